What follows belongs to an exercise in optimizing a design on an open flow for small area; a production flow would make more cautious choices. Only simulation tests tie the RTL to the original design; equivalence was not proved. Order is by start time. A run may have started before the one above it ended, and the first run may already hold edits. The series may have gaps, and a smaller design here may also do less where the tests do not look.

`flow/config.mk`:
```
export PLATFORM = sky130hd
export DESIGN_NAME = TwoDigitAdder
export DESIGN_NICKNAME = TwoDigitAdder
export VERILOG_FILES = /design/flow/design.v
export SDC_FILE = /design/flow/constraint.sdc
export NUM_CORES = 4
export LEC_CHECK = 0
export CAP_MARGIN = 20
export CORE_MARGIN = 2
export CORE_UTILIZATION = 40
export SLEW_MARGIN = 20
```
`flow/constraint.sdc`:
```
create_clock -name core_clock -period 40.0 [get_ports {clk}]
set_input_delay 8.0000 -clock core_clock [delete_from_list [all_inputs] [get_ports {clk}]]
set_output_delay 8.0000 -clock core_clock [all_outputs]
set_load 0.01 [all_outputs]
```
`flow/design.v`:
```
module ButtonDebounce(
    input wire clk,         
    input wire reset,       
    input wire button_in,   
    output reg button_out   
);
parameter DEBOUNCE_LIMIT = 20'h3FFFF;
reg [19:0] counter;
reg button_ff1, button_ff2;     
reg button_state;               
reg button_state_prev;          
always @(posedge clk) begin
    if (reset) begin
        button_ff1 <= 0;
        button_ff2 <= 0;
    end else begin
        button_ff1 <= button_in;
        button_ff2 <= button_ff1;
    end
end
always @(posedge clk) begin
    if (reset) begin
        counter <= 0;
        button_state <= 0;
    end else begin
        if (button_ff2 != button_state && counter < DEBOUNCE_LIMIT) begin
            counter <= counter + 1;
        end else if (counter == DEBOUNCE_LIMIT) begin
            button_state <= button_ff2;
            counter <= 0;
        end else begin
            counter <= 0;
        end
    end
end
always @(posedge clk) begin
    if (reset) begin
        button_state_prev <= 0;
        button_out <= 0;
    end else begin
        button_state_prev <= button_state;
        if (button_state && !button_state_prev) begin
            button_out <= 1;
        end else begin
            button_out <= 0;
        end
    end
end
endmodule
module uart_tx
#(parameter CLKS_PER_BIT = 10416)   
(
    input wire i_Clock,
    input wire i_Reset,
    input wire i_Tx_DV,
    input wire [7:0] i_Tx_Byte,
    output reg o_Tx_Active,
    output reg o_Tx_Serial,
    output reg o_Tx_Done
);
    localparam IDLE         = 3'b000;
    localparam TX_START_BIT = 3'b001;
    localparam TX_DATA_BITS = 3'b010;
    localparam TX_STOP_BIT  = 3'b011;
    localparam CLEANUP      = 3'b100;
    reg [2:0] r_SM_Main;
    reg [15:0] r_Clock_Count;
    reg [2:0] r_Bit_Index;
    reg [7:0] r_Tx_Data;
    always @(posedge i_Clock) begin
        if (i_Reset) begin
            r_SM_Main <= IDLE;
            r_Clock_Count <= 0;
            r_Bit_Index <= 0;
            o_Tx_Active <= 1'b0;
            o_Tx_Serial <= 1'b1;
            o_Tx_Done <= 1'b0;
        end else
        case (r_SM_Main)
            IDLE: begin
                o_Tx_Done <= 0;
                o_Tx_Serial <= 1'b1;
                r_Clock_Count <= 0;
                r_Bit_Index <= 0;
                if (i_Tx_DV) begin
                    r_Tx_Data <= i_Tx_Byte;
                    o_Tx_Active <= 1'b1;
                    r_SM_Main <= TX_START_BIT;
                end else begin
                    o_Tx_Active <= 1'b0;
                end
            end
            TX_START_BIT: begin
                o_Tx_Serial <= 1'b0;
                if (r_Clock_Count < CLKS_PER_BIT - 1) begin
                    r_Clock_Count <= r_Clock_Count + 1;
                end else begin
                    r_Clock_Count <= 0;
                    r_SM_Main <= TX_DATA_BITS;
                end
            end
            TX_DATA_BITS: begin
                o_Tx_Serial <= r_Tx_Data[r_Bit_Index];
                if (r_Clock_Count < CLKS_PER_BIT - 1) begin
                    r_Clock_Count <= r_Clock_Count + 1;
                end else begin
                    r_Clock_Count <= 0;
                    if (r_Bit_Index < 7) begin
                        r_Bit_Index <= r_Bit_Index + 1;
                    end else begin
                        r_Bit_Index <= 0;
                        r_SM_Main <= TX_STOP_BIT;
                    end
                end
            end
            TX_STOP_BIT: begin
                o_Tx_Serial <= 1'b1;
                if (r_Clock_Count < CLKS_PER_BIT - 1) begin
                    r_Clock_Count <= r_Clock_Count + 1;
                end else begin
                    r_Clock_Count <= 0;
                    r_SM_Main <= CLEANUP;
                    o_Tx_Done <= 1'b1;
                end
            end
            CLEANUP: begin
                o_Tx_Done <= 1'b0;
                r_SM_Main <= IDLE;
                o_Tx_Active <= 1'b0;
            end
            default: r_SM_Main <= IDLE;
        endcase
    end
endmodule
module TwoDigitAdder(
    input wire clk,
    input wire rst,
    input wire rx,
    input wire [3:0] switches,    
    input wire btn_right,    
    input wire btn_left,     
    input wire btn_up,       
    input wire btn_down,     
    input wire btn_calc,     
    output wire tx,
    output reg [3:0] an,
    output reg [6:0] seg,
    output reg [3:0] led
);
localparam CLK_FREQ = 100_000_000;
localparam BAUD_RATE = 9600;
localparam CLKS_PER_BIT = CLK_FREQ / BAUD_RATE;
wire btn_right_debounced;
wire btn_left_debounced;
wire btn_up_debounced;
wire btn_down_debounced;
wire btn_calc_debounced;
ButtonDebounce #(.DEBOUNCE_LIMIT(20'h3FFFF)) debounce_calc (
    .clk(clk),
    .reset(rst),
    .button_in(btn_calc),
    .button_out(btn_calc_debounced)
);
ButtonDebounce #(.DEBOUNCE_LIMIT(20'h3FFFF)) debounce_right (
    .clk(clk),
    .reset(rst),
    .button_in(btn_right),
    .button_out(btn_right_debounced)
);
ButtonDebounce #(.DEBOUNCE_LIMIT(20'h3FFFF)) debounce_left (
    .clk(clk),
    .reset(rst),
    .button_in(btn_left),
    .button_out(btn_left_debounced)
);
ButtonDebounce #(.DEBOUNCE_LIMIT(20'h3FFFF)) debounce_up (
    .clk(clk),
    .reset(rst),
    .button_in(btn_up),
    .button_out(btn_up_debounced)
);
ButtonDebounce #(.DEBOUNCE_LIMIT(20'h3FFFF)) debounce_down (
    .clk(clk),
    .reset(rst),
    .button_in(btn_down),
    .button_out(btn_down_debounced)
);
wire tx_active;
wire tx_done;
reg tx_dv;
reg [7:0] tx_byte;
uart_tx #(.CLKS_PER_BIT(CLKS_PER_BIT)) uart_transmitter (
    .i_Clock(clk),
    .i_Reset(rst),
    .i_Tx_DV(tx_dv),
    .i_Tx_Byte(tx_byte),
    .o_Tx_Active(tx_active),
    .o_Tx_Serial(tx),
    .o_Tx_Done(tx_done)
);
localparam WAIT_NUM1 = 4'd0,
           STORE_NUM1 = 4'd1,
           WAIT_NUM2 = 4'd2,
           STORE_NUM2 = 4'd3,
           WAIT_COMMAND = 4'd4,
           ADDITION = 4'd5,
           SUBTRACTION = 4'd6,
           MULTIPLICATION = 4'd7,
           DIVISION = 4'd8,
           DISPLAY_RESULT = 4'd9,
           WAIT_RESTART = 4'd10,
           SENDING_RESULT = 4'd11;  
reg [3:0] control_state;
reg [7:0] num1, num2;
reg [15:0] result;
reg result_negative;
reg division_by_zero;
reg [1:0] operation_type;
localparam OP_ADD = 2'd0,
           OP_SUB = 2'd1,
           OP_MUL = 2'd2,
           OP_DIV = 2'd3;
reg [16:0] refresh_counter;
reg [1:0] display_selector;
reg [3:0] current_digit;
reg dp;
localparam SHOW_NUM1 = 2'd0,
           SHOW_NUM2 = 2'd1,
           SHOW_RESULT = 2'd2,
           SHOW_BOTH = 2'd3;
reg [1:0] display_mode;
reg [2:0] tx_state;
reg [15:0] result_buffer;
reg display_uart_done;
reg tx_done_previous;  
always @(posedge clk) begin
    if (rst) begin
        tx_state <= 0;
        tx_dv <= 0;
        tx_byte <= 0;
        result_buffer <= 0;
        tx_done_previous <= 0;
    end else begin
        if (tx_done && !tx_done_previous) begin
            tx_dv <= 0;  
        end
        tx_done_previous <= tx_done;
        if (control_state == DISPLAY_RESULT && !display_uart_done) begin
            case (tx_state)
                0: begin
                    result_buffer <= result;
                    tx_byte <= ((result / 1000) % 10) + 8'd48;
                    if (!tx_dv && !tx_done) begin
                        tx_dv <= 1;
                    end
                    if (tx_done && !tx_done_previous) begin
                        tx_state <= 1;
                    end
                end
                1: begin
                    tx_byte <= ((result / 100) % 10) + 8'd48;
                    if (!tx_dv && !tx_done) begin
                        tx_dv <= 1;
                    end
                    if (tx_done && !tx_done_previous) begin
                        tx_state <= 2;
                    end
                end
                2: begin
                    tx_byte <= ((result / 10) % 10) + 8'd48;
                    if (!tx_dv && !tx_done) begin
                        tx_dv <= 1;
                    end
                    if (tx_done && !tx_done_previous) begin
                        tx_state <= 3;
                    end
                end
                3: begin
                    tx_byte <= (result % 10) + 8'd48;
                    if (!tx_dv && !tx_done) begin
                        tx_dv <= 1;
                    end
                    if (tx_done && !tx_done_previous) begin
                        tx_state <= 4;
                    end
                end
                4: begin
                    tx_byte <= 8'd10;  
                    if (!tx_dv && !tx_done) begin
                        tx_dv <= 1;
                    end
                    if (tx_done && !tx_done_previous) begin
                        tx_state <= 5;
                    end
                end
                5: begin
                    tx_dv <= 0;
                end
            endcase
        end else if (control_state != DISPLAY_RESULT) begin
            tx_dv <= 0;
            tx_state <= 0;
        end
    end
end
localparam IDLE = 2'd0,
           START_BIT = 2'd1,
           DATA_BITS = 2'd2,
           STOP_BIT = 2'd3;
reg [1:0] uart_state;
reg rx_data_valid;
reg [7:0] rx_byte;
reg [$clog2(CLKS_PER_BIT)-1:0] clk_count;
reg [2:0] bit_index;
always @(posedge clk) begin
    if (rst) begin
        uart_state <= IDLE;
        rx_data_valid <= 0;
        rx_byte <= 0;
        clk_count <= 0;
        bit_index <= 0;
    end else begin
        rx_data_valid <= 0;
        case (uart_state)
            IDLE: begin
                clk_count <= 0;
                bit_index <= 0;
                if (rx == 1'b0)
                    uart_state <= START_BIT;
            end
            START_BIT: begin
                if (clk_count == (CLKS_PER_BIT/2)) begin
                    if (rx == 1'b0) begin
                        clk_count <= 0;
                        uart_state <= DATA_BITS;
                    end else
                        uart_state <= IDLE;
                end else
                    clk_count <= clk_count + 1;
            end
            DATA_BITS: begin
                if (clk_count == (CLKS_PER_BIT-1)) begin
                    clk_count <= 0;
                    rx_byte[bit_index] <= rx;
                    if (bit_index == 7) begin
                        bit_index <= 0;
                        uart_state <= STOP_BIT;
                    end else
                        bit_index <= bit_index + 1;
                end else
                    clk_count <= clk_count + 1;
            end
            STOP_BIT: begin
                if (clk_count == (CLKS_PER_BIT-1)) begin
                    clk_count <= 0;
                    rx_data_valid <= 1;
                    uart_state <= IDLE;
                end else
                    clk_count <= clk_count + 1;
            end
        endcase
    end
end
always @(posedge clk) begin
    if (rst) begin
        control_state <= WAIT_NUM1;
        num1 <= 0; num2 <= 0; result <= 0;
        result_negative <= 0; division_by_zero <= 0;
        operation_type <= OP_ADD;
        display_mode <= SHOW_BOTH;  
        display_uart_done <= 0;
        led <= 4'b0000;
    end else begin
        if (control_state == DISPLAY_RESULT && !display_uart_done && tx_state == 3'd4 && tx_done && !tx_done_previous)
            display_uart_done <= 1;
        if (btn_right_debounced && num1 < 99) begin
            num1 <= num1 + 1;  
        end
        if (btn_left_debounced && num1 > 0) begin
            num1 <= num1 - 1;  
        end
        if (btn_up_debounced && num2 < 99) begin
            num2 <= num2 + 1;  
        end
        if (btn_down_debounced && num2 > 0) begin
            num2 <= num2 - 1;  
        end
                if (btn_calc_debounced) begin
            case (switches)
                4'b0001: begin   
                    operation_type <= OP_ADD;
                    led <= 4'b0001;
                    control_state <= ADDITION;
                end
                4'b0010: begin   
                    operation_type <= OP_SUB;
                    led <= 4'b0010;
                    control_state <= SUBTRACTION;
                end
                4'b0100: begin   
                    operation_type <= OP_MUL;
                    led <= 4'b0100;
                    control_state <= MULTIPLICATION;
                end
                4'b1000: begin   
                    operation_type <= OP_DIV;
                    led <= 4'b1000;
                    control_state <= DIVISION;
                end
                default: begin   
                    operation_type <= OP_ADD;
                    led <= 4'b0001;
                    control_state <= ADDITION;
                end
            endcase
        end
        if (rx_data_valid) begin
            case (control_state)
                WAIT_NUM1: begin
                    if (rx_byte >= 8'd48 && rx_byte <= 8'd57) begin
                        num1 <= rx_byte - 8'd48;
                        control_state <= STORE_NUM1;
                    end
                end
                STORE_NUM1: begin
                    if (rx_byte >= 8'd48 && rx_byte <= 8'd57) begin
                        num1 <= (num1 * 10) + (rx_byte - 8'd48);
                        control_state <= WAIT_NUM2;
                    end
                end
                WAIT_NUM2: begin
                    if (rx_byte >= 8'd48 && rx_byte <= 8'd57) begin
                        num2 <= rx_byte - 8'd48;
                        control_state <= STORE_NUM2;
                    end
                end
                STORE_NUM2: begin
                    if (rx_byte >= 8'd48 && rx_byte <= 8'd57) begin
                        num2 <= (num2 * 10) + (rx_byte - 8'd48);
                        control_state <= WAIT_COMMAND;
                    end
                end
                WAIT_COMMAND: begin
                    if (switches[0]) begin           
                        operation_type <= OP_ADD;
                        led <= 4'b0001;
                        control_state <= ADDITION;
                    end
                    else if (switches[1]) begin      
                        operation_type <= OP_SUB;
                        led <= 4'b0010;
                        control_state <= SUBTRACTION;
                    end
                    else if (switches[2]) begin      
                        operation_type <= OP_MUL;
                        led <= 4'b0100;
                        control_state <= MULTIPLICATION;
                    end
                    else if (switches[3]) begin      
                        operation_type <= OP_DIV;
                        led <= 4'b1000;
                        control_state <= DIVISION;
                    end
                    if (rx_byte == 8'd43) begin   
                        operation_type <= OP_ADD;
                        control_state <= ADDITION;
                    end else if (rx_byte == 8'd45) begin   
                        operation_type <= OP_SUB;
                        control_state <= SUBTRACTION;
                    end else if (rx_byte == 8'd42) begin   
                        operation_type <= OP_MUL;
                        control_state <= MULTIPLICATION;
                    end else if (rx_byte == 8'd47) begin   
                        operation_type <= OP_DIV;
                        control_state <= DIVISION;
                    end
                end
                DISPLAY_RESULT: begin
                    if (rx_byte == 8'd114 || rx_byte == 8'd82) begin   
                        control_state <= WAIT_NUM1;
                        display_uart_done <= 0;
                        num1 <= 0; num2 <= 0;
                    end
                    else if (rx_byte == 8'd110 || rx_byte == 8'd78) begin   
                        control_state <= WAIT_RESTART;
                        display_uart_done <= 0;
                    end
                end
                WAIT_RESTART: begin
                    if (rx_byte >= 8'd48 && rx_byte <= 8'd57) begin
                        num1 <= rx_byte - 8'd48;
                        num2 <= 0;
                        result <= 0;
                        result_negative <= 0;
                        division_by_zero <= 0;
                        led <= 4'b0000;
                        control_state <= STORE_NUM1;
                    end
                end
            endcase
        end
        case (control_state)
            ADDITION: begin
                result <= num1 + num2;
                result_negative <= 0;
                division_by_zero <= 0;
                display_uart_done <= 0;
                control_state <= DISPLAY_RESULT;
            end
            SUBTRACTION: begin
                if (num1 >= num2) begin
                    result <= num1 - num2;
                    result_negative <= 0;
                end else begin
                    result <= num2 - num1;
                    result_negative <= 1;
                end
                division_by_zero <= 0;
                display_uart_done <= 0;
                control_state <= DISPLAY_RESULT;
            end
            MULTIPLICATION: begin
                result <= num1 * num2;
                result_negative <= 0;
                division_by_zero <= 0;
                display_uart_done <= 0;
                control_state <= DISPLAY_RESULT;
            end
            DIVISION: begin
                if (num2 == 0) begin
                    result <= 0;
                    division_by_zero <= 1;
                end else begin
                    result <= num1 / num2;
                    division_by_zero <= 0;
                end
                result_negative <= 0;
                display_uart_done <= 0;
                control_state <= DISPLAY_RESULT;
            end
            DISPLAY_RESULT: begin
                display_mode <= SHOW_RESULT;
                case (operation_type)
                    OP_ADD: led <= 4'b0001;
                    OP_SUB: led <= 4'b0010;
                    OP_MUL: led <= 4'b0100;
                    OP_DIV: led <= 4'b1000;
                    default: led <= 4'b0000;
                endcase
            end
        endcase
    end
end
always @(posedge clk) begin
    if (rst) begin
        refresh_counter <= 0;
        display_selector <= 0;
        an <= 4'b1111;   
        seg <= 7'b1111111;  
        dp <= 1;  
    end else begin
        if (refresh_counter == 17'd100000) begin
            refresh_counter <= 0;
            if (display_selector == 2'd3) begin
                display_selector <= 0;
            end else begin
                display_selector <= display_selector + 1;
            end
        end else begin
            refresh_counter <= refresh_counter + 1;
        end
        dp <= 1;
        case (display_mode)
            SHOW_NUM1: begin
                case (display_selector)
                    2'd2: begin 
                        an <= 4'b1011; 
                        current_digit <= num1 % 10;         
                    end
                    2'd3: begin 
                        an <= 4'b0111; 
                        current_digit <= (num1 / 10) % 10;  
                    end
                    default: begin 
                        an <= 4'b1111; 
                        current_digit <= 0;                 
                    end
                endcase
            end
            SHOW_NUM2: begin
                case (display_selector)
                    2'd2: begin 
                        an <= 4'b1011; 
                        current_digit <= num2 % 10;         
                    end
                    2'd3: begin 
                        an <= 4'b0111; 
                        current_digit <= (num2 / 10) % 10;  
                    end
                    default: begin 
                        an <= 4'b1111; 
                        current_digit <= 0;                 
                    end
                endcase
            end
            SHOW_BOTH: begin
                case (display_selector)
                    2'd0: begin 
                        an <= 4'b1110; 
                        current_digit <= num2 % 10;         
                    end
                    2'd1: begin 
                        an <= 4'b1101; 
                        current_digit <= (num2 / 10) % 10;  
                    end
                    2'd2: begin 
                        an <= 4'b1011; 
                        current_digit <= num1 % 10;         
                    end
                    2'd3: begin 
                        an <= 4'b0111; 
                        current_digit <= (num1 / 10) % 10;  
                    end
                endcase
            end
            SHOW_RESULT: begin
                if (division_by_zero) begin
                    case (display_selector)
                        2'd0: begin   
                            an <= 4'b1110; 
                            current_digit <= 11;   
                        end
                        2'd1: begin   
                            an <= 4'b1101; 
                            current_digit <= 12;   
                        end
                        2'd2: begin   
                            an <= 4'b1011; 
                            current_digit <= 11;   
                        end
                        2'd3: begin   
                            an <= 4'b0111;
                            current_digit <= 14;   
                        end
                    endcase
                end
                else if (operation_type == OP_MUL) begin
                    case (display_selector)
                        2'd0: begin   
                            an <= 4'b1110; 
                            current_digit <= result % 10;
                        end
                        2'd1: begin   
                            an <= 4'b1101; 
                            current_digit <= (result / 10) % 10;
                        end
                        2'd2: begin   
                            an <= 4'b1011; 
                            current_digit <= (result / 100) % 10;
                        end
                        2'd3: begin   
                            an <= 4'b0111;
                                current_digit <= (result / 1000) % 10;
                        end
                    endcase
                end
                else if (operation_type == OP_DIV) begin
                    case (display_selector)
                        2'd0: begin   
                            an <= 4'b1110; 
                            current_digit <= result % 10;
                        end
                        2'd1: begin   
                            an <= 4'b1101; 
                            current_digit <= (result / 10) % 10;
                        end
                        2'd2: begin   
                            an <= 4'b1011;
                            current_digit <= (result / 100) % 10;
                        end
                        2'd3: begin   
                            an <= 4'b0111;
                            current_digit <= (result / 1000) % 10;
                        end
                    endcase
                end
                else begin
                    case (display_selector)
                        2'd0: begin 
                            an <= 4'b1110; 
                            current_digit <= result % 10;          
                        end
                        2'd1: begin 
                            an <= 4'b1101; 
                            current_digit <= (result / 10) % 10;   
                        end
                        2'd2: begin 
                            an <= 4'b1011; 
                            current_digit <= (result / 100) % 10;  
                        end
                        2'd3: begin
                            an <= 4'b0111;
                            if (result_negative) begin
                                current_digit <= 10;   
                                dp <= 0;               
                            end else begin
                                    an <= 4'b0111;
                                    current_digit <= (result / 100) % 10;
                            end
                        end
                    endcase
                end
            end
            default: begin
                an <= 4'b1111;
                current_digit <= 0;
            end
        endcase
        case (current_digit)
            4'd0: seg <= 7'b1000000;   
            4'd1: seg <= 7'b1111001;   
            4'd2: seg <= 7'b0100100;   
            4'd3: seg <= 7'b0110000;   
            4'd4: seg <= 7'b0011001;   
            4'd5: seg <= 7'b0010010;   
            4'd6: seg <= 7'b0000010;   
            4'd7: seg <= 7'b1111000;   
            4'd8: seg <= 7'b0000000;   
            4'd9: seg <= 7'b0010000;   
            4'd10: seg <= 7'b0111111;  
            4'd11: seg <= 7'b0101111;  
            4'd12: seg <= 7'b0100011;  
            4'd13: seg <= 7'b1000111;  
            4'd14: seg <= 7'b0000110;  
            default: seg <= 7'b1111111;  
        endcase
    end
end
endmodule
```
`flow/run.sh`:
```
#!/bin/bash
# synth_recipe.tcl (not shown) runs the flow's synth.tcl, then flattens the netlist and writes it again
# the make line also repeats each setting of config.mk as NAME=value (left out here)
make -C /OpenROAD-flow-scripts/flow DESIGN_CONFIG=/design/flow/config.mk WORK_HOME=/design/flow/orfs CLKGATE_MAP_FILE= SYNTH_SCRIPT=/design/flow/synth_recipe.tcl finish
```
==> results of run 1 <==
==> critical path, delay by kind of cell, from the launching register on <==
family | cells | cell delay, ps
buffers and inverters | 4 | 640
adder cells (fa/ha/maj) | 16 | 4820
AND/OR/NAND/NOR | 37 | 8150
multiplexers | 5 | 1690
AO/OA/AOI/OAI | 91 | 17550
flip-flops | 1 | 790
==> kinds of logic (layout without fill, tap and decap cells) <==
logic type               Yosys count  after routing  synth area share
buffers and inverters            432            353            0.0528
adder cells (fa/ha/maj)          319            319             0.129
XOR/XNOR                         304            304            0.0815
AO/OA/AOI/OAI                   1274           1274             0.263
flip-flops                       278            278             0.172
AND/OR/NAND/NOR                 1839           1839             0.267
multiplexers                     102            102            0.0347
other                              1             19          0.000114
==> stage by stage <==
step                      hold slack (ps)  worst slack [ps]
after global placement                371              7370
after global routing                  389              3030
after detailed placement              378              6460
final                                 384              6150
after CTS                             387              6340
after floorplan                       367              8420
==> registers in the layout, summed over array words and instances (netlist names), 4 cells and up, named ones only <==
| register | flops |
|---|---|
| seg | 7 |
| clk_count | 14 |
| uart_transmitter.r_Clock_Count | 16 |
| num1 | 8 |
| rx_byte | 8 |
| an | 4 |
| num2 | 8 |
| debounce_calc.counter | 20 |
| current_digit | 4 |
| debounce_left.counter | 20 |
| debounce_down.counter | 20 |
| tx_byte | 8 |
| debounce_right.counter | 20 |
| refresh_counter | 17 |
| led | 4 |
| debounce_up.counter | 20 |
| result | 16 |
| control_state | 4 |
| uart_transmitter.r_Tx_Data | 8 |
==> worst max path at each step <==
stage	from	slack [ps]	end
2_1_floorplan	num2[1]$_SDFF_PP0_	8420	result[0]$_SDFFE_PP0P_
3_3_place_gp	num2[1]$_SDFF_PP0_	7370	result[0]$_SDFFE_PP0P_
3_5_place_dp	num2[1]$_SDFF_PP0_	6460	result[0]$_SDFFE_PP0P_
4_1_cts	num2[1]$_SDFF_PP0_	6340	result[0]$_SDFFE_PP0P_
5_1_grt	num2[1]$_SDFF_PP0_	3030	result[0]$_SDFFE_PP0P_
6_report	num2[1]$_SDFF_PP0_	6150	result[0]$_SDFFE_PP0P_
==> metal layers <==
layer | wire, um | part of all wire | track usage | up-vias
met5 | 0 | 0 | 0 | -
met2 | 44200 | 0.46 | 0.370 | 866
li1 | - | - | - | 16400
met4 | 2420 | 0.025 | 0.0571 | 0
met3 | 5190 | 0.054 | 0.0193 | 147
met1 | 43800 | 0.46 | 0.293 | 15500
==> Yosys cell counts, types with 28 or more instances <==
| cell | instances |
|---|---|
| a211oi_1 | 38 |
| a21o_1 | 49 |
| a21oi_1 | 285 |
| a22oi_1 | 34 |
| a31oi_1 | 66 |
| and2_1 | 44 |
| and3_1 | 67 |
| clkbuf_1 | 167 |
| dfxtp_1 | 266 |
| fa_1 | 43 |
| ha_1 | 256 |
| inv_1 | 191 |
| mux2_2 | 44 |
| mux2i_1 | 50 |
| nand2_1 | 435 |
| nand2b_1 | 52 |
| nand3_1 | 168 |
| nand4_1 | 52 |
| nor2_1 | 579 |
| nor2b_1 | 50 |
| nor3_1 | 179 |
| nor4_1 | 43 |
| o211ai_1 | 38 |
| o21a_1 | 93 |
| o21ai_0 | 238 |
| o22ai_1 | 28 |
| o31ai_1 | 61 |
| or2_2 | 33 |
| or3_1 | 33 |
| xnor2_1 | 192 |
| xor2_1 | 108 |
==> final cells by class <==
type | count | share of cell area
Sequential cell | 278 | 0.161
Antenna cell | 1 | 0.0000710
Multi-Input combinational cell | 3856 | 0.729
Tap cell | 1070 | 0.0380
Clock buffer | 39 | 0.0243
Clock inverter | 19 | 0.00522
Inverter | 207 | 0.0220
Timing Repair Buffer | 88 | 0.0205
==> impl_results.md, run 1 <==
- Status: timing/DRC/antenna clean
- Reg2Reg Setup Slack: between 6000 and 7000 ps
- Final period util: 0.846
- WL final: 95600 um
- Period minus WS final: 33850 ps
- Largest net degree at the start of global routing: 73
- Setup bufs post-CTS: 0
- Element type at the critical path end: flip-flop
- Final ANT Viol Nets: 0
- Area of the multi-input gates: approximately 0.026 mm^2
- Hold Path Class: reg2reg
- # IOs: 28
- Fmax: 29.5 MHz
- Fillers: 8524
- Area of placed instances: 0.0342 mm^2
- Cell taking the most area after synthesis: dfxtp_1
- Initial Util: 0.403
- Final hold vios: 0
- Syn Inst Count: ~4500
- Area contributors post-synth: dfxtp_1 16%, ha_1 9.7%, nor2_1 6.6%
- Die height: 291 um
- Fraction of layout cells with a size suffix above 1: 0.0613
- Worst r2r src: num2[1]$_SDFF_PP0_
- CP peak stage delay: 790 ps
- Most used cell, CP: o21a_1
- Pre-antenna DRT Iters: 6
- Final Cell Area: between 0.03 and 0.04 mm^2
- Core box area: around 0.082 mm^2
- Max Slew Vio Count: 0
- Register Area: 0.00569 mm^2
- Top cell type's share of synthesized area: 0.161
- H-tree levels: 1
- Type of the worst setup path: reg2reg
- Yosys reg bits: 278
- Max Cap Violations: 0
- Initial antenna violation count: 0
- Ys async rst share: 0
- Startpoint types: flip-flop
- Final nets: 4773
- Gr usage total: 0.217
- CP max FO: 18
- Max Root-Sink Buffers: 3
- Syn_area_per_cell: 7.26 um^2
- Seq/Total Area, Yosys: 0.172
- Routability cong.: 0.912
- CTS tree: yes
- Hold Crit Start: debounce_left.button_state_prev$_SDFF_PP0_
- DPL Wire Length: 70900 um
- Number of global-route vias before repair: 30900
- R2R cell count: 153
- I/O Buffers: 27
- Worst-path clk slew: 70 ps
- Crit-path slowest cell: dfxtp_1
- Number of clock sinks: 278
- Cts repair resizes: 0
- Inst Count DP: around 5500
- Commonest non-fill, non-tap cell in the layout: nor2_1
- Final std cells w/o fill: 5558
- Residual DRC: 0
- Predominant post-synthesis flop cell: dfxtp_1
- Area of the mapped netlist: 0.0330 mm^2
- CTS Root Cell: clkbuf_16
- Die W: 291 um
- Setup TNS: 0 ps
- Number of flops mapped to enable cells by yosys: 12
- # setup viols final: 0
- Vias: 33000
- Number of DRC markers in iteration 0: 2553
- Area growth syn-to-layout: 6.70%
- Hold Path Sink: debounce_left.button_out$_SDFF_PP0_
- Synth Warn #: 3
- Worst Tran Pin Value: 1080 ps
- Clk Latency, worst-skew pair: just over 600 ps
- Setup Skew: 21.6 ps
- Wire per inst: ~17 um
- RSZ-0062 raised after global routing: false
- Reg2Reg Capture Point: result[0]$_SDFFE_PP0P_
- Worst Path Arrival: 34300 ps
- Most frequent cells in the layout: 579 x nor2_1, 435 x nand2_1, 284 x a21oi_1, 266 x dfxtp_1, 256 x ha_1
- Hold buffer count at cts: 0
- Row count: 105
- Post-layout util: 0.430
- Inserted Clock Buffers: 31
- Max_slew headroom: 0.277
- Synth unique cells: roughly 130
- Die ar.: 0.0849 mm^2
- Drt via density: 5.93
- Grt total ovfl: 0
- First-pass GRT wire length: 158000 um
- CP required: 40450 ps
- Worst hold path depth: 1
Power of run 1 is not shown: default switching activity piles up to over one toggle a cycle in this logic, so the estimate is an artifact.
==> run 2: changes to the inputs <==
==> flow/design.v (replaced) <==
module ButtonDebounce(
    input wire clk,
    input wire reset,
    input wire button_in,
    output reg button_out
);
reg button_ff1, button_ff2;
reg button_state;
reg button_state_prev;
reg [17:0] counter;
wire at_limit = (counter == 18'd0);
wire fb = counter[17] ^ counter[10] ^ (counter[16:0] == 17'd0);
wire run = ~reset & ~at_limit & (button_ff2 ^ button_state);
always @(posedge clk) begin
    if (reset) begin
        button_ff1 <= 1'b0;
        button_ff2 <= 1'b0;
        button_state <= 1'b0;
        button_state_prev <= 1'b0;
        button_out <= 1'b0;
    end else begin
        button_ff1 <= button_in;
        button_ff2 <= button_ff1;
        if (at_limit)
            button_state <= button_ff2;
        button_state_prev <= button_state;
        button_out <= button_state & ~button_state_prev;
    end
end
always @(posedge clk) begin
    counter[0] <= ~run | fb;
    counter[17:1] <= counter[16:0] & {17{run}};
end
endmodule
module uart_tx (
    input wire i_Clock,
    input wire i_Reset,
    input wire i_Tx_DV,
    input wire [3:0] i_Tx_Code,
    output reg o_Tx_Serial,
    output wire o_Tx_Done,
    output wire o_Tx_Done_Prev
);
    localparam IDLE    = 4'd0;
    localparam IDLE_D  = 4'd1;
    localparam START   = 4'd2;
    localparam STOP    = 4'd3;
    localparam CLEANUP = 4'd4;
    reg [3:0] r_SM;
    reg [13:0] r_Clock_Count;
    reg [3:0] r_Tx_Code;
    wire bit_end = (r_Clock_Count == 14'h0729);    
    wire idle = (r_SM[3:1] == 3'b000);
    wire is_nl = r_Tx_Code[3] & r_Tx_Code[1];
    reg data_bit;
    always @* begin
        case (r_SM[2:0])
            3'd0: data_bit = r_Tx_Code[0];
            3'd1: data_bit = r_Tx_Code[1];
            3'd2: data_bit = r_Tx_Code[2];
            3'd3: data_bit = r_Tx_Code[3];
            3'd4: data_bit = ~is_nl;
            3'd5: data_bit = ~is_nl;
            default: data_bit = 1'b0;
        endcase
    end
    assign o_Tx_Done = (r_SM == CLEANUP);
    assign o_Tx_Done_Prev = (r_SM == IDLE_D);
    always @(posedge i_Clock) begin
        if (i_Reset | idle | bit_end)
            r_Clock_Count <= 14'd0;
        else
            r_Clock_Count <= {r_Clock_Count[12:0], ~(r_Clock_Count[13] ^ r_Clock_Count[12])};
    end
    always @(posedge i_Clock) begin
        if (idle & i_Tx_DV)
            r_Tx_Code <= i_Tx_Code;
    end
    always @(posedge i_Clock) begin
        if (i_Reset) begin
            r_SM <= IDLE;
            o_Tx_Serial <= 1'b1;
        end else if (r_SM[3]) begin
            o_Tx_Serial <= data_bit;
            if (bit_end)
                r_SM <= (r_SM == 4'd15) ? STOP : r_SM + 4'd1;
        end else begin
            case (r_SM)
                IDLE, IDLE_D: begin
                    o_Tx_Serial <= 1'b1;
                    r_SM <= i_Tx_DV ? START : IDLE;
                end
                START: begin
                    o_Tx_Serial <= 1'b0;
                    if (bit_end) r_SM <= 4'd8;
                end
                STOP: begin
                    o_Tx_Serial <= 1'b1;
                    if (bit_end) r_SM <= CLEANUP;
                end
                CLEANUP: r_SM <= IDLE_D;
                default: r_SM <= IDLE;
            endcase
        end
    end
endmodule
module fa_cell(input wire a, input wire b, input wire c, output wire s, output wire co);
    assign s = a ^ b ^ c;
    assign co = (a & b) | (a & c) | (b & c);
endmodule
module add3(input wire [3:0] d, output wire [3:0] o);
    assign o[3] = d[3] | (d[2] & d[0]) | (d[2] & d[1]);
    assign o[2] = (d[3] & d[0]) | (d[2] & ~d[1] & ~d[0]);
    assign o[1] = (~d[3] & d[1] & (~d[2] | d[0])) | (d[3] & ~d[0]);
    assign o[0] = (d[3] & ~d[0]) | (~d[3] & ~d[2] & d[0]) | (d[2] & d[1] & ~d[0]);
endmodule
module mul8(input wire [7:0] a, input wire [7:0] b, output wire [15:0] p);
    wire [8:0] r [0:7];
    assign r[0] = {1'b0, a & {8{b[0]}}};
    assign p[0] = r[0][0];
    genvar i, j;
    generate
        for (i = 1; i < 8; i = i + 1) begin : row
            wire [8:0] c;
            assign c[0] = 1'b0;
            for (j = 0; j < 8; j = j + 1) begin : col
                fa_cell u(.a(r[i-1][j+1]), .b(a[j] & b[i]), .c(c[j]), .s(r[i][j]), .co(c[j+1]));
            end
            assign r[i][8] = c[8];
            assign p[i] = r[i][0];
        end
    endgenerate
    assign p[15:8] = r[7][8:1];
endmodule
module div8(input wire [7:0] a, input wire [7:0] b, output wire [7:0] q);
    wire [7:0] nb = ~b;
    wire [8:0] hz;
    assign hz[8] = 1'b1;
    genvar i, j;
    generate
        for (i = 7; i >= 0; i = i - 1) begin : hzg
            assign hz[i] = hz[i+1] & ~b[i];
        end
    endgenerate
    wire [7:0] rem [0:8];
    assign rem[8] = 8'd0;
    generate
        for (i = 7; i >= 0; i = i - 1) begin : st
            localparam W = 8 - i;
            wire [W-1:0] t;
            if (W > 1) begin : tw
                assign t = {rem[i+1][W-2:0], a[i]};
            end else begin : t1
                assign t = a[i];
            end
            wire [W:0] c;
            wire [W-1:0] d;
            assign c[0] = 1'b1;
            for (j = 0; j < W; j = j + 1) begin : sb
                fa_cell u(.a(t[j]), .b(nb[j]), .c(c[j]), .s(d[j]), .co(c[j+1]));
            end
            assign q[i] = hz[W] & c[W];
            if (i > 0) begin : rm
                assign rem[i][W-1:0] = q[i] ? d : t;
                if (W < 8) begin : pad
                    assign rem[i][7:W] = {(8-W){1'b0}};
                end
            end else begin : rm0
                assign rem[i] = 8'd0;
            end
        end
    endgenerate
endmodule
module bin2bcd16(input wire [15:0] x, output wire [15:0] bcd);
    wire [15:0] s [0:16];
    assign s[0] = 16'd0;
    genvar i, k;
    generate
        for (i = 0; i < 16; i = i + 1) begin : sh
            wire [15:0] adj;
            for (k = 0; k < 4; k = k + 1) begin : dg
                add3 u(.d(s[i][4*k+3:4*k]), .o(adj[4*k+3:4*k]));
            end
            assign s[i+1] = {adj[14:0], x[15-i]};
        end
    endgenerate
    assign bcd = s[16];
endmodule
module bin2bcd8(input wire [7:0] x, output wire [7:0] bcd);
    wire [7:0] s [0:8];
    assign s[0] = 8'd0;
    genvar i, k;
    generate
        for (i = 0; i < 8; i = i + 1) begin : sh
            wire [7:0] adj;
            for (k = 0; k < 2; k = k + 1) begin : dg
                add3 u(.d(s[i][4*k+3:4*k]), .o(adj[4*k+3:4*k]));
            end
            assign s[i+1] = {adj[6:0], x[7-i]};
        end
    endgenerate
    assign bcd = s[8];
endmodule
module TwoDigitAdder(
    input wire clk,
    input wire rst,
    input wire rx,
    input wire [3:0] switches,
    input wire btn_right,
    input wire btn_left,
    input wire btn_up,
    input wire btn_down,
    input wire btn_calc,
    output wire tx,
    output reg [3:0] an,
    output wire [6:0] seg,
    output reg [3:0] led
);
wire btn_right_debounced, btn_left_debounced;
wire btn_up_debounced, btn_down_debounced, btn_calc_debounced;
ButtonDebounce debounce_calc  (.clk(clk), .reset(rst), .button_in(btn_calc),  .button_out(btn_calc_debounced));
ButtonDebounce debounce_right (.clk(clk), .reset(rst), .button_in(btn_right), .button_out(btn_right_debounced));
ButtonDebounce debounce_left  (.clk(clk), .reset(rst), .button_in(btn_left),  .button_out(btn_left_debounced));
ButtonDebounce debounce_up    (.clk(clk), .reset(rst), .button_in(btn_up),    .button_out(btn_up_debounced));
ButtonDebounce debounce_down  (.clk(clk), .reset(rst), .button_in(btn_down),  .button_out(btn_down_debounced));
localparam WAIT_NUM1 = 4'd0,
           STORE_NUM1 = 4'd1,
           WAIT_NUM2 = 4'd2,
           STORE_NUM2 = 4'd3,
           WAIT_COMMAND = 4'd4,
           ADDITION = 4'd5,
           SUBTRACTION = 4'd6,
           MULTIPLICATION = 4'd7,
           DIVISION = 4'd8,
           DISPLAY_RESULT = 4'd9,
           WAIT_RESTART = 4'd10;
localparam OP_ADD = 2'd0,
           OP_SUB = 2'd1,
           OP_MUL = 2'd2,
           OP_DIV = 2'd3;
reg [3:0] control_state;
reg [7:0] num1, num2;
reg [15:0] result;           
reg result_negative;
reg division_by_zero;
reg [1:0] operation_type;
reg show_result;             
reg display_uart_done;
reg [2:0] tx_state;
reg tx_dv;
wire tx_done, tx_done_previous;
wire tx_done_edge = tx_done;     
reg [3:0] tx_code;
always @* begin
    case (tx_state)
        3'd0: tx_code = result[15:12];
        3'd1: tx_code = result[11:8];
        3'd2: tx_code = result[7:4];
        3'd3: tx_code = result[3:0];
        default: tx_code = 4'd10;
    endcase
end
uart_tx uart_transmitter (
    .i_Clock(clk),
    .i_Reset(rst),
    .i_Tx_DV(tx_dv),
    .i_Tx_Code(tx_code),
    .o_Tx_Serial(tx),
    .o_Tx_Done(tx_done),
    .o_Tx_Done_Prev(tx_done_previous)
);
wire in_display = (control_state == DISPLAY_RESULT);
always @(posedge clk) begin
    if (rst) begin
        tx_state <= 3'd0;
        tx_dv <= 1'b0;
    end else begin
        if (tx_done_edge)
            tx_dv <= 1'b0;
        if (in_display && !display_uart_done) begin
            if (tx_state == 3'd5) begin
                tx_dv <= 1'b0;
            end else begin
                if (!tx_dv && !tx_done)
                    tx_dv <= 1'b1;
                if (tx_done_edge)
                    tx_state <= tx_state + 3'd1;
            end
        end else if (!in_display) begin
            tx_dv <= 1'b0;
            tx_state <= 3'd0;
        end
    end
end
reg [3:0] rx_state;
reg [13:0] clk_count;
reg [7:0] rx_byte;
wire rx_data_valid = (rx_state == 4'd1);
wire rx_idle = (rx_state[3:1] == 3'b000);
wire half_bit = (clk_count == 14'h3a31);    
wire full_bit = (clk_count == 14'h0729);    
wire rx_sample = rx_state[3] ? full_bit :
                 (rx_state == 4'd2) ? half_bit :
                 (rx_state == 4'd3) ? full_bit : 1'b0;
always @(posedge clk) begin
    if (rst | rx_idle | rx_sample)
        clk_count <= 14'd0;
    else
        clk_count <= {clk_count[12:0], ~(clk_count[13] ^ clk_count[12])};
end
always @(posedge clk) begin
    if (rx_state[3] & full_bit)
        rx_byte <= {rx, rx_byte[7:1]};
end
always @(posedge clk) begin
    if (rst) begin
        rx_state <= 4'd0;
    end else if (rx_idle) begin
        rx_state <= rx ? 4'd0 : 4'd2;
    end else if (rx_sample) begin
        if (rx_state == 4'd2)
            rx_state <= rx ? 4'd0 : 4'd8;
        else if (rx_state == 4'd3)
            rx_state <= 4'd1;
        else if (rx_state == 4'd15)
            rx_state <= 4'd3;
        else
            rx_state <= rx_state + 4'd1;
    end
end
wire [15:0] product;
wire [7:0] quotient;
mul8 u_mul(.a(num1), .b(num2), .p(product));
div8 u_div(.a(num1), .b(num2), .q(quotient));
wire [8:0] sum = {1'b0, num1} + {1'b0, num2};
wire [8:0] diff = {1'b0, num1} - {1'b0, num2};    
wire num1_lt = diff[8];
wire [7:0] absdiff = num1_lt ? (~diff[7:0] + 8'd1) : diff[7:0];
wire num2_zero = (num2 == 8'd0);
reg [15:0] calc_bin;
always @* begin
    case (control_state)
        ADDITION:       calc_bin = {7'd0, sum};
        SUBTRACTION:    calc_bin = {8'd0, absdiff};
        MULTIPLICATION: calc_bin = product;
        default:        calc_bin = num2_zero ? 16'd0 : {8'd0, quotient};
    endcase
end
wire [15:0] calc_bcd;
bin2bcd16 u_conv(.x(calc_bin), .bcd(calc_bcd));
wire rx_is_digit = (rx_byte >= 8'd48) && (rx_byte <= 8'd57);
wire [7:0] rx_digit = {4'd0, rx_byte[3:0]};
always @(posedge clk) begin
    if (rst) begin
        control_state <= WAIT_NUM1;
        num1 <= 8'd0; num2 <= 8'd0; result <= 16'd0;
        result_negative <= 1'b0; division_by_zero <= 1'b0;
        operation_type <= OP_ADD;
        show_result <= 1'b0;
        display_uart_done <= 1'b0;
        led <= 4'b0000;
    end else begin
        if (in_display && !display_uart_done && tx_state == 3'd4 && tx_done_edge)
            display_uart_done <= 1'b1;
        if (btn_right_debounced && num1 < 8'd99) num1 <= num1 + 8'd1;
        if (btn_left_debounced && num1 != 8'd0) num1 <= num1 - 8'd1;
        if (btn_up_debounced && num2 < 8'd99) num2 <= num2 + 8'd1;
        if (btn_down_debounced && num2 != 8'd0) num2 <= num2 - 8'd1;
        if (btn_calc_debounced) begin
            case (switches)
                4'b0010: begin operation_type <= OP_SUB; led <= 4'b0010; control_state <= SUBTRACTION; end
                4'b0100: begin operation_type <= OP_MUL; led <= 4'b0100; control_state <= MULTIPLICATION; end
                4'b1000: begin operation_type <= OP_DIV; led <= 4'b1000; control_state <= DIVISION; end
                default: begin operation_type <= OP_ADD; led <= 4'b0001; control_state <= ADDITION; end
            endcase
        end
        if (rx_data_valid) begin
            case (control_state)
                WAIT_NUM1: if (rx_is_digit) begin
                    num1 <= rx_digit;
                    control_state <= STORE_NUM1;
                end
                STORE_NUM1: if (rx_is_digit) begin
                    num1 <= (num1 * 8'd10) + rx_digit;
                    control_state <= WAIT_NUM2;
                end
                WAIT_NUM2: if (rx_is_digit) begin
                    num2 <= rx_digit;
                    control_state <= STORE_NUM2;
                end
                STORE_NUM2: if (rx_is_digit) begin
                    num2 <= (num2 * 8'd10) + rx_digit;
                    control_state <= WAIT_COMMAND;
                end
                WAIT_COMMAND: begin
                    if (switches[0]) begin
                        operation_type <= OP_ADD; led <= 4'b0001; control_state <= ADDITION;
                    end else if (switches[1]) begin
                        operation_type <= OP_SUB; led <= 4'b0010; control_state <= SUBTRACTION;
                    end else if (switches[2]) begin
                        operation_type <= OP_MUL; led <= 4'b0100; control_state <= MULTIPLICATION;
                    end else if (switches[3]) begin
                        operation_type <= OP_DIV; led <= 4'b1000; control_state <= DIVISION;
                    end
                    if (rx_byte == 8'd43) begin
                        operation_type <= OP_ADD; control_state <= ADDITION;
                    end else if (rx_byte == 8'd45) begin
                        operation_type <= OP_SUB; control_state <= SUBTRACTION;
                    end else if (rx_byte == 8'd42) begin
                        operation_type <= OP_MUL; control_state <= MULTIPLICATION;
                    end else if (rx_byte == 8'd47) begin
                        operation_type <= OP_DIV; control_state <= DIVISION;
                    end
                end
                DISPLAY_RESULT: begin
                    if (rx_byte == 8'd114 || rx_byte == 8'd82) begin
                        control_state <= WAIT_NUM1;
                        display_uart_done <= 1'b0;
                        num1 <= 8'd0; num2 <= 8'd0;
                    end else if (rx_byte == 8'd110 || rx_byte == 8'd78) begin
                        control_state <= WAIT_RESTART;
                        display_uart_done <= 1'b0;
                    end
                end
                WAIT_RESTART: if (rx_is_digit) begin
                    num1 <= rx_digit;
                    num2 <= 8'd0;
                    result <= 16'd0;
                    result_negative <= 1'b0;
                    division_by_zero <= 1'b0;
                    led <= 4'b0000;
                    control_state <= STORE_NUM1;
                end
                default: ;
            endcase
        end
        case (control_state)
            ADDITION, SUBTRACTION, MULTIPLICATION, DIVISION: begin
                result <= calc_bcd;
                result_negative <= (control_state == SUBTRACTION) & num1_lt;
                division_by_zero <= (control_state == DIVISION) & num2_zero;
                display_uart_done <= 1'b0;
                control_state <= DISPLAY_RESULT;
            end
            DISPLAY_RESULT: begin
                show_result <= 1'b1;
                case (operation_type)
                    OP_ADD: led <= 4'b0001;
                    OP_SUB: led <= 4'b0010;
                    OP_MUL: led <= 4'b0100;
                    default: led <= 4'b1000;
                endcase
            end
            default: ;
        endcase
    end
end
reg [16:0] refresh_counter;
reg [1:0] display_selector;
reg [3:0] current_digit;
reg [3:0] shown_digit;       
wire refresh_end = (refresh_counter == 17'h0a8d7);    
always @(posedge clk) begin
    if (rst | refresh_end)
        refresh_counter <= 17'd0;
    else
        refresh_counter <= {refresh_counter[15:0], ~(refresh_counter[16] ^ refresh_counter[13])};
end
always @(posedge clk) begin
    if (rst)
        display_selector <= 2'd0;
    else if (refresh_end)
        display_selector <= display_selector + 2'd1;
end
always @(posedge clk) begin
    if (rst)
        an <= 4'b1111;
    else
        an <= ~(4'b0001 << display_selector);
end
wire [7:0] num_shown = display_selector[1] ? num1 : num2;
wire [7:0] num_bcd;
bin2bcd8 u_numconv(.x(num_shown), .bcd(num_bcd));
always @(posedge clk) begin
    if (!show_result) begin
        current_digit <= display_selector[0] ? num_bcd[7:4] : num_bcd[3:0];
    end else if (division_by_zero) begin
        case (display_selector)
            2'd0: current_digit <= 4'd11;
            2'd1: current_digit <= 4'd12;
            2'd2: current_digit <= 4'd11;
            default: current_digit <= 4'd14;
        endcase
    end else begin
        case (display_selector)
            2'd0: current_digit <= result[3:0];
            2'd1: current_digit <= result[7:4];
            2'd2: current_digit <= result[11:8];
            default: current_digit <= operation_type[1] ? result[15:12] :
                                      result_negative ? 4'd10 : result[11:8];
        endcase
    end
end
always @(posedge clk) begin
    if (rst)
        shown_digit <= 4'd15;
    else
        shown_digit <= current_digit;
end
reg [6:0] seg_r;
always @* begin
    case (shown_digit)
        4'd0: seg_r = 7'b1000000;
        4'd1: seg_r = 7'b1111001;
        4'd2: seg_r = 7'b0100100;
        4'd3: seg_r = 7'b0110000;
        4'd4: seg_r = 7'b0011001;
        4'd5: seg_r = 7'b0010010;
        4'd6: seg_r = 7'b0000010;
        4'd7: seg_r = 7'b1111000;
        4'd8: seg_r = 7'b0000000;
        4'd9: seg_r = 7'b0010000;
        4'd10: seg_r = 7'b0111111;
        4'd11: seg_r = 7'b0101111;
        4'd12: seg_r = 7'b0100011;
        4'd13: seg_r = 7'b1000111;
        4'd14: seg_r = 7'b0000110;
        default: seg_r = 7'b1111111;
    endcase
end
assign seg = seg_r;
endmodule
--- a/flow/config.mk
+++ b/flow/config.mk
@@ -5,6 +5,7 @@
 export SDC_FILE = /design/flow/constraint.sdc
 export NUM_CORES = 4
 export LEC_CHECK = 0
+export ABC_AREA = 1
 export CAP_MARGIN = 20
 export CORE_MARGIN = 2
 export CORE_UTILIZATION = 40
==> run 2 against run 1 <==
Final cell count decreased by 41%. Wire length decreased by 54%. Sequential share of layout area increased by 9.5 points.
==> impl_results.md, run 2 <==
- Synth unique cells: 65
- Post-Synth Simple-Gate Area: 0.320
- Cts repair resizes: 0
- Status: timing/DRC/antenna clean
- WL final: 43800 um
- Multiplexer share of the synthesized area: 0.00369
- # setup viols final: 0
- Inserted Clock Buffers: 26
- Final hold vios: 0
- Element type at the critical path end: flip-flop
- Predominant post-synthesis flop cell: dfxtp_1
- Max_slew headroom: 0.402
- Final period util: 0.395
- Setup bufs post-CTS: 0
- Routability cong.: roughly 0.9
- Worst Path Arrival: around 16000 ps
- I/O Buffers: 27
- Worst Tran Pin Value: 897 ps
- Pre-antenna DRT Iters: 7
- Yosys reg bits: between 200 and 250
- Initial Util: 0.406
- Area of the mapped netlist: between 0.015 and 0.02 mm^2
- XOR/XNOR share of the synthesized area: 0.0156
- Largest family of logic cells by synthesized area: simple AND/OR/NAND/NOR gates
- Drt via density: 5.02
- CP peak stage delay: 710 ps
- CP max FO: 13
- Area contributors post-synth: dfxtp_1 26%, nand2_1 11%, inv_1 9.2%
- Most used cell, CP: fa_1
- Largest net degree at the start of global routing: 74
- Most frequent cells in the layout: 548 x nand2_1, 443 x inv_1, 336 x nor2_1, 236 x dfxtp_1, 171 x nand3_1
- Final ANT Viol Nets: 0
- RSZ-0062 raised after global routing: false
- Ys async rst share: 0
- Number of DRC markers in iteration 0: 1117
- Post-Synth Adder-Cell Area: 0.149
- Number of clock sinks: 248
- Gr usage total: 0.188
- Number of flops mapped to enable cells by yosys: 12
- Vias: 16400
- Max Slew Vio Count: 0
- Max Cap Violations: 0
- CTS tree: yes
- Kind of cell adding the most delay to the critical path: adder cells
- Hold buffer count at cts: 0
- Setup TNS: 0 ps
- Number of antenna diodes: 0
- Top cell type's share of synthesized area: 0.263
- Seq/Total Area, Yosys: 0.283
- Commonest non-fill, non-tap cell in the layout: nand2_1
- Row count: 77
- Number of global-route vias before repair: approximately 16000
- Max Root-Sink Buffers: 3
- Synth Area in Compound Gates: 0.118
- Core box area: 0.0443 mm^2
- Syn_area_per_cell: 6.85 um^2
- Fraction of layout cells with a size suffix above 1: 0.0882
- H-tree levels: 1
- Synth Warn #: 7
- Hold Path Class: reg2reg
- Initial antenna violation count: 0
- Final nets: roughly 2800
- Type of the worst setup path: reg2reg
- Grt total ovfl: 0
- Die ar.: 0.0467 mm^2
- # IOs: 28
- Worst-path clk slew: 60 ps
- Syn Inst Count: 2624
- Wire per inst: 13.4 um
- Area growth syn-to-layout: 10.3%
- Cell taking the most area after synthesis: dfxtp_1
- Setup Skew: 15.7 ps
- Clk Latency, worst-skew pair: 550 ps
- First-pass GRT wire length: about 74000 um
- Die W: around 220 um
- Die height: around 220 um
- CP required: between 40000 and 50000 ps
- DPL Wire Length: 33800 um
- Commonest cells in the netlist: 548 x nand2_1, 443 x inv_1, 336 x nor2_1
- Crit-path slowest cell: dfxtp_1
- Crit path buf inv count: 7
- Period minus WS final: 15810 ps
- Fmax: 63.2 MHz
- CTS Root Cell: clkbuf_16
- Startpoint types: flip-flop
- Residual DRC: 0
- Top-count cell post-synth: nand2_1
==> run 2: worst paths after layout <==
path	startpoint	endpoint	slack, ps	depth (start not counted)
hold / removal	debounce_up.button_state_prev$_SDFF_PP0_	debounce_up.button_out$_SDFF_PP0_	380	1
setup reg to reg	num1[7]$_SDFF_PP0_	result[0]$_SDFFE_PP0P_	24190	59
hold reg to reg	debounce_up.button_state_prev$_SDFF_PP0_	debounce_up.button_out$_SDFF_PP0_	380	1
setup / recovery	num1[7]$_SDFF_PP0_	result[0]$_SDFFE_PP0P_	24190	59
==> run 2: routing by layer <==
layer  share of wire  GRT usage  vias to the layer above
met5               0          0                        -
met1            0.48      0.253                     7674
li1                -          -                     8402
met4           0.014     0.0324                        0
met3           0.035     0.0185                       45
met2            0.47      0.329                      282
==> run 2: kinds of logic after synthesis <==
logic type | after synthesis
compound gates | 357
fa+ha+maj | 172
xor+xnor | 32
buf+inv | 523
mux | 6
flops | 248
simple gates | 1286
==> run 2: per-stage QoR <==
step           hold WS (ps)  instance area, um^2  worst slack (ps)   util  std cells
6_report                383                19800             24190  0.447       3268
5_1_grt                 387                19800             23210  0.447       3268
4_1_cts                 382                19800             24420  0.447       3268
3_5_place_dp            380                19000             24510  0.428       3220
3_3_place_gp            380                19000             24900  0.428       3217
2_1_floorplan           373                18000             26140      -       2624
==> run 2: area by class of cell <==
class / instances / area [um^2]
Tap cell: 592 / 741
Clock buffer: 39 / 719
Fill cell: 4548 / 24500
Multi-Input combinational cell: 1853 / 10900
Sequential cell: 248 / 5080
Timing Repair Buffer: 51 / 445
Clock inverter: 9 / 129
Inverter: 476 / 1790
==> run 2: worst reg2reg max path: cells and delay by family (launching register included) <==
family          cells  cell delay [ps]
simple gates       13             2190
fa+ha+maj          27            10000
buf+inv             7             1010
compound gates     12             1820
flops               1              710
Power of run 2 is not shown: the default activity estimate is doubtful for this run.
==> run 3: changes to the inputs <==
--- a/flow/design.v
+++ b/flow/design.v
@@ -7,7 +7,9 @@
 reg button_ff1, button_ff2;
 reg button_state;
 reg button_state_prev;
-reg [17:0] counter;
+reg [17:0] cnt_q;
+localparam [17:0] INV = 18'h2AAAA;
+wire [17:0] counter = cnt_q ^ INV;
 wire at_limit = (counter == 18'd0);
 wire fb = counter[17] ^ counter[10] ^ (counter[16:0] == 17'd0);
 wire run = ~reset & ~at_limit & (button_ff2 ^ button_state);
@@ -16,20 +18,19 @@
         button_ff1 <= 1'b0;
         button_ff2 <= 1'b0;
         button_state <= 1'b0;
-        button_state_prev <= 1'b0;
         button_out <= 1'b0;
     end else begin
         button_ff1 <= button_in;
         button_ff2 <= button_ff1;
         if (at_limit)
             button_state <= button_ff2;
-        button_state_prev <= button_state;
         button_out <= button_state & ~button_state_prev;
     end
 end
+always @(posedge clk)
+    button_state_prev <= button_state;
 always @(posedge clk) begin
-    counter[0] <= ~run | fb;
-    counter[17:1] <= counter[16:0] & {17{run}};
+    cnt_q <= {counter[16:0] & {17{run}}, ~run | fb} ^ INV;
 end
 endmodule
 module uart_tx (
@@ -46,11 +47,14 @@
     localparam START   = 4'd2;
     localparam STOP    = 4'd3;
     localparam CLEANUP = 4'd4;
+    localparam [13:0] INV = 14'h2AAA;
     reg [3:0] r_SM;
-    reg [13:0] r_Clock_Count;
+    reg [13:0] cnt_q;
     reg [3:0] r_Tx_Code;
+    wire [13:0] r_Clock_Count = cnt_q ^ INV;
     wire bit_end = (r_Clock_Count == 14'h0729);    
     wire idle = (r_SM[3:1] == 3'b000);
+    wire cnt_run = ~(idle | bit_end);    
     wire is_nl = r_Tx_Code[3] & r_Tx_Code[1];
     reg data_bit;
     always @* begin
@@ -67,10 +71,7 @@
     assign o_Tx_Done = (r_SM == CLEANUP);
     assign o_Tx_Done_Prev = (r_SM == IDLE_D);
     always @(posedge i_Clock) begin
-        if (i_Reset | idle | bit_end)
-            r_Clock_Count <= 14'd0;
-        else
-            r_Clock_Count <= {r_Clock_Count[12:0], ~(r_Clock_Count[13] ^ r_Clock_Count[12])};
+        cnt_q <= ({r_Clock_Count[12:0], ~(r_Clock_Count[13] ^ r_Clock_Count[12])} & {14{cnt_run}}) ^ INV;
     end
     always @(posedge i_Clock) begin
         if (idle & i_Tx_DV)
@@ -109,22 +110,28 @@
     assign co = (a & b) | (a & c) | (b & c);
 endmodule
 module add3(input wire [3:0] d, output wire [3:0] o);
-    assign o[3] = d[3] | (d[2] & d[0]) | (d[2] & d[1]);
-    assign o[2] = (d[3] & d[0]) | (d[2] & ~d[1] & ~d[0]);
-    assign o[1] = (~d[3] & d[1] & (~d[2] | d[0])) | (d[3] & ~d[0]);
-    assign o[0] = (d[3] & ~d[0]) | (~d[3] & ~d[2] & d[0]) | (d[2] & d[1] & ~d[0]);
+    assign o[3] = d[3] | (d[2] & (d[1] | d[0]));
+    assign o[2] = d[0] ? d[3] : (d[2] & ~d[1]);
+    assign o[1] = d[0] ? d[1] : (d[3] | (~d[2] & d[1]));
+    assign o[0] = d[0] ? ~(d[3] | d[2]) : o[3];
 endmodule
-module mul8(input wire [7:0] a, input wire [7:0] b, output wire [15:0] p);
+module mac8(input wire [7:0] x, input wire [7:0] y, input wire [7:0] z,
+            input wire cin, output wire [15:0] p);
     wire [8:0] r [0:7];
-    assign r[0] = {1'b0, a & {8{b[0]}}};
-    assign p[0] = r[0][0];
     genvar i, j;
     generate
+        wire [8:0] c0;
+        assign c0[0] = cin;
+        for (j = 0; j < 8; j = j + 1) begin : row0
+            fa_cell u(.a(x[j] & y[0]), .b(z[j]), .c(c0[j]), .s(r[0][j]), .co(c0[j+1]));
+        end
+        assign r[0][8] = c0[8];
+        assign p[0] = r[0][0];
         for (i = 1; i < 8; i = i + 1) begin : row
             wire [8:0] c;
             assign c[0] = 1'b0;
             for (j = 0; j < 8; j = j + 1) begin : col
-                fa_cell u(.a(r[i-1][j+1]), .b(a[j] & b[i]), .c(c[j]), .s(r[i][j]), .co(c[j+1]));
+                fa_cell u(.a(r[i-1][j+1]), .b(x[j] & y[i]), .c(c[j]), .s(r[i][j]), .co(c[j+1]));
             end
             assign r[i][8] = c[8];
             assign p[i] = r[i][0];
@@ -201,6 +208,50 @@
     endgenerate
     assign bcd = s[8];
 endmodule
+module calc_unit(
+    input wire st_add, input wire st_sub, input wire st_mul, input wire st_div,
+    input wire st_s1, input wire st_s2,
+    input wire [7:0] num1, input wire [7:0] num2, input wire [3:0] digit,
+    output wire [15:0] bcd, output wire [7:0] mac_lo,
+    output wire num1_lt, output wire num2_zero
+);
+    wire st_store = st_s1 | st_s2;
+    wire [7:0] quotient;
+    div8 u_div(.a(num1), .b(num2), .q(quotient));
+    assign num2_zero = (num2 == 8'd0);
+    assign num1_lt = ~num2_zero & (quotient == 8'd0);
+    wire x_q  = st_div & ~num2_zero;
+    wire x_n2 = st_s2 | (st_sub & num1_lt);
+    wire x_n1 = ~st_div & ~x_n2;
+    wire [7:0] mac_x = ({8{x_n1}} & num1) | ({8{x_n2}} & num2) | ({8{x_q}} & quotient);
+    wire [7:0] mac_y = st_mul ? num2 : {4'b0000, st_store, 1'b0, st_store, ~st_store};
+    wire z_n2  = st_add;
+    wire z_nn1 = st_sub & num1_lt;
+    wire z_nn2 = st_sub & ~num1_lt;
+    wire [7:0] mac_z = ({8{z_n2}} & num2) | ({8{z_nn1}} & ~num1) | ({8{z_nn2}} & ~num2) |
+                       ({8{st_store}} & {4'b0000, digit});
+    wire [15:0] mac_p;
+    mac8 u_mac(.x(mac_x), .y(mac_y), .z(mac_z), .cin(st_sub), .p(mac_p));
+    assign mac_lo = mac_p[7:0];
+    wire [15:0] calc_bin = {mac_p[15:9], mac_p[8] & ~st_sub, mac_p[7:0]};
+    bin2bcd16 u_conv(.x(calc_bin), .bcd(bcd));
+endmodule
+module lt99(input wire [7:0] x, output wire lt);
+    wire l1 = ~x[1] | ~x[0];
+    wire l4 = ~x[4] & ~x[3] & ~x[2] & l1;
+    assign lt = ~x[7] & (~x[6] | ~x[5] | l4);
+endmodule
+module incdec8(input wire [7:0] x, input wire dec, output wire [7:0] y);
+    wire [8:0] t;
+    assign t[0] = 1'b1;
+    genvar i;
+    generate
+        for (i = 0; i < 8; i = i + 1) begin : b
+            assign y[i] = x[i] ^ t[i];
+            assign t[i+1] = t[i] & (x[i] ^ dec);
+        end
+    endgenerate
+endmodule
 module TwoDigitAdder(
     input wire clk,
     input wire rst,
@@ -223,17 +274,17 @@
 ButtonDebounce debounce_left  (.clk(clk), .reset(rst), .button_in(btn_left),  .button_out(btn_left_debounced));
 ButtonDebounce debounce_up    (.clk(clk), .reset(rst), .button_in(btn_up),    .button_out(btn_up_debounced));
 ButtonDebounce debounce_down  (.clk(clk), .reset(rst), .button_in(btn_down),  .button_out(btn_down_debounced));
-localparam WAIT_NUM1 = 4'd0,
-           STORE_NUM1 = 4'd1,
-           WAIT_NUM2 = 4'd2,
-           STORE_NUM2 = 4'd3,
-           WAIT_COMMAND = 4'd4,
-           ADDITION = 4'd5,
-           SUBTRACTION = 4'd6,
-           MULTIPLICATION = 4'd7,
-           DIVISION = 4'd8,
-           DISPLAY_RESULT = 4'd9,
-           WAIT_RESTART = 4'd10;
+localparam WAIT_NUM1      = 4'd0,
+           STORE_NUM1     = 4'd1,
+           WAIT_NUM2      = 4'd2,
+           STORE_NUM2     = 4'd3,
+           WAIT_COMMAND   = 4'd4,
+           DISPLAY_RESULT = 4'd5,
+           WAIT_RESTART   = 4'd6,
+           ADDITION       = 4'd12,
+           SUBTRACTION    = 4'd13,
+           MULTIPLICATION = 4'd14,
+           DIVISION       = 4'd15;
 localparam OP_ADD = 2'd0,
            OP_SUB = 2'd1,
            OP_MUL = 2'd2,
@@ -246,6 +297,15 @@
 reg [1:0] operation_type;
 reg show_result;             
 reg display_uart_done;
+wire in_op   = control_state[3] & control_state[2];
+wire st_add  = (control_state == ADDITION);
+wire st_sub  = (control_state == SUBTRACTION);
+wire st_mul  = (control_state == MULTIPLICATION);
+wire st_div  = (control_state == DIVISION);
+wire st_s1   = (control_state == STORE_NUM1);
+wire st_s2   = (control_state == STORE_NUM2);
+wire st_store = st_s1 | st_s2;
+wire in_display = (control_state == DISPLAY_RESULT);
 reg [2:0] tx_state;
 reg tx_dv;
 wire tx_done, tx_done_previous;
@@ -269,7 +329,6 @@
     .o_Tx_Done(tx_done),
     .o_Tx_Done_Prev(tx_done_previous)
 );
-wire in_display = (control_state == DISPLAY_RESULT);
 always @(posedge clk) begin
     if (rst) begin
         tx_state <= 3'd0;
@@ -292,9 +351,11 @@
         end
     end
 end
+localparam [13:0] RX_INV = 14'h2AAA;
 reg [3:0] rx_state;
-reg [13:0] clk_count;
+reg [13:0] rx_cnt_q;
 reg [7:0] rx_byte;
+wire [13:0] clk_count = rx_cnt_q ^ RX_INV;
 wire rx_data_valid = (rx_state == 4'd1);
 wire rx_idle = (rx_state[3:1] == 3'b000);
 wire half_bit = (clk_count == 14'h3a31);    
@@ -302,11 +363,9 @@
 wire rx_sample = rx_state[3] ? full_bit :
                  (rx_state == 4'd2) ? half_bit :
                  (rx_state == 4'd3) ? full_bit : 1'b0;
+wire rx_cnt_run = ~(rx_idle | rx_sample);    
 always @(posedge clk) begin
-    if (rst | rx_idle | rx_sample)
-        clk_count <= 14'd0;
-    else
-        clk_count <= {clk_count[12:0], ~(clk_count[13] ^ clk_count[12])};
+    rx_cnt_q <= ({clk_count[12:0], ~(clk_count[13] ^ clk_count[12])} & {14{rx_cnt_run}}) ^ RX_INV;
 end
 always @(posedge clk) begin
     if (rx_state[3] & full_bit)
@@ -328,28 +387,20 @@
             rx_state <= rx_state + 4'd1;
     end
 end
-wire [15:0] product;
-wire [7:0] quotient;
-mul8 u_mul(.a(num1), .b(num2), .p(product));
-div8 u_div(.a(num1), .b(num2), .q(quotient));
-wire [8:0] sum = {1'b0, num1} + {1'b0, num2};
-wire [8:0] diff = {1'b0, num1} - {1'b0, num2};    
-wire num1_lt = diff[8];
-wire [7:0] absdiff = num1_lt ? (~diff[7:0] + 8'd1) : diff[7:0];
-wire num2_zero = (num2 == 8'd0);
-reg [15:0] calc_bin;
-always @* begin
-    case (control_state)
-        ADDITION:       calc_bin = {7'd0, sum};
-        SUBTRACTION:    calc_bin = {8'd0, absdiff};
-        MULTIPLICATION: calc_bin = product;
-        default:        calc_bin = num2_zero ? 16'd0 : {8'd0, quotient};
-    endcase
-end
+wire rx_is_digit = (rx_byte[7:4] == 4'h3) & ~(rx_byte[3] & (rx_byte[2] | rx_byte[1]));
+wire [3:0] rx_digit = rx_byte[3:0];
 wire [15:0] calc_bcd;
-bin2bcd16 u_conv(.x(calc_bin), .bcd(calc_bcd));
-wire rx_is_digit = (rx_byte >= 8'd48) && (rx_byte <= 8'd57);
-wire [7:0] rx_digit = {4'd0, rx_byte[3:0]};
+wire [7:0] mac_lo;
+wire num1_lt, num2_zero;
+calc_unit u_calc(.st_add(st_add), .st_sub(st_sub), .st_mul(st_mul), .st_div(st_div),
+                 .st_s1(st_s1), .st_s2(st_s2), .num1(num1), .num2(num2), .digit(rx_digit),
+                 .bcd(calc_bcd), .mac_lo(mac_lo), .num1_lt(num1_lt), .num2_zero(num2_zero));
+wire num1_lt99, num2_lt99;
+lt99 u_lt1(.x(num1), .lt(num1_lt99));
+lt99 u_lt2(.x(num2), .lt(num2_lt99));
+wire [7:0] num1_step, num2_step;
+incdec8 u_step1(.x(num1), .dec(btn_left_debounced), .y(num1_step));
+incdec8 u_step2(.x(num2), .dec(btn_down_debounced), .y(num2_step));
 always @(posedge clk) begin
     if (rst) begin
         control_state <= WAIT_NUM1;
@@ -362,10 +413,10 @@
     end else begin
         if (in_display && !display_uart_done && tx_state == 3'd4 && tx_done_edge)
             display_uart_done <= 1'b1;
-        if (btn_right_debounced && num1 < 8'd99) num1 <= num1 + 8'd1;
-        if (btn_left_debounced && num1 != 8'd0) num1 <= num1 - 8'd1;
-        if (btn_up_debounced && num2 < 8'd99) num2 <= num2 + 8'd1;
-        if (btn_down_debounced && num2 != 8'd0) num2 <= num2 - 8'd1;
+        if ((btn_right_debounced && num1_lt99) || (btn_left_debounced && num1 != 8'd0))
+            num1 <= num1_step;
+        if ((btn_up_debounced && num2_lt99) || (btn_down_debounced && num2 != 8'd0))
+            num2 <= num2_step;
         if (btn_calc_debounced) begin
             case (switches)
                 4'b0010: begin operation_type <= OP_SUB; led <= 4'b0010; control_state <= SUBTRACTION; end
@@ -377,19 +428,19 @@
         if (rx_data_valid) begin
             case (control_state)
                 WAIT_NUM1: if (rx_is_digit) begin
-                    num1 <= rx_digit;
+                    num1 <= {4'd0, rx_digit};
                     control_state <= STORE_NUM1;
                 end
                 STORE_NUM1: if (rx_is_digit) begin
-                    num1 <= (num1 * 8'd10) + rx_digit;
+                    num1 <= mac_lo;
                     control_state <= WAIT_NUM2;
                 end
                 WAIT_NUM2: if (rx_is_digit) begin
-                    num2 <= rx_digit;
+                    num2 <= {4'd0, rx_digit};
                     control_state <= STORE_NUM2;
                 end
                 STORE_NUM2: if (rx_is_digit) begin
-                    num2 <= (num2 * 8'd10) + rx_digit;
+                    num2 <= mac_lo;
                     control_state <= WAIT_COMMAND;
                 end
                 WAIT_COMMAND: begin
@@ -423,7 +474,7 @@
                     end
                 end
                 WAIT_RESTART: if (rx_is_digit) begin
-                    num1 <= rx_digit;
+                    num1 <= {4'd0, rx_digit};
                     num2 <= 8'd0;
                     result <= 16'd0;
                     result_negative <= 1'b0;
@@ -434,37 +485,29 @@
                 default: ;
             endcase
         end
-        case (control_state)
-            ADDITION, SUBTRACTION, MULTIPLICATION, DIVISION: begin
-                result <= calc_bcd;
-                result_negative <= (control_state == SUBTRACTION) & num1_lt;
-                division_by_zero <= (control_state == DIVISION) & num2_zero;
-                display_uart_done <= 1'b0;
-                control_state <= DISPLAY_RESULT;
-            end
-            DISPLAY_RESULT: begin
-                show_result <= 1'b1;
-                case (operation_type)
-                    OP_ADD: led <= 4'b0001;
-                    OP_SUB: led <= 4'b0010;
-                    OP_MUL: led <= 4'b0100;
-                    default: led <= 4'b1000;
-                endcase
-            end
-            default: ;
-        endcase
+        if (in_op) begin
+            result <= calc_bcd;
+            result_negative <= st_sub & num1_lt;
+            division_by_zero <= st_div & num2_zero;
+            display_uart_done <= 1'b0;
+            control_state <= DISPLAY_RESULT;
+        end
+        if (in_display) begin
+            show_result <= 1'b1;
+            led <= 4'b0001 << operation_type;
+        end
     end
 end
-reg [16:0] refresh_counter;
+localparam [16:0] RF_INV = 17'h0AAAA;
+reg [16:0] rf_cnt_q;
 reg [1:0] display_selector;
 reg [3:0] current_digit;
 reg [3:0] shown_digit;       
+wire [16:0] refresh_counter = rf_cnt_q ^ RF_INV;
 wire refresh_end = (refresh_counter == 17'h0a8d7);    
+wire rf_run = ~(rst | refresh_end);
 always @(posedge clk) begin
-    if (rst | refresh_end)
-        refresh_counter <= 17'd0;
-    else
-        refresh_counter <= {refresh_counter[15:0], ~(refresh_counter[16] ^ refresh_counter[13])};
+    rf_cnt_q <= ({refresh_counter[15:0], ~(refresh_counter[16] ^ refresh_counter[13])} & {17{rf_run}}) ^ RF_INV;
 end
 always @(posedge clk) begin
     if (rst)
==> run 3 against run 2 <==
Design area shrank 13%. Largest cell class unchanged. Wire length fell by 15%. Critical path depth rose by 68. Utilization grew 0.18 points. Still clean.
==> impl_results.md, run 3 <==
- I/O Buffers: 27
- Fillers: 4007
- H-tree levels: 1
- Drt via density: 5.17
- Grt total ovfl: 0
- Area of placed instances: 0.0164 mm^2
- Crit-path slowest cell: a21oi_1
- Final ANT Viol Nets: 0
- Die ar.: 0.0405 mm^2
- Worst-path clk slew: around 70 ps
- CP peak stage delay: 630 ps
- Wire per inst: 13.7 um
- Final std cells w/o fill: 2713
- Number of DRC markers in iteration 0: roughly 1000
- Cts repair resizes: 0
- # IOs: 28
- DPL Wire Length: 28300 um
- CTS Root Cell: clkbuf_16
- Commonest cells in the netlist: 492 x nand2_1, 280 x nor2_1, 247 x inv_1
- Vias: approximately 14000
- Commonest non-fill, non-tap cell in the layout: nand2_1
- Clk Latency, worst-skew pair: 540 ps
- Top cell type's share of synthesized area: 0.304
- Setup Skew: 16.9 ps
- Fraction of layout cells with a size suffix above 1: 0.0907
- First-pass GRT wire length: 63700 um
- Inserted Clock Buffers: 26
- WL final: 37100 um
- Most used cell, CP: fa_1
- Max Cap Violations: 0
- Syn Inst Count: 2147
- Hold Path Class: reg2reg
- Max Root-Sink Buffers: 3
- Synth unique cells: 76
- Cell taking the most area after synthesis: dfxtp_1
- CP required: 40380 ps
- Syn_area_per_cell: 7.25 um^2
- Seq/Total Area, Yosys: 0.327
- # setup viols final: 0
- Yosys reg bits: 248
- CP max FO: 13
- Final hold vios: 0
- Status: timing/DRC/antenna clean
- Inst Count DP: 2665
- Area contributors post-synth: dfxtp_1 30%, nand2_1 12%, fa_1 9.8%
- Startpoint types: flip-flop
- Period minus WS final: 30640 ps
- Initial antenna violation count: 0
- Initial Util: 0.404
- Row count: 72
- Top-count cell post-synth: nand2_1
- Worst Path Arrival: 31020 ps
- Residual DRC: 0
- Core box area: 0.0386 mm^2
- Max Slew Vio Count: 0
- Type of the worst setup path: reg2reg
- Setup TNS: 0 ps
- Most frequent cells in the layout: 492 x nand2_1, 280 x nor2_1, 247 x inv_1, 236 x dfxtp_1, 127 x nand3_1
- RSZ-0062 raised after global routing: false
- Number of global-route vias before repair: 13700
- Pre-antenna DRT Iters: 6
- Setup bufs post-CTS: 0
- Number of clock sinks: approximately 250
- Final nets: 2306
- Area growth syn-to-layout: 11.3%
- Routability cong.: 0.962
- Ys async rst share: 0
- Largest net degree at the start of global routing: 68
- Synth Warn #: 7
- Element type at the critical path end: flip-flop
- Final Cell Area: around 0.017 mm^2
- Number of flops mapped to enable cells by yosys: 12
- Die height: between 200 and 250 um
- Number of antenna diodes: 0
- Worst Tran Pin Value: 1040 ps
- CTS tree: yes
- Final period util: 0.766
- Fmax: 32.6 MHz
- Die W: slightly above 200 um
- Hold buffer count at cts: 0
- Predominant post-synthesis flop cell: dfxtp_1
- Gr usage total: 0.183
- Max_slew headroom: 0.302
- Area of the mapped netlist: 0.0156 mm^2
run 3: area by class of cell:
type                    count  area, um^2  share of cell area
multi-input cells        1571        9230               0.533
clock buffers              35         756              0.0436
inverters                 295        1110              0.0642
clock inverters            13         185              0.0107
well taps                 518         648              0.0374
flip-flops and latches    248        5080               0.294
repair buffers             33         310              0.0179
run 3: cells by family after synthesis:
logic type | after synthesis | share of synthesized area
buffers and inverters | 328 | 0.0807
flip-flops | 248 | 0.327
XOR/XNOR | 15 | 0.00844
adder cells (fa/ha/maj) | 121 | 0.134
AND/OR/NAND/NOR | 1077 | 0.307
AO/OA/AOI/OAI | 358 | 0.143
run 3: worst paths after layout:
kind / cells after the start / slack [ps] / startpoint / endpoint
min: 0 / 380 / debounce_down.button_state$_SDFFE_PP0P_ / debounce_down.button_state_prev$_DFF_P_
max reg2reg: 127 / 9360 / num2[5]$_SDFF_PP0_ / result[13]$_SDFFE_PP0P_
min reg2reg: 0 / 380 / debounce_down.button_state$_SDFFE_PP0P_ / debounce_down.button_state_prev$_DFF_P_
max: 127 / 9360 / num2[5]$_SDFF_PP0_ / result[13]$_SDFFE_PP0P_
run 3: worst max-delay path, delay by kind of cell, from the launching register on:
family                   cells  cell delay (ps)
adder cells (fa/ha/maj)     45            18790
AO/OA/AOI/OAI               20             3520
flip-flops                   1              480
AND/OR/NAND/NOR             47             6160
buffers and inverters       15             1510
run 3: stage by stage:
stage / setup WS [ps] / hold WS [ps] / util
after floorplan: 12110 / 361 / -
after global placement: 10350 / 368 / 0.425
after detailed placement: 9440 / 372 / 0.425
after CTS: 9390 / 380 / 0.449
after global routing: 7210 / 391 / 0.449
final: 9360 / 378 / 0.449
run 3: metal layers:
layer | track usage | share of wire | vias to the layer above
met5 | 0 | 0 | -
met4 | 0.0439 | 0.020 | 0
met3 | 0.0256 | 0.049 | 55
met2 | 0.316 | 0.46 | 304
met1 | 0.244 | 0.47 | 6576
li1 | - | - | 7101
Power of run 3 is not shown: the default activity estimate is doubtful for this run.
==> run 4: changes to the inputs <==
==> flow/flow/run.sh (new file) <==
#!/bin/bash
# Own layout flow: the standard synthesis, then the combinational logic of its netlist is
# mapped again with a stronger ABC script (every flip-flop instance, name and cell type is kept),
# then the standard layout from the floorplan on. The new netlist is used only if ABC's cec
# proves it equivalent to the standard one (flip-flops cut into inputs and outputs); otherwise the
# standard netlist is laid out unchanged.
# Logs: log_synth.txt, log_reopt.txt, log_cec.txt, log_layout.txt in the work folder.
set -uo pipefail
W=$(pwd)
F=$W/flow
YOSYS=$(command -v yosys || true)
[[ -x "$YOSYS" ]] || YOSYS=$FLOW_HOME/../tools/install/yosys/bin/yosys
ABC=$(dirname "$YOSYS")/yosys-abc
R=$W/orfs/results/$FLOW_PLATFORM/TwoDigitAdder/base
LIB=$FLOW_HOME/platforms/$FLOW_PLATFORM/lib/sky130_fd_sc_hd__tt_025C_1v80.lib
TOP=$FLOW_TOP

bash standard.sh synth > "$W/log_synth.txt" 2>&1 || exit 1
cp "$R/1_2_yosys.v" "$W/synth_std.v"

# don't-use cells of the platform
DU=""
for c in $(grep -o "lpflow_[a-z0-9_]*\|probe[a-z_0-9]*" "$FLOW_HOME/platforms/$FLOW_PLATFORM/config.mk" | sort -u); do
  DU="$DU -dont_use sky130_fd_sc_hd__$c"
done
SEQ="sky130_fd_sc_hd__dfxtp_1 sky130_fd_sc_hd__dfxtp_2 sky130_fd_sc_hd__dfxtp_4 sky130_fd_sc_hd__edfxtp_1 sky130_fd_sc_hd__dfrtp_1 sky130_fd_sc_hd__dfrtp_2 sky130_fd_sc_hd__dfrtp_4 sky130_fd_sc_hd__dfstp_1 sky130_fd_sc_hd__dfxbp_1"

cat > "$W/reopt.ys" <<EOS
read_liberty -overwrite -ignore_miss_func $LIB
blackbox $SEQ
read_verilog -sv $W/synth_std.v
hierarchy -top $TOP
flatten
opt_clean -purge
abc -liberty $LIB $DU -script $F/abc_area.script -D $(awk "BEGIN{print $FLOW_PERIOD_NS*1000}")
opt_clean -purge
hilomap -singleton -hicell sky130_fd_sc_hd__conb_1 HI -locell sky130_fd_sc_hd__conb_1 LO
splitnets
opt_clean -purge
insbuf -buf sky130_fd_sc_hd__buf_4 A X
rename -hide w:_*
read_liberty -overwrite -setattr liberty_cell -lib $LIB
check -assert -mapped
stat -liberty $LIB
write_verilog -noattr -nohex -nodec $W/synth_reopt.v
EOS

use_reopt=0
if "$YOSYS" -l "$W/log_reopt.txt" "$W/reopt.ys" > /dev/null 2>&1; then
  # equivalence: flip-flops cut into ports in both netlists, then ABC cec
  ok=1
  for n in std reopt; do
    python3 "$F/cutff.py" "$W/synth_$n.v" "$W/cut_$n.v" >> "$W/log_cec.txt" 2>&1 || ok=0
    "$YOSYS" -q -p "read_liberty -overwrite -ignore_miss_func $LIB; read_verilog -sv $W/cut_$n.v; hierarchy -top $TOP; flatten; techmap; opt_clean -purge; setundef -zero; write_blif $W/cut_$n.blif" >> "$W/log_cec.txt" 2>&1 || ok=0
  done
  if [[ $ok == 1 ]]; then
    timeout 1200 "$ABC" -c "cec $W/cut_std.blif $W/cut_reopt.blif" >> "$W/log_cec.txt" 2>&1 || true
    if grep -q "Networks are equivalent" "$W/log_cec.txt"; then use_reopt=1; fi
  fi
fi
if [[ $use_reopt == 1 ]]; then
  echo "using the re-mapped netlist" | tee -a "$W/log_cec.txt"
  cp "$W/synth_reopt.v" "$R/1_2_yosys.v"
  touch "$R/1_2_yosys.v"
else
  echo "using the standard netlist" | tee -a "$W/log_cec.txt"
fi

bash standard.sh finish > "$W/log_layout.txt" 2>&1 || exit 1
==> flow/flow/abc_area.script (new file) <==
&get -n
&deepsyn -T 60
&put
dch -f
amap
strash
dch -f
amap
topo
==> flow/flow/cutff.py (new file) <==
#!/usr/bin/env python3
# cutff.py in.v out.v : turn every flip-flop instance into a port pair (Q -> input, next state -> output)
import re, sys
src = open(sys.argv[1]).read()
inst_re = re.compile(r'^\s*(sky130_fd_sc_hd__(e?dfxtp|dfrtp|dfxbp)_\d)\s+(\\\S+\s|\S+)\s*\((.*?)\);', re.S | re.M)
ports = []; decl = []; assigns = []
def pins(body):
    return dict(re.findall(r'\.(\w+)\(\s*(.*?)\s*\)\s*(?:,|$)', body.strip(), re.S))
n = 0
def repl(m):
    global n
    cell, kind, name, body = m.group(1), m.group(2), m.group(3).strip(), m.group(4)
    p = pins(body)
    tag = re.sub(r'[^A-Za-z0-9_]', '_', name)
    q, d = p['Q'], p['D']
    ports.append(f'ffq_{tag}'); ports.append(f'ffd_{tag}')
    decl.append(f'  input ffq_{tag};\n  output ffd_{tag};')
    assigns.append(f'  assign {q} = ffq_{tag} ;')
    if kind == 'edfxtp':
        assigns.append(f'  assign ffd_{tag} = {p["DE"]} ? {d} : {q} ;')
    else:
        assigns.append(f'  assign ffd_{tag} = {d} ;')
    n += 1
    return ''
out = inst_re.sub(repl, src)
# add ports to module header and declarations after header
m = re.search(r'module\s+TwoDigitAdder\s*\((.*?)\);', out, re.S)
hdr = m.group(0)
newhdr = hdr[:-2] + ', ' + ', '.join(ports) + ');\n' + '\n'.join(decl)
out = out.replace(hdr, newhdr, 1)
out = out.replace('endmodule', '\n'.join(assigns) + '\nendmodule', 1)
open(sys.argv[2], 'w').write(out)
print("cut", n, "flops", file=sys.stderr)
==> flow/standard.sh (new file) <==
#!/bin/bash
# synth_recipe.tcl (not shown) runs the flow's synth.tcl, then flattens the netlist and writes it again
# the make line also repeats each setting of config.mk as NAME=value (left out here)
make -C /OpenROAD-flow-scripts/flow DESIGN_CONFIG=/design/flow/config.mk WORK_HOME=/design/flow/orfs CLKGATE_MAP_FILE= SYNTH_SCRIPT=/design/flow/synth_recipe.tcl "${@:-finish}"
removed: flow/run.sh
==> run 4 against run 3 <==
Still clean on timing, DRC and antenna. Sequential share of layout area is 4.0 points higher. Worst hold slack worse by 31 ps. Global-route usage is 2.2 points higher. Design area is 12% lower. First-iteration DRC count is 0.40% higher.
==> impl_results.md, run 4 <==
- Status: timing/DRC/antenna clean
- Final Cell Area: 0.0153 mm^2
- Setup TNS: 0 ps
- Core box area: 0.0333 mm^2
- Setup bufs post-CTS: 0
- Number of global-route vias before repair: 12800
- # IOs: 28
- Worst hold slack: 347 ps
- Max Root-Sink Buffers: 3
- Cts repair resizes: 0
- Synth Warn #: 7
- Area growth syn-to-layout: 13.9%
- Initial Util: 0.403
- H-tree levels: 1
- Global routing's busiest layer: met2
- Fraction of layout cells with a size suffix above 1: 0.0303
- Most used cell, CP: o21ai_0
- Max Cap Violations: 0
- Hold buffer count at cts: 0
- Type of the worst setup path: reg2reg
- RSZ-0062 raised after global routing: false
- Drt via density: 5.57
- Number of antenna diodes: 0
- Vias: 13700
- Final nets: 2007
- Clk Latency, worst-skew pair: 570 ps
- Element type at the critical path end: flip-flop
- Inserted Clock Buffers: 28
- Number of clock sinks: about 250
- Number of DRC markers in iteration 0: ~1000
- Commonest non-fill, non-tap cell in the layout: nor2_1
- CP max FO: 9
- Max_slew headroom: 0.266
- Worst Tran Pin Value: 1090 ps
- Final hold vios: 0
- Wire per inst: 14.8 um
- I/O Buffers: 27
- Die height: roughly 190 um
- Row count: 67
- Met2 Usage GRT: 0.336
- Routability cong.: 0.928
- Initial antenna violation count: 0
- Final period util: 0.863
- Global Route met3 Usage: 0.0310
- Grt total ovfl: 0
- Final ANT Viol Nets: 0
- Syn_area_per_cell: 6.95 um^2
- Residual DRC: 0
- Crit-path slowest cell: o21ai_0
- Die W: 187 um
- Max Slew Vio Count: 0
- Largest net degree at the start of global routing: between 50 and 60
- GRT met1 Usage: 0.281
- Area of the mapped netlist: 0.0134 mm^2
- Setup Skew: 61.5 ps
- First-pass GRT wire length: 61400 um
- WL final: 36400 um
- Worst Path Arrival: 34900 ps
- Startpoint types: flip-flop
- Die ar.: approximately 0.035 mm^2
- CP required: 40400 ps
- CTS Root Cell: clkbuf_16
- Hold Path Class: reg2reg
- Period minus WS final: around 35000 ps
- Worst-path clk slew: 70 ps
- Gr usage total: 0.205
- Pre-antenna DRT Iters: 7
- Area of placed instances: 0.0143 mm^2
- Most frequent cells in the layout: 470 x nor2_1, 236 x dfxtp_1, 190 x clkinv_1, 179 x o21ai_0, 155 x nand2_1
- DPL Wire Length: between 20000 and 30000 um
- CTS tree: yes
- # setup viols final: 0
- Syn Inst Count: slightly below 2000
- Fmax: around 29 MHz
- CP peak stage delay: 870 ps
-- run 4: cell type report --
class	instances	area [um^2]
clock buffer	39	815
sequential	248	5080
clock inverter	12	148
fill	3427	18000
tap	448	561
timing repair buffer	39	355
inverter	191	717
multi-input combinational	1487	7580
-- run 4: critical path, delay by kind of cell, from the launching register on --
family          cells  cell delay (ps)
buf+inv            16             2940
flops               1              520
compound gates     97            19300
simple gates       76            11530
-- run 4: layer usage --
metal	wire length, um	vias up
li1	-	7035
met4	1010	0
met5	0	-
met3	2150	70
met2	15800	365
met1	17400	6246
-- run 4: worst paths after layout --
path / startpoint / to / slack [ps] / depth (start not counted)
setup / recovery: num2[5]$_SDFF_PP0_ / result[10]$_SDFFE_PP0P_ / 5490 / 189
hold / removal: debounce_calc.button_state$_SDFFE_PP0P_ / debounce_calc.button_state_prev$_DFF_P_ / 350 / 0
setup reg to reg: num2[5]$_SDFF_PP0_ / result[10]$_SDFFE_PP0P_ / 5490 / 189
hold reg to reg: debounce_calc.button_state$_SDFFE_PP0P_ / debounce_calc.button_state_prev$_DFF_P_ / 350 / 0
-- run 4: metrics by stage --
| step | util | instances | setup slack, ps |
|---|---|---|---|
| after floorplan | - | 1930 | 11520 |
| after global placement | 0.429 | 2413 | 7790 |
| after detailed placement | 0.429 | 2413 | 6330 |
| after CTS | 0.458 | 2464 | 6110 |
| after global routing | 0.459 | 2464 | 612 |
| final | 0.459 | 2464 | 5490 |
Power of run 4 is not shown: the default activity estimate is doubtful for this run.
==> run 5: changes to the inputs <==
--- a/flow/config.mk
+++ b/flow/config.mk
@@ -9,4 +9,5 @@
 export CAP_MARGIN = 20
 export CORE_MARGIN = 2
 export CORE_UTILIZATION = 40
+export CTS_BUF_LIST = sky130_fd_sc_hd__clkbuf_4
 export SLEW_MARGIN = 20
==> run 5 against run 4 <==
Die area unchanged. Sequential share of layout area rose by 0.20 points. Final cell count rose by 2.6%. Count of clock-buffer cells in the layout grew 57. First-iteration DRC count rose by 0.40%. Flip-flop and latch count unchanged. Critical path depth is 1 higher. Register-to-register slack worse by 40 ps. Non-clock buffer count is the same. Highest routed layer unchanged.
==> impl_results.md, run 5 <==
- Period minus WS final: 34550 ps
- Grt total ovfl: 0
- Max Slew Vio Count: 0
- R2R cell count: 190
- Initial Util: 0.403
- Pre-antenna DRT Iters: 9
- Element type at the critical path end: flip-flop
- RSZ-0062 raised after global routing: false
- Inst Count DP: roughly 2400
- Number of clock sinks: about 250
- Most frequent cells in the layout: 470 x nor2_1, 236 x dfxtp_1, 201 x clkinv_1, 179 x o21ai_0, 155 x nand2_1
- Max Cap Violations: 0
- Reg2Reg Setup Slack: 5450 ps
- Vias: 14000
- Core box area: around 0.033 mm^2
- Routability cong.: 0.928
- Commonest non-fill, non-tap cell in the layout: nor2_1
- Final std cells w/o fill: approximately 2500
- Syn_area_per_cell: ~6.9 um^2
- Residual DRC: 0
- Hold Path Class: reg2reg
- Cts repair resizes: 0
- Row count: 67
- CP required: 40580 ps
- Hold Crit Start: debounce_calc.cnt_q[6]$_DFF_P_
- CP max FO: 9
- Final ANT Viol Nets: 0
- Final hold vios: 0
- CTS Root Cell: clkbuf_4
- Crit-path slowest cell: o21ai_0
- Setup crit end: result[10]$_SDFFE_PP0P_
- Type of the worst setup path: reg2reg
- Final nets: 2046
- Fmax: 28.9 MHz
- Fillers: 3448
- Number of global-route vias before repair: 13100
- Worst Path Arrival: around 35000 ps
- CTS tree: yes
- Most used cell, CP: nor2_1
- Setup TNS: 0 ps
- Largest net degree at the start of global routing: 55
- Worst-path clk slew: 70 ps
- DPL Wire Length: 27100 um
- Final period util: 0.864
- WL final: roughly 37000 um
- Reg2Reg Capture Point: result[10]$_SDFFE_PP0P_
- Initial antenna violation count: 1
- Hold buffer count at cts: 0
- Die height: about 190 um
- H-tree levels: 3
- Die ar.: between 0.03 and 0.04 mm^2
- Worst Tran Pin Value: roughly 1100 ps
- Setup Skew: 61.7 ps
- Number of DRC markers in iteration 0: 1006
- Area of the mapped netlist: 0.0134 mm^2
- Area growth syn-to-layout: 13.2%
- I/O Buffers: 27
- Drt via density: 5.54
- Gr usage total: 0.210
- # IOs: 28
- Syn Inst Count: 1930
- Worst r2r src: num2[5]$_SDFF_PP0_
- Max_slew headroom: 0.284
- Synth Warn #: 7
- Max Root-Sink Buffers: 3
- Setup bufs post-CTS: 0
- Wire per inst: 14.6 um
- # setup viols final: 0
- Inserted Clock Buffers: 67
- Clk Latency, worst-skew pair: between 700 and 800 ps
- Fraction of layout cells with a size suffix above 1: 0.0577
- Critical Path Source: num2[5]$_SDFF_PP0_
- First-pass GRT wire length: 61800 um
- CP peak stage delay: 850 ps
- Startpoint types: flip-flop
- Status: timing/DRC/antenna clean
- Die W: 187 um
==> run 5: cell type report <==
cell class	instances	area, um^2	share of cell area
tap	448	561	0.0369
timing repair buffer	39	355	0.0234
clock buffer	96	721	0.0475
antenna	1	2.50	0.000165
inverter	191	717	0.0472
multi-input combinational	1487	7580	0.500
clock inverter	19	149	0.00981
sequential	248	5080	0.335
==> run 5: metrics by stage <==
stage          hold WS (ps)  setup WS, ps  cell area [um^2]   util
6_report                356          5450             15200  0.456
4_1_cts                 357          6150             15200  0.456
2_1_floorplan           338         11520             13400      -
3_3_place_gp            345          7790             14300  0.429
5_1_grt                 370           669             15200  0.456
3_5_place_dp            346          6330             14300  0.429
==> run 5: worst max-delay path: cells and delay by family, from the launching register on <==
family                 cells  cell delay [ps]
buffers and inverters     15             2880
DFF                        1              530
AOI/OAI and AO/OA         94            18530
and+or+nand+nor           81            12420
==> run 5: worst min path at each step <==
stage | slack (ps) | cells past startpoint | end
global route | 370 | 1 | debounce_calc.cnt_q[7]$_DFF_P_
CTS | 360 | 1 | debounce_calc.cnt_q[12]$_DFF_P_
detailed placement | 350 | 0 | debounce_up.button_state_prev$_DFF_P_
floorplan | 340 | 0 | debounce_up.button_state_prev$_DFF_P_
global placement | 340 | 0 | debounce_up.button_state_prev$_DFF_P_
finish | 360 | 1 | debounce_calc.cnt_q[7]$_DFF_P_
==> run 5: per-layer routing <==
metal  vias to the layer above  GRT usage  routed length, um
met4                         0     0.0907               1220
met3                        91     0.0490               2460
met2                       439      0.329              15900
li1                       7160          -                  -
met1                      6313      0.278              17200
met5                         -          0                  0
Power of run 5 is not shown: the default activity estimate is doubtful for this run.
==> run 6: changes to the inputs <==
--- a/flow/design.v
+++ b/flow/design.v
@@ -296,7 +296,6 @@
 reg division_by_zero;
 reg [1:0] operation_type;
 reg show_result;             
-reg display_uart_done;
 wire in_op   = control_state[3] & control_state[2];
 wire st_add  = (control_state == ADDITION);
 wire st_sub  = (control_state == SUBTRACTION);
@@ -336,15 +335,11 @@
     end else begin
         if (tx_done_edge)
             tx_dv <= 1'b0;
-        if (in_display && !display_uart_done) begin
-            if (tx_state == 3'd5) begin
-                tx_dv <= 1'b0;
-            end else begin
-                if (!tx_dv && !tx_done)
-                    tx_dv <= 1'b1;
-                if (tx_done_edge)
-                    tx_state <= tx_state + 3'd1;
-            end
+        if (in_display && tx_state != 3'd5) begin
+            if (!tx_dv && !tx_done)
+                tx_dv <= 1'b1;
+            if (tx_done_edge)
+                tx_state <= tx_state + 3'd1;
         end else if (!in_display) begin
             tx_dv <= 1'b0;
             tx_state <= 3'd0;
@@ -398,9 +393,13 @@
 wire num1_lt99, num2_lt99;
 lt99 u_lt1(.x(num1), .lt(num1_lt99));
 lt99 u_lt2(.x(num2), .lt(num2_lt99));
+wire num1_nz = (num1 != 8'd0);
+wire num2_nz = (num2 != 8'd0);
+wire num1_dec = btn_left_debounced & num1_nz;
+wire num2_dec = btn_down_debounced & num2_nz;
 wire [7:0] num1_step, num2_step;
-incdec8 u_step1(.x(num1), .dec(btn_left_debounced), .y(num1_step));
-incdec8 u_step2(.x(num2), .dec(btn_down_debounced), .y(num2_step));
+incdec8 u_step1(.x(num1), .dec(num1_dec), .y(num1_step));
+incdec8 u_step2(.x(num2), .dec(num2_dec), .y(num2_step));
 always @(posedge clk) begin
     if (rst) begin
         control_state <= WAIT_NUM1;
@@ -408,14 +407,11 @@
         result_negative <= 1'b0; division_by_zero <= 1'b0;
         operation_type <= OP_ADD;
         show_result <= 1'b0;
-        display_uart_done <= 1'b0;
         led <= 4'b0000;
     end else begin
-        if (in_display && !display_uart_done && tx_state == 3'd4 && tx_done_edge)
-            display_uart_done <= 1'b1;
-        if ((btn_right_debounced && num1_lt99) || (btn_left_debounced && num1 != 8'd0))
+        if ((btn_right_debounced && num1_lt99) || num1_dec)
             num1 <= num1_step;
-        if ((btn_up_debounced && num2_lt99) || (btn_down_debounced && num2 != 8'd0))
+        if ((btn_up_debounced && num2_lt99) || num2_dec)
             num2 <= num2_step;
         if (btn_calc_debounced) begin
             case (switches)
@@ -466,11 +462,9 @@
                 DISPLAY_RESULT: begin
                     if (rx_byte == 8'd114 || rx_byte == 8'd82) begin
                         control_state <= WAIT_NUM1;
-                        display_uart_done <= 1'b0;
                         num1 <= 8'd0; num2 <= 8'd0;
                     end else if (rx_byte == 8'd110 || rx_byte == 8'd78) begin
                         control_state <= WAIT_RESTART;
-                        display_uart_done <= 1'b0;
                     end
                 end
                 WAIT_RESTART: if (rx_is_digit) begin
@@ -489,7 +483,6 @@
             result <= calc_bcd;
             result_negative <= st_sub & num1_lt;
             division_by_zero <= st_div & num2_zero;
-            display_uart_done <= 1'b0;
             control_state <= DISPLAY_RESULT;
         end
         if (in_display) begin
--- a/flow/config.mk
+++ b/flow/config.mk
@@ -9,5 +9,4 @@
 export CAP_MARGIN = 20
 export CORE_MARGIN = 2
 export CORE_UTILIZATION = 40
-export CTS_BUF_LIST = sky130_fd_sc_hd__clkbuf_4
 export SLEW_MARGIN = 20
==> run 6 against run 5 <==
Global-route usage shrank 0.31 points. Area after synthesis shrank 0.28%. Utilization is 0.75 points higher. Sequential share of layout area shrank 0.091 points. Non-clock buffer count unchanged. Synthesized cell count decreased by 0.36%. Clock skew is 45 ps lower. Wire length grew 0.73%.
==> impl_results.md, run 6 <==
- Status: timing/DRC/antenna clean
- Grt total ovfl: 0
- Hold Path Class: reg2reg
- Max Root-Sink Buffers: 3
- Final hold vios: 0
- CP peak stage delay: 750 ps
- Final nets: between 1500 and 2000
- Period minus WS final: 35370 ps
- Worst Path Arrival: 35800 ps
- Initial antenna violation count: 0
- Setup bufs post-CTS: 0
- Routability cong.: 0.945
- Residual DRC: 0
- Commonest non-fill, non-tap cell in the layout: nor2_1
- Crit path buf inv count: 24
- Number of DRC markers in iteration 0: 1048
- Number of antenna diodes: 0
- Vias: 13700
- # IOs: 28
- Area of the multi-input gates: around 0.0075 mm^2
- Max_slew headroom: 0.358
- Initial Util: 0.409
- Clk Latency, worst-skew pair: 540 ps
- Crit path depth: 197
- Most used cell, CP: nor2_1
- Most frequent cells in the layout: 431 x nor2_1, 235 x dfxtp_1, 215 x clkinv_1, 196 x nand2_1, 184 x o21ai_0
- Hold buffer count at cts: 0
- Register Area: 0.00506 mm^2
- Max Slew Vio Count: 0
- Wire per inst: between 15 and 20 um
- Number of clock sinks: around 250
- Crit-path slowest cell: dfxtp_1
- Number of global-route vias before repair: 12500
- Die ar.: 0.0349 mm^2
- Type of the worst setup path: reg2reg
- Startpoint types: flip-flop
- Drt via density: 5.58
- Syn_area_per_cell: 6.95 um^2
- Row count: 66
- Gr usage total: 0.207
- Core box area: 0.0327 mm^2
- # setup viols final: 0
- CTS Root Cell: clkbuf_16
- CTS tree: yes
- Die height: 187 um
- Largest net degree at the start of global routing: 48
- Fillers: 3365
- Worst r2r src: num2[2]$_SDFF_PP0_
- Worst Tran Pin Value: 955 ps
- Critical Path Source: num2[2]$_SDFF_PP0_
- Kind of cell adding the most delay to the critical path: compound AO/OA/AOI/OAI gates
- Die W: 187 um
- Syn Inst Count: approximately 1900
- DPL Wire Length: roughly 28000 um
- Worst-path clk slew: 60 ps
- Max Cap Violations: 0
- Setup Skew: between 15 and 20 ps
- R2R cell count: 197
- Synth Warn #: 7
- Fmax: 28.3 MHz
- Setup TNS: 0 ps
- Worst hold path depth: 0
- Reg2Reg Setup Slack: 4630 ps
- Final ANT Viol Nets: 0
- Reg2Reg Capture Point: result[2]$_SDFFE_PP0P_
- First-pass GRT wire length: 61400 um
- RSZ-0062 raised after global routing: false
- Final period util: 0.884
- I/O Buffers: 27
- Inserted Clock Buffers: 26
- Pre-antenna DRT Iters: 6
- CP required: 40440 ps
- Element type at the critical path end: flip-flop
- Area growth syn-to-layout: 13.4%
- Area of the mapped netlist: 0.0134 mm^2
- WL final: around 37000 um
- H-tree levels: 1
- CP max FO: 13
- Fraction of layout cells with a size suffix above 1: 0.0309
- Setup crit end: result[2]$_SDFFE_PP0P_
run 6: worst min path at each step:
| stage | end | slack, ps | from |
|---|---|---|---|
| after global placement | debounce_calc.button_state_prev$_DFF_P_ | 340 | debounce_calc.button_state$_SDFFE_PP0P_ |
| after CTS | debounce_calc.button_state_prev$_DFF_P_ | 370 | debounce_calc.button_state$_SDFFE_PP0P_ |
| after detailed placement | debounce_calc.button_state_prev$_DFF_P_ | 350 | debounce_calc.button_state$_SDFFE_PP0P_ |
| after global routing | debounce_calc.button_state_prev$_DFF_P_ | 380 | debounce_calc.button_state$_SDFFE_PP0P_ |
| final | debounce_calc.button_state_prev$_DFF_P_ | 370 | debounce_calc.button_state$_SDFFE_PP0P_ |
| after floorplan | debounce_calc.button_state_prev$_DFF_P_ | 340 | debounce_calc.button_state$_SDFFE_PP0P_ |
run 6: layout make-up:
| class | instances | share of cell area |
|---|---|---|
| Clock buffer | 33 | 0.0494 |
| Clock inverter | 15 | 0.0102 |
| Inverter | 216 | 0.0537 |
| Multi-Input combinational cell | 1456 | 0.493 |
| Sequential cell | 247 | 0.334 |
| Tap cell | 442 | 0.0365 |
| Timing Repair Buffer | 39 | 0.0233 |
run 6: what timing repair did:
| item | CTS | global route |
|---|---|---|
| endpoints found under the setup margin | 0 | 1 |
| gates resized for setup | 0 | 1 |
| endpoints found under the hold margin | 0 | 0 |
run 6: per-layer routing:
| metal | vias up | part of all wire | GRT usage |
|---|---|---|---|
| met5 | - | 0 | 0 |
| met4 | 0 | 0.025 | 0.0571 |
| met3 | 75 | 0.054 | 0.0256 |
| met2 | 343 | 0.44 | 0.338 |
| met1 | 6238 | 0.48 | 0.288 |
| li1 | 7012 | - | - |
run 6: worst register-to-register path, delay by kind of cell, from the launching register on:
| family | cells | cell delay [ps] |
|---|---|---|
| AND/OR/NAND/NOR | 81 | 11100 |
| flip-flops | 1 | 750 |
| AO/OA/AOI/OAI | 92 | 19320 |
| buffers and inverters | 24 | 4190 |
run 6: metrics by stage:
step	setup slack [ps]	hold WS (ps)	instance area, um^2	utilization	cells
after detailed placement	5110	351	14200	0.435	2399
after global placement	6840	343	14200	0.435	2399
after floorplan	11130	338	13400	-	1923
final	4630	366	15200	0.463	2448
after CTS	4980	365	15100	0.463	2447
after global routing	116	378	15200	0.463	2448
Power of run 6 is not shown: the default activity estimate is doubtful for this run.
==> run 7: changes to the inputs <==
--- a/flow/flow/run.sh
+++ b/flow/flow/run.sh
@@ -4,6 +4,7 @@
 # then the standard layout from the floorplan on. The new netlist is used only if ABC's cec
 # proves it equivalent to the standard one (flip-flops cut into inputs and outputs); otherwise the
 # standard netlist is laid out unchanged.
+# The clock tree is built with small buffers and without dummy loads (CTS_ARGS below).
 # Logs: log_synth.txt, log_reopt.txt, log_cec.txt, log_layout.txt in the work folder.
 set -uo pipefail
 W=$(pwd)
@@ -66,4 +67,6 @@
   echo "using the standard netlist" | tee -a "$W/log_cec.txt"
 fi
 
+# clock tree: small clock buffers in larger clusters, no dummy loads
+export CTS_ARGS="-sink_clustering_enable -repair_clock_nets -dont_use_dummy_load -buf_list sky130_fd_sc_hd__clkbuf_8 -sink_clustering_size 15 -sink_clustering_max_diameter 50"
 bash standard.sh finish > "$W/log_layout.txt" 2>&1 || exit 1
==> run 7 against run 6 <==
Register-to-register slack worse by 60 ps. Via count down 0.17%. Clock skew grew 92 ps. Still clean. Wire length shrank 0.61%.
==> impl_results.md, run 7 <==
- DP Worst Slack: just over 5000 ps
- Period minus WS final: 35420 ps
- Final setup margin: 4580 ps
- Area of the multi-input gates: ~0.0075 mm^2
- Row count: 66
- Vias: around 14000
- Element type at the critical path end: flip-flop
- Register Area: 0.00506 mm^2
- Most used cell, CP: nor2_1
- Inserted Clock Buffers: 25
- Die height: 187 um
- CTS tree: yes
- Most frequent cells in the layout: 431 x nor2_1, 235 x dfxtp_1, 215 x clkinv_1, 196 x nand2_1, 184 x o21ai_0
- WL final: 36900 um
- Setup TNS: 0 ps
- Grt total ovfl: 0
- Routability cong.: 0.945
- Initial antenna violation count: 0
- Synth Warn #: 7
- Max Cap Violations: 0
- Max_slew headroom: 0.397
- Status: timing/DRC/antenna clean
- CP required: just over 40000 ps
- # setup viols final: 0
- Number of DRC markers in iteration 0: approximately 1100
- Syn_area_per_cell: 6.95 um^2
- Fmax: 28.2 MHz
- Area of the mapped netlist: about 0.013 mm^2
- I/O Buffers: 27
- Hold Path Class: reg2reg
- RSZ-0062 raised after global routing: false
- CP peak stage delay: 730 ps
- Worst hold slack: about 350 ps
- GRT met1 Usage: 0.284
- Initial Util: 0.409
- Met2 Usage GRT: 0.339
- DPL Wire Length: 27800 um
- Drt via density: 5.63
- Commonest non-fill, non-tap cell in the layout: nor2_1
- Largest net degree at the start of global routing: 48
- Crit-path slowest cell: dfxtp_1
- Final ANT Viol Nets: 0
- Global routing's busiest layer: met2
- Number of clock sinks: 247
- Area growth syn-to-layout: 9.21%
- Die W: 187 um
- Wire per inst: around 15 um
- Fraction of layout cells with a size suffix above 1: 0.0202
- Worst Tran Pin Value: between 800 and 900 ps
- Startpoint types: flip-flop
- Gr usage total: 0.207
- Syn Inst Count: 1923
- Number of global-route vias before repair: ~13000
- Max Root-Sink Buffers: 3
- First-pass GRT wire length: 61300 um
- Final hold vios: 0
- Number of antenna diodes: 0
- Fillers: roughly 3400
- Final period util: 0.886
- Residual DRC: 0
- Type of the worst setup path: reg2reg
- Final nets: 1997
- H-tree levels: 1
- Worst-path clk slew: 90 ps
- Max Slew Vio Count: 0
- # IOs: 28
- Setup Skew: 108 ps
- Core box area: 0.0327 mm^2
- Global Route met3 Usage: 0.0299
- Pre-antenna DRT Iters: 8
- Clk Latency, worst-skew pair: 600 ps
- Die ar.: between 0.03 and 0.04 mm^2
- CTS Root Cell: clkbuf_8
- Worst Path Arrival: 35840 ps
- CP max FO: 13
run 7: per-stage QoR:
step | instances | cell area, um^2 | utilization
final | 2425 | 14600 | 0.446
after global routing | 2425 | 14600 | 0.446
after CTS | 2424 | 14600 | 0.446
after detailed placement | 2399 | 14200 | 0.435
after global placement | 2399 | 14200 | 0.435
after floorplan | 1923 | 13400 | -
run 7: final timing paths:
| path | slack (ps) | endpoint | cells after the start | from |
|---|---|---|---|---|
| worst max-delay path | 4580 | result[2]$_SDFFE_PP0P_ | 198 | num2[2]$_SDFF_PP0_ |
| worst min-delay path | 350 | debounce_down.cnt_q[3]$_DFF_P_ | 1 | debounce_down.cnt_q[2]$_DFF_P_ |
| worst max register to register | 4580 | result[2]$_SDFFE_PP0P_ | 198 | num2[2]$_SDFF_PP0_ |
| worst min register to register | 350 | debounce_down.cnt_q[3]$_DFF_P_ | 1 | debounce_down.cnt_q[2]$_DFF_P_ |
run 7: worst max-delay path: cells and delay by family, from the launching register on:
kind | cells | cell delay (ps)
and+or+nand+nor | 82 | 11100
buffers and inverters | 24 | 4150
AOI/OAI and AO/OA | 92 | 19310
DFF | 1 | 730
run 7: repair_timing:
action,CTS,global route
hold buffers,0,0
endpoints found under the hold margin,0,0
setup endpoints to repair,0,2
setup buffers,0,0
resized for setup,0,1
run 7: per-layer routing:
layer  part of all wire  wire length (um)  vias up
met1               0.47             17400     6235
met4              0.027               982        0
met2               0.44             16300      353
met5                  0                 0        -
li1                   -                 -     6980
met3              0.058              2140       77
run 7: layout make-up:
type	count	area share
clock buffers	25	0.0236
inverters	216	0.0558
multi-input cells	1456	0.512
flip-flops and latches	247	0.347
well taps	442	0.0379
repair buffers	39	0.0242
Power of run 7 is not shown: the default activity estimate is doubtful for this run.
==> run 8: changes to the inputs <==
--- a/flow/flow/run.sh
+++ b/flow/flow/run.sh
@@ -68,5 +68,5 @@
 fi
 
 # clock tree: small clock buffers in larger clusters, no dummy loads
-export CTS_ARGS="-sink_clustering_enable -repair_clock_nets -dont_use_dummy_load -buf_list sky130_fd_sc_hd__clkbuf_8 -sink_clustering_size 15 -sink_clustering_max_diameter 50"
+export CTS_ARGS="-sink_clustering_enable -repair_clock_nets -dont_use_dummy_load -buf_list sky130_fd_sc_hd__clkbuf_4 -sink_clustering_size 9 -sink_clustering_max_diameter 40"
 bash standard.sh finish > "$W/log_layout.txt" 2>&1 || exit 1
==> run 8 against run 7 <==
Still clean. Synthesized cell count unchanged. Critical path depth unchanged. Area after synthesis unchanged. Die area unchanged. Flip-flop and latch count unchanged. Non-clock buffer count unchanged. Setup slack better by 37 ps. Maximum frequency up 0.10%. Via count up 0.15%. Highest routed layer unchanged.
==> impl_results.md, run 8 <==
- Wire per inst: 15.2 um
- Post-layout util: 0.444
- Syn Inst Count: 1923
- Fraction of layout cells with a size suffix above 1: 0.0261
- CP required: between 40000 and 50000 ps
- DPL Wire Length: 27800 um
- Fillers: 3426
- Inserted Clock Buffers: 37
- I/O Buffers: 27
- Hold buffer count at cts: 0
- Max Slew Vio Count: 0
- Worst hold path depth: 0
- Final ANT Viol Nets: 0
- Routability cong.: between 0.9 and 1
- Final hold vios: 0
- CTS tree: yes
- Final setup margin: between 4000 and 5000 ps
- Pre-antenna DRT Iters: 6
- Setup TNS: 0 ps
- Type of the worst setup path: reg2reg
- CP max FO: 14
- Syn_area_per_cell: 6.95 um^2
- Number of global-route vias before repair: 12600
- WL final: between 30000 and 40000 um
- Residual DRC: 0
- Final period util: 0.885
- Crit path depth: 198
- Reg2Reg Setup Slack: 4610 ps
- Vias: 13700
- Max_slew headroom: 0.360
- Worst Tran Pin Value: between 900 and 1000 ps
- Die ar.: approximately 0.035 mm^2
- Area of the multi-input gates: 0.00747 mm^2
- Area of the mapped netlist: 0.0134 mm^2
- Status: timing/DRC/antenna clean
- Worst Path Arrival: 35910 ps
- Setup Skew: between 70 and 80 ps
- # setup viols final: 0
- Final nets: 2009
- Grt total ovfl: 0
- Max Cap Violations: 0
- Crit-path slowest cell: dfxtp_1
- Most frequent cells in the layout: 431 x nor2_1, 235 x dfxtp_1, 215 x clkinv_1, 196 x nand2_1, 184 x o21ai_0
- H-tree levels: 2
- Commonest non-fill, non-tap cell in the layout: nor2_1
- Number of clock sinks: ~250
- First-pass GRT wire length: 61300 um
- Core box area: 0.0327 mm^2
- Clk Latency, worst-skew pair: between 600 and 700 ps
- Die height: around 190 um
- Die W: 187 um
- Initial Util: 0.409
- Area growth syn-to-layout: 8.73%
- CTS Root Cell: clkbuf_4
- Startpoint types: flip-flop
- Most used cell, CP: nor2_1
- Element type at the critical path end: flip-flop
- Kind of cell adding the most delay to the critical path: compound AO/OA/AOI/OAI gates
- Period minus WS final: 35390 ps
- Setup bufs post-CTS: 0
- Cts repair resizes: 0
- Initial antenna violation count: 1
- Worst-path clk slew: 90 ps
- CP peak stage delay: 770 ps
- Register Area: 0.00506 mm^2
- Drt via density: 5.61
- R2R cell count: approximately 200
- Crit path buf inv count: 24
- Hold Path Class: reg2reg
- Largest net degree at the start of global routing: 48
- Number of DRC markers in iteration 0: ~1100
- Fmax: 28.3 MHz
- Max Root-Sink Buffers: 3
- # IOs: 28
- DP Worst Slack: about 5100 ps
- Gr usage total: 0.209
- Row count: 66
- RSZ-0062 raised after global routing: false
- Synth Warn #: 7
run 8: worst paths after layout:
path	start	end
setup / recovery	num2[4]$_SDFF_PP0_	result[2]$_SDFFE_PP0P_
hold / removal	debounce_calc.button_state$_SDFFE_PP0P_	debounce_calc.button_state_prev$_DFF_P_
hold reg to reg	debounce_calc.button_state$_SDFFE_PP0P_	debounce_calc.button_state_prev$_DFF_P_
setup reg to reg	num2[4]$_SDFF_PP0_	result[2]$_SDFFE_PP0P_
run 8: metal layers:
metal  up-vias  global-route usage  part of all wire
met5         -                   0                 0
met4         0              0.0653             0.025
met3        84              0.0372             0.067
met2       400               0.337              0.44
met1      6169               0.283              0.47
li1       7012                   -                 -
run 8: worst register-to-register path: cells and delay by family, from the launching register on:
kind	cells	cell delay (ps)
buffers and inverters	24	4170
AND/OR/NAND/NOR	82	11110
flip-flops	1	770
AO/OA/AOI/OAI	92	19310
run 8: cell type report:
| type | count | share of cell area |
|---|---|---|
| clock buffer | 37 | 0.0191 |
| multi-input combinational | 1456 | 0.514 |
| timing repair buffer | 39 | 0.0243 |
| antenna | 1 | 0.000172 |
| tap | 442 | 0.0381 |
| inverter | 216 | 0.0560 |
| sequential | 247 | 0.348 |
run 8: metrics by stage:
stage | instances | hold slack, ps | area (um^2)
finish | 2438 | 336 | 14500
global route | 2438 | 352 | 14500
CTS | 2436 | 344 | 14500
detailed placement | 2399 | 351 | 14200
global placement | 2399 | 343 | 14200
floorplan | 1923 | 338 | 13400
Power of run 8 is not shown: the default activity estimate is doubtful for this run.
==> run 9: changes to the inputs <==
--- a/flow/flow/run.sh
+++ b/flow/flow/run.sh
@@ -4,7 +4,8 @@
 # then the standard layout from the floorplan on. The new netlist is used only if ABC's cec
 # proves it equivalent to the standard one (flip-flops cut into inputs and outputs); otherwise the
 # standard netlist is laid out unchanged.
-# The clock tree is built with small buffers and without dummy loads (CTS_ARGS below).
+# The clock tree is built with small buffers and without dummy loads (CTS_ARGS below), and the
+# port buffers are the platform's smallest buffer (BUFFER_PORTS_ARGS below).
 # Logs: log_synth.txt, log_reopt.txt, log_cec.txt, log_layout.txt in the work folder.
 set -uo pipefail
 W=$(pwd)
@@ -69,4 +70,6 @@
 
 # clock tree: small clock buffers in larger clusters, no dummy loads
 export CTS_ARGS="-sink_clustering_enable -repair_clock_nets -dont_use_dummy_load -buf_list sky130_fd_sc_hd__clkbuf_4 -sink_clustering_size 9 -sink_clustering_max_diameter 40"
+# every input and output port still gets its own buffer, the smallest one
+export BUFFER_PORTS_ARGS="-inputs -outputs -buffer_cell sky130_fd_sc_hd__buf_1"
 bash standard.sh finish > "$W/log_layout.txt" 2>&1 || exit 1
==> run 9 against run 8 <==
Wire length fell by 0.52%. Flip-flop and latch count did not move. Worst hold slack improved by 26 ps. Count of clock-buffer cells in the layout fell by 1. Global-route usage fell by 0.28 points. Utilization fell by 0.55 points. Critical endpoint unchanged. Largest cell class unchanged.
==> impl_results.md, run 9 <==
- Hold Path Sink: debounce_calc.button_state_prev$_DFF_P_
- Fmax: 28.7 MHz
- Residual DRC: 0
- Die height: 187 um
- Wire per inst: 15.1 um
- Kind of cell adding the most delay to the critical path: compound AO/OA/AOI/OAI gates
- Largest net degree at the start of global routing: 48
- Initial antenna violation count: 1
- # setup viols final: 0
- Max Slew Vio Count: 0
- Syn_area_per_cell: slightly below 7 um^2
- Hold Crit Start: debounce_calc.button_state$_SDFFE_PP0P_
- Final period util: 0.871
- Drt via density: 5.63
- H-tree levels: 2
- I/O Buffers: 27
- CTS Root Cell: clkbuf_4
- Vias: 13700
- Commonest non-fill, non-tap cell in the layout: nor2_1
- CP max FO: 14
- Pre-antenna DRT Iters: 7
- Status: timing/DRC/antenna clean
- Startpoint types: flip-flop
- WL final: 36800 um
- Cts repair resizes: 0
- Most frequent cells in the layout: 431 x nor2_1, 235 x dfxtp_1, 216 x clkinv_1, 196 x nand2_1, 185 x o21ai_0
- Setup Skew: 114 ps
- Setup bufs post-CTS: 0
- Final nets: 2008
- Reg2Reg Capture Point: result[2]$_SDFFE_PP0P_
- CTS tree: yes
- Max_slew headroom: 0.277
- Max Root-Sink Buffers: 3
- Worst Tran Pin Value: 1080 ps
- Clk Latency, worst-skew pair: around 650 ps
- Max Cap Violations: 0
- Crit path buf inv count: 24
- Number of DRC markers in iteration 0: 1189
- CP peak stage delay: 670 ps
- Core box area: 0.0327 mm^2
- Most used cell, CP: nor2_1
- Setup TNS: 0 ps
- Hold buffer count at cts: 0
- Area growth syn-to-layout: 7.39%
- Crit-path slowest cell: dfxtp_1
- Inserted Clock Buffers: 36
- Final hold vios: 0
- Die W: 187 um
- First-pass GRT wire length: 60900 um
- Final ANT Viol Nets: 0
- Die ar.: 0.0349 mm^2
- DPL Wire Length: 27500 um
- Worst r2r src: num2[4]$_SDFF_PP0_
- Initial Util: 0.409
- Routability cong.: 0.964
- Gr usage total: 0.206
- RSZ-0062 raised after global routing: false
- Worst Path Arrival: 35310 ps
- Worst hold path depth: 0
- Synth Warn #: 7
- Number of global-route vias before repair: ~13000
- Reg2Reg Setup Slack: 5140 ps
- Element type at the critical path end: flip-flop
- Syn Inst Count: just under 2000
- # IOs: 28
- R2R cell count: 200
- Row count: 66
- CP required: 40460 ps
- Grt total ovfl: 0
- Type of the worst setup path: reg2reg
- Fraction of layout cells with a size suffix above 1: 0.0246
- Area of the mapped netlist: 0.0134 mm^2
- Hold Path Class: reg2reg
- Worst-path clk slew: around 90 ps
- Number of clock sinks: 247
- Period minus WS final: 34860 ps
## run 9: layout make-up
type | count | area (um^2)
clock buffers | 36 | 270
well taps | 442 | 553
flip-flops and latches | 247 | 5060
fillers | 3456 | 18300
multi-input cells | 1456 | 7460
diodes | 1 | 2.50
repair buffers | 39 | 190
inverters | 216 | 811
## run 9: worst max path at each step
stage	from	end	slack [ps]	depth (start not counted)
finish	num2[4]$_SDFF_PP0_	result[2]$_SDFFE_PP0P_	5140	200
global route	num2[4]$_SDFF_PP0_	result[2]$_SDFFE_PP0P_	50	201
CTS	num2[4]$_SDFF_PP0_	result[2]$_SDFFE_PP0P_	5610	200
detailed placement	num2[4]$_SDFF_PP0_	result[2]$_SDFFE_PP0P_	5820	198
global placement	num2[4]$_SDFF_PP0_	result[2]$_SDFFE_PP0P_	7460	200
floorplan	num2[6]$_SDFF_PP0_	result[2]$_SDFFE_PP0P_	11130	200
## run 9: routing by layer
metal  share of wire  vias up  global-route usage
met5               0        -                   0
met4           0.024        0              0.0678
met3           0.063       86              0.0305
met2            0.44      412               0.336
met1            0.47     6211               0.279
li1                -     7012                   -
## run 9: stage by stage
| step | cells | hold slack [ps] | worst slack (ps) | instance area [um^2] | utilization |
|---|---|---|---|---|---|
| detailed placement | 2399 | 351 | 5820 | 14100 | 0.430 |
| finish | 2437 | 362 | 5140 | 14400 | 0.439 |
| floorplan | 1923 | 338 | 11130 | 13400 | - |
| CTS | 2435 | 365 | 5610 | 14300 | 0.439 |
| global route | 2437 | 370 | 49.1 | 14400 | 0.439 |
| global placement | 2399 | 346 | 7460 | 14100 | 0.430 |
Power of run 9 is not shown: the default activity estimate is doubtful for this run.
==> run 10: changes to the inputs <==
--- a/flow/config.mk
+++ b/flow/config.mk
@@ -8,5 +8,5 @@
 export ABC_AREA = 1
 export CAP_MARGIN = 20
 export CORE_MARGIN = 2
-export CORE_UTILIZATION = 40
+export CORE_UTILIZATION = 60
 export SLEW_MARGIN = 20
==> run 10 against run 9 <==
Wire length down 4.3%. Die area shrank 33%. Critical endpoint unchanged. Worst hold slack is essentially flat. Area after synthesis is the same. Still clean on timing, DRC and antenna. Largest cell class unchanged. Via count is 0.17% higher. Maximum frequency is 0.29% lower.
==> impl_results.md, run 10 <==
- Element type at the critical path end: flip-flop
- Grt total ovfl: 0
- Number of DRC markers in iteration 0: 1312
- Die height: ~150 um
- Period minus WS final: 34960 ps
- Largest net degree at the start of global routing: between 40 and 50
- Crit path buf inv count: 24
- Fillers: 2054
- I/O Buffers: 27
- Most used cell, CP: nor2_1
- CP peak stage delay: 700 ps
- Setup Skew: 112 ps
- Final nets: 2007
- Max_slew headroom: 0.307
- Gr usage total: 0.295
- Most frequent cells in the layout: 430 x nor2_1, 235 x dfxtp_1, 215 x clkinv_1, 196 x nand2_1, 184 x o21ai_0
- Max Slew Vio Count: 0
- Number of clock sinks: 247
- Core box area: ~0.022 mm^2
- Synth Warn #: 7
- Die ar.: 0.0235 mm^2
- Clk Latency, worst-skew pair: about 640 ps
- First-pass GRT wire length: 58900 um
- Setup TNS: 0 ps
- Drt via density: ~6.0
- Row count: 54
- Pre-antenna DRT Iters: 9
- # IOs: 28
- Final hold vios: 0
- Hold Path Class: reg2reg
- Number of global-route vias before repair: about 13000
- Commonest non-fill, non-tap cell in the layout: nor2_1
- Syn_area_per_cell: 6.95 um^2
- Area growth syn-to-layout: 5.90%
- Wire per inst: 15.5 um
- Routability cong.: 1.03
- Syn Inst Count: 1923
- Residual DRC: 0
- Crit-path slowest cell: dfxtp_1
- Initial Util: 0.612
- Max Cap Violations: 0
- Fraction of layout cells with a size suffix above 1: 0.0261
- Final period util: 0.874
- Cts repair resizes: 0
- Worst Tran Pin Value: 1010 ps
- Initial antenna violation count: 1
- Area of the mapped netlist: 0.0134 mm^2
- DPL Wire Length: 26300 um
- CTS Root Cell: clkbuf_4
- Worst-path clk slew: 90 ps
- Worst Path Arrival: 35440 ps
- Startpoint types: flip-flop
- Inserted Clock Buffers: 36
- Setup bufs post-CTS: 0
- Type of the worst setup path: reg2reg
- H-tree levels: 2
- # setup viols final: 0
- Die W: roughly 150 um
- Kind of cell adding the most delay to the critical path: compound AO/OA/AOI/OAI gates
- Hold buffer count at cts: 0
- Status: timing/DRC/antenna clean
- Vias: ~14000
- CP max FO: 14
- CTS tree: yes
- WL final: approximately 35000 um
- CP required: between 40000 and 50000 ps
- RSZ-0062 raised after global routing: false
- Max Root-Sink Buffers: 3
- Final ANT Viol Nets: 0
- Fmax: 28.6 MHz
-- run 10: cell type report --
class	count	area (um^2)	area share
multi-input cells	1456	7470	0.528
flip-flops and latches	247	5060	0.358
inverters	216	811	0.0573
well taps	280	350	0.0248
clock buffers	36	270	0.0191
repair buffers	38	183	0.0129
diodes	1	2.50	0.000177
-- run 10: path summary, 6_finish.rpt --
path | endpoint | start | slack (ps) | cells after the start
setup / recovery | result[2]$_SDFFE_PP0P_ | num2[4]$_SDFF_PP0_ | 5040 | 200
hold / removal | debounce_calc.button_out$_SDFF_PP0_ | debounce_calc.button_state_prev$_DFF_P_ | 360 | 1
setup reg to reg | result[2]$_SDFFE_PP0P_ | num2[4]$_SDFF_PP0_ | 5040 | 200
hold reg to reg | debounce_calc.button_out$_SDFF_PP0_ | debounce_calc.button_state_prev$_DFF_P_ | 360 | 1
-- run 10: metal layers --
| metal | GRT usage | wire [um] | vias up |
|---|---|---|---|
| li1 | - | - | 6991 |
| met3 | 0.0394 | 2370 | 100 |
| met5 | 0 | 0 | - |
| met4 | 0.110 | 1050 | 0 |
| met2 | 0.506 | 16300 | 469 |
| met1 | 0.381 | 15500 | 6185 |
-- run 10: stage by stage --
| stage | std cells | cell area, um^2 | hold WS, ps | worst slack (ps) | utilization |
|---|---|---|---|---|---|
| floorplan | 1923 | 13400 | 338 | 11130 | - |
| global placement | 2236 | 13900 | 344 | 6850 | 0.635 |
| detailed placement | 2236 | 13900 | 350 | 5290 | 0.635 |
| CTS | 2272 | 14100 | 363 | 5060 | 0.648 |
| global route | 2274 | 14200 | 371 | 134 | 0.649 |
| finish | 2274 | 14200 | 362 | 5040 | 0.649 |
Power of run 10 is not shown: the default activity estimate is doubtful for this run.
==> run 11: changes to the inputs <==
==> flow/flow/run.sh (replaced) <==
#!/bin/bash
# Own layout flow: the standard synthesis, then the combinational logic of its netlist is
# mapped again with a stronger ABC script, in two passes (every flip-flop instance, name and cell
# type is kept), then the standard layout from the floorplan on. A re-mapped netlist is used
# only if ABC's cec proves it equivalent to the standard one (flip-flops cut into inputs and
# outputs); of those, the smallest is laid out, else the standard netlist is laid out unchanged.
# The clock tree is built with small buffers and without dummy loads (CTS_ARGS below), and the
# port buffers are the platform's smallest buffer (BUFFER_PORTS_ARGS below).
# Logs: log_synth.txt, log_reopt1.txt, log_reopt2.txt, log_cec.txt, log_layout.txt in the work folder.
set -uo pipefail
W=$(pwd)
F=$W/flow
YOSYS=$(command -v yosys || true)
[[ -x "$YOSYS" ]] || YOSYS=$FLOW_HOME/../tools/install/yosys/bin/yosys
ABC=$(dirname "$YOSYS")/yosys-abc
R=$W/orfs/results/$FLOW_PLATFORM/TwoDigitAdder/base
LIB=$FLOW_HOME/platforms/$FLOW_PLATFORM/lib/sky130_fd_sc_hd__tt_025C_1v80.lib
TOP=$FLOW_TOP

bash standard.sh synth > "$W/log_synth.txt" 2>&1 || exit 1
cp "$R/1_2_yosys.v" "$W/synth_std.v"

# don't-use cells of the platform
DU=""
for c in $(grep -o "lpflow_[a-z0-9_]*\|probe[a-z_0-9]*" "$FLOW_HOME/platforms/$FLOW_PLATFORM/config.mk" | sort -u); do
  DU="$DU -dont_use sky130_fd_sc_hd__$c"
done
SEQ="sky130_fd_sc_hd__dfxtp_1 sky130_fd_sc_hd__dfxtp_2 sky130_fd_sc_hd__dfxtp_4 sky130_fd_sc_hd__edfxtp_1 sky130_fd_sc_hd__dfrtp_1 sky130_fd_sc_hd__dfrtp_2 sky130_fd_sc_hd__dfrtp_4 sky130_fd_sc_hd__dfstp_1 sky130_fd_sc_hd__dfxbp_1"
PERIOD_PS=$(awk "BEGIN{print $FLOW_PERIOD_NS*1000}")

# combinational equivalence of $1 with the standard netlist: flip-flops cut into ports, ABC cec
to_blif() {
  python3 "$F/cutff.py" "$1" "$2.v" >> "$W/log_cec.txt" 2>&1 &&
  "$YOSYS" -q -p "read_liberty -overwrite -ignore_miss_func $LIB; read_verilog -sv $2.v; hierarchy -top $TOP; flatten; techmap; opt_clean -purge; setundef -zero; write_blif $2.blif" >> "$W/log_cec.txt" 2>&1
}
equivalent() {
  to_blif "$1" "$W/cut_$2" || return 1
  echo "== cec $2" >> "$W/log_cec.txt"
  timeout 1200 "$ABC" -c "cec $W/cut_std.blif $W/cut_$2.blif" > "$W/cec_$2.txt" 2>&1
  cat "$W/cec_$2.txt" >> "$W/log_cec.txt"
  grep -q "Networks are equivalent" "$W/cec_$2.txt"
}

best=""
best_area=1e18
if to_blif "$W/synth_std.v" "$W/cut_std"; then
  prev=$W/synth_std.v
  for p in 1 2; do
    cat > "$W/reopt$p.ys" <<EOS
read_liberty -overwrite -ignore_miss_func $LIB
blackbox $SEQ
read_verilog -sv $prev
hierarchy -top $TOP
flatten
opt_clean -purge
abc -liberty $LIB $DU -script $F/abc_area.script -D $PERIOD_PS
opt_clean -purge
hilomap -singleton -hicell sky130_fd_sc_hd__conb_1 HI -locell sky130_fd_sc_hd__conb_1 LO
splitnets
opt_clean -purge
insbuf -buf sky130_fd_sc_hd__buf_4 A X
rename -hide w:_*
read_liberty -overwrite -setattr liberty_cell -lib $LIB
check -assert -mapped
stat -liberty $LIB
write_verilog -noattr -nohex -nodec $W/synth_r$p.v
EOS
    "$YOSYS" -l "$W/log_reopt$p.txt" "$W/reopt$p.ys" > /dev/null 2>&1 || break
    area=$(grep "Chip area" "$W/log_reopt$p.txt" | tail -1 | awk '{print $NF}')
    if equivalent "$W/synth_r$p.v" "r$p"; then
      echo "pass $p: equivalent, area $area" | tee -a "$W/log_cec.txt"
      if awk "BEGIN{exit !($area < $best_area)}"; then best=$W/synth_r$p.v; best_area=$area; fi
      prev=$W/synth_r$p.v
    else
      echo "pass $p: not proved equivalent" | tee -a "$W/log_cec.txt"
      break
    fi
  done
fi
if [[ -n "$best" ]]; then
  echo "using $best (area $best_area)" | tee -a "$W/log_cec.txt"
  cp "$best" "$R/1_2_yosys.v"
  touch "$R/1_2_yosys.v"
else
  echo "using the standard netlist" | tee -a "$W/log_cec.txt"
fi

# clock tree: small clock buffers in small clusters, no dummy loads
export CTS_ARGS="-sink_clustering_enable -repair_clock_nets -dont_use_dummy_load -buf_list sky130_fd_sc_hd__clkbuf_4 -sink_clustering_size 9 -sink_clustering_max_diameter 40"
# every input and output port still gets its own buffer, the smallest one
export BUFFER_PORTS_ARGS="-inputs -outputs -buffer_cell sky130_fd_sc_hd__buf_1"
bash standard.sh finish > "$W/log_layout.txt" 2>&1 || exit 1
--- a/flow/config.mk
+++ b/flow/config.mk
@@ -8,5 +8,5 @@
 export ABC_AREA = 1
 export CAP_MARGIN = 20
 export CORE_MARGIN = 2
-export CORE_UTILIZATION = 60
+export CORE_UTILIZATION = 40
 export SLEW_MARGIN = 20
==> run 11 against run 10 <==
Utilization down 21 points. Synthesized cell count unchanged. Final cell count up 7.2%. Die area up 49%. Count of clock-buffer cells in the layout unchanged. Wire length up 4.5%. Global-route usage down 8.9 points. Maximum frequency up 0.29%. Critical path type unchanged. Largest cell class unchanged.
==> impl_results.md, run 11 <==
- Routability cong.: ~0.96
- Most used cell, CP: nor2_1
- Setup bufs post-CTS: 0
- Die height: 187 um
- Max Root-Sink Buffers: 3
- Fmax: 28.7 MHz
- CTS tree: yes
- DPL Wire Length: 27500 um
- Syn Inst Count: 1923
- Cts repair resizes: 0
- Most frequent cells in the layout: 431 x nor2_1, 235 x dfxtp_1, 216 x clkinv_1, 196 x nand2_1, 185 x o21ai_0
- Grt total ovfl: 0
- Worst Tran Pin Value: 1080 ps
- Type of the worst setup path: reg2reg
- Syn_area_per_cell: 6.95 um^2
- RSZ-0062 raised after global routing: false
- Row count: 66
- Die ar.: ~0.035 mm^2
- Final period util: 0.871
- WL final: ~37000 um
- Area growth syn-to-layout: 7.39%
- CTS Root Cell: clkbuf_4
- Largest net degree at the start of global routing: 48
- First-pass GRT wire length: around 60000 um
- Number of clock sinks: 247
- Vias: 13700
- Max_slew headroom: 0.277
- Inst Count DP: approximately 2400
- Wire per inst: 15.1 um
- Die W: ~190 um
- CP max FO: 14
- Synth Warn #: 7
- Hold Path Class: reg2reg
- CP required: between 40000 and 50000 ps
- Max Slew Vio Count: 0
- Residual DRC: 0
- Core box area: roughly 0.033 mm^2
- I/O Buffers: 27
- Final nets: between 2000 and 2500
- Inserted Clock Buffers: 36
- Pre-antenna DRT Iters: 7
- CP peak stage delay: between 600 and 700 ps
- Period minus WS final: 34860 ps
- Worst hold slack: 362 ps
- Number of global-route vias before repair: 12600
- Clk Latency, worst-skew pair: approximately 650 ps
- Element type at the critical path end: flip-flop
- Final ANT Viol Nets: 0
- Final std cells w/o fill: 2437
- Final hold vios: 0
- Worst-path clk slew: 90 ps
- Setup TNS: 0 ps
- Gr usage total: 0.206
- Commonest non-fill, non-tap cell in the layout: nor2_1
- Setup Skew: 114 ps
- Initial Util: 0.409
- H-tree levels: 2
- Startpoint types: flip-flop
- Drt via density: about 5.6
- Initial antenna violation count: 1
- Worst Path Arrival: 35310 ps
- Crit-path slowest cell: dfxtp_1
- Number of DRC markers in iteration 0: 1189
- Fraction of layout cells with a size suffix above 1: 0.0246
- # IOs: 28
- Area of the mapped netlist: 0.0134 mm^2
- # setup viols final: 0
- Max Cap Violations: 0
- Status: timing/DRC/antenna clean
- Hold buffer count at cts: 0
run 11: worst max-delay path: cells and delay by family, from the launching register on:
family / cells / cell delay, ps
and+or+nand+nor: 83 / 11260
buffers and inverters: 24 / 4240
DFF: 1 / 670
AOI/OAI and AO/OA: 93 / 18530
run 11: layout make-up:
cell class	count	area (um^2)
Fill cell	3456	18300
Inverter	216	811
Timing Repair Buffer	39	190
Sequential cell	247	5060
Clock buffer	36	270
Antenna cell	1	2.50
Tap cell	442	553
Multi-Input combinational cell	1456	7460
run 11: per-layer routing:
metal | global-route usage | share of wire | vias to the layer above
met4 | 0.0678 | 0.024 | 0
met2 | 0.336 | 0.44 | 412
met1 | 0.279 | 0.47 | 6211
li1 | - | - | 7012
met3 | 0.0305 | 0.063 | 86
met5 | 0 | 0 | -
run 11: worst paths after layout:
kind	from	end	slack, ps	cells past startpoint
worst max-delay path	num2[4]$_SDFF_PP0_	result[2]$_SDFFE_PP0P_	5140	200
worst min-delay path	debounce_calc.button_state$_SDFFE_PP0P_	debounce_calc.button_state_prev$_DFF_P_	360	0
worst max register to register	num2[4]$_SDFF_PP0_	result[2]$_SDFFE_PP0P_	5140	200
worst min register to register	debounce_calc.button_state$_SDFFE_PP0P_	debounce_calc.button_state_prev$_DFF_P_	360	0
run 11: through the flow:
step | setup WS (ps) | cell area (um^2) | util
after global routing | 49.1 | 14400 | 0.439
after floorplan | 11130 | 13400 | -
after CTS | 5610 | 14300 | 0.439
after detailed placement | 5820 | 14100 | 0.430
final | 5140 | 14400 | 0.439
after global placement | 7460 | 14100 | 0.430
Power of run 11 is not shown: the default activity estimate is doubtful for this run.
==> run 12: changes to the inputs <==
--- a/flow/flow/run.sh
+++ b/flow/flow/run.sh
@@ -1,6 +1,7 @@
 #!/bin/bash
 # Own layout flow: the standard synthesis, then the combinational logic of its netlist is
-# mapped again with a stronger ABC script, in two passes (every flip-flop instance, name and cell
+# mapped again with two stronger ABC scripts, each on the standard netlist (every flip-flop
+# instance, name and cell
 # type is kept), then the standard layout from the floorplan on. A re-mapped netlist is used
 # only if ABC's cec proves it equivalent to the standard one (flip-flops cut into inputs and
 # outputs); of those, the smallest is laid out, else the standard netlist is laid out unchanged.
@@ -45,7 +46,9 @@
 best_area=1e18
 if to_blif "$W/synth_std.v" "$W/cut_std"; then
   prev=$W/synth_std.v
+  scripts=("$F/abc_area.script" "$F/abc_deep2.script")
   for p in 1 2; do
+    script=${scripts[$((p-1))]}
     cat > "$W/reopt$p.ys" <<EOS
 read_liberty -overwrite -ignore_miss_func $LIB
 blackbox $SEQ
@@ -53,7 +56,7 @@
 hierarchy -top $TOP
 flatten
 opt_clean -purge
-abc -liberty $LIB $DU -script $F/abc_area.script -D $PERIOD_PS
+abc -liberty $LIB $DU -script $script -D $PERIOD_PS
 opt_clean -purge
 hilomap -singleton -hicell sky130_fd_sc_hd__conb_1 HI -locell sky130_fd_sc_hd__conb_1 LO
 splitnets
@@ -65,15 +68,13 @@
 stat -liberty $LIB
 write_verilog -noattr -nohex -nodec $W/synth_r$p.v
 EOS
-    "$YOSYS" -l "$W/log_reopt$p.txt" "$W/reopt$p.ys" > /dev/null 2>&1 || break
+    "$YOSYS" -l "$W/log_reopt$p.txt" "$W/reopt$p.ys" > /dev/null 2>&1 || continue
     area=$(grep "Chip area" "$W/log_reopt$p.txt" | tail -1 | awk '{print $NF}')
     if equivalent "$W/synth_r$p.v" "r$p"; then
       echo "pass $p: equivalent, area $area" | tee -a "$W/log_cec.txt"
       if awk "BEGIN{exit !($area < $best_area)}"; then best=$W/synth_r$p.v; best_area=$area; fi
-      prev=$W/synth_r$p.v
     else
       echo "pass $p: not proved equivalent" | tee -a "$W/log_cec.txt"
-      break
     fi
   done
 fi
==> flow/flow/abc_deep2.script (new file) <==
&get -n
&deepsyn -T 60
&put
dch -f
amap
strash
&get -n
&deepsyn -T 30
&put
dch -f
amap
strash
dch -f
amap
topo
==> run 12 against run 11 <==
Still clean on timing, DRC and antenna. Global-route usage rose by 1.3 points. Sequential share of layout area rose by 0.27 points. Count of clock-buffer cells in the layout unchanged. Via count decreased by 0.24%. Clock skew decreased by 3.4 ps.
==> impl_results.md, run 12 <==
- Area growth syn-to-layout: 7.52%
- CP peak stage delay: approximately 800 ps
- Max Cap Violations: 0
- Status: timing/DRC/antenna clean
- CTS Root Cell: clkbuf_4
- Critical Path Source: num2[5]$_SDFF_PP0_
- Clk Latency, worst-skew pair: 640 ps
- Row count: 66
- Syn Inst Count: around 1900
- Crit-path slowest cell: dfxtp_1
- Initial antenna violation count: 2
- Residual DRC: 0
- Most frequent cells in the layout: 416 x nor2_1, 235 x dfxtp_1, 199 x o21ai_0, 191 x clkinv_1, 166 x nand2_1
- Worst-path clk slew: 100 ps
- Worst Tran Pin Value: 978 ps
- Syn_area_per_cell: about 7 um^2
- # IOs: 28
- Setup TNS: 0 ps
- WL met3: 2200 um
- Fraction of layout cells with a size suffix above 1: 0.0264
- Initial Util: 0.407
- CTS tree: yes
- R2R cell count: between 150 and 200
- Fillers: 3443
- Worst r2r src: num2[5]$_SDFF_PP0_
- Fmax: 28.7 MHz
- Number of DRC markers in iteration 0: 956
- Final std cells w/o fill: 2414
- Reg2Reg Setup Slack: 5200 ps
- Hold Path Sink: debounce_calc.cnt_q[3]$_DFF_P_
- Element type at the critical path end: flip-flop
- Largest net degree at the start of global routing: between 50 and 60
- Max Slew Vio Count: 0
- Reg2Reg Capture Point: result[8]$_SDFFE_PP0P_
- Max_slew headroom: 0.348
- Final ANT Viol Nets: 0
- Commonest non-fill, non-tap cell in the layout: nor2_1
- Startpoint types: flip-flop
- Inst Count DP: 2377
- Wire per inst: 15.4 um
- Gr usage total: 0.219
- CP required: 40460 ps
- Setup bufs post-CTS: 0
- Vias: about 14000
- Die height: 186 um
- Core box area: 0.0325 mm^2
- Period minus WS final: ~35000 ps
- Final setup margin: around 5200 ps
- Top Metal Used: met5
- Drt via density: about 5.7
- # setup viols final: 0
- Die ar.: roughly 0.035 mm^2
- H-tree levels: 2
- RSZ-0062 raised after global routing: false
- Final period util: 0.870
- Grt total ovfl: 0
- Final hold vios: 0
- I/O Buffers: 27
- DP Worst Slack: 5860 ps
- Pre-antenna DRT Iters: 5
- First-pass GRT wire length: 62100 um
- CP max FO: 12
- Max Root-Sink Buffers: 3
- Wire length on met1: 17100 um
- Number of global-route vias before repair: 12700
- Final nets: approximately 2000
- Area of the mapped netlist: 0.0132 mm^2
- Synth Warn #: 7
- Inserted Clock Buffers: 36
- Hold Path Class: reg2reg
- Hold Crit Start: debounce_calc.cnt_q[2]$_DFF_P_
- Met2 wire length: 17000 um
- Type of the worst setup path: reg2reg
- Number of clock sinks: 247
- WL final: 37200 um
- Most used cell, CP: o21ai_0
- Worst Path Arrival: 35260 ps
- Worst hold path depth: 1
- Routability cong.: 0.991
- Die W: 186 um
- DPL Wire Length: about 28000 um
- Setup Skew: 111 ps
- Hold buffer count at cts: 0
## run 12: layout make-up
type                            instances  area [um^2]  area share
Inverter                              193          728      0.0511
Sequential cell                       247         5060       0.356
Tap cell                              442          553      0.0388
Timing Repair Buffer                   38          185      0.0130
Multi-Input combinational cell       1457         7440       0.522
Clock buffer                           36          270      0.0190
Antenna cell                            1         2.50    0.000176
## run 12: per-layer routing
metal,vias up,track usage
met5,-,0
met4,2,0.0677
met3,80,0.0358
met2,394,0.361
met1,6236,0.292
li1,6976,-
## run 12: how the worst max path moves through the flow
stage | cells past startpoint | slack, ps | endpoint
after floorplan | 187 | 11610 | result[8]$_SDFFE_PP0P_
after global placement | 185 | 7280 | result[8]$_SDFFE_PP0P_
after detailed placement | 185 | 5860 | result[8]$_SDFFE_PP0P_
after CTS | 185 | 5700 | result[8]$_SDFFE_PP0P_
after global routing | 192 | 30 | result[8]$_SDFFE_PP0P_
final | 184 | 5200 | result[8]$_SDFFE_PP0P_
## run 12: critical path, delay by kind of cell (launching register included)
family | cells | cell delay [ps]
buffers and inverters | 16 | 3310
and+or+nand+nor | 72 | 10290
AOI/OAI and AO/OA | 96 | 20270
DFF | 1 | 800
## run 12: what timing repair did
item,CTS,global route
hold endpoints to repair,0,0
setup endpoints to repair,0,2
resized for setup,0,1
## run 12: per-stage QoR
step                      hold WS [ps]  cell area (um^2)   util
final                              353             14200  0.438
after global routing               373             14200  0.438
after CTS                          353             14200  0.437
after detailed placement           365             14000  0.429
after global placement             361             14000  0.429
after floorplan                    353             13200      -
Power of run 12 is not shown: the default activity estimate is doubtful for this run.

-- port drivers added, routing unchanged --
The results above use ideal ports. As a check the final layouts listed here were re-extracted and re-timed, cells and wires unchanged. Step 1: set_driving_cell puts a clkbuf_16 on clk and a buf_2 on each other input, an assumption about the parent block. Step 2 adds t to the input delays and takes it off the output delays; t is the mean of the earliest and latest rising clock arrival at the registers after step 1. Input paths then give back, and output paths get back, about the clock's delay inside the block. Three values: no drivers, after step 1, after step 2; two values: the first two.
run | t (ns) | slack for setup (ns) | hold WS [ns] | clock arrival spread, ns | cell pins on the clock port's net
run 1 | 0.675 | 6.153 / 6.153 / 6.153 | 0.384 / 0.384 / 0.384 | 0.025 / 0.025 | 1
run 2 | 0.597 | 24.187 / 24.187 / 24.187 | 0.383 / 0.383 / 0.383 | 0.017 / 0.016 | 1
run 3 | 0.589 | 9.363 / 9.363 / 9.363 | 0.378 / 0.378 / 0.378 | 0.018 / 0.017 | 1
run 4 | 0.592 | 5.495 / 5.495 / 5.495 | 0.347 / 0.347 / 0.347 | 0.062 / 0.062 | 1
run 5 | 0.751 | 5.454 / 5.454 / 5.454 | 0.356 / 0.356 / 0.356 | 0.061 / 0.062 | 1
run 6 | 0.579 | 4.634 / 4.634 / 4.634 | 0.366 / 0.366 / 0.366 | 0.017 / 0.017 | 1
run 7 | 0.589 | 4.575 / 4.575 / 4.575 | 0.345 / 0.345 / 0.345 | 0.108 / 0.109 | 1
run 8 | 0.681 | 4.612 / 4.612 / 4.612 | 0.336 / 0.336 / 0.336 | 0.086 / 0.086 | 1
run 9 | 0.635 | 5.143 / 5.143 / 5.143 | 0.362 / 0.362 / 0.362 | 0.117 / 0.117 | 1
run 10 | 0.621 | 5.041 / 5.041 / 5.041 | 0.362 / 0.362 / 0.362 | 0.114 / 0.115 | 1
run 11 | 0.635 | 5.143 / 5.143 / 5.143 | 0.362 / 0.362 / 0.362 | 0.117 / 0.117 | 1
run 12 | 0.631 | 5.200 / 5.200 / 5.200 | 0.353 / 0.353 / 0.353 | 0.113 / 0.113 | 1
After both steps every run listed still meets setup and hold.
